This is an optimization exercise on Yosys and OpenROAD, whose aim is small area, not a production implementation. RTL that was checked went through simulation tests only; none was proved equivalent to the original. Runs are listed by start time; runs that overlapped did not see each other's results, and the first one shown may already differ from the original design. The series may have gaps, and a smaller design here may also do less where the tests do not look. Only the layout flow was run in runs 1 to 6; the RTL was not checked for function there. In runs 13 to 15 the design's own scripts or RTL, not TritonCTS, make the clock network. No driver is modelled on the clock port, so clock power and skew are understated where the tree is cut down; a real chip needs a root buffer or a tree.

File: flow/config.mk
export PLATFORM = sky130hd
export DESIGN_NAME = traffic_light_top
export DESIGN_NICKNAME = traffic_light_top
export VERILOG_FILES = /design/flow/design.v
export SDC_FILE = /design/flow/constraint.sdc
export NUM_CORES = 4
export LEC_CHECK = 0
export CAP_MARGIN = 20
export CORE_MARGIN = 2
export CORE_UTILIZATION = 40
export SLEW_MARGIN = 20
File: flow/constraint.sdc
create_clock -name core_clock -period 10.0 [get_ports {clk}]
set_input_delay 2.0000 -clock core_clock [delete_from_list [all_inputs] [get_ports {clk}]]
set_output_delay 2.0000 -clock core_clock [all_outputs]
set_load 0.01 [all_outputs]
File: flow/design.v
package tl_pkg;
  typedef enum logic [3:0] {
    S0_A_STRAIGHT = 4'd0,
    S1_A_S_YELLOW = 4'd1,
    S2_A_LEFT     = 4'd2,
    S3_A_L_YELLOW = 4'd3,
    S4_B_STRAIGHT = 4'd4,
    S5_B_S_YELLOW = 4'd5,
    S6_B_LEFT     = 4'd6,
    S7_B_L_YELLOW = 4'd7,
    S8_OVERRIDE   = 4'd8,   
    S9_ALL_RED    = 4'd9    
  } state_t;
  typedef enum logic [3:0] {
    CODE_NONE     = 4'b0000,
    CODE_B_PED_1  = 4'b0001,  
    CODE_B_LEFT_1 = 4'b0010,  
    CODE_B_TH_1   = 4'b0011,  
    CODE_B_PED_2  = 4'b0100,  
    CODE_B_LEFT_2 = 4'b0101,  
    CODE_B_TH_2   = 4'b0110,  
    CODE_A_PED_1  = 4'b0111,  
    CODE_A_LEFT_1 = 4'b1000,  
    CODE_A_TH_1   = 4'b1001,  
    CODE_A_PED_2  = 4'b1010,  
    CODE_A_LEFT_2 = 4'b1011,  
    CODE_A_TH_2   = 4'b1100   
  } code_t;
  function automatic bit in_green_state(state_t s);
    in_green_state = (s==S0_A_STRAIGHT || s==S2_A_LEFT || s==S4_B_STRAIGHT || s==S6_B_LEFT);
  endfunction
  function automatic bit in_yellow_state(state_t s);
    in_yellow_state = (s==S1_A_S_YELLOW || s==S3_A_L_YELLOW || s==S5_B_S_YELLOW || s==S7_B_L_YELLOW);
  endfunction
endpackage : tl_pkg
module tl_timer(
  input  logic        clk,
  input  logic        rst_n,
  input  logic        load,
  input  logic [63:0] cycles,
  output logic        expired
);
  logic [63:0] cnt;
  always_ff @(posedge clk or negedge rst_n) begin
    if (!rst_n)         cnt <= 64'd0;
    else if (load)      cnt <= cycles;
    else if (cnt != 0)  cnt <= cnt - 1;
  end
  assign expired = (cnt == 0);
endmodule
module debounce_sync #(
  parameter int unsigned CYCLES = 1_000_000   
)(
  input  logic clk, rst_n,
  input  logic din,          
  output logic dout          
);
  logic d1, d2;
  always_ff @(posedge clk or negedge rst_n) begin
    if (!rst_n) begin d1<=0; d2<=0; end
    else         begin d1<=din; d2<=d1; end
  end
  logic        stable_state;
  logic [$clog2(CYCLES+1)-1:0] cnt;
  always_ff @(posedge clk or negedge rst_n) begin
    if (!rst_n) begin
      stable_state <= 1'b0;
      cnt          <= '0;
    end else begin
      if (d2 != stable_state) begin
        if (cnt >= CYCLES) begin
          stable_state <= d2;
          cnt          <= '0;
        end else begin
          cnt <= cnt + 1'b1;
        end
      end else begin
        cnt <= '0;
      end
    end
  end
  assign dout = stable_state;
endmodule
import tl_pkg::*;
module btn_interface #(
  parameter int unsigned F_CLK_HZ      = 50_000_000,
  parameter int unsigned T_DEBOUNCE_MS = 20
)(
  input  logic        clk,
  input  logic        rst_n,
  input  logic [11:0] btn_raw,     
  input  logic        accept_jump,  
  output logic        jump_req,     
  output logic [3:0] jump_state  
);
  localparam int unsigned DEBOUNCE_CYC = (F_CLK_HZ / 1000) * T_DEBOUNCE_MS;
  logic [11:0] btn_db;
  for (genvar i = 0; i < 12; i++) begin : g_db
    debounce_sync #(.CYCLES(DEBOUNCE_CYC)) u_db (
      .clk  (clk),
      .rst_n(rst_n),
      .din  (btn_raw[i]),
      .dout (btn_db[i])
    );
  end
  logic [11:0] btn_q;
  always_ff @(posedge clk or negedge rst_n) begin
    if (!rst_n) btn_q <= '0;
    else         btn_q <= btn_db;
  end
  wire [11:0] btn_rise =  btn_db & ~btn_q;
  logic        busy;
  logic [11:0] req_onehot;
  function automatic logic [11:0] pick_first_onehot(input logic [11:0] x);
    pick_first_onehot = 12'b0;
    for (int k=11;k>=0;k--) if (x[k]) pick_first_onehot = (12'b1 << k);
  endfunction
  always_ff @(posedge clk or negedge rst_n) begin
    if (!rst_n) begin
      busy       <= 1'b0;
      req_onehot <= '0;
    end else begin
      if (!busy) begin
        if (|btn_rise) begin
          busy       <= 1'b1;                  
          req_onehot <= pick_first_onehot(btn_rise);
        end
      end else begin
        if (accept_jump) begin                 
          busy       <= 1'b0;
          req_onehot <= '0;
        end
      end
    end
  end
  function automatic logic [3:0] enc12_to4 (input logic [11:0] oh);
    case (1'b1)
      oh[0]:  enc12_to4 = CODE_B_PED_1;
      oh[1]:  enc12_to4 = CODE_B_LEFT_1;
      oh[2]:  enc12_to4 = CODE_B_TH_1;
      oh[3]:  enc12_to4 = CODE_B_PED_2;
      oh[4]:  enc12_to4 = CODE_B_LEFT_2;
      oh[5]:  enc12_to4 = CODE_B_TH_2;
      oh[6]:  enc12_to4 = CODE_A_PED_1;
      oh[7]:  enc12_to4 = CODE_A_LEFT_1;
      oh[8]:  enc12_to4 = CODE_A_TH_1;
      oh[9]:  enc12_to4 = CODE_A_PED_2;
      oh[10]: enc12_to4 = CODE_A_LEFT_2;
      oh[11]: enc12_to4 = CODE_A_TH_2;
      default:enc12_to4 = CODE_NONE;
    endcase
  endfunction
  logic [3:0] enc_code;
  always_comb enc_code = busy ? enc12_to4(req_onehot) : CODE_NONE;
  always_comb begin
    jump_req = (enc_code != CODE_NONE);  
    case (enc_code)
      CODE_B_PED_1, CODE_B_PED_2,
      CODE_B_TH_1,  CODE_B_TH_2: jump_state = S4_B_STRAIGHT;
      CODE_B_LEFT_1, CODE_B_LEFT_2:       jump_state = S6_B_LEFT;
      CODE_A_PED_1, CODE_A_PED_2,
      CODE_A_TH_1,  CODE_A_TH_2: jump_state = S0_A_STRAIGHT;
      CODE_A_LEFT_1, CODE_A_LEFT_2:       jump_state = S2_A_LEFT;
      default: jump_state = S8_OVERRIDE; 
    endcase
  end
endmodule
import tl_pkg::*;
module tl_fsm #(
  parameter int unsigned F_CLK_HZ      = 50_000_000,
  parameter int unsigned T_GREEN_S_THR = 30,  
  parameter int unsigned T_GREEN_S_LT  = 10,  
  parameter int unsigned T_YELLOW_S    = 3,
  parameter int unsigned T_ALLRED_S    = 1
)(
  input  logic         clk,
  input  logic         rst_n,
  input  logic         jump_req,           
  input  logic [3:0] jump_state,       
  output logic         accept_jump,        
  output logic [3:0] cur_state
);
  localparam longint G_THR_CYC = longint'(F_CLK_HZ) * T_GREEN_S_THR;
  localparam longint G_LT_CYC  = longint'(F_CLK_HZ) * T_GREEN_S_LT;
  localparam longint Y_CYC     = longint'(F_CLK_HZ) * T_YELLOW_S;
  localparam longint AR_CYC    = longint'(F_CLK_HZ) * T_ALLRED_S;
  logic [3:0] cur;
  logic [3:0] nxt;
  assign cur_state = cur;
  logic [3:0] last_yellow;
  logic [3:0] jump_target;
  logic load_tmr;
  logic [63:0] dur_cycles;
  logic t_expired;
  tl_timer u_tmr (
    .clk    (clk),
    .rst_n  (rst_n),
    .load   (load_tmr),
    .cycles (dur_cycles),
    .expired(t_expired)
  );
  function automatic logic [63:0] duration_cycles(input logic [3:0] s);
    case (s)
      S0_A_STRAIGHT, S4_B_STRAIGHT: duration_cycles = G_THR_CYC;
      S2_A_LEFT,     S6_B_LEFT:     duration_cycles = G_LT_CYC;
      S1_A_S_YELLOW, S3_A_L_YELLOW,
      S5_B_S_YELLOW, S7_B_L_YELLOW: duration_cycles = Y_CYC;
      S9_ALL_RED:                   duration_cycles = AR_CYC;
      S8_OVERRIDE:                  duration_cycles = Y_CYC;  
      default:                      duration_cycles = G_THR_CYC;
    endcase
  endfunction
  always_ff @(posedge clk or negedge rst_n) begin
    if (!rst_n) begin
      cur          <= S0_A_STRAIGHT;
      last_yellow  <= S7_B_L_YELLOW;  
      jump_target  <= S0_A_STRAIGHT;
    end else begin
      cur <= nxt;
      if (accept_jump) jump_target <= jump_state;
      if (nxt==S1_A_S_YELLOW || nxt==S3_A_L_YELLOW ||
          nxt==S5_B_S_YELLOW || nxt==S7_B_L_YELLOW) begin
        last_yellow <= nxt;
      end
    end
  end
  logic cur_ne_nxt;
  assign cur_ne_nxt = (nxt != cur);
  always_comb begin
    dur_cycles = duration_cycles(nxt);
    load_tmr   = cur_ne_nxt;  
  end
  function automatic logic [3:0] next_green_after_ar(input logic [3:0] lastY);
    case (lastY)
      S1_A_S_YELLOW: next_green_after_ar = S2_A_LEFT;      
      S3_A_L_YELLOW: next_green_after_ar = S4_B_STRAIGHT;  
      S5_B_S_YELLOW: next_green_after_ar = S6_B_LEFT;      
      S7_B_L_YELLOW: next_green_after_ar = S0_A_STRAIGHT;  
      default:        next_green_after_ar = S0_A_STRAIGHT;
    endcase
  endfunction
  always_comb begin
    nxt         = cur;
    accept_jump = 1'b0;
    case (cur)
      S0_A_STRAIGHT: begin
        if (t_expired) nxt = S1_A_S_YELLOW;
      end
      S1_A_S_YELLOW: begin
        if (t_expired) nxt = S9_ALL_RED;
      end
      S2_A_LEFT: begin
        if (t_expired) nxt = S3_A_L_YELLOW;
      end
      S3_A_L_YELLOW: begin
        if (t_expired) nxt = S9_ALL_RED;
      end
      S4_B_STRAIGHT: begin
        if (t_expired) nxt = S5_B_S_YELLOW;
      end
      S5_B_S_YELLOW: begin
        if (t_expired) nxt = S9_ALL_RED;
      end
      S6_B_LEFT: begin
        if (t_expired) nxt = S7_B_L_YELLOW;
      end
      S7_B_L_YELLOW: begin
        if (t_expired) nxt = S9_ALL_RED;
      end
      S9_ALL_RED: begin
        if (t_expired) begin
          if (jump_req) begin
            accept_jump = 1'b1;    
            nxt         = S8_OVERRIDE;
          end else begin
            nxt = next_green_after_ar(last_yellow);
          end
        end
      end
      S8_OVERRIDE: begin
        if (t_expired) begin
          case (jump_target)
            S0_A_STRAIGHT: nxt = S0_A_STRAIGHT;
            S2_A_LEFT:     nxt = S2_A_LEFT;
            S4_B_STRAIGHT: nxt = S4_B_STRAIGHT;
            S6_B_LEFT:     nxt = S6_B_LEFT;
            default:       nxt = S0_A_STRAIGHT;
          endcase
        end
      end
      default: nxt = S0_A_STRAIGHT;
    endcase
  end
endmodule
import tl_pkg::*;
module light_mapper(
  input  logic [3:0] s,
  output logic a_straight_r, a_straight_y, a_straight_g,
  output logic a_left_r,     a_left_y,     a_left_g,
  output logic a_p_r,        a_p_g,
  output logic b_straight_r, b_straight_y, b_straight_g,
  output logic b_left_r,     b_left_y,     b_left_g,
  output logic b_p_r,        b_p_g
);
  task automatic set_all_red();
    begin
      a_straight_r=1; a_straight_y=0; a_straight_g=0;
      a_left_r    =1; a_left_y    =0; a_left_g    =0;
      a_p_r       =1; a_p_g       =0;
      b_straight_r=1; b_straight_y=0; b_straight_g=0;
      b_left_r    =1; b_left_y    =0; b_left_g    =0;
      b_p_r       =1; b_p_g       =0;
    end
  endtask
  always_comb begin
    set_all_red();
    case (s)
      S0_A_STRAIGHT: begin
        a_straight_r=0; a_straight_g=1;
        a_p_r=0;        a_p_g=1;
        a_left_r=1;
      end
      S1_A_S_YELLOW: begin
        a_straight_r=0; a_straight_y=1;
      end
      S2_A_LEFT: begin
        a_left_r=0; a_left_g=1;
        a_p_r=1;   a_p_g=0;
      end
      S3_A_L_YELLOW: begin
        a_left_r=0; a_left_y=1;
      end
      S4_B_STRAIGHT: begin
        b_straight_r=0; b_straight_g=1;
        b_p_r=0;        b_p_g=1;
        b_left_r=1;
      end
      S5_B_S_YELLOW: begin
        b_straight_r=0; b_straight_y=1;
      end
      S6_B_LEFT: begin
        b_left_r=0; b_left_g=1;
        b_p_r=1;   b_p_g=0;
      end
      S7_B_L_YELLOW: begin
        b_left_r=0; b_left_y=1;
      end
      S8_OVERRIDE: begin
        a_straight_r=0; a_straight_y=1;
        b_straight_r=0; b_straight_y=1;
      end
      S9_ALL_RED: begin end
    endcase
  end
endmodule
import tl_pkg::*;
module traffic_light_top #(
  parameter int unsigned F_CLK_HZ      = 1_000,
  parameter int unsigned T_GREEN_S_THR = 30,  
  parameter int unsigned T_GREEN_S_LT  = 10,  
  parameter int unsigned T_YELLOW_S    = 3,
  parameter int unsigned T_ALLRED_S    = 1,
  parameter int unsigned T_DEBOUNCE_MS = 20
)
(
  input  logic        clk,
  input  logic        rst_n,
  input  logic [11:0] btn_raw,
  output logic a_straight_r, a_straight_y, a_straight_g,
  output logic a_left_r,     a_left_y,     a_left_g,
  output logic a_p_r,        a_p_g,
  output logic b_straight_r, b_straight_y, b_straight_g,
  output logic b_left_r,     b_left_y,     b_left_g,
  output logic b_p_r,        b_p_g
);
  logic        jump_req;
  logic [3:0]      jump_state;
  logic        accept_jump;
  btn_interface #(
    .F_CLK_HZ(F_CLK_HZ),
    .T_DEBOUNCE_MS(T_DEBOUNCE_MS)
  ) u_btn_if (
    .clk         (clk),
    .rst_n       (rst_n),
    .btn_raw     (btn_raw),
    .accept_jump (accept_jump),
    .jump_req    (jump_req),
    .jump_state  (jump_state)
  );
  logic [3:0] cur_state;
  tl_fsm #(
    .F_CLK_HZ      (F_CLK_HZ),
    .T_GREEN_S_THR (T_GREEN_S_THR),
    .T_GREEN_S_LT  (T_GREEN_S_LT),
    .T_YELLOW_S    (T_YELLOW_S),
    .T_ALLRED_S    (T_ALLRED_S)
  ) u_fsm (
    .clk         (clk),
    .rst_n       (rst_n),
    .jump_req    (jump_req),
    .jump_state  (jump_state),
    .accept_jump (accept_jump),
    .cur_state   (cur_state)
  );
  light_mapper u_map (
    .s               (cur_state),
    .a_straight_r    (a_straight_r),
    .a_straight_y    (a_straight_y),
    .a_straight_g    (a_straight_g),
    .a_left_r        (a_left_r),
    .a_left_y        (a_left_y),
    .a_left_g        (a_left_g),
    .a_p_r           (a_p_r),
    .a_p_g           (a_p_g),
    .b_straight_r    (b_straight_r),
    .b_straight_y    (b_straight_y),
    .b_straight_g    (b_straight_g),
    .b_left_r        (b_left_r),
    .b_left_y        (b_left_y),
    .b_left_g        (b_left_g),
    .b_p_r           (b_p_r),
    .b_p_g           (b_p_g)
  );
endmodule
File: flow/run.sh
#!/bin/bash
# synth_recipe.tcl (not shown) runs the flow's synth.tcl, then flattens the netlist and writes it again
# the make line also repeats each setting of config.mk as NAME=value (left out here)
make -C /OpenROAD-flow-scripts/flow DESIGN_CONFIG=/design/flow/config.mk WORK_HOME=/design/flow/orfs CLKGATE_MAP_FILE= SYNTH_SCRIPT=/design/flow/synth_recipe.tcl finish
==> run_summary.xml, run 1 <==
<?xml version="1.0" encoding="UTF-8"?>
<metrics>
  <group name="synth">
    <metric name="synth_area_leader_cell" unit="">sky130_fd_sc_hd__dfrtp_1</metric>
    <metric name="postSynth.asyncResetShare" unit="">1.00</metric>
    <metric name="synth-warning-count" unit="">5</metric>
    <metric name="synth_seq_area_share" unit="">0.531</metric>
    <metric name="postSynth.topFlopCell" unit="">sky130_fd_sc_hd__dfrtp_1</metric>
    <metric name="netlist_top_cells_area" unit="">sky130_fd_sc_hd__dfrtp_1 52%, sky130_fd_sc_hd__nor2_1 4.3%, sky130_fd_sc_hd__ha_1 4.1%, sky130_fd_sc_hd__xor2_1 3.8%, sky130_fd_sc_hd__xnor2_1 2.8%</metric>
    <metric name="synthesized_netlist_cell_count" unit="">885</metric>
    <metric name="synth_fp_nets" unit="">929</metric>
    <metric name="synthDistinctLibCells" unit="">63</metric>
    <metric name="yosysTopAreaCellShare" unit="">0.523</metric>
    <metric name="syn-mean-instance-area" unit="sq um">10.4</metric>
    <metric name="number_of_enable_flip_flop_cells_after_synthesis" unit="">0</metric>
    <metric name="ys_ff_latch" unit="">196</metric>
    <metric name="post_synthesis_instance_area" unit="sq um">9240</metric>
  </group>
  <group name="worst_setup_path">
    <metric name="critPathCaptureType" unit="">output pin</metric>
    <metric name="critical_path_peak_fanout" unit="">4</metric>
    <metric name="worst_r2r_startpoint" unit="">u_fsm.u_tmr.cnt[8]</metric>
    <metric name="worstSetupPathType" unit="">flop to output pin</metric>
    <metric name="critical_path.cell_chain" unit="">nor2b_1, o21bai_1, a21oi_1, o21bai_1, a21oi_1, o21ai_0, ha_1, nand2_1, o21a_1, nor2_1, clkdlybuf4s50_1</metric>
    <metric name="worstPathArrival" unit="ps">3100</metric>
    <metric name="cp_data_required_time" unit="ps">8000</metric>
    <metric name="critical-path-slowest-cell" unit="">sky130_fd_sc_hd__clkdlybuf4s50_1</metric>
    <metric name="worst-r2r-cell-count" unit="">6</metric>
    <metric name="critPathLaunchType" unit="">flop</metric>
    <metric name="worst_setup_path_startpoint" unit="">u_btn_if.req_onehot[10]</metric>
    <metric name="cpPeakStageDelay" unit="ps">550</metric>
  </group>
  <group name="placement">
    <metric name="preCtsSetupSlack" unit="ps">5370</metric>
    <metric name="placement.io_buffers" unit="">29</metric>
    <metric name="globalplace.congestion" unit="">0.811</metric>
    <metric name="place_hpwl" unit="microns">12000</metric>
  </group>
  <group name="final_layout">
    <metric name="diodes" unit="">0</metric>
    <metric name="layout_common_cells" unit="">193 x sky130_fd_sc_hd__dfrtp_1, 107 x sky130_fd_sc_hd__nor2_1, 51 x sky130_fd_sc_hd__inv_1</metric>
    <metric name="finalNetCount" unit="">961</metric>
    <metric name="area_delta_synth_final" unit="%">13.0</metric>
    <metric name="leading_cell_type_in_the_layout_fill_and_taps_excluded" unit="">sky130_fd_sc_hd__dfrtp_1</metric>
    <metric name="postLayoutCoreUtil" unit="">0.461</metric>
    <metric name="layout-drive-gt1-share" unit="">0.0806</metric>
  </group>
  <group name="clock_network">
    <metric name="clock_tree.root_cell" unit="">sky130_fd_sc_hd__clkbuf_16</metric>
    <metric name="tritoncts" unit="">done</metric>
    <metric name="clk-insertion-delay-late" unit="ps">440</metric>
    <metric name="numCtsBuffers" unit="">17</metric>
    <metric name="clkSlewWorstSetupHoldPaths" unit="ps">80</metric>
    <metric name="hold_buffers" unit="">0</metric>
    <metric name="post-cts-setup-buffer-count" unit="">0</metric>
    <metric name="postCtsResizedCells" unit="">0</metric>
    <metric name="clock-sinks" unit="">196</metric>
    <metric name="clk_path_buf_depth" unit="">2</metric>
    <metric name="htree_levels" unit="">4</metric>
  </group>
  <group name="grt">
    <metric name="grt_antenna_before_repair" unit="">0</metric>
    <metric name="first_global_vias" unit="">6249</metric>
    <metric name="grt_max_degree" unit="">91</metric>
    <metric name="grt.total_usage" unit="">0.156</metric>
    <metric name="first_pass_grt_wire_length" unit="microns">30800</metric>
    <metric name="grt_overflow_total" unit="">0</metric>
  </group>
  <group name="timing">
    <metric name="setup_tns" unit="ps">0</metric>
    <metric name="final-setup-viol-count" unit="">0</metric>
    <metric name="finalCritPeriodShare" unit="">0.510</metric>
    <metric name="worst_slack" unit="ps">4900</metric>
    <metric name="max_clock_freq" unit="GHz">0.196</metric>
    <metric name="hold_viol" unit="">0</metric>
    <metric name="worst_slew_pin_slew" unit="ps">1120</metric>
    <metric name="drv_slew" unit="">0</metric>
    <metric name="timing.slew.headroom" unit="">0.247</metric>
    <metric name="whs" unit="ps">353</metric>
    <metric name="layout_min_cycle_time" unit="ps">5100</metric>
    <metric name="skew" unit="ps">11.8</metric>
    <metric name="unrepaired_setup_endpoints_after_global_routing" unit="">no</metric>
  </group>
  <group name="drt">
    <metric name="final_antenna_net_count" unit="">0</metric>
    <metric name="detailedRoute.firstIterationViolations" unit="">378</metric>
    <metric name="detailed_route_wire_length" unit="microns">17700</metric>
    <metric name="num_vias" unit="">6440</metric>
    <metric name="route.detailed.wl_per_inst" unit="microns">14.5</metric>
    <metric name="first_pass_iters" unit="">5</metric>
    <metric name="drt_drc_violations_left" unit="">0</metric>
    <metric name="avgViaCountPerCell" unit="">5.30</metric>
  </group>
  <group name="floorplan">
    <metric name="std_cell_rows" unit="">55</metric>
    <metric name="initial_core_util" unit="">0.408</metric>
    <metric name="placeableCoreArea" unit="sq um">22600</metric>
    <metric name="die_x" unit="microns">156</metric>
    <metric name="die_area" unit="sq um">24300</metric>
    <metric name="pin_count" unit="">30</metric>
    <metric name="die_height" unit="microns">156</metric>
  </group>
  <group name="outcome">
    <metric name="outcome" unit="">finished clean</metric>
  </group>
  <group name="hold_path">
    <metric name="hold_path.class" unit="">flop to flop</metric>
    <metric name="cell_count_of_the_worst_hold_path" unit="">0</metric>
    <metric name="hold_path_startpoint" unit="">u_btn_if.g_db[7].u_db.d1</metric>
  </group>
  <group name="run">
    <metric name="drv.max_cap_violation_count" unit="">0</metric>
  </group>
</metrics>
-- flip-flops by register name, indices dropped and copies added, names as in the netlist --
| signal | count |
|---|---|
| u_btn_if.btn_q | 12 |
| u_btn_if.busy | 1 |
| u_btn_if.g_db.u_db.cnt | 60 |
| u_btn_if.g_db.u_db.d1 | 12 |
| u_btn_if.g_db.u_db.d2 | 12 |
| u_btn_if.g_db.u_db.stable_state | 12 |
| u_btn_if.req_onehot | 12 |
| u_fsm.cur | 4 |
| u_fsm.jump_target | 3 |
| u_fsm.last_yellow | 4 |
| u_fsm.u_tmr.cnt | 64 |
-- cell type report --
cell class / count / area (sq um)
Clock buffer: 17 / 425
Tap cell: 285 / 357
Clock inverter: 15 / 181
Timing Repair Buffer: 34 / 332
Inverter: 51 / 191
Multi-Input combinational cell: 617 / 4050
Sequential cell: 196 / 4910
Fill cell: 2131 / 12200
-- synthesized netlist by cell type, types with 17 or more instances --
cell type	count
sky130_fd_sc_hd__inv_1	51
sky130_fd_sc_hd__dfrtp_1	193
sky130_fd_sc_hd__nor3_1	23
sky130_fd_sc_hd__o21ai_0	29
sky130_fd_sc_hd__nand3_1	27
sky130_fd_sc_hd__nor2_1	107
sky130_fd_sc_hd__xor2_1	40
sky130_fd_sc_hd__a21oi_1	36
sky130_fd_sc_hd__o31ai_1	17
sky130_fd_sc_hd__and3_1	18
sky130_fd_sc_hd__a211oi_1	17
sky130_fd_sc_hd__nand2_1	47
sky130_fd_sc_hd__or4_1	19
sky130_fd_sc_hd__ha_1	30
sky130_fd_sc_hd__xnor2_1	30
-- metrics by stage --
| stage | instance area [sq um] | std cells |
|---|---|---|
| final | 10400 | 1215 |
| after global routing | 10400 | 1215 |
| after CTS | 10400 | 1215 |
| after detailed placement | 9830 | 1183 |
| after global placement | 9830 | 1183 |
| after floorplan | 9240 | 885 |
-- per-layer routing --
| layer | share of wire | track usage | routed length, microns |
|---|---|---|---|
| met1 | 0.50 | 0.217 | 8770 |
| met2 | 0.46 | 0.248 | 8200 |
| met3 | 0.026 | 0.0292 | 466 |
| met4 | 0.013 | 0.0467 | 231 |
| met5 | 0 | 0 | 0 |
-- path summary, 6_finish.rpt --
check                                               end  slack (ps)
min in group asynchronous  u_btn_if.g_db[7].u_db.cnt[2]        1590
max                                            a_left_g        4900
min reg2reg                    u_btn_if.g_db[7].u_db.d2         350
min                            u_btn_if.g_db[7].u_db.d2         350
max in group asynchronous           u_fsm.u_tmr.cnt[13]        6540
max reg2reg                      u_btn_if.req_onehot[5]        6470
-- worst max-delay path: cells and delay by family (launching register included) --
kind	cells	cell delay, ps
adder cells (fa/ha/maj)	1	260
flip-flops	1	400
AND/OR/NAND/NOR	3	390
AO/OA/AOI/OAI	6	1060
buffers and inverters	1	550
-- kinds of logic (layout without fill, tap and decap cells) --
group | after synthesis | in the layout | synth area share
flip-flops | 196 | 196 | 0.531
multiplexers | 23 | 23 | 0.0268
AO/OA/AOI/OAI | 159 | 159 | 0.112
XOR/XNOR | 70 | 70 | 0.0664
AND/OR/NAND/NOR | 335 | 335 | 0.190
adder cells (fa/ha/maj) | 30 | 30 | 0.0406
buffers and inverters | 72 | 117 | 0.0329
Power of run 1 is not shown: the default activity estimate is doubtful for this run.
==> inputs of run 2 (changes only) <==
==> flow/design.v (replaced) <==
package tl_pkg;
  localparam logic [1:0] M_GRN = 2'b00;
  localparam logic [1:0] M_YEL = 2'b01;
  localparam logic [1:0] M_RED = 2'b11;
  localparam logic [1:0] M_OVR = 2'b10;
  localparam logic [1:0] P_AS = 2'b00;
  localparam logic [1:0] P_AL = 2'b01;
  localparam logic [1:0] P_BS = 2'b10;
  localparam logic [1:0] P_BL = 2'b11;
  localparam logic [1:0] D_THR = 2'd0;  
  localparam logic [1:0] D_LT  = 2'd1;  
  localparam logic [1:0] D_YEL = 2'd2;  
  localparam logic [1:0] D_AR  = 2'd3;  
endpackage : tl_pkg
import tl_pkg::*;
module tl_timer #(
  parameter longint D_THR_CYC = 30000,
  parameter longint D_LT_CYC  = 10000,
  parameter longint D_YEL_CYC = 3000,
  parameter longint D_AR_CYC  = 1000
)(
  input  logic       clk,
  input  logic       rst_n,
  input  logic [1:0] cls,       
  output logic       expired
);
  if (D_THR_CYC == 30000 && D_LT_CYC == 10000 &&
      D_YEL_CYC == 3000  && D_AR_CYC == 1000) begin : g_lfsr
    localparam logic [14:0] T_END  = 15'h7bdb;
    localparam logic [14:0] L_THR  = 15'h3cf1;
    localparam logic [14:0] L_LT   = 15'h7df5;
    localparam logic [14:0] L_YEL  = 15'h64f1;
    localparam logic [14:0] L_AR   = 15'h1cf1;
    logic [14:0] cnt;
    logic [14:0] ld;
    always_comb begin
      case (cls)
        D_THR:   ld = L_THR;
        D_LT:    ld = L_LT;
        D_YEL:   ld = L_YEL;
        default: ld = L_AR;
      endcase
    end
    always_ff @(posedge clk or negedge rst_n) begin
      if (!rst_n)       cnt <= T_END;
      else if (expired) cnt <= ld;
      else              cnt <= {cnt[13:0], cnt[14] ^ cnt[10]};
    end
    assign expired = (cnt == T_END);
  end else begin : g_bin
    localparam longint MAXD = (D_THR_CYC > D_LT_CYC) ? D_THR_CYC : D_LT_CYC;
    localparam int W = $clog2(MAXD + 1);
    logic [W-1:0] cnt;
    logic [W-1:0] ld;
    always_comb begin
      case (cls)
        D_THR:   ld = W'(D_THR_CYC);
        D_LT:    ld = W'(D_LT_CYC);
        D_YEL:   ld = W'(D_YEL_CYC);
        default: ld = W'(D_AR_CYC);
      endcase
    end
    always_ff @(posedge clk or negedge rst_n) begin
      if (!rst_n)       cnt <= '0;
      else if (expired) cnt <= ld;
      else              cnt <= cnt - 1'b1;
    end
    assign expired = (cnt == '0);
  end
endmodule
module debounce_sync #(
  parameter int unsigned CYCLES = 20
)(
  input  logic clk, rst_n,
  input  logic din,          
  output logic dout,         
  output logic rise_nx       
);
  logic d1, d2;
  always_ff @(posedge clk or negedge rst_n) begin
    if (!rst_n) begin d1<=0; d2<=0; end
    else         begin d1<=din; d2<=d1; end
  end
  logic stable_state;
  logic differ, hit;
  assign differ = d2 ^ stable_state;
  if (CYCLES == 20) begin : g_lfsr
    localparam logic [4:0] CNT0 = 5'b00101;
    logic [4:0] cnt;
    always_ff @(posedge clk or negedge rst_n) begin
      if (!rst_n)              cnt <= CNT0;
      else if (differ && !hit) cnt <= {cnt[3:0], cnt[4] ^ cnt[1]};
      else                     cnt <= CNT0;
    end
    assign hit = !cnt[4] && !cnt[3] && !cnt[0];
  end else begin : g_bin
    logic [$clog2(CYCLES+1)-1:0] cnt;
    always_ff @(posedge clk or negedge rst_n) begin
      if (!rst_n)              cnt <= '0;
      else if (differ && !hit) cnt <= cnt + 1'b1;
      else                     cnt <= '0;
    end
    assign hit = (cnt >= CYCLES);
  end
  always_ff @(posedge clk or negedge rst_n) begin
    if (!rst_n)             stable_state <= 1'b0;
    else if (differ && hit) stable_state <= d2;
  end
  assign dout    = stable_state;
  assign rise_nx = differ && hit && d2;
endmodule
import tl_pkg::*;
module btn_interface #(
  parameter int unsigned F_CLK_HZ      = 50_000_000,
  parameter int unsigned T_DEBOUNCE_MS = 20
)(
  input  logic        clk,
  input  logic        rst_n,
  input  logic [11:0] btn_raw,
  input  logic        accept_jump,  
  output logic        jump_req,     
  output logic [1:0]  jump_phase    
);
  localparam int unsigned DEBOUNCE_CYC = (F_CLK_HZ / 1000) * T_DEBOUNCE_MS;
  logic [11:0] rise_nx;
  for (genvar i = 0; i < 12; i++) begin : g_db
    debounce_sync #(.CYCLES(DEBOUNCE_CYC)) u_db (
      .clk    (clk),
      .rst_n  (rst_n),
      .din    (btn_raw[i]),
      .dout   (),
      .rise_nx(rise_nx[i])
    );
  end
  function automatic logic [1:0] target(input int k);
    case (k)
      0, 2, 3, 5:  target = P_BS;
      1, 4:        target = P_BL;
      6, 8, 9, 11: target = P_AS;
      default:     target = P_AL;
    endcase
  endfunction
  logic [1:0] pick;
  always_comb begin
    pick = 2'b00;
    for (int k = 11; k >= 0; k--) if (rise_nx[k]) pick = target(k);
  end
  logic       ev_v;    
  logic       busy;
  logic [1:0] tgt;     
  logic       busy_nx;
  assign busy_nx = busy ? !accept_jump : ev_v;
  always_ff @(posedge clk or negedge rst_n) begin
    if (!rst_n) begin
      ev_v <= 1'b0;
      busy <= 1'b0;
      tgt  <= 2'b00;
    end else begin
      ev_v <= |rise_nx;
      busy <= busy_nx;
      if (!busy_nx) tgt <= pick;
    end
  end
  assign jump_req   = busy;
  assign jump_phase = tgt;
endmodule
import tl_pkg::*;
module tl_fsm #(
  parameter int unsigned F_CLK_HZ      = 50_000_000,
  parameter int unsigned T_GREEN_S_THR = 30,  
  parameter int unsigned T_GREEN_S_LT  = 10,  
  parameter int unsigned T_YELLOW_S    = 3,
  parameter int unsigned T_ALLRED_S    = 1
)(
  input  logic       clk,
  input  logic       rst_n,
  input  logic       jump_req,     
  input  logic [1:0] jump_phase,   
  output logic       accept_jump,  
  output logic [1:0] mode,
  output logic [1:0] phase
);
  logic       expired;
  logic [1:0] cls;
  tl_timer #(
    .D_THR_CYC(longint'(F_CLK_HZ) * T_GREEN_S_THR),
    .D_LT_CYC (longint'(F_CLK_HZ) * T_GREEN_S_LT),
    .D_YEL_CYC(longint'(F_CLK_HZ) * T_YELLOW_S),
    .D_AR_CYC (longint'(F_CLK_HZ) * T_ALLRED_S)
  ) u_tmr (
    .clk    (clk),
    .rst_n  (rst_n),
    .cls    (cls),
    .expired(expired)
  );
  logic [1:0] mode_nx, phase_nx;
  always_comb begin
    accept_jump = 1'b0;
    mode_nx     = M_GRN;
    phase_nx    = phase;
    cls         = D_YEL;
    case (mode)
      M_GRN: begin mode_nx = M_YEL; cls = D_YEL; end
      M_YEL: begin mode_nx = M_RED; cls = D_AR;  end
      M_RED: begin
        if (jump_req) begin
          accept_jump = expired;
          mode_nx     = M_OVR;
          phase_nx    = jump_phase;
          cls         = D_YEL;
        end else begin
          mode_nx     = M_GRN;
          phase_nx    = phase + 2'd1;
          cls         = phase[0] ? D_THR : D_LT;
        end
      end
      default: begin  
        mode_nx = M_GRN;
        cls     = phase[0] ? D_LT : D_THR;
      end
    endcase
  end
  always_ff @(posedge clk or negedge rst_n) begin
    if (!rst_n) begin
      mode  <= M_GRN;
      phase <= P_AS;
    end else if (expired) begin
      mode  <= mode_nx;
      phase <= phase_nx;
    end
  end
endmodule
import tl_pkg::*;
module light_mapper(
  input  logic [1:0] mode,
  input  logic [1:0] phase,
  output logic a_straight_r, a_straight_y, a_straight_g,
  output logic a_left_r,     a_left_y,     a_left_g,
  output logic a_p_r,        a_p_g,
  output logic b_straight_r, b_straight_y, b_straight_g,
  output logic b_left_r,     b_left_y,     b_left_g,
  output logic b_p_r,        b_p_g
);
  logic grn, yel, ovr;
  assign grn = (mode == M_GRN);
  assign yel = (mode == M_YEL);
  assign ovr = (mode == M_OVR);
  assign a_straight_g = grn && phase == P_AS;
  assign a_straight_y = (yel && phase == P_AS) || ovr;
  assign a_straight_r = !(a_straight_g || a_straight_y);
  assign a_left_g     = grn && phase == P_AL;
  assign a_left_y     = yel && phase == P_AL;
  assign a_left_r     = !(a_left_g || a_left_y);
  assign a_p_g        = a_straight_g;
  assign a_p_r        = !a_straight_g;
  assign b_straight_g = grn && phase == P_BS;
  assign b_straight_y = (yel && phase == P_BS) || ovr;
  assign b_straight_r = !(b_straight_g || b_straight_y);
  assign b_left_g     = grn && phase == P_BL;
  assign b_left_y     = yel && phase == P_BL;
  assign b_left_r     = !(b_left_g || b_left_y);
  assign b_p_g        = b_straight_g;
  assign b_p_r        = !b_straight_g;
endmodule
import tl_pkg::*;
module traffic_light_top #(
  parameter int unsigned F_CLK_HZ      = 1_000,
  parameter int unsigned T_GREEN_S_THR = 30,  
  parameter int unsigned T_GREEN_S_LT  = 10,  
  parameter int unsigned T_YELLOW_S    = 3,
  parameter int unsigned T_ALLRED_S    = 1,
  parameter int unsigned T_DEBOUNCE_MS = 20
)
(
  input  logic        clk,
  input  logic        rst_n,
  input  logic [11:0] btn_raw,
  output logic a_straight_r, a_straight_y, a_straight_g,
  output logic a_left_r,     a_left_y,     a_left_g,
  output logic a_p_r,        a_p_g,
  output logic b_straight_r, b_straight_y, b_straight_g,
  output logic b_left_r,     b_left_y,     b_left_g,
  output logic b_p_r,        b_p_g
);
  logic       jump_req;
  logic [1:0] jump_phase;
  logic       accept_jump;
  btn_interface #(
    .F_CLK_HZ(F_CLK_HZ),
    .T_DEBOUNCE_MS(T_DEBOUNCE_MS)
  ) u_btn_if (
    .clk         (clk),
    .rst_n       (rst_n),
    .btn_raw     (btn_raw),
    .accept_jump (accept_jump),
    .jump_req    (jump_req),
    .jump_phase  (jump_phase)
  );
  logic [1:0] mode, phase;
  tl_fsm #(
    .F_CLK_HZ      (F_CLK_HZ),
    .T_GREEN_S_THR (T_GREEN_S_THR),
    .T_GREEN_S_LT  (T_GREEN_S_LT),
    .T_YELLOW_S    (T_YELLOW_S),
    .T_ALLRED_S    (T_ALLRED_S)
  ) u_fsm (
    .clk         (clk),
    .rst_n       (rst_n),
    .jump_req    (jump_req),
    .jump_phase  (jump_phase),
    .accept_jump (accept_jump),
    .mode        (mode),
    .phase       (phase)
  );
  light_mapper u_map (
    .mode            (mode),
    .phase           (phase),
    .a_straight_r    (a_straight_r),
    .a_straight_y    (a_straight_y),
    .a_straight_g    (a_straight_g),
    .a_left_r        (a_left_r),
    .a_left_y        (a_left_y),
    .a_left_g        (a_left_g),
    .a_p_r           (a_p_r),
    .a_p_g           (a_p_g),
    .b_straight_r    (b_straight_r),
    .b_straight_y    (b_straight_y),
    .b_straight_g    (b_straight_g),
    .b_left_r        (b_left_r),
    .b_left_y        (b_left_y),
    .b_left_g        (b_left_g),
    .b_p_r           (b_p_r),
    .b_p_g           (b_p_g)
  );
endmodule
==> run_summary.xml, run 2 <==
<?xml version="1.0" encoding="UTF-8"?>
<metrics>
  <group name="outcome">
    <metric name="outcome" unit="">finished clean</metric>
  </group>
  <group name="floorplan">
    <metric name="die_height" unit="microns">112</metric>
    <metric name="pin_count" unit="">30</metric>
    <metric name="initial_core_util" unit="">0.409</metric>
    <metric name="std_cell_rows" unit="">39</metric>
    <metric name="die_x" unit="microns">112</metric>
    <metric name="placeableCoreArea" unit="sq um">11400</metric>
    <metric name="die_area" unit="sq um">12500</metric>
  </group>
  <group name="run">
    <metric name="drv.max_cap_violation_count" unit="">0</metric>
  </group>
  <group name="placement">
    <metric name="place.detailed.instances" unit="">532</metric>
    <metric name="place_hpwl" unit="microns">4660</metric>
    <metric name="globalplace.congestion" unit="">0.809</metric>
    <metric name="detailed_place.area" unit="sq um">5070</metric>
    <metric name="placement.io_buffers" unit="">29</metric>
  </group>
  <group name="hold_path">
    <metric name="hold_path.class" unit="">flop to flop</metric>
    <metric name="hold_path_startpoint" unit="">u_btn_if.g_db[7].u_db.d1</metric>
  </group>
  <group name="clock_network">
    <metric name="numCtsBuffers" unit="">17</metric>
    <metric name="clkSlewWorstSetupHoldPaths" unit="ps">50</metric>
    <metric name="clock_tree.root_cell" unit="">sky130_fd_sc_hd__clkbuf_16</metric>
    <metric name="clk_path_buf_depth" unit="">2</metric>
    <metric name="post-cts-setup-buffer-count" unit="">0</metric>
    <metric name="hold_buffers" unit="">0</metric>
    <metric name="postCtsResizedCells" unit="">0</metric>
    <metric name="tritoncts" unit="">done</metric>
    <metric name="clock-sinks" unit="">119</metric>
    <metric name="htree_levels" unit="">4</metric>
    <metric name="clk-insertion-delay-late" unit="ps">400</metric>
  </group>
  <group name="timing">
    <metric name="hold_viol" unit="">0</metric>
    <metric name="unrepaired_setup_endpoints_after_global_routing" unit="">no</metric>
    <metric name="finalCritPeriodShare" unit="">0.399</metric>
    <metric name="worst_slew_pin_slew" unit="ps">879</metric>
    <metric name="drv_slew" unit="">0</metric>
    <metric name="whs" unit="ps">345</metric>
    <metric name="max_clock_freq" unit="GHz">0.250</metric>
    <metric name="skew" unit="ps">9.22</metric>
    <metric name="final-setup-viol-count" unit="">0</metric>
    <metric name="layout_min_cycle_time" unit="ps">3990</metric>
    <metric name="setup_tns" unit="ps">0</metric>
    <metric name="timing.slew.headroom" unit="">0.410</metric>
  </group>
  <group name="worst_setup_path">
    <metric name="endpoint" unit="">b_straight_y</metric>
    <metric name="cp_data_required_time" unit="ps">8000</metric>
    <metric name="worstPathArrival" unit="ps">1990</metric>
    <metric name="critPathLaunchType" unit="">flop</metric>
    <metric name="critical_path_peak_fanout" unit="">9</metric>
    <metric name="r2r_setup_slack" unit="ps">7870</metric>
    <metric name="worstSetupPathType" unit="">flop to output pin</metric>
    <metric name="crit-reg2reg-capture" unit="">u_fsm.phase[0]</metric>
    <metric name="critPathCaptureType" unit="">output pin</metric>
    <metric name="worst_r2r_startpoint" unit="">u_fsm.u_tmr.g_lfsr.cnt[6]</metric>
    <metric name="worst_setup_path_startpoint" unit="">u_fsm.mode[1]</metric>
    <metric name="worst-r2r-cell-count" unit="">5</metric>
  </group>
  <group name="drt">
    <metric name="avgViaCountPerCell" unit="">4.76</metric>
    <metric name="detailed_route_wire_length" unit="microns">7010</metric>
    <metric name="first_pass_iters" unit="">4</metric>
    <metric name="drt_drc_violations_left" unit="">0</metric>
    <metric name="final_antenna_net_count" unit="">0</metric>
    <metric name="num_vias" unit="">2686</metric>
    <metric name="detailedRoute.firstIterationViolations" unit="">91</metric>
    <metric name="route.detailed.wl_per_inst" unit="microns">12.4</metric>
  </group>
  <group name="grt">
    <metric name="grt_overflow_total" unit="">0</metric>
    <metric name="grt.total_usage" unit="">0.127</metric>
    <metric name="first_global_vias" unit="">2762</metric>
    <metric name="first_pass_grt_wire_length" unit="microns">12400</metric>
    <metric name="grt_antenna_before_repair" unit="">0</metric>
    <metric name="grt_max_degree" unit="">64</metric>
  </group>
  <group name="final_layout">
    <metric name="registers.top_by_ff_count" unit="">u_btn_if.g_db.u_db.g_lfsr.cnt</metric>
    <metric name="largest_register_ffs" unit="">60</metric>
    <metric name="finalNetCount" unit="">429</metric>
    <metric name="area_delta_synth_final" unit="%">21.7</metric>
    <metric name="biggestRegsByFlops" unit="">u_btn_if.g_db.u_db.g_lfsr.cnt: 60 flops, u_fsm.u_tmr.g_lfsr.cnt: 15 flops</metric>
    <metric name="design_area" unit="sq um">5660</metric>
    <metric name="diodes" unit="">0</metric>
    <metric name="fillCellCount" unit="">1003</metric>
    <metric name="leading_cell_type_in_the_layout_fill_and_taps_excluded" unit="">sky130_fd_sc_hd__dfrtp_1</metric>
    <metric name="multiInputGateArea" unit="sq um">1530</metric>
    <metric name="layout_common_cells" unit="">83 x sky130_fd_sc_hd__dfrtp_1, 52 x sky130_fd_sc_hd__and2_1, 36 x sky130_fd_sc_hd__dfstp_2</metric>
    <metric name="final_cells" unit="">564</metric>
    <metric name="layout-drive-gt1-share" unit="">0.202</metric>
    <metric name="seqCellArea" unit="sq um">3020</metric>
  </group>
  <group name="synth">
    <metric name="syn-mean-instance-area" unit="sq um">12.6</metric>
    <metric name="number_of_enable_flip_flop_cells_after_synthesis" unit="">0</metric>
    <metric name="synth-warning-count" unit="">4</metric>
    <metric name="synth_area_leader_cell" unit="">sky130_fd_sc_hd__dfrtp_1</metric>
    <metric name="synth_fp_nets" unit="">391</metric>
    <metric name="netlist_top_cells_count" unit="">83 x sky130_fd_sc_hd__dfrtp_1, 52 x sky130_fd_sc_hd__and2_1, 36 x sky130_fd_sc_hd__dfstp_2, 25 x sky130_fd_sc_hd__nor3_1, 19 x sky130_fd_sc_hd__nor2_1</metric>
    <metric name="ys_ff_latch" unit="">119</metric>
    <metric name="yosysMostFrequentCell" unit="">sky130_fd_sc_hd__dfrtp_1</metric>
    <metric name="post_synthesis_instance_area" unit="sq um">4650</metric>
    <metric name="synthesized_netlist_cell_count" unit="">370</metric>
    <metric name="yosysTopAreaCellShare" unit="">0.447</metric>
    <metric name="netlist_top_cells_area" unit="">sky130_fd_sc_hd__dfrtp_1 45%, sky130_fd_sc_hd__dfstp_2 20%, sky130_fd_sc_hd__and2_1 7.0%, sky130_fd_sc_hd__mux2_2 3.1%, sky130_fd_sc_hd__nor3_1 2.7%</metric>
    <metric name="postSynth.topFlopCell" unit="">sky130_fd_sc_hd__dfrtp_1</metric>
    <metric name="synth_seq_area_share" unit="">0.650</metric>
    <metric name="postSynth.asyncResetShare" unit="">1.00</metric>
    <metric name="synthDistinctLibCells" unit="">34</metric>
  </group>
</metrics>
==> run 2: stage by stage <==
stage	setup slack, ps	utilization
2_1_floorplan	6890	-
3_3_place_gp	6500	0.446
3_5_place_dp	6430	0.446
4_1_cts	5990	0.498
5_1_grt	5850	0.498
6_report	6010	0.498
==> run 2: kinds of logic after synthesis <==
group / after synthesis / synth area share
buf+inv: 24 / 0.0218
compound gates: 32 / 0.0458
mux: 17 / 0.0401
simple gates: 158 / 0.199
xor+xnor: 13 / 0.0245
flops: 119 / 0.650
fa+ha+maj: 7 / 0.0188
==> run 2: cell type report <==
class / instances / share of cell area
clock buffers: 23 / 0.0863
multi-input cells: 227 / 0.270
flip-flops and latches: 119 / 0.534
clock inverters: 9 / 0.0173
well taps: 143 / 0.0316
inverters: 13 / 0.00863
repair buffers: 30 / 0.0522
==> run 2: metal layers <==
metal,part of all wire,GRT usage,up-vias,wire (microns)
li1,-,-,1302,-
met1,0.46,0.153,1341,3230
met2,0.49,0.200,37,3410
met3,0.042,0.0539,6,291
met4,0.011,0.0519,0,76
met5,0,0,-,0
==> run 2: critical path, cell delays in order, from the launching register on <==
cell and delay, ps:
sky130_fd_sc_hd__dfrtp_1 510, sky130_fd_sc_hd__inv_1 180, sky130_fd_sc_hd__nor2_1 260, sky130_fd_sc_hd__a21o_1 120, sky130_fd_sc_hd__clkdlybuf4s50_1 540
==> run 2: worst min-delay path by stage <==
stage	end	slack, ps	cells past startpoint
global placement	u_btn_if.g_db[7].u_db.d2	330	0
global route	u_btn_if.g_db[9].u_db.d2	350	0
finish	u_btn_if.g_db[7].u_db.d2	350	0
CTS	u_btn_if.g_db[7].u_db.d2	350	0
detailed placement	u_btn_if.g_db[7].u_db.d2	330	0
floorplan	u_btn_if.g_db[0].u_db.d2	330	0
Power of run 2 is not shown: the default activity estimate is doubtful for this run.
==> inputs of run 3 (changes only) <==
--- a/flow/config.mk
+++ b/flow/config.mk
@@ -8,4 +8,5 @@
 export CAP_MARGIN = 20
 export CORE_MARGIN = 2
 export CORE_UTILIZATION = 40
+export CTS_BUF_LIST = sky130_fd_sc_hd__clkbuf_8
 export SLEW_MARGIN = 20
==> run_summary.xml, run 3 <==
<?xml version="1.0" encoding="UTF-8"?>
<metrics>
  <group name="outcome">
    <metric name="outcome" unit="">finished clean</metric>
  </group>
  <group name="timing">
    <metric name="unrepaired_setup_endpoints_after_global_routing" unit="">no</metric>
    <metric name="worst_slew_pin_slew" unit="ps">845</metric>
    <metric name="setup_tns" unit="ps">0</metric>
    <metric name="layout_min_cycle_time" unit="ps">4020</metric>
    <metric name="max_clock_freq" unit="GHz">0.248</metric>
    <metric name="drv_slew" unit="">0</metric>
    <metric name="skew" unit="ps">11.7</metric>
    <metric name="hold_viol" unit="">0</metric>
    <metric name="final-setup-viol-count" unit="">0</metric>
    <metric name="timing.slew.headroom" unit="">0.433</metric>
    <metric name="finalCritPeriodShare" unit="">0.402</metric>
  </group>
  <group name="worst_setup_path">
    <metric name="critical_path_cell_count" unit="">4</metric>
    <metric name="cp_data_required_time" unit="ps">8000</metric>
    <metric name="critPathCaptureType" unit="">output pin</metric>
    <metric name="worst_setup_path_startpoint" unit="">u_fsm.mode[1]</metric>
    <metric name="worstSetupPathType" unit="">flop to output pin</metric>
    <metric name="worst_r2r_startpoint" unit="">u_fsm.u_tmr.g_lfsr.cnt[6]</metric>
    <metric name="worstPathArrival" unit="ps">2020</metric>
    <metric name="critPathBufInv" unit="">2</metric>
    <metric name="worst-r2r-cell-count" unit="">5</metric>
    <metric name="critical_path_peak_fanout" unit="">9</metric>
    <metric name="critPathLaunchType" unit="">flop</metric>
    <metric name="path_delay_family" unit="">buffers and inverters</metric>
    <metric name="critical-path-slowest-cell" unit="">sky130_fd_sc_hd__clkdlybuf4s50_1</metric>
    <metric name="critical_path.cell_chain" unit="">inv_1, nor2_1, a21o_1, clkdlybuf4s50_1</metric>
    <metric name="cpPeakStageDelay" unit="ps">530</metric>
  </group>
  <group name="drt">
    <metric name="avgViaCountPerCell" unit="">4.73</metric>
    <metric name="detailedRoute.firstIterationViolations" unit="">84</metric>
    <metric name="detailed_route_wire_length" unit="microns">6910</metric>
    <metric name="final_antenna_net_count" unit="">0</metric>
    <metric name="route.detailed.wl_per_inst" unit="microns">12.3</metric>
    <metric name="num_vias" unit="">2666</metric>
    <metric name="drt_drc_violations_left" unit="">0</metric>
    <metric name="first_pass_iters" unit="">4</metric>
  </group>
  <group name="hold_path">
    <metric name="hold_path.class" unit="">flop to flop</metric>
    <metric name="cell_count_of_the_worst_hold_path" unit="">0</metric>
    <metric name="hold_path_startpoint" unit="">u_btn_if.g_db[7].u_db.d1</metric>
  </group>
  <group name="clock_network">
    <metric name="clock_tree.root_cell" unit="">sky130_fd_sc_hd__clkbuf_8</metric>
    <metric name="clk_path_buf_depth" unit="">2</metric>
    <metric name="hold_buffers" unit="">0</metric>
    <metric name="postCtsResizedCells" unit="">0</metric>
    <metric name="numCtsBuffers" unit="">17</metric>
    <metric name="tritoncts" unit="">done</metric>
    <metric name="post-cts-setup-buffer-count" unit="">0</metric>
    <metric name="clk-insertion-delay-late" unit="ps">430</metric>
    <metric name="htree_levels" unit="">4</metric>
    <metric name="clkSlewWorstSetupHoldPaths" unit="ps">60</metric>
    <metric name="clock-sinks" unit="">119</metric>
  </group>
  <group name="synth">
    <metric name="syn-mean-instance-area" unit="sq um">12.6</metric>
    <metric name="synth_seq_area_share" unit="">0.650</metric>
    <metric name="ys_ff_latch" unit="">119</metric>
    <metric name="number_of_enable_flip_flop_cells_after_synthesis" unit="">0</metric>
    <metric name="netlist_top_cells_area" unit="">sky130_fd_sc_hd__dfrtp_1 45%, sky130_fd_sc_hd__dfstp_2 20%, sky130_fd_sc_hd__and2_1 7.0%, sky130_fd_sc_hd__mux2_2 3.1%, sky130_fd_sc_hd__nor3_1 2.7%</metric>
    <metric name="synthesized_netlist_cell_count" unit="">370</metric>
    <metric name="yosysMostFrequentCell" unit="">sky130_fd_sc_hd__dfrtp_1</metric>
    <metric name="postSynth.topFlopCell" unit="">sky130_fd_sc_hd__dfrtp_1</metric>
    <metric name="synth-warning-count" unit="">4</metric>
    <metric name="netlist_top_cells_count" unit="">83 x sky130_fd_sc_hd__dfrtp_1, 52 x sky130_fd_sc_hd__and2_1, 36 x sky130_fd_sc_hd__dfstp_2, 25 x sky130_fd_sc_hd__nor3_1, 19 x sky130_fd_sc_hd__nor2_1</metric>
    <metric name="synth_fp_nets" unit="">391</metric>
    <metric name="synthDistinctLibCells" unit="">34</metric>
    <metric name="postSynth.asyncResetShare" unit="">1.00</metric>
    <metric name="yosysTopAreaCellShare" unit="">0.447</metric>
    <metric name="synth_area_leader_cell" unit="">sky130_fd_sc_hd__dfrtp_1</metric>
    <metric name="post_synthesis_instance_area" unit="sq um">4650</metric>
  </group>
  <group name="final_layout">
    <metric name="area_delta_synth_final" unit="%">17.5</metric>
    <metric name="finalNetCount" unit="">429</metric>
    <metric name="diodes" unit="">0</metric>
    <metric name="leading_cell_type_in_the_layout_fill_and_taps_excluded" unit="">sky130_fd_sc_hd__dfrtp_1</metric>
    <metric name="largest_register_ffs" unit="">60</metric>
    <metric name="fillCellCount" unit="">1032</metric>
    <metric name="postLayoutCoreUtil" unit="">0.481</metric>
    <metric name="layout-drive-gt1-share" unit="">0.202</metric>
    <metric name="layout_common_cells" unit="">83 x sky130_fd_sc_hd__dfrtp_1, 52 x sky130_fd_sc_hd__and2_1, 36 x sky130_fd_sc_hd__dfstp_2</metric>
    <metric name="biggestRegsByFlops" unit="">u_btn_if.g_db.u_db.g_lfsr.cnt: 60 flops, u_fsm.u_tmr.g_lfsr.cnt: 15 flops</metric>
    <metric name="registers.top_by_ff_count" unit="">u_btn_if.g_db.u_db.g_lfsr.cnt</metric>
  </group>
  <group name="grt">
    <metric name="grt_max_degree" unit="">64</metric>
    <metric name="first_global_vias" unit="">2739</metric>
    <metric name="grt_antenna_before_repair" unit="">0</metric>
    <metric name="first_pass_grt_wire_length" unit="microns">12200</metric>
    <metric name="grt_overflow_total" unit="">0</metric>
    <metric name="grt.total_usage" unit="">0.126</metric>
  </group>
  <group name="floorplan">
    <metric name="pin_count" unit="">30</metric>
    <metric name="die_area" unit="sq um">12500</metric>
    <metric name="die_x" unit="microns">112</metric>
    <metric name="std_cell_rows" unit="">39</metric>
    <metric name="placeableCoreArea" unit="sq um">11400</metric>
    <metric name="initial_core_util" unit="">0.409</metric>
    <metric name="die_height" unit="microns">112</metric>
  </group>
  <group name="run">
    <metric name="drv.max_cap_violation_count" unit="">0</metric>
  </group>
  <group name="placement">
    <metric name="placement.io_buffers" unit="">29</metric>
    <metric name="globalplace.congestion" unit="">0.809</metric>
    <metric name="place_hpwl" unit="microns">4660</metric>
  </group>
</metrics>
[run 3: cell counts after synthesis]
Identical to the previous run, type by type.
[run 3: worst paths after layout]
path	slack, ps	end
min in group asynchronous	1640	u_btn_if.g_db[1].u_db.g_lfsr.cnt[4]
setup reg to reg	7890	u_fsm.phase[0]
max in group asynchronous	7180	u_btn_if.g_db[11].u_db.stable_state
setup / recovery	5980	b_straight_y
hold reg to reg	350	u_btn_if.g_db[7].u_db.d2
hold / removal	350	u_btn_if.g_db[7].u_db.d2
[run 3: metal layers]
metal  wire length, microns  track usage
met2                   3390        0.196
met4                    132       0.0667
met5                      0            0
met3                    263       0.0474
met1                   3130        0.152
[run 3: logic make-up after synthesis]
kind of cell	count (synthesis)	synth area share
DFF	119	0.650
AOI/OAI and AO/OA	32	0.0458
and+or+nand+nor	158	0.199
xor gates and xnor gates	13	0.0245
buffers and inverters	24	0.0218
muxes	17	0.0401
adders and majority gates	7	0.0188
[run 3: area by class of cell]
class | count | area [sq um] | share of cell area
repair buffers | 30 | 295 | 0.0540
well taps | 143 | 179 | 0.0327
flip-flops and latches | 119 | 3020 | 0.553
multi-input cells | 227 | 1530 | 0.279
clock inverters | 11 | 105 | 0.0192
clock buffers | 21 | 289 | 0.0529
inverters | 13 | 48.8 | 0.00893
[run 3: worst reg2reg max path: cells and delay by family, from the launching register on]
family	cells	cell delay, ps
AOI/OAI and AO/OA	1	100
DFF	1	580
and+or+nand+nor	4	1350
[run 3: metrics by stage]
step	std cells	hold WS [ps]	cell area (sq um)	setup slack, ps
finish	564	348	5470	5980
global route	564	356	5470	5820
CTS	564	350	5470	5950
detailed placement	532	335	5070	6430
global placement	532	334	5070	6500
floorplan	370	331	4650	6890
Power of run 3 is not shown: the default activity estimate is doubtful for this run.
==> inputs of run 4 (changes only) <==
--- a/flow/config.mk
+++ b/flow/config.mk
@@ -8,5 +8,5 @@
 export CAP_MARGIN = 20
 export CORE_MARGIN = 2
 export CORE_UTILIZATION = 40
-export CTS_BUF_LIST = sky130_fd_sc_hd__clkbuf_8
+export CTS_BUF_LIST = sky130_fd_sc_hd__clkbuf_4
 export SLEW_MARGIN = 20
==> run_summary.xml, run 4 <==
<?xml version="1.0" encoding="UTF-8"?>
<metrics>
  <group name="floorplan">
    <metric name="placeableCoreArea" unit="sq um">11400</metric>
    <metric name="initial_core_util" unit="">0.409</metric>
    <metric name="die_area" unit="sq um">12500</metric>
    <metric name="die_x" unit="microns">112</metric>
    <metric name="pin_count" unit="">30</metric>
    <metric name="std_cell_rows" unit="">39</metric>
    <metric name="die_height" unit="microns">112</metric>
  </group>
  <group name="synth">
    <metric name="synthDistinctLibCells" unit="">34</metric>
    <metric name="synth_fp_nets" unit="">391</metric>
    <metric name="post_synthesis_instance_area" unit="sq um">4650</metric>
    <metric name="netlist_top_cells_count" unit="">83 x sky130_fd_sc_hd__dfrtp_1, 52 x sky130_fd_sc_hd__and2_1, 36 x sky130_fd_sc_hd__dfstp_2, 25 x sky130_fd_sc_hd__nor3_1, 19 x sky130_fd_sc_hd__nor2_1</metric>
    <metric name="synth_seq_area_share" unit="">0.650</metric>
    <metric name="yosysTopAreaCellShare" unit="">0.447</metric>
    <metric name="postSynth.topFlopCell" unit="">sky130_fd_sc_hd__dfrtp_1</metric>
    <metric name="synthesized_netlist_cell_count" unit="">370</metric>
    <metric name="syn-mean-instance-area" unit="sq um">12.6</metric>
    <metric name="yosysMostFrequentCell" unit="">sky130_fd_sc_hd__dfrtp_1</metric>
    <metric name="synth-warning-count" unit="">4</metric>
    <metric name="synth_area_leader_cell" unit="">sky130_fd_sc_hd__dfrtp_1</metric>
    <metric name="netlist_top_cells_area" unit="">sky130_fd_sc_hd__dfrtp_1 45%, sky130_fd_sc_hd__dfstp_2 20%, sky130_fd_sc_hd__and2_1 7.0%, sky130_fd_sc_hd__mux2_2 3.1%, sky130_fd_sc_hd__nor3_1 2.7%</metric>
    <metric name="number_of_enable_flip_flop_cells_after_synthesis" unit="">0</metric>
    <metric name="ys_ff_latch" unit="">119</metric>
    <metric name="postSynth.asyncResetShare" unit="">1.00</metric>
  </group>
  <group name="hold_path">
    <metric name="worst_hold_path.endpoint" unit="">u_btn_if.g_db[10].u_db.d2</metric>
    <metric name="hold_path.class" unit="">flop to flop</metric>
    <metric name="hold_path_startpoint" unit="">u_btn_if.g_db[10].u_db.d1</metric>
    <metric name="cell_count_of_the_worst_hold_path" unit="">0</metric>
  </group>
  <group name="timing">
    <metric name="layout_min_cycle_time" unit="ps">4100</metric>
    <metric name="worst_slack" unit="ps">5900</metric>
    <metric name="timing.slew.headroom" unit="">0.436</metric>
    <metric name="hold_viol" unit="">0</metric>
    <metric name="final-setup-viol-count" unit="">0</metric>
    <metric name="worst_slew_pin_slew" unit="ps">840</metric>
    <metric name="setup_tns" unit="ps">0</metric>
    <metric name="finalCritPeriodShare" unit="">0.410</metric>
    <metric name="skew" unit="ps">18.3</metric>
    <metric name="drv_slew" unit="">0</metric>
    <metric name="max_clock_freq" unit="GHz">0.244</metric>
    <metric name="unrepaired_setup_endpoints_after_global_routing" unit="">no</metric>
  </group>
  <group name="placement">
    <metric name="globalplace.congestion" unit="">0.809</metric>
    <metric name="place_hpwl" unit="microns">4660</metric>
    <metric name="preCtsSetupSlack" unit="ps">6430</metric>
    <metric name="place.detailed.instances" unit="">532</metric>
    <metric name="detailed_place.area" unit="sq um">5070</metric>
    <metric name="placement.io_buffers" unit="">29</metric>
  </group>
  <group name="clock_network">
    <metric name="clk-insertion-delay-late" unit="ps">500</metric>
    <metric name="clk_path_buf_depth" unit="">2</metric>
    <metric name="postCtsResizedCells" unit="">0</metric>
    <metric name="clock-sinks" unit="">119</metric>
    <metric name="clock_tree.root_cell" unit="">sky130_fd_sc_hd__clkbuf_4</metric>
    <metric name="hold_buffers" unit="">0</metric>
    <metric name="numCtsBuffers" unit="">17</metric>
    <metric name="clkSlewWorstSetupHoldPaths" unit="ps">100</metric>
    <metric name="post-cts-setup-buffer-count" unit="">0</metric>
    <metric name="htree_levels" unit="">4</metric>
    <metric name="tritoncts" unit="">done</metric>
  </group>
  <group name="drt">
    <metric name="num_vias" unit="">2658</metric>
    <metric name="detailed_route_wire_length" unit="microns">6840</metric>
    <metric name="detailedRoute.firstIterationViolations" unit="">75</metric>
    <metric name="final_antenna_net_count" unit="">0</metric>
    <metric name="first_pass_iters" unit="">4</metric>
    <metric name="avgViaCountPerCell" unit="">4.71</metric>
    <metric name="drt_drc_violations_left" unit="">0</metric>
    <metric name="route.detailed.wl_per_inst" unit="microns">12.1</metric>
  </group>
  <group name="worst_setup_path">
    <metric name="worst_r2r_startpoint" unit="">u_fsm.u_tmr.g_lfsr.cnt[6]</metric>
    <metric name="critical-path-slowest-cell" unit="">sky130_fd_sc_hd__clkdlybuf4s50_1</metric>
    <metric name="critical_path_cell_count" unit="">4</metric>
    <metric name="critPathLaunchType" unit="">flop</metric>
    <metric name="worstPathArrival" unit="ps">2100</metric>
    <metric name="critPathBufInv" unit="">2</metric>
    <metric name="critical_path.cell_chain" unit="">inv_1, nor2_1, a21o_1, clkdlybuf4s50_1</metric>
    <metric name="critical_path_peak_fanout" unit="">9</metric>
    <metric name="critPathCaptureType" unit="">output pin</metric>
    <metric name="path_delay_family" unit="">buffers and inverters</metric>
    <metric name="cpPeakStageDelay" unit="ps">530</metric>
    <metric name="r2r_setup_slack" unit="ps">7890</metric>
    <metric name="crit-reg2reg-capture" unit="">u_fsm.phase[0]</metric>
    <metric name="worst-r2r-cell-count" unit="">5</metric>
    <metric name="worstSetupPathType" unit="">flop to output pin</metric>
    <metric name="cp_data_required_time" unit="ps">8000</metric>
  </group>
  <group name="final_layout">
    <metric name="design_area" unit="sq um">5330</metric>
    <metric name="registers.top_by_ff_count" unit="">u_btn_if.g_db.u_db.g_lfsr.cnt</metric>
    <metric name="area_delta_synth_final" unit="%">14.6</metric>
    <metric name="layout_common_cells" unit="">83 x sky130_fd_sc_hd__dfrtp_1, 52 x sky130_fd_sc_hd__and2_1, 36 x sky130_fd_sc_hd__dfstp_2</metric>
    <metric name="leading_cell_type_in_the_layout_fill_and_taps_excluded" unit="">sky130_fd_sc_hd__dfrtp_1</metric>
    <metric name="finalNetCount" unit="">429</metric>
    <metric name="biggestRegsByFlops" unit="">u_btn_if.g_db.u_db.g_lfsr.cnt: 60 flops, u_fsm.u_tmr.g_lfsr.cnt: 15 flops</metric>
    <metric name="fillCellCount" unit="">1048</metric>
    <metric name="largest_register_ffs" unit="">60</metric>
    <metric name="final_cells" unit="">564</metric>
    <metric name="seqCellArea" unit="sq um">3020</metric>
    <metric name="diodes" unit="">0</metric>
    <metric name="layout-drive-gt1-share" unit="">0.197</metric>
    <metric name="multiInputGateArea" unit="sq um">1530</metric>
  </group>
  <group name="grt">
    <metric name="grt.total_usage" unit="">0.125</metric>
    <metric name="grt_overflow_total" unit="">0</metric>
    <metric name="grt_antenna_before_repair" unit="">0</metric>
    <metric name="first_global_vias" unit="">2732</metric>
    <metric name="grt_max_degree" unit="">64</metric>
    <metric name="first_pass_grt_wire_length" unit="microns">12200</metric>
  </group>
  <group name="run">
    <metric name="drv.max_cap_violation_count" unit="">0</metric>
  </group>
  <group name="outcome">
    <metric name="outcome" unit="">finished clean</metric>
  </group>
</metrics>
-- run 4: changes by cell type in the layout (fill, tap and decap cells not counted), sizes merged --
cell	delta
inv	-2
clkinv	+4
clkbuf	-2
-- run 4: cells by family after synthesis --
group / after synthesis / synth area share
AOI/OAI and AO/OA: 32 / 0.0458
adders and majority gates: 7 / 0.0188
muxes: 17 / 0.0401
and+or+nand+nor: 158 / 0.199
DFF: 119 / 0.650
buffers and inverters: 24 / 0.0218
xor gates and xnor gates: 13 / 0.0245
-- run 4: cell type report --
class,instances,share of cell area
well taps,143,0.0336
repair buffers,30,0.0554
clock buffers,19,0.0268
inverters,13,0.00916
clock inverters,13,0.0211
multi-input cells,227,0.286
flip-flops and latches,119,0.568
-- run 4: how the worst max path moves through the flow --
| stage | start | endpoint | slack (ps) |
|---|---|---|---|
| detailed placement | u_fsm.mode[1] | b_straight_y | 6430 |
| finish | u_fsm.mode[1] | b_straight_y | 5900 |
| global placement | u_fsm.mode[1] | b_straight_y | 6500 |
| floorplan | u_fsm.mode[0] | a_straight_g | 6890 |
| global route | u_fsm.mode[1] | b_straight_y | 5700 |
| CTS | u_fsm.mode[1] | b_straight_y | 5840 |
-- run 4: through the flow --
step / hold slack, ps / utilization
global placement: 334 / 0.446
finish: 352 / 0.468
CTS: 358 / 0.468
floorplan: 331 / -
detailed placement: 335 / 0.446
global route: 359 / 0.468
-- run 4: layer usage --
| layer | GRT usage | part of all wire | vias to the layer above |
|---|---|---|---|
| met5 | 0 | 0 | - |
| met4 | 0.0667 | 0.016 | 0 |
| met3 | 0.0474 | 0.038 | 10 |
| met2 | 0.195 | 0.49 | 31 |
| met1 | 0.152 | 0.46 | 1313 |
| li1 | - | - | 1304 |
Power of run 4 is not shown: the default activity estimate is doubtful for this run.
==> inputs of run 5 (changes only) <==
--- a/flow/config.mk
+++ b/flow/config.mk
@@ -9,4 +9,6 @@
 export CORE_MARGIN = 2
 export CORE_UTILIZATION = 40
 export CTS_BUF_LIST = sky130_fd_sc_hd__clkbuf_4
+export CTS_CLUSTER_DIAMETER = 100
+export CTS_CLUSTER_SIZE = 30
 export SLEW_MARGIN = 20
==> run_summary.xml, run 5 <==
<?xml version="1.0" encoding="UTF-8"?>
<metrics>
  <group name="worst_setup_path">
    <metric name="critPathBufInv" unit="">2</metric>
    <metric name="cp_data_required_time" unit="ps">8000</metric>
    <metric name="worst_setup_path_startpoint" unit="">u_fsm.mode[1]</metric>
    <metric name="cpPeakStageDelay" unit="ps">530</metric>
    <metric name="critical_path_peak_fanout" unit="">9</metric>
    <metric name="path_delay_family" unit="">buffers and inverters</metric>
    <metric name="crit-reg2reg-capture" unit="">u_fsm.phase[0]</metric>
    <metric name="worst_r2r_startpoint" unit="">u_fsm.u_tmr.g_lfsr.cnt[6]</metric>
    <metric name="critPathLaunchType" unit="">flop</metric>
    <metric name="critical_path.cell_chain" unit="">inv_1, nor2_1, a21o_1, clkdlybuf4s50_1</metric>
    <metric name="r2r_setup_slack" unit="ps">7890</metric>
    <metric name="worstPathArrival" unit="ps">2100</metric>
    <metric name="critical-path-slowest-cell" unit="">sky130_fd_sc_hd__clkdlybuf4s50_1</metric>
    <metric name="worst-r2r-cell-count" unit="">5</metric>
    <metric name="worstSetupPathType" unit="">flop to output pin</metric>
    <metric name="critPathCaptureType" unit="">output pin</metric>
  </group>
  <group name="synth">
    <metric name="ys_ff_latch" unit="">119</metric>
    <metric name="synthesized_netlist_cell_count" unit="">370</metric>
    <metric name="synth_fp_nets" unit="">391</metric>
    <metric name="post_synthesis_instance_area" unit="sq um">4650</metric>
    <metric name="yosysTopAreaCellShare" unit="">0.447</metric>
    <metric name="synthAdderAreaFrac" unit="">0.0188</metric>
    <metric name="dominant_combinational_cell_family_by_area_after_synthesis" unit="">simple AND/OR/NAND/NOR gates</metric>
    <metric name="synthXorXnorAreaFrac" unit="">0.0245</metric>
    <metric name="synthDistinctLibCells" unit="">34</metric>
    <metric name="postSynth.asyncResetShare" unit="">1.00</metric>
    <metric name="number_of_enable_flip_flop_cells_after_synthesis" unit="">0</metric>
    <metric name="netlist_top_cells_count" unit="">83 x sky130_fd_sc_hd__dfrtp_1, 52 x sky130_fd_sc_hd__and2_1, 36 x sky130_fd_sc_hd__dfstp_2, 25 x sky130_fd_sc_hd__nor3_1, 19 x sky130_fd_sc_hd__nor2_1</metric>
    <metric name="synth_area_leader_cell" unit="">sky130_fd_sc_hd__dfrtp_1</metric>
    <metric name="syn-mean-instance-area" unit="sq um">12.6</metric>
    <metric name="synth-warning-count" unit="">4</metric>
    <metric name="simple_gate_share_of_the_synthesized_area" unit="">0.199</metric>
    <metric name="netlist_top_cells_area" unit="">sky130_fd_sc_hd__dfrtp_1 45%, sky130_fd_sc_hd__dfstp_2 20%, sky130_fd_sc_hd__and2_1 7.0%, sky130_fd_sc_hd__mux2_2 3.1%, sky130_fd_sc_hd__nor3_1 2.7%</metric>
    <metric name="compound_gate_fraction_of_synth_area" unit="">0.0457</metric>
    <metric name="yosysMostFrequentCell" unit="">sky130_fd_sc_hd__dfrtp_1</metric>
    <metric name="synth.mux.area_fraction" unit="">0.0401</metric>
    <metric name="synth_seq_area_share" unit="">0.650</metric>
    <metric name="postSynth.topFlopCell" unit="">sky130_fd_sc_hd__dfrtp_1</metric>
  </group>
  <group name="clock_network">
    <metric name="clk-insertion-delay-late" unit="ps">500</metric>
    <metric name="clk_path_buf_depth" unit="">2</metric>
    <metric name="clkSlewWorstSetupHoldPaths" unit="ps">100</metric>
    <metric name="clock_tree.root_cell" unit="">sky130_fd_sc_hd__clkbuf_4</metric>
    <metric name="tritoncts" unit="">done</metric>
    <metric name="htree_levels" unit="">4</metric>
    <metric name="postCtsResizedCells" unit="">0</metric>
    <metric name="numCtsBuffers" unit="">17</metric>
    <metric name="post-cts-setup-buffer-count" unit="">0</metric>
    <metric name="hold_buffers" unit="">0</metric>
    <metric name="clock-sinks" unit="">119</metric>
  </group>
  <group name="drt">
    <metric name="route.detailed.wl_per_inst" unit="microns">12.1</metric>
    <metric name="drt-met1-wl" unit="microns">3110</metric>
    <metric name="avgViaCountPerCell" unit="">4.71</metric>
    <metric name="uppermost_metal_layer_occupied_by_signal_nets" unit="">met4</metric>
    <metric name="met2_length" unit="microns">3360</metric>
    <metric name="met3_wirelength" unit="microns">257</metric>
    <metric name="first_pass_iters" unit="">4</metric>
    <metric name="detailed_route_wire_length" unit="microns">6840</metric>
    <metric name="drt_drc_violations_left" unit="">0</metric>
    <metric name="detailedRoute.firstIterationViolations" unit="">75</metric>
    <metric name="final_antenna_net_count" unit="">0</metric>
    <metric name="num_vias" unit="">2658</metric>
  </group>
  <group name="hold_path">
    <metric name="worst_hold_path.endpoint" unit="">u_btn_if.g_db[10].u_db.d2</metric>
    <metric name="cell_count_of_the_worst_hold_path" unit="">0</metric>
    <metric name="hold_path_startpoint" unit="">u_btn_if.g_db[10].u_db.d1</metric>
    <metric name="hold_path.class" unit="">flop to flop</metric>
  </group>
  <group name="final_layout">
    <metric name="registers.top_by_ff_count" unit="">u_btn_if.g_db.u_db.g_lfsr.cnt</metric>
    <metric name="leading_cell_type_in_the_layout_fill_and_taps_excluded" unit="">sky130_fd_sc_hd__dfrtp_1</metric>
    <metric name="largest_register_ffs" unit="">60</metric>
    <metric name="fillCellCount" unit="">1048</metric>
    <metric name="biggestRegsByFlops" unit="">u_btn_if.g_db.u_db.g_lfsr.cnt: 60 flops, u_fsm.u_tmr.g_lfsr.cnt: 15 flops</metric>
    <metric name="area_delta_synth_final" unit="%">14.6</metric>
    <metric name="finalNetCount" unit="">429</metric>
    <metric name="diodes" unit="">0</metric>
    <metric name="layout-drive-gt1-share" unit="">0.197</metric>
    <metric name="layout_common_cells" unit="">83 x sky130_fd_sc_hd__dfrtp_1, 52 x sky130_fd_sc_hd__and2_1, 36 x sky130_fd_sc_hd__dfstp_2</metric>
  </group>
  <group name="timing">
    <metric name="unrepaired_setup_endpoints_after_global_routing" unit="">no</metric>
    <metric name="final-setup-viol-count" unit="">0</metric>
    <metric name="layout_min_cycle_time" unit="ps">4100</metric>
    <metric name="worst_slew_pin_slew" unit="ps">840</metric>
    <metric name="skew" unit="ps">18.3</metric>
    <metric name="drv_slew" unit="">0</metric>
    <metric name="setup_tns" unit="ps">0</metric>
    <metric name="hold_viol" unit="">0</metric>
    <metric name="finalCritPeriodShare" unit="">0.410</metric>
    <metric name="max_clock_freq" unit="GHz">0.244</metric>
    <metric name="timing.slew.headroom" unit="">0.436</metric>
  </group>
  <group name="grt">
    <metric name="grt_max_degree" unit="">64</metric>
    <metric name="first_pass_grt_wire_length" unit="microns">12200</metric>
    <metric name="grt_overflow_total" unit="">0</metric>
    <metric name="grt_antenna_before_repair" unit="">0</metric>
    <metric name="first_global_vias" unit="">2732</metric>
    <metric name="grt.total_usage" unit="">0.125</metric>
  </group>
  <group name="floorplan">
    <metric name="die_height" unit="microns">112</metric>
    <metric name="pin_count" unit="">30</metric>
    <metric name="die_area" unit="sq um">12500</metric>
    <metric name="placeableCoreArea" unit="sq um">11400</metric>
    <metric name="std_cell_rows" unit="">39</metric>
    <metric name="die_x" unit="microns">112</metric>
    <metric name="initial_core_util" unit="">0.409</metric>
  </group>
  <group name="placement">
    <metric name="globalplace.congestion" unit="">0.809</metric>
    <metric name="place_hpwl" unit="microns">4660</metric>
    <metric name="placement.io_buffers" unit="">29</metric>
  </group>
  <group name="run">
    <metric name="drv.max_cap_violation_count" unit="">0</metric>
  </group>
  <group name="outcome">
    <metric name="outcome" unit="">finished clean</metric>
  </group>
</metrics>
[run 5: cell counts in the layout (fill, tap and decap cells not counted)]
Identical to the previous run, type by type.
[run 5: metrics by stage]
step	setup slack, ps	hold WS [ps]	std cells	util	cell area (sq um)
final	5900	352	564	0.468	5330
after global routing	5700	359	564	0.468	5330
after CTS	5840	358	564	0.468	5330
after detailed placement	6430	335	532	0.446	5070
after global placement	6500	334	532	0.446	5070
after floorplan	6890	331	370	-	4650
[run 5: logic make-up after synthesis]
kind of cell	after synthesis
buffers and inverters	24
AND/OR/NAND/NOR	158
multiplexers	17
adder cells (fa/ha/maj)	7
AO/OA/AOI/OAI	32
XOR/XNOR	13
flip-flops	119
[run 5: layer usage]
layer | global-route usage | vias to the layer above
li1 | - | 1304
met1 | 0.152 | 1313
met2 | 0.195 | 31
met3 | 0.0474 | 10
met4 | 0.0667 | 0
met5 | 0 | -
[run 5: how the worst max path moves through the flow]
| stage | slack, ps | to | cells past startpoint |
|---|---|---|---|
| after floorplan | 6890 | a_straight_g | 5 |
| after global placement | 6500 | b_straight_y | 4 |
| after detailed placement | 6430 | b_straight_y | 4 |
| after CTS | 5840 | b_straight_y | 4 |
| after global routing | 5700 | b_straight_y | 4 |
| final | 5900 | b_straight_y | 4 |
[run 5: layout make-up]
class                   instances  area [sq um]  share of cell area
well taps                     143           179              0.0336
multi-input cells             227          1530               0.286
repair buffers                 30           295              0.0554
clock buffers                  19           143              0.0268
inverters                      13          48.8             0.00916
clock inverters                13           113              0.0211
flip-flops and latches        119          3020               0.568
Power of run 5 is not shown: the default activity estimate is doubtful for this run.
==> inputs of run 6 (changes only) <==
--- a/flow/config.mk
+++ b/flow/config.mk
@@ -8,7 +8,7 @@
 export CAP_MARGIN = 20
 export CORE_MARGIN = 2
 export CORE_UTILIZATION = 40
-export CTS_BUF_LIST = sky130_fd_sc_hd__clkbuf_4
-export CTS_CLUSTER_DIAMETER = 100
-export CTS_CLUSTER_SIZE = 30
+export CTS_BUF_LIST = sky130_fd_sc_hd__clkbuf_8
+export CTS_CLUSTER_DIAMETER = 150
+export CTS_CLUSTER_SIZE = 40
 export SLEW_MARGIN = 20
==> run_summary.xml, run 6 <==
<?xml version="1.0" encoding="UTF-8"?>
<metrics>
  <group name="synth">
    <metric name="ys_ff_latch" unit="">119</metric>
    <metric name="number_of_enable_flip_flop_cells_after_synthesis" unit="">0</metric>
    <metric name="postSynth.topFlopCell" unit="">sky130_fd_sc_hd__dfrtp_1</metric>
    <metric name="synth_area_leader_cell" unit="">sky130_fd_sc_hd__dfrtp_1</metric>
    <metric name="synth_seq_area_share" unit="">0.650</metric>
    <metric name="synth-warning-count" unit="">4</metric>
    <metric name="synth_fp_nets" unit="">391</metric>
    <metric name="synthesized_netlist_cell_count" unit="">370</metric>
    <metric name="synthDistinctLibCells" unit="">34</metric>
    <metric name="syn-mean-instance-area" unit="sq um">12.6</metric>
    <metric name="postSynth.asyncResetShare" unit="">1.00</metric>
    <metric name="netlist_top_cells_area" unit="">sky130_fd_sc_hd__dfrtp_1 45%, sky130_fd_sc_hd__dfstp_2 20%, sky130_fd_sc_hd__and2_1 7.0%, sky130_fd_sc_hd__mux2_2 3.1%, sky130_fd_sc_hd__nor3_1 2.7%</metric>
    <metric name="yosysMostFrequentCell" unit="">sky130_fd_sc_hd__dfrtp_1</metric>
    <metric name="yosysTopAreaCellShare" unit="">0.447</metric>
    <metric name="post_synthesis_instance_area" unit="sq um">4650</metric>
    <metric name="netlist_top_cells_count" unit="">83 x sky130_fd_sc_hd__dfrtp_1, 52 x sky130_fd_sc_hd__and2_1, 36 x sky130_fd_sc_hd__dfstp_2, 25 x sky130_fd_sc_hd__nor3_1, 19 x sky130_fd_sc_hd__nor2_1</metric>
  </group>
  <group name="outcome">
    <metric name="outcome" unit="">finished clean</metric>
  </group>
  <group name="drt">
    <metric name="route.detailed.wl_per_inst" unit="microns">12.3</metric>
    <metric name="avgViaCountPerCell" unit="">4.73</metric>
    <metric name="detailed_route_wire_length" unit="microns">6910</metric>
    <metric name="first_pass_iters" unit="">4</metric>
    <metric name="num_vias" unit="">2666</metric>
    <metric name="drt_drc_violations_left" unit="">0</metric>
    <metric name="final_antenna_net_count" unit="">0</metric>
    <metric name="detailedRoute.firstIterationViolations" unit="">84</metric>
  </group>
  <group name="worst_setup_path">
    <metric name="worst_r2r_startpoint" unit="">u_fsm.u_tmr.g_lfsr.cnt[6]</metric>
    <metric name="critical_path_peak_fanout" unit="">9</metric>
    <metric name="critPathLaunchType" unit="">flop</metric>
    <metric name="r2r_setup_slack" unit="ps">7890</metric>
    <metric name="cp_data_required_time" unit="ps">8000</metric>
    <metric name="worst-r2r-cell-count" unit="">5</metric>
    <metric name="critPathCaptureType" unit="">output pin</metric>
    <metric name="worstSetupPathType" unit="">flop to output pin</metric>
    <metric name="worstPathArrival" unit="ps">2020</metric>
    <metric name="crit-reg2reg-capture" unit="">u_fsm.phase[0]</metric>
  </group>
  <group name="hold_path">
    <metric name="hold_path_startpoint" unit="">u_btn_if.g_db[7].u_db.d1</metric>
    <metric name="cell_count_of_the_worst_hold_path" unit="">0</metric>
    <metric name="hold_path.class" unit="">flop to flop</metric>
    <metric name="worst_hold_path.endpoint" unit="">u_btn_if.g_db[7].u_db.d2</metric>
  </group>
  <group name="floorplan">
    <metric name="pin_count" unit="">30</metric>
    <metric name="initial_core_util" unit="">0.409</metric>
    <metric name="die_x" unit="microns">112</metric>
    <metric name="std_cell_rows" unit="">39</metric>
    <metric name="die_area" unit="sq um">12500</metric>
    <metric name="placeableCoreArea" unit="sq um">11400</metric>
    <metric name="die_height" unit="microns">112</metric>
  </group>
  <group name="final_layout">
    <metric name="area_delta_synth_final" unit="%">17.5</metric>
    <metric name="registers.top_by_ff_count" unit="">u_btn_if.g_db.u_db.g_lfsr.cnt</metric>
    <metric name="diodes" unit="">0</metric>
    <metric name="biggestRegsByFlops" unit="">u_btn_if.g_db.u_db.g_lfsr.cnt: 60 flops, u_fsm.u_tmr.g_lfsr.cnt: 15 flops</metric>
    <metric name="finalNetCount" unit="">429</metric>
    <metric name="final_cells" unit="">564</metric>
    <metric name="layout_common_cells" unit="">83 x sky130_fd_sc_hd__dfrtp_1, 52 x sky130_fd_sc_hd__and2_1, 36 x sky130_fd_sc_hd__dfstp_2</metric>
    <metric name="leading_cell_type_in_the_layout_fill_and_taps_excluded" unit="">sky130_fd_sc_hd__dfrtp_1</metric>
    <metric name="layout-drive-gt1-share" unit="">0.202</metric>
    <metric name="largest_register_ffs" unit="">60</metric>
  </group>
  <group name="timing">
    <metric name="unrepaired_setup_endpoints_after_global_routing" unit="">no</metric>
    <metric name="worst_slew_pin_slew" unit="ps">845</metric>
    <metric name="hold_viol" unit="">0</metric>
    <metric name="max_clock_freq" unit="GHz">0.248</metric>
    <metric name="skew" unit="ps">11.7</metric>
    <metric name="final-setup-viol-count" unit="">0</metric>
    <metric name="timing.slew.headroom" unit="">0.433</metric>
    <metric name="drv_slew" unit="">0</metric>
    <metric name="layout_min_cycle_time" unit="ps">4020</metric>
    <metric name="whs" unit="ps">348</metric>
    <metric name="finalCritPeriodShare" unit="">0.402</metric>
    <metric name="setup_tns" unit="ps">0</metric>
  </group>
  <group name="clock_network">
    <metric name="tritoncts" unit="">done</metric>
    <metric name="hold_buffers" unit="">0</metric>
    <metric name="clock-sinks" unit="">119</metric>
    <metric name="clock_tree.root_cell" unit="">sky130_fd_sc_hd__clkbuf_8</metric>
    <metric name="post-cts-setup-buffer-count" unit="">0</metric>
    <metric name="clk_path_buf_depth" unit="">2</metric>
    <metric name="postCtsResizedCells" unit="">0</metric>
    <metric name="clkSlewWorstSetupHoldPaths" unit="ps">60</metric>
    <metric name="clk-insertion-delay-late" unit="ps">430</metric>
    <metric name="htree_levels" unit="">4</metric>
    <metric name="numCtsBuffers" unit="">17</metric>
  </group>
  <group name="placement">
    <metric name="placement.io_buffers" unit="">29</metric>
    <metric name="globalplace.congestion" unit="">0.809</metric>
    <metric name="place.detailed.instances" unit="">532</metric>
    <metric name="place_hpwl" unit="microns">4660</metric>
  </group>
  <group name="grt">
    <metric name="groute.layer.met3.usage" unit="">0.0474</metric>
    <metric name="global_route.usage.met2" unit="">0.196</metric>
    <metric name="global_route.usage.met1" unit="">0.152</metric>
    <metric name="grt_overflow_total" unit="">0</metric>
    <metric name="grt.total_usage" unit="">0.126</metric>
    <metric name="grt_max_degree" unit="">64</metric>
    <metric name="first_pass_grt_wire_length" unit="microns">12200</metric>
    <metric name="grt_most_used_layer" unit="">met2</metric>
    <metric name="grt_antenna_before_repair" unit="">0</metric>
    <metric name="first_global_vias" unit="">2739</metric>
  </group>
  <group name="run">
    <metric name="drv.max_cap_violation_count" unit="">0</metric>
  </group>
</metrics>
## run 6: through the flow
stage	utilization	cell area, sq um	setup WS [ps]
2_1_floorplan	-	4650	6890
3_3_place_gp	0.446	5070	6500
3_5_place_dp	0.446	5070	6430
4_1_cts	0.481	5470	5950
5_1_grt	0.481	5470	5820
6_report	0.481	5470	5980
## run 6: kinds of logic (layout without fill, tap and decap cells)
logic type,Yosys count,after routing,synth area share
AND/OR/NAND/NOR,158,158,0.199
flip-flops,119,119,0.650
AO/OA/AOI/OAI,32,32,0.0458
buffers and inverters,24,75,0.0218
multiplexers,17,17,0.0401
XOR/XNOR,13,13,0.0245
adder cells (fa/ha/maj),7,7,0.0188
## run 6: routing by layer
layer	part of all wire	wire length [microns]
met1	0.45	3130
met2	0.49	3390
met3	0.038	263
met4	0.019	132
met5	0	0
## run 6: critical path, stage by stage, from the launching register on
cell	delay, ps
sky130_fd_sc_hd__dfrtp_1	510
sky130_fd_sc_hd__inv_1	170
sky130_fd_sc_hd__nor2_1	260
sky130_fd_sc_hd__a21o_1	120
sky130_fd_sc_hd__clkdlybuf4s50_1	530
## run 6: final cells by class
type                            instances  area, sq um
Clock buffer                           21          289
Tap cell                              143          179
Clock inverter                         11          105
Sequential cell                       119         3020
Fill cell                            1032         5900
Inverter                               13         48.8
Multi-Input combinational cell        227         1530
Timing Repair Buffer                   30          295
## run 6: worst max path at each step
stage                   from      endpoint  slack [ps]  depth (start not counted)
2_1_floorplan  u_fsm.mode[0]  a_straight_g        6890                          5
3_3_place_gp   u_fsm.mode[1]  b_straight_y        6500                          4
3_5_place_dp   u_fsm.mode[1]  b_straight_y        6430                          4
4_1_cts        u_fsm.mode[1]  b_straight_y        5950                          4
5_1_grt        u_fsm.mode[1]  b_straight_y        5820                          4
6_report       u_fsm.mode[1]  b_straight_y        5980                          4
Power of run 6 is not shown: the default activity estimate is doubtful for this run.
==> inputs of run 7 (changes only) <==
--- a/flow/design.v
+++ b/flow/design.v
@@ -21,18 +21,17 @@
 )(
   input  logic       clk,
   input  logic       rst_n,
-  input  logic [1:0] cls,       
+  input  logic [1:0] cls,
   output logic       expired
 );
-  if (D_THR_CYC == 30000 && D_LT_CYC == 10000 &&
-      D_YEL_CYC == 3000  && D_AR_CYC == 1000) begin : g_lfsr
-    localparam logic [14:0] T_END  = 15'h7bdb;
-    localparam logic [14:0] L_THR  = 15'h3cf1;
-    localparam logic [14:0] L_LT   = 15'h7df5;
-    localparam logic [14:0] L_YEL  = 15'h64f1;
-    localparam logic [14:0] L_AR   = 15'h1cf1;
-    logic [14:0] cnt;
-    logic [14:0] ld;
+    localparam logic [14:0] POL    = 15'h2aaa;
+    localparam logic [14:0] T_END  = 15'h6f6e;
+    localparam logic [14:0] L_THR  = 15'h73c7;
+    localparam logic [14:0] L_LT   = 15'h77d5;
+    localparam logic [14:0] L_YEL  = 15'h13c5;
+    localparam logic [14:0] L_AR   = 15'h73c6;
+    logic [14:0] p, c, ld;
+    assign c = p ^ POL;
     always_comb begin
       case (cls)
         D_THR:   ld = L_THR;
@@ -42,39 +41,19 @@
       endcase
     end
     always_ff @(posedge clk or negedge rst_n) begin
-      if (!rst_n)       cnt <= T_END;
-      else if (expired) cnt <= ld;
-      else              cnt <= {cnt[13:0], cnt[14] ^ cnt[10]};
+      if (!rst_n)       p <= T_END ^ POL;
+      else if (expired) p <= ld ^ POL;
+      else              p <= {c[13:0], c[14] ^ c[10]} ^ POL;
     end
-    assign expired = (cnt == T_END);
-  end else begin : g_bin
-    localparam longint MAXD = (D_THR_CYC > D_LT_CYC) ? D_THR_CYC : D_LT_CYC;
-    localparam int W = $clog2(MAXD + 1);
-    logic [W-1:0] cnt;
-    logic [W-1:0] ld;
-    always_comb begin
-      case (cls)
-        D_THR:   ld = W'(D_THR_CYC);
-        D_LT:    ld = W'(D_LT_CYC);
-        D_YEL:   ld = W'(D_YEL_CYC);
-        default: ld = W'(D_AR_CYC);
-      endcase
-    end
-    always_ff @(posedge clk or negedge rst_n) begin
-      if (!rst_n)       cnt <= '0;
-      else if (expired) cnt <= ld;
-      else              cnt <= cnt - 1'b1;
-    end
-    assign expired = (cnt == '0);
-  end
+    assign expired = (c == T_END);
 endmodule
 module debounce_sync #(
   parameter int unsigned CYCLES = 20
 )(
   input  logic clk, rst_n,
-  input  logic din,          
-  output logic dout,         
-  output logic rise_nx       
+  input  logic din,
+  output logic dout,
+  output logic rise_nx
 );
   logic d1, d2;
   always_ff @(posedge clk or negedge rst_n) begin
@@ -84,24 +63,18 @@
   logic stable_state;
   logic differ, hit;
   assign differ = d2 ^ stable_state;
-  if (CYCLES == 20) begin : g_lfsr
-    localparam logic [4:0] CNT0 = 5'b00101;
-    logic [4:0] cnt;
-    always_ff @(posedge clk or negedge rst_n) begin
-      if (!rst_n)              cnt <= CNT0;
-      else if (differ && !hit) cnt <= {cnt[3:0], cnt[4] ^ cnt[1]};
-      else                     cnt <= CNT0;
-    end
-    assign hit = !cnt[4] && !cnt[3] && !cnt[0];
-  end else begin : g_bin
-    logic [$clog2(CYCLES+1)-1:0] cnt;
-    always_ff @(posedge clk or negedge rst_n) begin
-      if (!rst_n)              cnt <= '0;
-      else if (differ && !hit) cnt <= cnt + 1'b1;
-      else                     cnt <= '0;
-    end
-    assign hit = (cnt >= CYCLES);
+  localparam logic [4:0] POL = 5'd10;
+  localparam logic [4:0] CNT0 = 5'd10;
+  localparam logic [4:0] CEND = 5'd13;
+  localparam logic [4:0] MASK = 5'd19;
+  logic [4:0] p, c;
+  assign c = p ^ POL;
+  always_ff @(posedge clk or negedge rst_n) begin
+    if (!rst_n)              p <= CNT0 ^ POL;
+    else if (differ && !hit) p <= {c[3:0], c[4] ^ c[1]} ^ POL;
+    else                     p <= CNT0 ^ POL;
   end
+  assign hit = ((c & MASK) == (CEND & MASK));
   always_ff @(posedge clk or negedge rst_n) begin
     if (!rst_n)             stable_state <= 1'b0;
     else if (differ && hit) stable_state <= d2;
--- a/flow/config.mk
+++ b/flow/config.mk
@@ -8,7 +8,5 @@
 export CAP_MARGIN = 20
 export CORE_MARGIN = 2
 export CORE_UTILIZATION = 40
-export CTS_BUF_LIST = sky130_fd_sc_hd__clkbuf_8
-export CTS_CLUSTER_DIAMETER = 150
-export CTS_CLUSTER_SIZE = 40
+export CTS_BUF_LIST = sky130_fd_sc_hd__clkbuf_4
 export SLEW_MARGIN = 20
==> run_summary.xml, run 7 <==
<?xml version="1.0" encoding="UTF-8"?>
<metrics>
  <group name="grt">
    <metric name="grt_overflow_total" unit="">0</metric>
    <metric name="grt_max_degree" unit="">79</metric>
    <metric name="grt_antenna_before_repair" unit="">0</metric>
    <metric name="grt.total_usage" unit="">0.124</metric>
    <metric name="first_global_vias" unit="">2452</metric>
    <metric name="first_pass_grt_wire_length" unit="microns">11000</metric>
  </group>
  <group name="drt">
    <metric name="first_pass_iters" unit="">4</metric>
    <metric name="detailedRoute.firstIterationViolations" unit="">105</metric>
    <metric name="met3_wirelength" unit="microns">306</metric>
    <metric name="drt_drc_violations_left" unit="">0</metric>
    <metric name="route.detailed.wl_per_inst" unit="microns">11.3</metric>
    <metric name="final_antenna_net_count" unit="">0</metric>
    <metric name="num_vias" unit="">2432</metric>
    <metric name="met2_length" unit="microns">2710</metric>
    <metric name="detailed_route_wire_length" unit="microns">6210</metric>
    <metric name="drt-met1-wl" unit="microns">3110</metric>
    <metric name="uppermost_metal_layer_occupied_by_signal_nets" unit="">met4</metric>
    <metric name="avgViaCountPerCell" unit="">4.44</metric>
  </group>
  <group name="synth">
    <metric name="postSynth.asyncResetShare" unit="">1.00</metric>
    <metric name="synth_seq_area_share" unit="">0.686</metric>
    <metric name="post_synthesis_instance_area" unit="sq um">4350</metric>
    <metric name="number_of_enable_flip_flop_cells_after_synthesis" unit="">0</metric>
    <metric name="ys_ff_latch" unit="">119</metric>
    <metric name="synth-warning-count" unit="">4</metric>
    <metric name="yosysTopAreaCellShare" unit="">0.650</metric>
    <metric name="yosysMostFrequentCell" unit="">sky130_fd_sc_hd__dfrtp_1</metric>
    <metric name="netlist_top_cells_count" unit="">113 x sky130_fd_sc_hd__dfrtp_1, 70 x sky130_fd_sc_hd__nor2_1, 27 x sky130_fd_sc_hd__inv_1, 24 x sky130_fd_sc_hd__nand2_1, 13 x sky130_fd_sc_hd__xnor2_1</metric>
    <metric name="synth_fp_nets" unit="">373</metric>
    <metric name="postSynth.topFlopCell" unit="">sky130_fd_sc_hd__dfrtp_1</metric>
    <metric name="syn-mean-instance-area" unit="sq um">12.4</metric>
    <metric name="synthesized_netlist_cell_count" unit="">352</metric>
    <metric name="synthDistinctLibCells" unit="">36</metric>
    <metric name="synth_area_leader_cell" unit="">sky130_fd_sc_hd__dfrtp_1</metric>
    <metric name="netlist_top_cells_area" unit="">sky130_fd_sc_hd__dfrtp_1 65%, sky130_fd_sc_hd__nor2_1 6.0%, sky130_fd_sc_hd__dfstp_2 3.6%, sky130_fd_sc_hd__mux2_2 2.8%, sky130_fd_sc_hd__xnor2_1 2.6%</metric>
  </group>
  <group name="worst_setup_path">
    <metric name="cp_data_required_time" unit="ps">8000</metric>
    <metric name="cpPeakStageDelay" unit="ps">520</metric>
    <metric name="worstPathArrival" unit="ps">2050</metric>
    <metric name="critical_path_peak_fanout" unit="">9</metric>
    <metric name="critPathLaunchType" unit="">flop</metric>
    <metric name="critPathBufInv" unit="">2</metric>
    <metric name="critical-path-slowest-cell" unit="">sky130_fd_sc_hd__clkdlybuf4s50_1</metric>
    <metric name="worstSetupPathType" unit="">flop to output pin</metric>
    <metric name="critical_path.cell_chain" unit="">inv_1, nor2_1, a21o_1, clkdlybuf4s50_1</metric>
    <metric name="critPathCaptureType" unit="">output pin</metric>
    <metric name="path_delay_family" unit="">buffers and inverters</metric>
  </group>
  <group name="run">
    <metric name="drv.max_cap_violation_count" unit="">0</metric>
  </group>
  <group name="timing">
    <metric name="setup_tns" unit="ps">0</metric>
    <metric name="drv_slew" unit="">0</metric>
    <metric name="finalCritPeriodShare" unit="">0.405</metric>
    <metric name="unrepaired_setup_endpoints_after_global_routing" unit="">no</metric>
    <metric name="timing.slew.headroom" unit="">0.381</metric>
    <metric name="skew" unit="ps">15.1</metric>
    <metric name="max_clock_freq" unit="GHz">0.247</metric>
    <metric name="hold_viol" unit="">0</metric>
    <metric name="worst_slew_pin_slew" unit="ps">928</metric>
    <metric name="layout_min_cycle_time" unit="ps">4050</metric>
    <metric name="final-setup-viol-count" unit="">0</metric>
  </group>
  <group name="placement">
    <metric name="placement.io_buffers" unit="">29</metric>
    <metric name="place_hpwl" unit="microns">4210</metric>
    <metric name="globalplace.congestion" unit="">0.763</metric>
  </group>
  <group name="final_layout">
    <metric name="largest_register_ffs" unit="">60</metric>
    <metric name="layout_common_cells" unit="">113 x sky130_fd_sc_hd__dfrtp_1, 70 x sky130_fd_sc_hd__nor2_1, 28 x sky130_fd_sc_hd__clkdlybuf4s50_1</metric>
    <metric name="seqCellArea" unit="sq um">2990</metric>
    <metric name="layout-drive-gt1-share" unit="">0.123</metric>
    <metric name="fillCellCount" unit="">1023</metric>
    <metric name="diodes" unit="">0</metric>
    <metric name="biggestRegsByFlops" unit="">u_btn_if.g_db.u_db.p: 60 flops, u_fsm.u_tmr.p: 15 flops</metric>
    <metric name="area_delta_synth_final" unit="%">16.1</metric>
    <metric name="finalNetCount" unit="">416</metric>
    <metric name="registers.top_by_ff_count" unit="">u_btn_if.g_db.u_db.p</metric>
    <metric name="leading_cell_type_in_the_layout_fill_and_taps_excluded" unit="">sky130_fd_sc_hd__dfrtp_1</metric>
    <metric name="multiInputGateArea" unit="sq um">1240</metric>
  </group>
  <group name="clock_network">
    <metric name="clock_tree.root_cell" unit="">sky130_fd_sc_hd__clkbuf_4</metric>
    <metric name="hold_buffers" unit="">0</metric>
    <metric name="tritoncts" unit="">done</metric>
    <metric name="clkSlewWorstSetupHoldPaths" unit="ps">100</metric>
    <metric name="post-cts-setup-buffer-count" unit="">0</metric>
    <metric name="clock-sinks" unit="">119</metric>
    <metric name="htree_levels" unit="">4</metric>
    <metric name="postCtsResizedCells" unit="">0</metric>
    <metric name="clk_path_buf_depth" unit="">2</metric>
    <metric name="clk-insertion-delay-late" unit="ps">490</metric>
    <metric name="numCtsBuffers" unit="">17</metric>
  </group>
  <group name="floorplan">
    <metric name="placeableCoreArea" unit="sq um">10700</metric>
    <metric name="die_area" unit="sq um">11700</metric>
    <metric name="die_height" unit="microns">108</metric>
    <metric name="pin_count" unit="">30</metric>
    <metric name="initial_core_util" unit="">0.405</metric>
    <metric name="die_x" unit="microns">108</metric>
    <metric name="std_cell_rows" unit="">38</metric>
  </group>
  <group name="outcome">
    <metric name="outcome" unit="">finished clean</metric>
  </group>
  <group name="hold_path">
    <metric name="hold_path.class" unit="">flop to flop</metric>
  </group>
</metrics>
==> run 7: logic make-up (layout without fill, tap and decap cells) <==
group                    Yosys count  count (layout)  synth area share
AO/OA/AOI/OAI                     20              20            0.0282
AND/OR/NAND/NOR                  133             133             0.148
buffers and inverters             33              89            0.0302
multiplexers                      15              15            0.0377
XOR/XNOR                          25              25            0.0503
adder cells (fa/ha/maj)            7               7            0.0201
flip-flops                       119             119             0.686
==> run 7: worst paths after layout <==
kind / start / to / slack (ps) / cells after the start
setup / recovery: u_fsm.mode[1] / b_straight_y / 5950 / 4
hold / removal: u_btn_if.g_db[1].u_db.d1 / u_btn_if.g_db[1].u_db.d2 / 360 / 0
setup reg to reg: u_fsm.u_tmr.p[7] / u_btn_if.tgt[0] / 7980 / 5
hold reg to reg: u_btn_if.g_db[1].u_db.d1 / u_btn_if.g_db[1].u_db.d2 / 360 / 0
max in group asynchronous: rst_n / u_btn_if.g_db[9].u_db.d2 / 7230 / 2
min in group asynchronous: rst_n / u_fsm.u_tmr.p[9] / 1460 / 1
==> run 7: metal layers <==
metal,vias to the layer above,track usage
li1,1221,-
met1,1165,0.164
met2,37,0.181
met3,9,0.0506
met4,0,0.0522
met5,-,0
==> run 7: final cells by class <==
cell class,instances,share of cell area
clock buffers,20,0.0297
clock inverters,12,0.0218
inverters,27,0.0201
multi-input cells,200,0.245
flip-flops and latches,119,0.591
well taps,140,0.0347
repair buffers,30,0.0584
==> run 7: metrics by stage <==
step                area [sq um]  instances  hold WS, ps  setup WS (ps)  utilization
finish                      5050        548          356           5950        0.470
floorplan                   4350        352          331           6950            -
detailed placement          4790        516          335           6480        0.446
global placement            4790        516          332           6530        0.446
CTS                         5050        548          359           5920        0.470
global route                5050        548          362           5710        0.470
Power of run 7 is not shown: the default activity estimate is doubtful for this run.
==> inputs of run 8 (changes only) <==
==> flow/flow/run.sh (new file) <==
#!/bin/bash
cp standard.sh standard_copy.sh.txt 2>/dev/null
export BUFFER_PORTS_ARGS="-buffer_cell sky130_fd_sc_hd__buf_1"
export CTS_ARGS="-sink_clustering_enable -repair_clock_nets -buf_list sky130_fd_sc_hd__clkbuf_4 -dont_use_dummy_load"
bash standard.sh > standard.log 2>&1
==> flow/standard.sh (new file) <==
#!/bin/bash
# synth_recipe.tcl (not shown) runs the flow's synth.tcl, then flattens the netlist and writes it again
# the make line also repeats each setting of config.mk as NAME=value (left out here)
make -C /OpenROAD-flow-scripts/flow DESIGN_CONFIG=/design/flow/config.mk WORK_HOME=/design/flow/orfs CLKGATE_MAP_FILE= SYNTH_SCRIPT=/design/flow/synth_recipe.tcl "${@:-finish}"
removed: flow/run.sh
==> run_summary.xml, run 8 <==
<?xml version="1.0" encoding="UTF-8"?>
<metrics>
  <group name="timing">
    <metric name="timing.slew.headroom" unit="">0.532</metric>
    <metric name="max_clock_freq" unit="GHz">0.274</metric>
    <metric name="worst_slew_pin_slew" unit="ps">703</metric>
    <metric name="layout_min_cycle_time" unit="ps">3650</metric>
    <metric name="finalCritPeriodShare" unit="">0.365</metric>
    <metric name="final-setup-viol-count" unit="">0</metric>
    <metric name="skew" unit="ps">25.4</metric>
    <metric name="hold_viol" unit="">0</metric>
    <metric name="setup_tns" unit="ps">0</metric>
    <metric name="drv_slew" unit="">0</metric>
    <metric name="unrepaired_setup_endpoints_after_global_routing" unit="">no</metric>
  </group>
  <group name="grt">
    <metric name="first_global_vias" unit="">2409</metric>
    <metric name="groute.layer.met3.usage" unit="">0.0434</metric>
    <metric name="grt_overflow_total" unit="">0</metric>
    <metric name="grt_max_degree" unit="">82</metric>
    <metric name="grt_most_used_layer" unit="">met2</metric>
    <metric name="global_route.usage.met1" unit="">0.174</metric>
    <metric name="first_pass_grt_wire_length" unit="microns">11200</metric>
    <metric name="grt_antenna_before_repair" unit="">0</metric>
    <metric name="grt.total_usage" unit="">0.125</metric>
    <metric name="global_route.usage.met2" unit="">0.175</metric>
  </group>
  <group name="placement">
    <metric name="placement.io_buffers" unit="">29</metric>
    <metric name="globalplace.congestion" unit="">0.709</metric>
    <metric name="place_hpwl" unit="microns">4220</metric>
  </group>
  <group name="worst_setup_path">
    <metric name="critical_path.cell_chain" unit="">inv_1, nor2_1, a21o_1, buf_1</metric>
    <metric name="path_delay_family" unit="">flip-flops</metric>
    <metric name="critical_path_peak_fanout" unit="">9</metric>
    <metric name="worst-r2r-cell-count" unit="">5</metric>
    <metric name="cp_data_required_time" unit="ps">8000</metric>
    <metric name="worstSetupPathType" unit="">flop to output pin</metric>
    <metric name="worstPathArrival" unit="ps">1650</metric>
    <metric name="critical-path-slowest-cell" unit="">sky130_fd_sc_hd__dfrtp_1</metric>
    <metric name="critPathBufInv" unit="">2</metric>
    <metric name="critical_path_cell_count" unit="">4</metric>
    <metric name="cpPeakStageDelay" unit="ps">470</metric>
    <metric name="critPathCaptureType" unit="">output pin</metric>
    <metric name="critPathLaunchType" unit="">flop</metric>
  </group>
  <group name="drt">
    <metric name="detailed_route_wire_length" unit="microns">6250</metric>
    <metric name="avgViaCountPerCell" unit="">4.56</metric>
    <metric name="num_vias" unit="">2428</metric>
    <metric name="route.detailed.wl_per_inst" unit="microns">11.7</metric>
    <metric name="first_pass_iters" unit="">4</metric>
    <metric name="drt_drc_violations_left" unit="">0</metric>
    <metric name="final_antenna_net_count" unit="">0</metric>
    <metric name="detailedRoute.firstIterationViolations" unit="">150</metric>
  </group>
  <group name="floorplan">
    <metric name="die_area" unit="sq um">11700</metric>
    <metric name="initial_core_util" unit="">0.405</metric>
    <metric name="std_cell_rows" unit="">38</metric>
    <metric name="die_height" unit="microns">108</metric>
    <metric name="pin_count" unit="">30</metric>
    <metric name="placeableCoreArea" unit="sq um">10700</metric>
    <metric name="die_x" unit="microns">108</metric>
  </group>
  <group name="clock_network">
    <metric name="tritoncts" unit="">done</metric>
    <metric name="htree_levels" unit="">4</metric>
    <metric name="clk-insertion-delay-late" unit="ps">490</metric>
    <metric name="clock-sinks" unit="">119</metric>
    <metric name="clkSlewWorstSetupHoldPaths" unit="ps">90</metric>
    <metric name="numCtsBuffers" unit="">17</metric>
    <metric name="hold_buffers" unit="">0</metric>
    <metric name="clock_tree.root_cell" unit="">sky130_fd_sc_hd__clkbuf_4</metric>
    <metric name="post-cts-setup-buffer-count" unit="">0</metric>
    <metric name="clk_path_buf_depth" unit="">2</metric>
    <metric name="postCtsResizedCells" unit="">0</metric>
  </group>
  <group name="final_layout">
    <metric name="largest_register_ffs" unit="">60</metric>
    <metric name="diodes" unit="">0</metric>
    <metric name="leading_cell_type_in_the_layout_fill_and_taps_excluded" unit="">sky130_fd_sc_hd__dfrtp_1</metric>
    <metric name="layout_common_cells" unit="">113 x sky130_fd_sc_hd__dfrtp_1, 70 x sky130_fd_sc_hd__nor2_1, 28 x sky130_fd_sc_hd__buf_1</metric>
    <metric name="area_delta_synth_final" unit="%">9.11</metric>
    <metric name="finalNetCount" unit="">416</metric>
    <metric name="biggestRegsByFlops" unit="">u_btn_if.g_db.u_db.p: 60 flops, u_fsm.u_tmr.p: 15 flops</metric>
    <metric name="layout-drive-gt1-share" unit="">0.0992</metric>
    <metric name="registers.top_by_ff_count" unit="">u_btn_if.g_db.u_db.p</metric>
  </group>
  <group name="synth">
    <metric name="postSynth.asyncResetShare" unit="">1.00</metric>
    <metric name="synthDistinctLibCells" unit="">36</metric>
    <metric name="synth_seq_area_share" unit="">0.686</metric>
    <metric name="yosysMostFrequentCell" unit="">sky130_fd_sc_hd__dfrtp_1</metric>
    <metric name="synthesized_netlist_cell_count" unit="">352</metric>
    <metric name="netlist_top_cells_area" unit="">sky130_fd_sc_hd__dfrtp_1 65%, sky130_fd_sc_hd__nor2_1 6.0%, sky130_fd_sc_hd__dfstp_2 3.6%, sky130_fd_sc_hd__mux2_2 2.8%, sky130_fd_sc_hd__xnor2_1 2.6%</metric>
    <metric name="ys_ff_latch" unit="">119</metric>
    <metric name="netlist_top_cells_count" unit="">113 x sky130_fd_sc_hd__dfrtp_1, 70 x sky130_fd_sc_hd__nor2_1, 27 x sky130_fd_sc_hd__inv_1, 24 x sky130_fd_sc_hd__nand2_1, 13 x sky130_fd_sc_hd__xnor2_1</metric>
    <metric name="yosysTopAreaCellShare" unit="">0.650</metric>
    <metric name="synth_area_leader_cell" unit="">sky130_fd_sc_hd__dfrtp_1</metric>
    <metric name="post_synthesis_instance_area" unit="sq um">4350</metric>
    <metric name="postSynth.topFlopCell" unit="">sky130_fd_sc_hd__dfrtp_1</metric>
    <metric name="syn-mean-instance-area" unit="sq um">12.4</metric>
    <metric name="number_of_enable_flip_flop_cells_after_synthesis" unit="">0</metric>
    <metric name="synth_fp_nets" unit="">373</metric>
    <metric name="synth-warning-count" unit="">4</metric>
  </group>
  <group name="outcome">
    <metric name="outcome" unit="">finished clean</metric>
  </group>
  <group name="hold_path">
    <metric name="cell_count_of_the_worst_hold_path" unit="">0</metric>
    <metric name="hold_path.class" unit="">flop to flop</metric>
  </group>
  <group name="run">
    <metric name="drv.max_cap_violation_count" unit="">0</metric>
  </group>
</metrics>
## run 8: cell types whose count changed in the layout (fill, tap and decap cells not counted), sizes merged
cell,before,now
clkdlybuf4s50,28,0
buf,2,29
clkinv,8,0
bufinv,2,0
clkbuf,20,18
clkinvlp,2,0
## run 8: final cells by class
| type | instances | area, sq um |
|---|---|---|
| sequential | 119 | 2990 |
| fill | 1049 | 6000 |
| inverter | 27 | 101 |
| tap | 140 | 175 |
| timing repair buffer | 30 | 124 |
| multi-input combinational | 200 | 1240 |
| clock buffer | 17 | 128 |
## run 8: cell families after synthesis
group           share of synthesized area
simple gates                        0.148
xor+xnor                           0.0503
fa+ha+maj                          0.0201
compound gates                     0.0282
mux                                0.0377
flops                               0.686
buf+inv                            0.0302
## run 8: path summary, 6_finish.rpt
kind	start	to	slack, ps
worst min-delay path	u_btn_if.g_db[7].u_db.d1	u_btn_if.g_db[7].u_db.d2	350
worst max-delay path	u_fsm.mode[1]	a_straight_y	6350
max in group asynchronous	rst_n	u_btn_if.g_db[4].u_db.stable_state	7400
worst min register to register	u_btn_if.g_db[7].u_db.d1	u_btn_if.g_db[7].u_db.d2	350
worst max register to register	u_fsm.u_tmr.p[5]	u_btn_if.tgt[0]	7970
min in group asynchronous	rst_n	u_fsm.u_tmr.p[13]	1520
## run 8: through the flow
step	setup slack (ps)	instance area, sq um	hold slack, ps	instances	util
5_1_grt	6120	4750	363	533	0.442
3_3_place_gp	6540	4620	332	516	0.430
4_1_cts	6340	4750	357	533	0.442
6_report	6350	4750	355	533	0.442
2_1_floorplan	6950	4350	331	352	-
3_5_place_dp	6510	4620	335	516	0.430
## run 8: routing by layer
metal	wire (microns)	up-vias
met4	95	0
met5	0	-
met2	2800	43
met3	268	8
li1	-	1201
met1	3080	1176
Power of run 8 is not shown: the default activity estimate is doubtful for this run.
==> inputs of run 9 (changes only) <==
--- a/flow/design.v
+++ b/flow/design.v
@@ -21,15 +21,17 @@
 )(
   input  logic       clk,
   input  logic       rst_n,
-  input  logic [1:0] cls,
+  input  logic [1:0] cls,       
   output logic       expired
 );
-    localparam logic [14:0] POL    = 15'h2aaa;
-    localparam logic [14:0] T_END  = 15'h6f6e;
-    localparam logic [14:0] L_THR  = 15'h73c7;
-    localparam logic [14:0] L_LT   = 15'h77d5;
-    localparam logic [14:0] L_YEL  = 15'h13c5;
-    localparam logic [14:0] L_AR   = 15'h73c6;
+  if (D_THR_CYC == 30000 && D_LT_CYC == 10000 &&
+      D_YEL_CYC == 3000  && D_AR_CYC == 1000) begin : g_lfsr
+    localparam logic [14:0] POL   = 15'h2aaa;
+    localparam logic [14:0] T_END = 15'h6f6e;
+    localparam logic [14:0] L_THR = 15'h73c7;  
+    localparam logic [14:0] L_LT  = 15'h77d5;  
+    localparam logic [14:0] L_YEL = 15'h13c5;  
+    localparam logic [14:0] L_AR  = 15'h73c6;  
     logic [14:0] p, c, ld;
     assign c = p ^ POL;
     always_comb begin
@@ -46,14 +48,34 @@
       else              p <= {c[13:0], c[14] ^ c[10]} ^ POL;
     end
     assign expired = (c == T_END);
+  end else begin : g_bin
+    localparam longint MAXD = (D_THR_CYC > D_LT_CYC) ? D_THR_CYC : D_LT_CYC;
+    localparam int W = $clog2(MAXD + 1);
+    logic [W-1:0] cnt;
+    logic [W-1:0] ld;
+    always_comb begin
+      case (cls)
+        D_THR:   ld = W'(D_THR_CYC);
+        D_LT:    ld = W'(D_LT_CYC);
+        D_YEL:   ld = W'(D_YEL_CYC);
+        default: ld = W'(D_AR_CYC);
+      endcase
+    end
+    always_ff @(posedge clk or negedge rst_n) begin
+      if (!rst_n)       cnt <= '0;
+      else if (expired) cnt <= ld;
+      else              cnt <= cnt - 1'b1;
+    end
+    assign expired = (cnt == '0);
+  end
 endmodule
 module debounce_sync #(
   parameter int unsigned CYCLES = 20
 )(
   input  logic clk, rst_n,
-  input  logic din,
-  output logic dout,
-  output logic rise_nx
+  input  logic din,          
+  output logic dout,         
+  output logic rise_nx       
 );
   logic d1, d2;
   always_ff @(posedge clk or negedge rst_n) begin
@@ -63,18 +85,28 @@
   logic stable_state;
   logic differ, hit;
   assign differ = d2 ^ stable_state;
-  localparam logic [4:0] POL = 5'd10;
-  localparam logic [4:0] CNT0 = 5'd10;
-  localparam logic [4:0] CEND = 5'd13;
-  localparam logic [4:0] MASK = 5'd19;
-  logic [4:0] p, c;
-  assign c = p ^ POL;
-  always_ff @(posedge clk or negedge rst_n) begin
-    if (!rst_n)              p <= CNT0 ^ POL;
-    else if (differ && !hit) p <= {c[3:0], c[4] ^ c[1]} ^ POL;
-    else                     p <= CNT0 ^ POL;
+  if (CYCLES == 20) begin : g_sr
+    localparam logic [4:0] POL  = 5'd26;
+    localparam logic [4:0] CNT0 = 5'd26;
+    localparam logic [4:0] CEND = 5'd13;
+    localparam logic [4:0] MASK = 5'd22;
+    logic [4:0] p, c;
+    assign c = p ^ POL;
+    always_ff @(posedge clk or negedge rst_n) begin
+      if (!rst_n)      p <= CNT0 ^ POL;
+      else if (differ) p <= {c[3:0], !(c[4] ^ c[3])} ^ POL;
+      else             p <= CNT0 ^ POL;
+    end
+    assign hit = ((c & MASK) == (CEND & MASK));
+  end else begin : g_bin
+    logic [$clog2(CYCLES+1)-1:0] cnt;
+    always_ff @(posedge clk or negedge rst_n) begin
+      if (!rst_n)              cnt <= '0;
+      else if (differ && !hit) cnt <= cnt + 1'b1;
+      else                     cnt <= '0;
+    end
+    assign hit = (cnt >= CYCLES);
   end
-  assign hit = ((c & MASK) == (CEND & MASK));
   always_ff @(posedge clk or negedge rst_n) begin
     if (!rst_n)             stable_state <= 1'b0;
     else if (differ && hit) stable_state <= d2;
==> flow/flow/run.sh (replaced) <==
#!/bin/bash
export BUFFER_PORTS_ARGS="-buffer_cell sky130_fd_sc_hd__buf_1"
export CTS_ARGS="-sink_clustering_enable -repair_clock_nets -buf_list sky130_fd_sc_hd__clkbuf_4 -dont_use_dummy_load"
bash standard.sh > standard.log 2>&1
==> run_summary.xml, run 9 <==
<?xml version="1.0" encoding="UTF-8"?>
<metrics>
  <group name="outcome">
    <metric name="outcome" unit="">finished clean</metric>
  </group>
  <group name="clock_network">
    <metric name="postCtsResizedCells" unit="">0</metric>
    <metric name="numCtsBuffers" unit="">17</metric>
    <metric name="tritoncts" unit="">done</metric>
    <metric name="clock-sinks" unit="">119</metric>
    <metric name="post-cts-setup-buffer-count" unit="">0</metric>
    <metric name="clock_tree.root_cell" unit="">sky130_fd_sc_hd__clkbuf_4</metric>
    <metric name="htree_levels" unit="">4</metric>
    <metric name="hold_buffers" unit="">0</metric>
    <metric name="clkSlewWorstSetupHoldPaths" unit="ps">120</metric>
    <metric name="clk-insertion-delay-late" unit="ps">490</metric>
    <metric name="clk_path_buf_depth" unit="">2</metric>
  </group>
  <group name="floorplan">
    <metric name="die_height" unit="microns">107</metric>
    <metric name="std_cell_rows" unit="">37</metric>
    <metric name="die_x" unit="microns">107</metric>
    <metric name="initial_core_util" unit="">0.413</metric>
    <metric name="pin_count" unit="">30</metric>
    <metric name="placeableCoreArea" unit="sq um">10300</metric>
    <metric name="die_area" unit="sq um">11500</metric>
  </group>
  <group name="drt">
    <metric name="met3_wirelength" unit="microns">259</metric>
    <metric name="detailedRoute.firstIterationViolations" unit="">87</metric>
    <metric name="final_antenna_net_count" unit="">0</metric>
    <metric name="avgViaCountPerCell" unit="">4.63</metric>
    <metric name="drt_drc_violations_left" unit="">0</metric>
    <metric name="detailed_route_wire_length" unit="microns">5920</metric>
    <metric name="uppermost_metal_layer_occupied_by_signal_nets" unit="">met4</metric>
    <metric name="drt-met1-wl" unit="microns">2960</metric>
    <metric name="met2_length" unit="microns">2620</metric>
    <metric name="first_pass_iters" unit="">4</metric>
    <metric name="num_vias" unit="">2351</metric>
    <metric name="route.detailed.wl_per_inst" unit="microns">11.7</metric>
  </group>
  <group name="final_layout">
    <metric name="leading_cell_type_in_the_layout_fill_and_taps_excluded" unit="">sky130_fd_sc_hd__dfrtp_1</metric>
    <metric name="finalNetCount" unit="">395</metric>
    <metric name="layout-drive-gt1-share" unit="">0.108</metric>
    <metric name="biggestRegsByFlops" unit="">u_btn_if.g_db.u_db.g_sr.p: 60 flops, u_fsm.u_tmr.g_lfsr.p: 15 flops</metric>
    <metric name="layout_common_cells" unit="">113 x sky130_fd_sc_hd__dfrtp_1, 57 x sky130_fd_sc_hd__nor2_1, 28 x sky130_fd_sc_hd__buf_1</metric>
    <metric name="registers.top_by_ff_count" unit="">u_btn_if.g_db.u_db.g_sr.p</metric>
    <metric name="fillCellCount" unit="">963</metric>
    <metric name="area_delta_synth_final" unit="%">9.09</metric>
    <metric name="diodes" unit="">0</metric>
    <metric name="largest_register_ffs" unit="">60</metric>
    <metric name="design_area" unit="sq um">4650</metric>
  </group>
  <group name="placement">
    <metric name="place_hpwl" unit="microns">4090</metric>
    <metric name="globalplace.congestion" unit="">0.720</metric>
    <metric name="placement.io_buffers" unit="">29</metric>
    <metric name="detailed_place.area" unit="sq um">4530</metric>
  </group>
  <group name="synth">
    <metric name="ys_ff_latch" unit="">119</metric>
    <metric name="yosysMostFrequentCell" unit="">sky130_fd_sc_hd__dfrtp_1</metric>
    <metric name="synth_fp_nets" unit="">352</metric>
    <metric name="number_of_enable_flip_flop_cells_after_synthesis" unit="">0</metric>
    <metric name="netlist_top_cells_area" unit="">sky130_fd_sc_hd__dfrtp_1 66%, sky130_fd_sc_hd__nor2_1 5.0%, sky130_fd_sc_hd__dfstp_2 3.7%, sky130_fd_sc_hd__xnor2_1 2.7%, sky130_fd_sc_hd__mux2_2 2.6%</metric>
    <metric name="yosysTopAreaCellShare" unit="">0.663</metric>
    <metric name="post_synthesis_instance_area" unit="sq um">4270</metric>
    <metric name="postSynth.topFlopCell" unit="">sky130_fd_sc_hd__dfrtp_1</metric>
    <metric name="postSynth.asyncResetShare" unit="">1.00</metric>
    <metric name="synth_seq_area_share" unit="">0.700</metric>
    <metric name="netlist_top_cells_count" unit="">113 x sky130_fd_sc_hd__dfrtp_1, 57 x sky130_fd_sc_hd__nor2_1, 17 x sky130_fd_sc_hd__inv_1, 14 x sky130_fd_sc_hd__nand2_1, 14 x sky130_fd_sc_hd__nand3_1</metric>
    <metric name="synthDistinctLibCells" unit="">35</metric>
    <metric name="synth-warning-count" unit="">4</metric>
    <metric name="synthesized_netlist_cell_count" unit="">331</metric>
    <metric name="syn-mean-instance-area" unit="sq um">12.9</metric>
    <metric name="synth_area_leader_cell" unit="">sky130_fd_sc_hd__dfrtp_1</metric>
  </group>
  <group name="worst_setup_path">
    <metric name="worstSetupPathType" unit="">flop to output pin</metric>
    <metric name="worstPathArrival" unit="ps">1630</metric>
    <metric name="worst_r2r_startpoint" unit="">u_fsm.u_tmr.g_lfsr.p[10]</metric>
    <metric name="critical_path_peak_fanout" unit="">9</metric>
    <metric name="critical-path-slowest-cell" unit="">sky130_fd_sc_hd__dfrtp_1</metric>
    <metric name="path_delay_family" unit="">flip-flops</metric>
    <metric name="worst_setup_path_startpoint" unit="">u_fsm.mode[1]</metric>
    <metric name="critical_path.cell_chain" unit="">inv_1, nor2_1, a21o_1, buf_1</metric>
    <metric name="r2r_setup_slack" unit="ps">7980</metric>
    <metric name="critPathBufInv" unit="">2</metric>
    <metric name="critPathCaptureType" unit="">output pin</metric>
    <metric name="worst-r2r-cell-count" unit="">5</metric>
    <metric name="critPathLaunchType" unit="">flop</metric>
    <metric name="crit-reg2reg-capture" unit="">u_btn_if.tgt[0]</metric>
    <metric name="cp_data_required_time" unit="ps">8000</metric>
    <metric name="cpPeakStageDelay" unit="ps">470</metric>
  </group>
  <group name="run">
    <metric name="drv.max_cap_violation_count" unit="">0</metric>
  </group>
  <group name="grt">
    <metric name="first_global_vias" unit="">2342</metric>
    <metric name="grt_overflow_total" unit="">0</metric>
    <metric name="grt_max_degree" unit="">80</metric>
    <metric name="grt_antenna_before_repair" unit="">0</metric>
    <metric name="first_pass_grt_wire_length" unit="microns">10400</metric>
    <metric name="grt.total_usage" unit="">0.118</metric>
  </group>
  <group name="timing">
    <metric name="layout_min_cycle_time" unit="ps">3630</metric>
    <metric name="max_clock_freq" unit="GHz">0.275</metric>
    <metric name="drv_slew" unit="">0</metric>
    <metric name="whs" unit="ps">348</metric>
    <metric name="hold_viol" unit="">0</metric>
    <metric name="finalCritPeriodShare" unit="">0.363</metric>
    <metric name="final-setup-viol-count" unit="">0</metric>
    <metric name="setup_tns" unit="ps">0</metric>
    <metric name="skew" unit="ps">48.2</metric>
    <metric name="worst_slew_pin_slew" unit="ps">913</metric>
    <metric name="unrepaired_setup_endpoints_after_global_routing" unit="">no</metric>
    <metric name="timing.slew.headroom" unit="">0.391</metric>
  </group>
  <group name="hold_path">
    <metric name="worst_hold_path.endpoint" unit="">u_btn_if.g_db[2].u_db.g_sr.p[1]</metric>
    <metric name="hold_path.class" unit="">flop to flop</metric>
    <metric name="hold_path_startpoint" unit="">u_btn_if.g_db[2].u_db.g_sr.p[0]</metric>
    <metric name="cell_count_of_the_worst_hold_path" unit="">1</metric>
  </group>
</metrics>
## run 9: cell type report
cell class,count,area [sq um],share of cell area
Tap cell,136,170,0.0366
Clock buffer,17,128,0.0274
Multi-Input combinational cell,189,1190,0.255
Timing Repair Buffer,30,120,0.0258
Sequential cell,119,2990,0.642
Inverter,17,63.8,0.0137
## run 9: worst max path at each step
stage	depth (start not counted)	endpoint
floorplan	5	a_straight_g
global placement	2	u_btn_if.g_db[10].u_db.g_sr.p[3]
detailed placement	2	u_btn_if.g_db[10].u_db.g_sr.p[0]
CTS	4	a_straight_y
global route	4	b_straight_y
finish	4	a_straight_y
## run 9: cells by family (layout without fill, tap and decap cells)
family | Yosys count | count (layout) | synth area share
fa+ha+maj | 7 | 7 | 0.0205
buf+inv | 23 | 64 | 0.0220
mux | 14 | 14 | 0.0358
xor+xnor | 25 | 25 | 0.0513
flops | 119 | 119 | 0.700
simple gates | 121 | 121 | 0.138
compound gates | 22 | 22 | 0.0326
## run 9: routing by layer
metal / track usage / vias up
met1: 0.158 / 1145
met2: 0.169 / 40
met3: 0.0454 / 6
met5: 0 / -
li1: - / 1160
met4: 0.0584 / 0
## run 9: per-stage QoR
step / instances / util / worst slack, ps
after floorplan: 331 / - / 6950
after CTS: 508 / 0.451 / 6320
after detailed placement: 491 / 0.438 / 6520
after global routing: 508 / 0.451 / 6100
final: 508 / 0.451 / 6370
after global placement: 491 / 0.438 / 6560
Power of run 9 is not shown: the default activity estimate is doubtful for this run.
==> inputs of run 10 (changes only) <==
--- a/flow/design.v
+++ b/flow/design.v
@@ -215,7 +215,7 @@
           cls         = D_YEL;
         end else begin
           mode_nx     = M_GRN;
-          phase_nx    = phase + 2'd1;
+          phase_nx    = {phase[0] ? !phase[1] : phase[1], !phase[0]};
           cls         = phase[0] ? D_THR : D_LT;
         end
       end
==> run_summary.xml, run 10 <==
<?xml version="1.0" encoding="UTF-8"?>
<metrics>
  <group name="synth">
    <metric name="synth_fp_nets" unit="">350</metric>
    <metric name="yosysMostFrequentCell" unit="">sky130_fd_sc_hd__dfrtp_1</metric>
    <metric name="netlist_top_cells_count" unit="">113 x sky130_fd_sc_hd__dfrtp_1, 63 x sky130_fd_sc_hd__nor2_1, 17 x sky130_fd_sc_hd__inv_1, 16 x sky130_fd_sc_hd__nand3_1</metric>
    <metric name="synth_area_leader_cell" unit="">sky130_fd_sc_hd__dfrtp_1</metric>
    <metric name="post_synthesis_instance_area" unit="sq um">4250</metric>
    <metric name="synthesized_netlist_cell_count" unit="">333</metric>
    <metric name="synth-warning-count" unit="">4</metric>
    <metric name="ys_ff_latch" unit="">119</metric>
    <metric name="synth_seq_area_share" unit="">0.703</metric>
    <metric name="number_of_enable_flip_flop_cells_after_synthesis" unit="">0</metric>
    <metric name="netlist_top_cells_area" unit="">sky130_fd_sc_hd__dfrtp_1 67%, sky130_fd_sc_hd__nor2_1 5.6%, sky130_fd_sc_hd__dfstp_2 3.7%, sky130_fd_sc_hd__xnor2_1 2.7%, sky130_fd_sc_hd__mux2_2 2.7%</metric>
    <metric name="postSynth.topFlopCell" unit="">sky130_fd_sc_hd__dfrtp_1</metric>
    <metric name="yosysTopAreaCellShare" unit="">0.666</metric>
    <metric name="syn-mean-instance-area" unit="sq um">12.8</metric>
    <metric name="postSynth.asyncResetShare" unit="">1.00</metric>
    <metric name="synthDistinctLibCells" unit="">33</metric>
  </group>
  <group name="final_layout">
    <metric name="design_area" unit="sq um">4640</metric>
    <metric name="largest_register_ffs" unit="">60</metric>
    <metric name="diodes" unit="">0</metric>
    <metric name="finalNetCount" unit="">394</metric>
    <metric name="registers.top_by_ff_count" unit="">u_btn_if.g_db.u_db.g_sr.p</metric>
    <metric name="fillCellCount" unit="">961</metric>
    <metric name="leading_cell_type_in_the_layout_fill_and_taps_excluded" unit="">sky130_fd_sc_hd__dfrtp_1</metric>
    <metric name="postLayoutCoreUtil" unit="">0.449</metric>
    <metric name="biggestRegsByFlops" unit="">u_btn_if.g_db.u_db.g_sr.p: 60 flops, u_fsm.u_tmr.g_lfsr.p: 15 flops</metric>
    <metric name="area_delta_synth_final" unit="%">9.22</metric>
    <metric name="layout-drive-gt1-share" unit="">0.112</metric>
    <metric name="layout_common_cells" unit="">113 x sky130_fd_sc_hd__dfrtp_1, 63 x sky130_fd_sc_hd__nor2_1, 28 x sky130_fd_sc_hd__buf_1</metric>
  </group>
  <group name="clock_network">
    <metric name="clkSlewWorstSetupHoldPaths" unit="ps">70</metric>
    <metric name="post-cts-setup-buffer-count" unit="">0</metric>
    <metric name="htree_levels" unit="">4</metric>
    <metric name="clock-sinks" unit="">119</metric>
    <metric name="hold_buffers" unit="">0</metric>
    <metric name="numCtsBuffers" unit="">17</metric>
    <metric name="clk-insertion-delay-late" unit="ps">490</metric>
    <metric name="postCtsResizedCells" unit="">0</metric>
    <metric name="clk_path_buf_depth" unit="">2</metric>
    <metric name="tritoncts" unit="">done</metric>
    <metric name="clock_tree.root_cell" unit="">sky130_fd_sc_hd__clkbuf_4</metric>
  </group>
  <group name="placement">
    <metric name="place_hpwl" unit="microns">4140</metric>
    <metric name="placement.io_buffers" unit="">29</metric>
    <metric name="globalplace.congestion" unit="">0.756</metric>
    <metric name="detailed_place.area" unit="sq um">4510</metric>
    <metric name="preCtsSetupSlack" unit="ps">6510</metric>
  </group>
  <group name="drt">
    <metric name="first_pass_iters" unit="">4</metric>
    <metric name="avgViaCountPerCell" unit="">4.67</metric>
    <metric name="final_antenna_net_count" unit="">0</metric>
    <metric name="detailed_route_wire_length" unit="microns">6010</metric>
    <metric name="detailedRoute.firstIterationViolations" unit="">77</metric>
    <metric name="num_vias" unit="">2387</metric>
    <metric name="drt_drc_violations_left" unit="">0</metric>
    <metric name="route.detailed.wl_per_inst" unit="microns">11.8</metric>
  </group>
  <group name="timing">
    <metric name="setup_tns" unit="ps">0</metric>
    <metric name="final-setup-viol-count" unit="">0</metric>
    <metric name="worst_slew_pin_slew" unit="ps">855</metric>
    <metric name="drv_slew" unit="">0</metric>
    <metric name="layout_min_cycle_time" unit="ps">3600</metric>
    <metric name="finalCritPeriodShare" unit="">0.360</metric>
    <metric name="worst_slack" unit="ps">6400</metric>
    <metric name="hold_viol" unit="">0</metric>
    <metric name="unrepaired_setup_endpoints_after_global_routing" unit="">no</metric>
    <metric name="max_clock_freq" unit="GHz">0.277</metric>
    <metric name="skew" unit="ps">41.6</metric>
    <metric name="timing.slew.headroom" unit="">0.430</metric>
  </group>
  <group name="floorplan">
    <metric name="die_area" unit="sq um">11500</metric>
    <metric name="pin_count" unit="">30</metric>
    <metric name="std_cell_rows" unit="">37</metric>
    <metric name="die_height" unit="microns">107</metric>
    <metric name="placeableCoreArea" unit="sq um">10300</metric>
    <metric name="die_x" unit="microns">107</metric>
    <metric name="initial_core_util" unit="">0.411</metric>
  </group>
  <group name="worst_setup_path">
    <metric name="critical_path.cell_chain" unit="">inv_1, nor2_1, a21oi_1, nor2_1, buf_1</metric>
    <metric name="worstSetupPathType" unit="">flop to output pin</metric>
    <metric name="worstPathArrival" unit="ps">1600</metric>
    <metric name="critical-path-slowest-cell" unit="">sky130_fd_sc_hd__dfrtp_1</metric>
    <metric name="critPathCaptureType" unit="">output pin</metric>
    <metric name="critPathLaunchType" unit="">flop</metric>
    <metric name="critical_path_peak_fanout" unit="">8</metric>
    <metric name="critical_path.most_common_cell" unit="">sky130_fd_sc_hd__nor2_1</metric>
    <metric name="cpPeakStageDelay" unit="ps">430</metric>
    <metric name="cp_data_required_time" unit="ps">8000</metric>
  </group>
  <group name="grt">
    <metric name="first_pass_grt_wire_length" unit="microns">10800</metric>
    <metric name="grt_overflow_total" unit="">0</metric>
    <metric name="grt.total_usage" unit="">0.124</metric>
    <metric name="grt_antenna_before_repair" unit="">0</metric>
    <metric name="first_global_vias" unit="">2386</metric>
    <metric name="grt_max_degree" unit="">73</metric>
  </group>
  <group name="hold_path">
    <metric name="hold_path.class" unit="">flop to flop</metric>
  </group>
  <group name="outcome">
    <metric name="outcome" unit="">finished clean</metric>
  </group>
  <group name="run">
    <metric name="drv.max_cap_violation_count" unit="">0</metric>
  </group>
</metrics>
==> run 10: per-stage QoR <==
step | instances | hold slack [ps]
2_1_floorplan | 333 | 331
3_3_place_gp | 494 | 334
3_5_place_dp | 494 | 339
4_1_cts | 511 | 354
5_1_grt | 511 | 358
6_report | 511 | 352
==> run 10: worst paths after layout <==
| check | start | to | slack [ps] | cells past startpoint |
|---|---|---|---|---|
| worst max-delay path | u_fsm.mode[1] | a_straight_y | 6400 | 5 |
| worst min-delay path | u_btn_if.g_db[10].u_db.d1 | u_btn_if.g_db[10].u_db.d2 | 350 | 0 |
| worst max register to register | u_fsm.u_tmr.g_lfsr.p[10] | u_btn_if.tgt[0] | 7950 | 4 |
| worst min register to register | u_btn_if.g_db[10].u_db.d1 | u_btn_if.g_db[10].u_db.d2 | 350 | 0 |
| max in group asynchronous | rst_n | u_btn_if.g_db[7].u_db.g_sr.p[2] | 7090 | 2 |
| min in group asynchronous | rst_n | u_fsm.u_tmr.g_lfsr.p[13] | 1530 | 1 |
==> run 10: worst max-delay path: cells and delay by family (launching register included) <==
family                 cells  cell delay [ps]
buffers and inverters      2              320
AO/OA/AOI/OAI              1               90
AND/OR/NAND/NOR            2              320
flip-flops                 1              430
==> run 10: area by class of cell <==
class	count	area, sq um	share of cell area
sequential	119	2990	0.644
multi-input combinational	192	1170	0.252
tap	136	170	0.0367
clock buffer	17	128	0.0275
timing repair buffer	30	120	0.0259
inverter	17	63.8	0.0138
==> run 10: metal layers <==
layer / vias to the layer above / global-route usage / wire (microns) / share of wire
li1: 1164 / - / - / -
met5: - / 0 / 0 / 0
met1: 1173 / 0.155 / 2930 / 0.49
met3: 5 / 0.0559 / 275 / 0.046
met4: 0 / 0.0501 / 59 / 0.0098
met2: 45 / 0.187 / 2740 / 0.46
==> run 10: cells by family (layout without fill, tap and decap cells) <==
logic type	after synthesis	count (layout)	synth area share
AND/OR/NAND/NOR	128	128	0.146
flip-flops	119	119	0.703
XOR/XNOR	25	25	0.0516
AO/OA/AOI/OAI	24	24	0.0383
buffers and inverters	22	64	0.0212
multiplexers	12	12	0.0312
adder cells (fa/ha/maj)	3	3	0.00884
Power of run 10 is not shown: the default activity estimate is doubtful for this run.
==> inputs of run 11 (changes only) <==
--- a/flow/config.mk
+++ b/flow/config.mk
@@ -7,6 +7,6 @@
 export LEC_CHECK = 0
 export CAP_MARGIN = 20
 export CORE_MARGIN = 2
-export CORE_UTILIZATION = 40
+export CORE_UTILIZATION = 60
 export CTS_BUF_LIST = sky130_fd_sc_hd__clkbuf_4
 export SLEW_MARGIN = 20
==> run_summary.xml, run 11 <==
<?xml version="1.0" encoding="UTF-8"?>
<metrics>
  <group name="outcome">
    <metric name="outcome" unit="">finished clean</metric>
  </group>
  <group name="timing">
    <metric name="drv_slew" unit="">0</metric>
    <metric name="finalCritPeriodShare" unit="">0.363</metric>
    <metric name="skew" unit="ps">41.3</metric>
    <metric name="worst_slew_pin_slew" unit="ps">760</metric>
    <metric name="layout_min_cycle_time" unit="ps">3630</metric>
    <metric name="whs" unit="ps">351</metric>
    <metric name="max_clock_freq" unit="GHz">0.276</metric>
    <metric name="final-setup-viol-count" unit="">0</metric>
    <metric name="unrepaired_setup_endpoints_after_global_routing" unit="">no</metric>
    <metric name="timing.slew.headroom" unit="">0.493</metric>
    <metric name="setup_tns" unit="ps">0</metric>
    <metric name="hold_viol" unit="">0</metric>
  </group>
  <group name="worst_setup_path">
    <metric name="critical_path.cell_chain" unit="">inv_1, nor2_1, a21oi_1, nor2_1, buf_1</metric>
    <metric name="cp_data_required_time" unit="ps">8000</metric>
    <metric name="path_delay_family" unit="">flip-flops</metric>
    <metric name="critical_path_peak_fanout" unit="">8</metric>
    <metric name="critical_path.most_common_cell" unit="">sky130_fd_sc_hd__nor2_1</metric>
    <metric name="cpPeakStageDelay" unit="ps">450</metric>
    <metric name="critPathBufInv" unit="">2</metric>
    <metric name="critical-path-slowest-cell" unit="">sky130_fd_sc_hd__dfrtp_1</metric>
    <metric name="critPathLaunchType" unit="">flop</metric>
    <metric name="worstPathArrival" unit="ps">1630</metric>
    <metric name="worstSetupPathType" unit="">flop to output pin</metric>
    <metric name="critPathCaptureType" unit="">output pin</metric>
  </group>
  <group name="synth">
    <metric name="yosysMostFrequentCell" unit="">sky130_fd_sc_hd__dfrtp_1</metric>
    <metric name="netlist_top_cells_count" unit="">113 x sky130_fd_sc_hd__dfrtp_1, 63 x sky130_fd_sc_hd__nor2_1, 17 x sky130_fd_sc_hd__inv_1, 16 x sky130_fd_sc_hd__nand3_1</metric>
    <metric name="synth-warning-count" unit="">4</metric>
    <metric name="synthDistinctLibCells" unit="">33</metric>
    <metric name="synth_fp_nets" unit="">350</metric>
    <metric name="ys_ff_latch" unit="">119</metric>
    <metric name="synthesized_netlist_cell_count" unit="">333</metric>
    <metric name="number_of_enable_flip_flop_cells_after_synthesis" unit="">0</metric>
    <metric name="netlist_top_cells_area" unit="">sky130_fd_sc_hd__dfrtp_1 67%, sky130_fd_sc_hd__nor2_1 5.6%, sky130_fd_sc_hd__dfstp_2 3.7%, sky130_fd_sc_hd__xnor2_1 2.7%, sky130_fd_sc_hd__mux2_2 2.7%</metric>
    <metric name="synth_seq_area_share" unit="">0.703</metric>
    <metric name="postSynth.topFlopCell" unit="">sky130_fd_sc_hd__dfrtp_1</metric>
    <metric name="synth_area_leader_cell" unit="">sky130_fd_sc_hd__dfrtp_1</metric>
    <metric name="yosysTopAreaCellShare" unit="">0.666</metric>
    <metric name="syn-mean-instance-area" unit="sq um">12.8</metric>
    <metric name="post_synthesis_instance_area" unit="sq um">4250</metric>
    <metric name="postSynth.asyncResetShare" unit="">1.00</metric>
  </group>
  <group name="grt">
    <metric name="first_global_vias" unit="">2404</metric>
    <metric name="first_pass_grt_wire_length" unit="microns">10900</metric>
    <metric name="grt_overflow_total" unit="">0</metric>
    <metric name="grt_max_degree" unit="">63</metric>
    <metric name="grt_antenna_before_repair" unit="">0</metric>
    <metric name="grt.total_usage" unit="">0.193</metric>
  </group>
  <group name="drt">
    <metric name="final_antenna_net_count" unit="">0</metric>
    <metric name="detailed_route_wire_length" unit="microns">6390</metric>
    <metric name="detailedRoute.firstIterationViolations" unit="">75</metric>
    <metric name="num_vias" unit="">2383</metric>
    <metric name="route.detailed.wl_per_inst" unit="microns">13.6</metric>
    <metric name="avgViaCountPerCell" unit="">5.06</metric>
    <metric name="first_pass_iters" unit="">5</metric>
    <metric name="drt_drc_violations_left" unit="">0</metric>
  </group>
  <group name="final_layout">
    <metric name="layout_common_cells" unit="">113 x sky130_fd_sc_hd__dfrtp_1, 63 x sky130_fd_sc_hd__nor2_1, 28 x sky130_fd_sc_hd__buf_1</metric>
    <metric name="diodes" unit="">0</metric>
    <metric name="layout-drive-gt1-share" unit="">0.112</metric>
    <metric name="design_area" unit="sq um">4590</metric>
    <metric name="area_delta_synth_final" unit="%">8.04</metric>
    <metric name="biggestRegsByFlops" unit="">u_btn_if.g_db.u_db.g_sr.p: 60 flops, u_fsm.u_tmr.g_lfsr.p: 15 flops</metric>
    <metric name="finalNetCount" unit="">394</metric>
    <metric name="registers.top_by_ff_count" unit="">u_btn_if.g_db.u_db.g_sr.p</metric>
    <metric name="final_cells" unit="">471</metric>
    <metric name="leading_cell_type_in_the_layout_fill_and_taps_excluded" unit="">sky130_fd_sc_hd__dfrtp_1</metric>
    <metric name="largest_register_ffs" unit="">60</metric>
  </group>
  <group name="run">
    <metric name="drv.max_cap_violation_count" unit="">0</metric>
  </group>
  <group name="floorplan">
    <metric name="pin_count" unit="">30</metric>
    <metric name="die_area" unit="sq um">7770</metric>
    <metric name="die_height" unit="microns">88.1</metric>
    <metric name="die_x" unit="microns">88.1</metric>
    <metric name="initial_core_util" unit="">0.622</metric>
    <metric name="placeableCoreArea" unit="sq um">6830</metric>
    <metric name="std_cell_rows" unit="">30</metric>
  </group>
  <group name="placement">
    <metric name="detailed_place.area" unit="sq um">4460</metric>
    <metric name="place_hpwl" unit="microns">4390</metric>
    <metric name="placement.io_buffers" unit="">29</metric>
    <metric name="place.detailed.instances" unit="">454</metric>
    <metric name="globalplace.congestion" unit="">0.766</metric>
  </group>
  <group name="clock_network">
    <metric name="postCtsResizedCells" unit="">0</metric>
    <metric name="numCtsBuffers" unit="">17</metric>
    <metric name="hold_buffers" unit="">0</metric>
    <metric name="tritoncts" unit="">done</metric>
    <metric name="clock_tree.root_cell" unit="">sky130_fd_sc_hd__clkbuf_4</metric>
    <metric name="post-cts-setup-buffer-count" unit="">0</metric>
    <metric name="clock-sinks" unit="">119</metric>
    <metric name="htree_levels" unit="">4</metric>
    <metric name="clk_path_buf_depth" unit="">2</metric>
    <metric name="clkSlewWorstSetupHoldPaths" unit="ps">80</metric>
    <metric name="clk-insertion-delay-late" unit="ps">490</metric>
  </group>
  <group name="hold_path">
    <metric name="hold_path.class" unit="">flop to flop</metric>
  </group>
</metrics>
-- run 11: cell counts after synthesis --
No cell type changed its count.
-- run 11: cell type report --
type	instances	area (sq um)
sequential	119	2990
inverter	17	63.8
tap	96	120
multi-input combinational	192	1170
clock buffer	17	128
fill	531	2240
timing repair buffer	30	120
-- run 11: metal layers --
layer	up-vias	wire length, microns	track usage
met3	7	283	0.0820
met2	47	3030	0.288
met5	-	0	0
met4	0	75	0.0702
li1	1163	-	-
met1	1166	3000	0.257
-- run 11: worst register-to-register path, cell delays in order (launching register included) --
cell and delay, ps:
sky130_fd_sc_hd__dfstp_2 540, sky130_fd_sc_hd__nor4b_2 240, sky130_fd_sc_hd__nand4_1 450, sky130_fd_sc_hd__nor3_1 480, sky130_fd_sc_hd__o21ai_0 180, sky130_fd_sc_hd__mux2i_1 160
-- run 11: path summary, 6_finish.rpt --
| check | startpoint | endpoint | slack [ps] | cells past startpoint |
|---|---|---|---|---|
| max reg2reg | u_fsm.u_tmr.g_lfsr.p[8] | u_fsm.phase[0] | 7860 | 5 |
| min | u_btn_if.g_db[5].u_db.d1 | u_btn_if.g_db[5].u_db.d2 | 350 | 0 |
| min reg2reg | u_btn_if.g_db[5].u_db.d1 | u_btn_if.g_db[5].u_db.d2 | 350 | 0 |
| min in group asynchronous | rst_n | u_btn_if.g_db[11].u_db.d1 | 1600 | 1 |
| max in group asynchronous | rst_n | u_btn_if.g_db[5].u_db.g_sr.p[3] | 7120 | 2 |
| max | u_fsm.mode[1] | b_straight_y | 6370 | 5 |
-- run 11: per-stage QoR --
step	setup slack, ps	utilization
floorplan	6900	-
global placement	6580	0.653
detailed placement	6560	0.653
CTS	6350	0.672
global route	6150	0.672
finish	6370	0.672
-- run 11: cell families (layout without fill, tap and decap cells) --
family / after synthesis / in the layout / synth area share
adders and majority gates: 3 / 3 / 0.00884
DFF: 119 / 119 / 0.703
xor gates and xnor gates: 25 / 25 / 0.0516
buffers and inverters: 22 / 64 / 0.0212
muxes: 12 / 12 / 0.0312
and+or+nand+nor: 128 / 128 / 0.146
AOI/OAI and AO/OA: 24 / 24 / 0.0383
Power of run 11 is not shown: the default activity estimate is doubtful for this run.
==> inputs of run 12 (changes only) <==
--- a/flow/design.v
+++ b/flow/design.v
@@ -26,12 +26,12 @@
 );
   if (D_THR_CYC == 30000 && D_LT_CYC == 10000 &&
       D_YEL_CYC == 3000  && D_AR_CYC == 1000) begin : g_lfsr
-    localparam logic [14:0] POL   = 15'h2aaa;
-    localparam logic [14:0] T_END = 15'h6f6e;
-    localparam logic [14:0] L_THR = 15'h73c7;  
-    localparam logic [14:0] L_LT  = 15'h77d5;  
-    localparam logic [14:0] L_YEL = 15'h13c5;  
-    localparam logic [14:0] L_AR  = 15'h73c6;  
+    localparam logic [14:0] POL   = 15'h5555;
+    localparam logic [14:0] T_END = 15'h5edc;
+    localparam logic [14:0] L_THR = 15'h678f;  
+    localparam logic [14:0] L_LT  = 15'h6faa;  
+    localparam logic [14:0] L_YEL = 15'h278a;  
+    localparam logic [14:0] L_AR  = 15'h678d;  
     logic [14:0] p, c, ld;
     assign c = p ^ POL;
     always_comb begin
--- a/flow/config.mk
+++ b/flow/config.mk
@@ -7,6 +7,6 @@
 export LEC_CHECK = 0
 export CAP_MARGIN = 20
 export CORE_MARGIN = 2
-export CORE_UTILIZATION = 60
+export CORE_UTILIZATION = 40
 export CTS_BUF_LIST = sky130_fd_sc_hd__clkbuf_4
 export SLEW_MARGIN = 20
==> run_summary.xml, run 12 <==
<?xml version="1.0" encoding="UTF-8"?>
<metrics>
  <group name="outcome">
    <metric name="outcome" unit="">finished clean</metric>
  </group>
  <group name="placement">
    <metric name="place.detailed.instances" unit="">489</metric>
    <metric name="placement.io_buffers" unit="">29</metric>
    <metric name="preCtsSetupSlack" unit="ps">6530</metric>
    <metric name="place_hpwl" unit="microns">4000</metric>
    <metric name="globalplace.congestion" unit="">0.689</metric>
  </group>
  <group name="grt">
    <metric name="first_global_vias" unit="">2373</metric>
    <metric name="grt.total_usage" unit="">0.124</metric>
    <metric name="first_pass_grt_wire_length" unit="microns">10800</metric>
    <metric name="grt_antenna_before_repair" unit="">0</metric>
    <metric name="grt_overflow_total" unit="">0</metric>
    <metric name="grt_max_degree" unit="">67</metric>
  </group>
  <group name="final_layout">
    <metric name="layout-drive-gt1-share" unit="">0.111</metric>
    <metric name="diodes" unit="">0</metric>
    <metric name="layout_common_cells" unit="">113 x sky130_fd_sc_hd__dfrtp_1, 68 x sky130_fd_sc_hd__nor2_1, 28 x sky130_fd_sc_hd__buf_1</metric>
    <metric name="biggestRegsByFlops" unit="">u_btn_if.g_db.u_db.g_sr.p: 60 flops, u_fsm.u_tmr.g_lfsr.p: 15 flops</metric>
    <metric name="fillCellCount" unit="">981</metric>
    <metric name="largest_register_ffs" unit="">60</metric>
    <metric name="registers.top_by_ff_count" unit="">u_btn_if.g_db.u_db.g_sr.p</metric>
    <metric name="area_delta_synth_final" unit="%">9.29</metric>
    <metric name="finalNetCount" unit="">389</metric>
    <metric name="final_cells" unit="">506</metric>
    <metric name="leading_cell_type_in_the_layout_fill_and_taps_excluded" unit="">sky130_fd_sc_hd__dfrtp_1</metric>
  </group>
  <group name="drt">
    <metric name="avgViaCountPerCell" unit="">4.61</metric>
    <metric name="route.detailed.wl_per_inst" unit="microns">11.8</metric>
    <metric name="drt_drc_violations_left" unit="">0</metric>
    <metric name="detailedRoute.firstIterationViolations" unit="">97</metric>
    <metric name="detailed_route_wire_length" unit="microns">5950</metric>
    <metric name="final_antenna_net_count" unit="">0</metric>
    <metric name="num_vias" unit="">2333</metric>
    <metric name="first_pass_iters" unit="">4</metric>
  </group>
  <group name="floorplan">
    <metric name="die_height" unit="microns">107</metric>
    <metric name="placeableCoreArea" unit="sq um">10300</metric>
    <metric name="die_x" unit="microns">107</metric>
    <metric name="initial_core_util" unit="">0.410</metric>
    <metric name="std_cell_rows" unit="">37</metric>
    <metric name="pin_count" unit="">30</metric>
    <metric name="die_area" unit="sq um">11400</metric>
  </group>
  <group name="worst_setup_path">
    <metric name="critPathCaptureType" unit="">output pin</metric>
    <metric name="cpPeakStageDelay" unit="ps">440</metric>
    <metric name="critPathLaunchType" unit="">flop</metric>
    <metric name="critical_path.cell_chain" unit="">inv_1, nor2_1, a21oi_1, nor2_1, buf_1</metric>
    <metric name="critical_path_peak_fanout" unit="">8</metric>
    <metric name="cp_data_required_time" unit="ps">8000</metric>
    <metric name="critical_path.most_common_cell" unit="">sky130_fd_sc_hd__nor2_1</metric>
    <metric name="worstSetupPathType" unit="">flop to output pin</metric>
    <metric name="worstPathArrival" unit="ps">1610</metric>
    <metric name="critical-path-slowest-cell" unit="">sky130_fd_sc_hd__dfrtp_1</metric>
  </group>
  <group name="synth">
    <metric name="post_synthesis_instance_area" unit="sq um">4220</metric>
    <metric name="synthAdderAreaFrac" unit="">0.00890</metric>
    <metric name="synthesized_netlist_cell_count" unit="">328</metric>
    <metric name="netlist_top_cells_count" unit="">113 x sky130_fd_sc_hd__dfrtp_1, 68 x sky130_fd_sc_hd__nor2_1, 15 x sky130_fd_sc_hd__inv_1, 15 x sky130_fd_sc_hd__nand3_1</metric>
    <metric name="synth.mux.area_fraction" unit="">0.0344</metric>
    <metric name="synthXorXnorAreaFrac" unit="">0.0519</metric>
    <metric name="yosysMostFrequentCell" unit="">sky130_fd_sc_hd__dfrtp_1</metric>
    <metric name="yosysTopAreaCellShare" unit="">0.670</metric>
    <metric name="dominant_combinational_cell_family_by_area_after_synthesis" unit="">simple AND/OR/NAND/NOR gates</metric>
    <metric name="ys_ff_latch" unit="">119</metric>
    <metric name="syn-mean-instance-area" unit="sq um">12.9</metric>
    <metric name="postSynth.asyncResetShare" unit="">1.00</metric>
    <metric name="compound_gate_fraction_of_synth_area" unit="">0.0323</metric>
    <metric name="synth_fp_nets" unit="">345</metric>
    <metric name="synth-warning-count" unit="">4</metric>
    <metric name="number_of_enable_flip_flop_cells_after_synthesis" unit="">0</metric>
    <metric name="synth_seq_area_share" unit="">0.708</metric>
    <metric name="synth_area_leader_cell" unit="">sky130_fd_sc_hd__dfrtp_1</metric>
    <metric name="simple_gate_share_of_the_synthesized_area" unit="">0.145</metric>
    <metric name="postSynth.topFlopCell" unit="">sky130_fd_sc_hd__dfrtp_1</metric>
    <metric name="synthDistinctLibCells" unit="">33</metric>
    <metric name="netlist_top_cells_area" unit="">sky130_fd_sc_hd__dfrtp_1 67%, sky130_fd_sc_hd__nor2_1 6.1%, sky130_fd_sc_hd__dfstp_2 3.7%, sky130_fd_sc_hd__mux2_2 3.2%, sky130_fd_sc_hd__xor2_1 2.7%</metric>
  </group>
  <group name="timing">
    <metric name="setup_tns" unit="ps">0</metric>
    <metric name="whs" unit="ps">339</metric>
    <metric name="drv_slew" unit="">0</metric>
    <metric name="worst_slew_pin_slew" unit="ps">792</metric>
    <metric name="timing.slew.headroom" unit="">0.472</metric>
    <metric name="max_clock_freq" unit="GHz">0.277</metric>
    <metric name="layout_min_cycle_time" unit="ps">3610</metric>
    <metric name="unrepaired_setup_endpoints_after_global_routing" unit="">no</metric>
    <metric name="worst_slack" unit="ps">6390</metric>
    <metric name="final-setup-viol-count" unit="">0</metric>
    <metric name="finalCritPeriodShare" unit="">0.361</metric>
    <metric name="skew" unit="ps">37.6</metric>
    <metric name="hold_viol" unit="">0</metric>
  </group>
  <group name="clock_network">
    <metric name="clock_tree.root_cell" unit="">sky130_fd_sc_hd__clkbuf_4</metric>
    <metric name="post-cts-setup-buffer-count" unit="">0</metric>
    <metric name="htree_levels" unit="">4</metric>
    <metric name="postCtsResizedCells" unit="">0</metric>
    <metric name="clk_path_buf_depth" unit="">2</metric>
    <metric name="numCtsBuffers" unit="">17</metric>
    <metric name="clkSlewWorstSetupHoldPaths" unit="ps">80</metric>
    <metric name="hold_buffers" unit="">0</metric>
    <metric name="tritoncts" unit="">done</metric>
    <metric name="clock-sinks" unit="">119</metric>
    <metric name="clk-insertion-delay-late" unit="ps">490</metric>
  </group>
  <group name="hold_path">
    <metric name="hold_path.class" unit="">flop to flop</metric>
  </group>
  <group name="run">
    <metric name="drv.max_cap_violation_count" unit="">0</metric>
  </group>
</metrics>
## run 12: critical path, delay by kind of cell (launching register included)
family                 cells  cell delay [ps]
DFF                        1              440
buffers and inverters      2              350
AOI/OAI and AO/OA          1              190
and+or+nand+nor            2              170
## run 12: cell families (layout without fill, tap and decap cells)
family,count (synthesis),in the layout
adder cells (fa/ha/maj),3,3
multiplexers,13,13
XOR/XNOR,25,25
flip-flops,119,119
AO/OA/AOI/OAI,19,19
AND/OR/NAND/NOR,129,129
buffers and inverters,20,62
## run 12: metrics by stage
step           utilization  instance area (sq um)
5_1_grt              0.449                   4610
3_5_place_dp         0.436                   4480
6_report             0.449                   4610
3_3_place_gp         0.436                   4480
2_1_floorplan            -                   4220
4_1_cts              0.449                   4610
## run 12: final cells by class
type,count,area [sq um],share of cell area
Multi-Input combinational cell,189,1150,0.249
Timing Repair Buffer,30,120,0.0261
Clock buffer,17,128,0.0277
Tap cell,136,170,0.0369
Inverter,15,56.3,0.0122
Sequential cell,119,2990,0.648
## run 12: worst paths after layout
| kind | cells after the start | startpoint | slack (ps) | to |
|---|---|---|---|---|
| worst max-delay path | 5 | u_fsm.mode[1] | 6390 | b_straight_y |
| worst min-delay path | 0 | u_btn_if.g_db[9].u_db.d1 | 340 | u_btn_if.g_db[9].u_db.d2 |
| worst max register to register | 4 | u_fsm.u_tmr.g_lfsr.p[0] | 7640 | u_fsm.phase[0] |
| worst min register to register | 0 | u_btn_if.g_db[9].u_db.d1 | 340 | u_btn_if.g_db[9].u_db.d2 |
| max in group asynchronous | 2 | rst_n | 7100 | u_btn_if.g_db[3].u_db.g_sr.p[3] |
| min in group asynchronous | 1 | rst_n | 1600 | u_btn_if.g_db[10].u_db.g_sr.p[0] |
## run 12: layer usage
metal  vias up  share of wire  wire length [microns]  GRT usage
met5         -              0                      0          0
met4         0          0.019                    115     0.0612
met1      1133           0.51                   3010      0.164
li1       1146              -                      -          -
met2        45           0.43                   2580      0.178
met3         9          0.042                    250     0.0492
Power of run 12 is not shown: the default activity estimate is doubtful for this run.
==> inputs of run 13 (changes only) <==
==> flow/flow/run.sh (replaced) <==
#!/bin/bash
export BUFFER_PORTS_ARGS="-buffer_cell sky130_fd_sc_hd__buf_1"
export CTS_ARGS="-sink_clustering_enable -repair_clock_nets -buf_list sky130_fd_sc_hd__clkbuf_4 -dont_use_dummy_load"
export POST_CTS_TCL="$PWD/flow/post_cts.tcl"
bash standard.sh > standard.log 2>&1
==> flow/flow/post_cts.tcl (new file) <==
# Replace the clock tree that CTS built with one level of NCLK buffers
# (CLKCELL), each driving the flip-flops of one placement cluster.
set nclk [expr {[info exists ::env(MY_NCLK)] ? $::env(MY_NCLK) : 4}]
set clkcell [expr {[info exists ::env(MY_CLKCELL)] ? $::env(MY_CLKCELL) : "sky130_fd_sc_hd__clkbuf_16"}]
set block [ord::get_db_block]
set db [ord::get_db]
set clk_bterm [$block findBTerm clk]
set clk_net [$clk_bterm getNet]
# collect the clock sinks and remove the CTS buffers
set sinks {}
set todo [list $clk_net]
set del_insts {}
set del_nets {}
while {[llength $todo]} {
  set n [lindex $todo 0]; set todo [lrange $todo 1 end]
  foreach it [$n getITerms] {
    if {![$it isInputSignal]} { continue }
    set inst [$it getInst]
    set m [[$inst getMaster] getName]
    if {[string match "sky130_fd_sc_hd__clkbuf_*" $m] || [string match "sky130_fd_sc_hd__clkinv*" $m]} {
      lappend del_insts $inst
      foreach o [$inst getITerms] {
        if {[$o isOutputSignal] && [$o getNet] ne "NULL"} { lappend todo [$o getNet]; lappend del_nets [$o getNet] }
      }
    } else {
      lappend sinks $it
    }
  }
}
puts "myclk: [llength $sinks] sinks, removing [llength $del_insts] clock cells"
foreach it $sinks { $it disconnect }
foreach inst $del_insts { odb::dbInst_destroy $inst }
foreach n $del_nets { odb::dbNet_destroy $n }
# k-means on sink locations
set pts {}
foreach it $sinks {
  set b [[$it getInst] getBBox]
  lappend pts [list [expr {([$b xMin]+[$b xMax])/2.0}] [expr {([$b yMin]+[$b yMax])/2.0}]]
}
set xs [lsort -real [lmap p $pts {lindex $p 0}]]
# initial centres: spread along a grid
set die [$block getDieArea]
set W [$die xMax]; set H [$die yMax]
set cents {}
if {$nclk == 4} {
  set cents [list [list [expr $W*0.25] [expr $H*0.25]] [list [expr $W*0.75] [expr $H*0.25]] [list [expr $W*0.25] [expr $H*0.75]] [list [expr $W*0.75] [expr $H*0.75]]]
} else {
  for {set k 0} {$k < $nclk} {incr k} { lappend cents [list [expr {$W*($k+0.5)/$nclk}] [expr {$H*0.5}]] }
}
for {set iter 0} {$iter < 50} {incr iter} {
  set asg {}
  foreach p $pts {
    set best 0; set bd 1e30
    for {set k 0} {$k < $nclk} {incr k} {
      set c [lindex $cents $k]
      set d [expr {abs([lindex $p 0]-[lindex $c 0]) + abs([lindex $p 1]-[lindex $c 1])}]
      if {$d < $bd} { set bd $d; set best $k }
    }
    lappend asg $best
  }
  set new {}
  for {set k 0} {$k < $nclk} {incr k} {
    set sx 0; set sy 0; set n 0
    foreach p $pts a $asg { if {$a == $k} { set sx [expr {$sx+[lindex $p 0]}]; set sy [expr {$sy+[lindex $p 1]}]; incr n } }
    if {$n} { lappend new [list [expr {$sx/$n}] [expr {$sy/$n}]] } else { lappend new [lindex $cents $k] }
  }
  set cents $new
}
set master [$db findMaster $clkcell]
for {set k 0} {$k < $nclk} {incr k} {
  set inst [odb::dbInst_create $block $master "myclkbuf_$k"]
  set net [odb::dbNet_create $block "myclknet_$k"]
  $net setSigType CLOCK
  set c [lindex $cents $k]
  $inst setLocation [expr {int([lindex $c 0])}] [expr {int([lindex $c 1])}]
  $inst setPlacementStatus PLACED
  [$inst findITerm A] connect $clk_net
  [$inst findITerm X] connect $net
  set n 0
  foreach it $sinks a $asg { if {$a == $k} { $it connect $net; incr n } }
  puts "myclk: buffer $k at $c drives $n sinks"
}
detailed_placement
check_placement -verbose
estimate_parasitics -placement
set_propagated_clock [all_clocks]
report_clock_skew
repair_timing -hold -hold_margin 0.05 -verbose
detailed_placement
check_placement -verbose
--- a/flow/config.mk
+++ b/flow/config.mk
@@ -7,6 +7,6 @@
 export LEC_CHECK = 0
 export CAP_MARGIN = 20
 export CORE_MARGIN = 2
-export CORE_UTILIZATION = 40
+export CORE_UTILIZATION = 60
 export CTS_BUF_LIST = sky130_fd_sc_hd__clkbuf_4
 export SLEW_MARGIN = 20
==> run_summary.xml, run 13 <==
<?xml version="1.0" encoding="UTF-8"?>
<metrics>
  <group name="grt">
    <metric name="first_pass_grt_wire_length" unit="microns">9740</metric>
    <metric name="grt_overflow_total" unit="">0</metric>
    <metric name="first_global_vias" unit="">2167</metric>
    <metric name="grt_antenna_before_repair" unit="">0</metric>
    <metric name="global_route.usage.met1" unit="">0.227</metric>
    <metric name="grt.total_usage" unit="">0.163</metric>
    <metric name="groute.layer.met3.usage" unit="">0.0396</metric>
    <metric name="grt_max_degree" unit="">63</metric>
    <metric name="global_route.usage.met2" unit="">0.267</metric>
    <metric name="grt_most_used_layer" unit="">met2</metric>
  </group>
  <group name="timing">
    <metric name="unrepaired_setup_endpoints_after_global_routing" unit="">no</metric>
    <metric name="layout_min_cycle_time" unit="ps">3300</metric>
    <metric name="timing.slew.headroom" unit="">0.453</metric>
    <metric name="setup_tns" unit="ps">0</metric>
    <metric name="worst_slew_pin_slew" unit="ps">821</metric>
    <metric name="finalCritPeriodShare" unit="">0.330</metric>
    <metric name="skew" unit="ps">15.0</metric>
    <metric name="final-setup-viol-count" unit="">0</metric>
    <metric name="max_clock_freq" unit="GHz">0.303</metric>
    <metric name="drv_slew" unit="">0</metric>
    <metric name="hold_viol" unit="">0</metric>
  </group>
  <group name="final_layout">
    <metric name="registers.top_by_ff_count" unit="">u_btn_if.g_db.u_db.g_sr.p</metric>
    <metric name="finalNetCount" unit="">376</metric>
    <metric name="layout_common_cells" unit="">113 x sky130_fd_sc_hd__dfrtp_1, 68 x sky130_fd_sc_hd__nor2_1, 28 x sky130_fd_sc_hd__buf_1</metric>
    <metric name="area_delta_synth_final" unit="%">7.45</metric>
    <metric name="diodes" unit="">0</metric>
    <metric name="leading_cell_type_in_the_layout_fill_and_taps_excluded" unit="">sky130_fd_sc_hd__dfrtp_1</metric>
    <metric name="largest_register_ffs" unit="">60</metric>
    <metric name="biggestRegsByFlops" unit="">u_btn_if.g_db.u_db.g_sr.p: 60 flops, u_fsm.u_tmr.g_lfsr.p: 15 flops</metric>
    <metric name="layout-drive-gt1-share" unit="">0.0784</metric>
    <metric name="fillCellCount" unit="">533</metric>
  </group>
  <group name="synth">
    <metric name="ys_ff_latch" unit="">119</metric>
    <metric name="synth_seq_area_share" unit="">0.708</metric>
    <metric name="synth_fp_nets" unit="">345</metric>
    <metric name="yosysTopAreaCellShare" unit="">0.670</metric>
    <metric name="netlist_top_cells_count" unit="">113 x sky130_fd_sc_hd__dfrtp_1, 68 x sky130_fd_sc_hd__nor2_1, 15 x sky130_fd_sc_hd__inv_1, 15 x sky130_fd_sc_hd__nand3_1</metric>
    <metric name="postSynth.topFlopCell" unit="">sky130_fd_sc_hd__dfrtp_1</metric>
    <metric name="synth_area_leader_cell" unit="">sky130_fd_sc_hd__dfrtp_1</metric>
    <metric name="synthDistinctLibCells" unit="">33</metric>
    <metric name="post_synthesis_instance_area" unit="sq um">4220</metric>
    <metric name="postSynth.asyncResetShare" unit="">1.00</metric>
    <metric name="synthesized_netlist_cell_count" unit="">328</metric>
    <metric name="netlist_top_cells_area" unit="">sky130_fd_sc_hd__dfrtp_1 67%, sky130_fd_sc_hd__nor2_1 6.1%, sky130_fd_sc_hd__dfstp_2 3.7%, sky130_fd_sc_hd__mux2_2 3.2%, sky130_fd_sc_hd__xor2_1 2.7%</metric>
    <metric name="synth-warning-count" unit="">4</metric>
    <metric name="syn-mean-instance-area" unit="sq um">12.9</metric>
    <metric name="number_of_enable_flip_flop_cells_after_synthesis" unit="">0</metric>
    <metric name="yosysMostFrequentCell" unit="">sky130_fd_sc_hd__dfrtp_1</metric>
  </group>
  <group name="placement">
    <metric name="place_hpwl" unit="microns">3930</metric>
    <metric name="globalplace.congestion" unit="">0.753</metric>
    <metric name="placement.io_buffers" unit="">29</metric>
  </group>
  <group name="floorplan">
    <metric name="std_cell_rows" unit="">30</metric>
    <metric name="placeableCoreArea" unit="sq um">6790</metric>
    <metric name="die_height" unit="microns">87.8</metric>
    <metric name="pin_count" unit="">30</metric>
    <metric name="die_x" unit="microns">87.8</metric>
    <metric name="initial_core_util" unit="">0.621</metric>
    <metric name="die_area" unit="sq um">7720</metric>
  </group>
  <group name="worst_setup_path">
    <metric name="worstPathArrival" unit="ps">1300</metric>
    <metric name="r2r_setup_slack" unit="ps">7590</metric>
    <metric name="worst-r2r-cell-count" unit="">4</metric>
    <metric name="critical_path.cell_chain" unit="">inv_1, nor2_1, a21oi_1, nor2_1, buf_1</metric>
    <metric name="critPathCaptureType" unit="">output pin</metric>
    <metric name="critPathBufInv" unit="">2</metric>
    <metric name="critical_path.most_common_cell" unit="">sky130_fd_sc_hd__nor2_1</metric>
    <metric name="critical-path-slowest-cell" unit="">sky130_fd_sc_hd__dfrtp_1</metric>
    <metric name="cp_data_required_time" unit="ps">8000</metric>
    <metric name="worstSetupPathType" unit="">flop to output pin</metric>
    <metric name="cpPeakStageDelay" unit="ps">440</metric>
    <metric name="crit-reg2reg-capture" unit="">u_fsm.phase[0]</metric>
    <metric name="worst_setup_path_startpoint" unit="">u_fsm.mode[1]</metric>
    <metric name="critical_path_peak_fanout" unit="">8</metric>
    <metric name="worst_r2r_startpoint" unit="">u_fsm.u_tmr.g_lfsr.p[9]</metric>
    <metric name="critPathLaunchType" unit="">flop</metric>
    <metric name="path_delay_family" unit="">flip-flops</metric>
  </group>
  <group name="drt">
    <metric name="route.detailed.wl_per_inst" unit="microns">12.5</metric>
    <metric name="final_antenna_net_count" unit="">0</metric>
    <metric name="first_pass_iters" unit="">4</metric>
    <metric name="num_vias" unit="">2243</metric>
    <metric name="avgViaCountPerCell" unit="">4.95</metric>
    <metric name="detailed_route_wire_length" unit="microns">5680</metric>
    <metric name="detailedRoute.firstIterationViolations" unit="">43</metric>
    <metric name="drt_drc_violations_left" unit="">0</metric>
  </group>
  <group name="outcome">
    <metric name="outcome" unit="">finished clean</metric>
  </group>
  <group name="run">
    <metric name="drv.max_cap_violation_count" unit="">0</metric>
  </group>
  <group name="hold_path">
    <metric name="cell_count_of_the_worst_hold_path" unit="">0</metric>
    <metric name="hold_path.class" unit="">flop to flop</metric>
    <metric name="hold_path_startpoint" unit="">u_btn_if.g_db[11].u_db.d1</metric>
    <metric name="worst_hold_path.endpoint" unit="">u_btn_if.g_db[11].u_db.d2</metric>
  </group>
  <group name="clock_network">
    <metric name="clk-insertion-delay-late" unit="ps">170</metric>
    <metric name="clkSlewWorstSetupHoldPaths" unit="ps">100</metric>
    <metric name="clock-sinks" unit="">119</metric>
  </group>
</metrics>
## run 13: cell counts after synthesis
Identical to the previous run, type by type.
## run 13: area by class of cell
| class | instances | area, sq um | area share |
|---|---|---|---|
| Buffer | 4 | 100 | 0.0221 |
| Inverter | 15 | 56.3 | 0.0124 |
| Multi-Input combinational cell | 189 | 1150 | 0.254 |
| Sequential cell | 119 | 2990 | 0.659 |
| Tap cell | 96 | 120 | 0.0265 |
| Timing Repair Buffer | 30 | 120 | 0.0265 |
## run 13: cell families (layout without fill, tap and decap cells)
group	Yosys count	after routing	synth area share
AOI/OAI and AO/OA	19	19	0.0323
xor gates and xnor gates	25	25	0.0519
adders and majority gates	3	3	0.00890
buffers and inverters	20	49	0.0196
DFF	119	119	0.708
muxes	13	13	0.0344
and+or+nand+nor	129	129	0.145
## run 13: worst max-delay path by stage
stage                                       endpoint  slack [ps]  depth (start not counted)
finish                                  b_straight_y        6700                          5
global route                            a_straight_y        6520                          5
global placement           u_btn_if.g_db[11].u_db.d1        6590                          2
detailed placement  u_btn_if.g_db[10].u_db.g_sr.p[2]        6550                          2
floorplan                               a_straight_g        6910                          5
## run 13: layer usage
metal | part of all wire | wire, microns | up-vias
li1 | - | - | 1112
met1 | 0.49 | 2800 | 1093
met2 | 0.47 | 2650 | 32
met3 | 0.031 | 177 | 6
met4 | 0.010 | 57 | 0
met5 | 0 | 0 | -
## run 13: per-stage QoR
step | instances | utilization | hold WS [ps] | instance area, sq um | worst slack (ps)
floorplan | 328 | - | 331 | 4220 | 6910
global route | 453 | 0.667 | 365 | 4530 | 6520
finish | 453 | 0.667 | 357 | 4530 | 6700
detailed placement | 449 | 0.652 | 336 | 4430 | 6550
global placement | 449 | 0.652 | 331 | 4430 | 6590
Power of run 13 is not shown: the default activity estimate is doubtful for this run.
==> inputs of run 14 (changes only) <==
--- a/flow/flow/post_cts.tcl
+++ b/flow/flow/post_cts.tcl
@@ -1,7 +1,7 @@
 # Replace the clock tree that CTS built with one level of NCLK buffers
 # (CLKCELL), each driving the flip-flops of one placement cluster.
 set nclk [expr {[info exists ::env(MY_NCLK)] ? $::env(MY_NCLK) : 4}]
-set clkcell [expr {[info exists ::env(MY_CLKCELL)] ? $::env(MY_CLKCELL) : "sky130_fd_sc_hd__clkbuf_16"}]
+set clkcell [expr {[info exists ::env(MY_CLKCELL)] ? $::env(MY_CLKCELL) : "sky130_fd_sc_hd__buf_12"}]
 set block [ord::get_db_block]
 set db [ord::get_db]
 set clk_bterm [$block findBTerm clk]
==> run_summary.xml, run 14 <==
<?xml version="1.0" encoding="UTF-8"?>
<metrics>
  <group name="worst_setup_path">
    <metric name="path_delay_family" unit="">flip-flops</metric>
    <metric name="cpPeakStageDelay" unit="ps">440</metric>
    <metric name="worstPathArrival" unit="ps">1280</metric>
    <metric name="critPathCaptureType" unit="">output pin</metric>
    <metric name="worstSetupPathType" unit="">flop to output pin</metric>
    <metric name="critical_path.cell_chain" unit="">inv_1, nor2_1, a21oi_1, nor2_1, buf_1</metric>
    <metric name="critPathBufInv" unit="">2</metric>
    <metric name="worst_r2r_startpoint" unit="">u_fsm.u_tmr.g_lfsr.p[9]</metric>
    <metric name="critical_path_peak_fanout" unit="">8</metric>
    <metric name="cp_data_required_time" unit="ps">8000</metric>
    <metric name="critical_path.most_common_cell" unit="">sky130_fd_sc_hd__nor2_1</metric>
    <metric name="critPathLaunchType" unit="">flop</metric>
    <metric name="critical-path-slowest-cell" unit="">sky130_fd_sc_hd__dfrtp_1</metric>
    <metric name="worst_setup_path_startpoint" unit="">u_fsm.mode[1]</metric>
  </group>
  <group name="floorplan">
    <metric name="die_x" unit="microns">87.8</metric>
    <metric name="pin_count" unit="">30</metric>
    <metric name="placeableCoreArea" unit="sq um">6790</metric>
    <metric name="std_cell_rows" unit="">30</metric>
    <metric name="initial_core_util" unit="">0.621</metric>
    <metric name="die_height" unit="microns">87.8</metric>
    <metric name="die_area" unit="sq um">7720</metric>
  </group>
  <group name="synth">
    <metric name="synth_seq_area_share" unit="">0.708</metric>
    <metric name="synthesized_netlist_cell_count" unit="">328</metric>
    <metric name="syn-mean-instance-area" unit="sq um">12.9</metric>
    <metric name="yosysMostFrequentCell" unit="">sky130_fd_sc_hd__dfrtp_1</metric>
    <metric name="synth_fp_nets" unit="">345</metric>
    <metric name="postSynth.asyncResetShare" unit="">1.00</metric>
    <metric name="ys_ff_latch" unit="">119</metric>
    <metric name="yosysTopAreaCellShare" unit="">0.670</metric>
    <metric name="postSynth.topFlopCell" unit="">sky130_fd_sc_hd__dfrtp_1</metric>
    <metric name="synth-warning-count" unit="">4</metric>
    <metric name="post_synthesis_instance_area" unit="sq um">4220</metric>
    <metric name="synth_area_leader_cell" unit="">sky130_fd_sc_hd__dfrtp_1</metric>
    <metric name="netlist_top_cells_count" unit="">113 x sky130_fd_sc_hd__dfrtp_1, 68 x sky130_fd_sc_hd__nor2_1, 15 x sky130_fd_sc_hd__inv_1, 15 x sky130_fd_sc_hd__nand3_1</metric>
    <metric name="netlist_top_cells_area" unit="">sky130_fd_sc_hd__dfrtp_1 67%, sky130_fd_sc_hd__nor2_1 6.1%, sky130_fd_sc_hd__dfstp_2 3.7%, sky130_fd_sc_hd__mux2_2 3.2%, sky130_fd_sc_hd__xor2_1 2.7%</metric>
    <metric name="synthDistinctLibCells" unit="">33</metric>
    <metric name="number_of_enable_flip_flop_cells_after_synthesis" unit="">0</metric>
  </group>
  <group name="final_layout">
    <metric name="area_delta_synth_final" unit="%">6.97</metric>
    <metric name="layout-drive-gt1-share" unit="">0.0784</metric>
    <metric name="final_cells" unit="">453</metric>
    <metric name="layout_common_cells" unit="">113 x sky130_fd_sc_hd__dfrtp_1, 68 x sky130_fd_sc_hd__nor2_1, 28 x sky130_fd_sc_hd__buf_1</metric>
    <metric name="biggestRegsByFlops" unit="">u_btn_if.g_db.u_db.g_sr.p: 60 flops, u_fsm.u_tmr.g_lfsr.p: 15 flops</metric>
    <metric name="largest_register_ffs" unit="">60</metric>
    <metric name="postLayoutCoreUtil" unit="">0.664</metric>
    <metric name="registers.top_by_ff_count" unit="">u_btn_if.g_db.u_db.g_sr.p</metric>
    <metric name="finalNetCount" unit="">376</metric>
    <metric name="leading_cell_type_in_the_layout_fill_and_taps_excluded" unit="">sky130_fd_sc_hd__dfrtp_1</metric>
    <metric name="diodes" unit="">0</metric>
  </group>
  <group name="drt">
    <metric name="avgViaCountPerCell" unit="">4.93</metric>
    <metric name="detailed_route_wire_length" unit="microns">5610</metric>
    <metric name="final_antenna_net_count" unit="">0</metric>
    <metric name="drt_drc_violations_left" unit="">0</metric>
    <metric name="num_vias" unit="">2234</metric>
    <metric name="detailedRoute.firstIterationViolations" unit="">43</metric>
    <metric name="route.detailed.wl_per_inst" unit="microns">12.4</metric>
    <metric name="first_pass_iters" unit="">4</metric>
  </group>
  <group name="run">
    <metric name="drv.max_cap_violation_count" unit="">0</metric>
  </group>
  <group name="outcome">
    <metric name="outcome" unit="">finished clean</metric>
  </group>
  <group name="timing">
    <metric name="setup_tns" unit="ps">0</metric>
    <metric name="skew" unit="ps">18.4</metric>
    <metric name="worst_slew_pin_slew" unit="ps">816</metric>
    <metric name="layout_min_cycle_time" unit="ps">3280</metric>
    <metric name="max_clock_freq" unit="GHz">0.305</metric>
    <metric name="drv_slew" unit="">0</metric>
    <metric name="hold_viol" unit="">0</metric>
    <metric name="final-setup-viol-count" unit="">0</metric>
    <metric name="timing.slew.headroom" unit="">0.456</metric>
    <metric name="finalCritPeriodShare" unit="">0.328</metric>
    <metric name="unrepaired_setup_endpoints_after_global_routing" unit="">no</metric>
  </group>
  <group name="clock_network">
    <metric name="clkSlewWorstSetupHoldPaths" unit="ps">110</metric>
    <metric name="clock-sinks" unit="">119</metric>
    <metric name="clk-insertion-delay-late" unit="ps">150</metric>
  </group>
  <group name="placement">
    <metric name="placement.io_buffers" unit="">29</metric>
    <metric name="place_hpwl" unit="microns">3930</metric>
    <metric name="globalplace.congestion" unit="">0.753</metric>
    <metric name="place.detailed.instances" unit="">449</metric>
  </group>
  <group name="grt">
    <metric name="first_pass_grt_wire_length" unit="microns">9630</metric>
    <metric name="grt_overflow_total" unit="">0</metric>
    <metric name="first_global_vias" unit="">2131</metric>
    <metric name="grt_antenna_before_repair" unit="">0</metric>
    <metric name="grt.total_usage" unit="">0.162</metric>
    <metric name="grt_max_degree" unit="">63</metric>
  </group>
  <group name="hold_path">
    <metric name="hold_path_startpoint" unit="">u_btn_if.g_db[11].u_db.d1</metric>
    <metric name="hold_path.class" unit="">flop to flop</metric>
  </group>
</metrics>
==> run 14: cell counts after synthesis <==
No cell type changed its count.
==> run 14: area by class of cell <==
| cell class | instances | area, sq um |
|---|---|---|
| inverters | 15 | 56.3 |
| multi-input cells | 189 | 1150 |
| repair buffers | 30 | 120 |
| fillers | 535 | 2280 |
| flip-flops and latches | 119 | 2990 |
| plain buffers | 4 | 80.1 |
| well taps | 96 | 120 |
==> run 14: logic make-up after synthesis <==
logic type | count (synthesis) | synth area share
buffers and inverters | 20 | 0.0196
flip-flops | 119 | 0.708
XOR/XNOR | 25 | 0.0519
AND/OR/NAND/NOR | 129 | 0.145
multiplexers | 13 | 0.0344
AO/OA/AOI/OAI | 19 | 0.0323
adder cells (fa/ha/maj) | 3 | 0.00890
==> run 14: metal layers <==
| metal | part of all wire | vias to the layer above | GRT usage |
|---|---|---|---|
| li1 | - | 1111 | - |
| met1 | 0.50 | 1087 | 0.228 |
| met2 | 0.46 | 31 | 0.261 |
| met3 | 0.032 | 5 | 0.0405 |
| met4 | 0.010 | 0 | 0.0378 |
| met5 | 0 | - | 0 |
==> run 14: worst paths after layout <==
check	to	slack, ps	cells after the start
worst max-delay path	b_straight_y	6720	5
worst min register to register	u_btn_if.g_db[11].u_db.d2	360	0
worst max register to register	u_fsm.phase[0]	7600	4
max in group asynchronous	u_btn_if.g_db[10].u_db.g_sr.p[1]	6850	2
min in group asynchronous	u_btn_if.g_db[2].u_db.g_sr.p[4]	1950	1
worst min-delay path	u_btn_if.g_db[11].u_db.d2	360	0
==> run 14: stage by stage <==
| step | setup slack (ps) | hold slack (ps) | area [sq um] |
|---|---|---|---|
| after detailed placement | 6550 | 336 | 4430 |
| after global placement | 6590 | 331 | 4430 |
| after global routing | 6520 | 366 | 4510 |
| final | 6720 | 357 | 4510 |
| after floorplan | 6910 | 331 | 4220 |
==> run 14: worst reg2reg max path, stage by stage, from the launching register on <==
cell                       delay (ps)
sky130_fd_sc_hd__dfstp_2          540
sky130_fd_sc_hd__nor4bb_1         320
sky130_fd_sc_hd__nand4_1          480
sky130_fd_sc_hd__nor3_1           550
sky130_fd_sc_hd__mux2_2           390
Power of run 14 is not shown: the default activity estimate is doubtful for this run.
==> inputs of run 15 (changes only) <==
--- a/flow/design.v
+++ b/flow/design.v
@@ -108,11 +108,11 @@
     assign hit = (cnt >= CYCLES);
   end
   always_ff @(posedge clk or negedge rst_n) begin
-    if (!rst_n)             stable_state <= 1'b0;
-    else if (differ && hit) stable_state <= d2;
+    if (!rst_n)   stable_state <= 1'b0;
+    else          stable_state <= stable_state ^ (differ && hit);  
   end
   assign dout    = stable_state;
-  assign rise_nx = differ && hit && d2;
+  assign rise_nx = hit && d2 && !stable_state;
 endmodule
 import tl_pkg::*;
 module btn_interface #(
==> run_summary.xml, run 15 <==
<?xml version="1.0" encoding="UTF-8"?>
<metrics>
  <group name="hold_path">
    <metric name="hold_path.class" unit="">flop to flop</metric>
    <metric name="hold_path_startpoint" unit="">u_btn_if.g_db[1].u_db.d1</metric>
  </group>
  <group name="synth">
    <metric name="synth-warning-count" unit="">4</metric>
    <metric name="yosysMostFrequentCell" unit="">sky130_fd_sc_hd__dfrtp_1</metric>
    <metric name="synthDistinctLibCells" unit="">33</metric>
    <metric name="ys_ff_latch" unit="">119</metric>
    <metric name="yosysTopAreaCellShare" unit="">0.673</metric>
    <metric name="post_synthesis_instance_area" unit="sq um">4200</metric>
    <metric name="synth_seq_area_share" unit="">0.711</metric>
    <metric name="synth_fp_nets" unit="">346</metric>
    <metric name="postSynth.topFlopCell" unit="">sky130_fd_sc_hd__dfrtp_1</metric>
    <metric name="number_of_enable_flip_flop_cells_after_synthesis" unit="">0</metric>
    <metric name="synth_area_leader_cell" unit="">sky130_fd_sc_hd__dfrtp_1</metric>
    <metric name="synthesized_netlist_cell_count" unit="">329</metric>
    <metric name="netlist_top_cells_count" unit="">113 x sky130_fd_sc_hd__dfrtp_1, 68 x sky130_fd_sc_hd__nor2_1, 16 x sky130_fd_sc_hd__inv_1, 15 x sky130_fd_sc_hd__nand3_1, 14 x sky130_fd_sc_hd__nand2_1</metric>
    <metric name="postSynth.asyncResetShare" unit="">1.00</metric>
    <metric name="syn-mean-instance-area" unit="sq um">12.8</metric>
    <metric name="netlist_top_cells_area" unit="">sky130_fd_sc_hd__dfrtp_1 67%, sky130_fd_sc_hd__nor2_1 6.1%, sky130_fd_sc_hd__dfstp_2 3.8%, sky130_fd_sc_hd__mux2_2 2.9%, sky130_fd_sc_hd__xor2_1 2.7%</metric>
  </group>
  <group name="grt">
    <metric name="grt_antenna_before_repair" unit="">0</metric>
    <metric name="grt_overflow_total" unit="">0</metric>
    <metric name="first_pass_grt_wire_length" unit="microns">9670</metric>
    <metric name="first_global_vias" unit="">2215</metric>
    <metric name="grt_max_degree" unit="">61</metric>
    <metric name="grt.total_usage" unit="">0.163</metric>
  </group>
  <group name="placement">
    <metric name="place.detailed.instances" unit="">450</metric>
    <metric name="placement.io_buffers" unit="">29</metric>
    <metric name="preCtsSetupSlack" unit="ps">6570</metric>
    <metric name="globalplace.congestion" unit="">0.762</metric>
    <metric name="place_hpwl" unit="microns">3950</metric>
  </group>
  <group name="final_layout">
    <metric name="diodes" unit="">0</metric>
    <metric name="postLayoutCoreUtil" unit="">0.662</metric>
    <metric name="finalNetCount" unit="">377</metric>
    <metric name="area_delta_synth_final" unit="%">7.00</metric>
    <metric name="layout_common_cells" unit="">113 x sky130_fd_sc_hd__dfrtp_1, 68 x sky130_fd_sc_hd__nor2_1, 28 x sky130_fd_sc_hd__buf_1</metric>
    <metric name="layout-drive-gt1-share" unit="">0.0726</metric>
    <metric name="leading_cell_type_in_the_layout_fill_and_taps_excluded" unit="">sky130_fd_sc_hd__dfrtp_1</metric>
    <metric name="final_cells" unit="">454</metric>
  </group>
  <group name="drt">
    <metric name="detailedRoute.firstIterationViolations" unit="">83</metric>
    <metric name="num_vias" unit="">2251</metric>
    <metric name="avgViaCountPerCell" unit="">4.96</metric>
    <metric name="first_pass_iters" unit="">4</metric>
    <metric name="drt_drc_violations_left" unit="">0</metric>
    <metric name="route.detailed.wl_per_inst" unit="microns">11.9</metric>
    <metric name="detailed_route_wire_length" unit="microns">5380</metric>
    <metric name="final_antenna_net_count" unit="">0</metric>
  </group>
  <group name="timing">
    <metric name="unrepaired_setup_endpoints_after_global_routing" unit="">no</metric>
    <metric name="hold_viol" unit="">0</metric>
    <metric name="layout_min_cycle_time" unit="ps">3240</metric>
    <metric name="skew" unit="ps">20.8</metric>
    <metric name="drv_slew" unit="">0</metric>
    <metric name="worst_slew_pin_slew" unit="ps">778</metric>
    <metric name="final-setup-viol-count" unit="">0</metric>
    <metric name="finalCritPeriodShare" unit="">0.324</metric>
    <metric name="worst_slack" unit="ps">6760</metric>
    <metric name="max_clock_freq" unit="GHz">0.309</metric>
    <metric name="timing.slew.headroom" unit="">0.481</metric>
    <metric name="setup_tns" unit="ps">0</metric>
  </group>
  <group name="floorplan">
    <metric name="placeableCoreArea" unit="sq um">6790</metric>
    <metric name="die_height" unit="microns">87.7</metric>
    <metric name="std_cell_rows" unit="">30</metric>
    <metric name="pin_count" unit="">30</metric>
    <metric name="initial_core_util" unit="">0.618</metric>
    <metric name="die_x" unit="microns">87.7</metric>
    <metric name="die_area" unit="sq um">7690</metric>
  </group>
  <group name="worst_setup_path">
    <metric name="critical_path.cell_chain" unit="">inv_1, nor2_1, a21oi_1, nor2_1, buf_1</metric>
    <metric name="critical-path-slowest-cell" unit="">sky130_fd_sc_hd__dfrtp_1</metric>
    <metric name="worst_setup_path_startpoint" unit="">u_fsm.mode[1]</metric>
    <metric name="critical_path.most_common_cell" unit="">sky130_fd_sc_hd__nor2_1</metric>
    <metric name="critPathLaunchType" unit="">flop</metric>
    <metric name="worstPathArrival" unit="ps">1240</metric>
    <metric name="worst_r2r_startpoint" unit="">u_fsm.u_tmr.g_lfsr.p[0]</metric>
    <metric name="critPathCaptureType" unit="">output pin</metric>
    <metric name="cpPeakStageDelay" unit="ps">420</metric>
    <metric name="cp_data_required_time" unit="ps">8000</metric>
    <metric name="worstSetupPathType" unit="">flop to output pin</metric>
    <metric name="critical_path_peak_fanout" unit="">8</metric>
  </group>
  <group name="outcome">
    <metric name="outcome" unit="">finished clean</metric>
  </group>
  <group name="clock_network">
    <metric name="clk-insertion-delay-late" unit="ps">150</metric>
    <metric name="clkSlewWorstSetupHoldPaths" unit="ps">90</metric>
    <metric name="clock-sinks" unit="">119</metric>
  </group>
  <group name="run">
    <metric name="drv.max_cap_violation_count" unit="">0</metric>
  </group>
</metrics>
## run 15: per-stage QoR
step / hold WS (ps) / area, sq um
floorplan: 331 / 4200
global placement: 332 / 4410
detailed placement: 336 / 4410
global route: 369 / 4490
finish: 355 / 4490
## run 15: cell type report
cell class	count	area [sq um]
timing repair buffer	30	120
tap	96	120
fill	515	2300
inverter	16	60.1
sequential	119	2990
buffer	4	80.1
multi-input combinational	189	1130
## run 15: worst paths after layout
path | slack [ps] | cells past startpoint | end
max | 6760 | 5 | a_straight_y
min | 360 | 0 | u_btn_if.g_db[1].u_db.d2
max reg2reg | 7720 | 5 | u_btn_if.tgt[0]
min reg2reg | 360 | 0 | u_btn_if.g_db[1].u_db.d2
max in group asynchronous | 6880 | 2 | asynchronous set/reset pin
min in group asynchronous | 1960 | 1 | u_btn_if.g_db[6].u_db.g_sr.p[0]
## run 15: kinds of logic after synthesis
family,synth area share
compound gates,0.0313
xor+xnor,0.0521
flops,0.711
simple gates,0.144
buf+inv,0.0206
fa+ha+maj,0.00894
mux,0.0319
## run 15: metal layers
| layer | vias up | part of all wire | GRT usage |
|---|---|---|---|
| li1 | 1122 | - | - |
| met1 | 1093 | 0.48 | 0.218 |
| met2 | 31 | 0.48 | 0.275 |
| met3 | 5 | 0.025 | 0.0254 |
| met4 | 0 | 0.015 | 0.0545 |
| met5 | - | 0 | 0 |
## run 15: critical path, delay by kind of cell, from the launching register on
kind | cells | cell delay, ps
AND/OR/NAND/NOR | 2 | 300
flip-flops | 1 | 420
AO/OA/AOI/OAI | 1 | 80
buffers and inverters | 2 | 300
Power of run 15 is not shown: the default activity estimate is doubtful for this run.

[port drivers added, routing unchanged]
Ports are ideal in the flow. The routed layouts listed here were re-timed in OpenROAD. Step 1 assumes that a clkbuf_16 drives the clock port and a buf_2 every other input. Step 2 moves the port delays by t, midway between the first and last clock arrival at a register: inputs arrive t later, outputs are due t later. That takes back most of the time a late clock gives input paths. a / b / c = ideal ports / drivers / drivers and shift; a / b = the first two.
| run | shift t [ns] | setup slack, ns | worst setup path at the end | worst register clock-pin slew, ns | worst data-port slew with drivers (ns) |
|---|---|---|---|---|---|
| run 1 | 0.477 | 4.903 / 4.859 / 5.337 | register to output | 0.08 / 0.08 | 0.06 |
| run 2 | 0.435 | 6.007 / 5.972 / 6.407 | register to output | 0.06 / 0.06 | 0.03 |
| run 3 | 0.453 | 5.975 / 5.942 / 6.395 | register to output | 0.07 / 0.07 | 0.03 |
| run 4 | 0.522 | 5.899 / 5.869 / 6.391 | register to output | 0.11 / 0.11 | 0.03 |
| run 5 | 0.522 | 5.899 / 5.869 / 6.391 | register to output | 0.11 / 0.11 | 0.03 |
| run 6 | 0.453 | 5.975 / 5.942 / 6.395 | register to output | 0.07 / 0.07 | 0.03 |
| run 7 | 0.511 | 5.954 / 5.925 / 6.436 | register to output | 0.10 / 0.10 | 0.03 |
| run 8 | 0.501 | 6.351 / 6.321 / 6.822 | register to output | 0.10 / 0.10 | 0.03 |
| run 9 | 0.492 | 6.368 / 6.338 / 6.636 | input, reset recovery | 0.12 / 0.12 | 0.03 |
| run 10 | 0.497 | 6.396 / 6.366 / 6.601 | input, reset recovery | 0.12 / 0.12 | 0.04 |
| run 11 | 0.504 | 6.373 / 6.342 / 6.625 | input, reset recovery | 0.12 / 0.12 | 0.03 |
| run 12 | 0.501 | 6.393 / 6.363 / 6.606 | input, reset recovery | 0.11 / 0.11 | 0.03 |
| run 13 | 0.239 | 6.700 / 6.624 / 6.679 | input, reset recovery | 0.11 / 0.11 | 0.04 |
| run 14 | 0.224 | 6.721 / 6.637 / 6.683 | input, reset recovery | 0.12 / 0.12 | 0.04 |
| run 15 | 0.220 | 6.764 / 6.682 / 6.716 | input, reset recovery | 0.12 / 0.12 | 0.03 |
After both steps setup and hold are still met in every run listed. For run 15, which loses most, drivers alone change the setup slack by -0.082 ns; drivers and shift together by -0.048 ns. Setup slack includes reset recovery checks.
